Background: an optimization exercise with open tools, aiming at small area. Do not read the settings as production practice.
Where RTL was checked, it was by simulation tests only, not by an equivalence proof against the original.
The runs stand in the order in which they began. Some may have run side by side, so a run need not build on the results above it, and the first need not be the original design.
The series may have gaps, and a smaller design here may also do less where the tests do not look.
No functional check of the RTL was part of run 4.
The flow treats the clock pin as an ideal source, which a real chip does not have.
Power figures rest on the tool's default switching activity, not on a simulated workload.

`design/flow/config.mk`:
```
export PLATFORM = sky130hd
export DESIGN_NAME = top
export DESIGN_NICKNAME = top
export VERILOG_FILES = /design/flow/design.v
export SDC_FILE = /design/flow/constraint.sdc
export NUM_CORES = 4
export LEC_CHECK = 0
export CAP_MARGIN = 20
export CORE_MARGIN = 2
export CORE_UTILIZATION = 40
export SLEW_MARGIN = 20
```
`design/flow/constraint.sdc`:
```
create_clock -name core_clock -period 5.0 [get_ports {clk}]
set_input_delay 1.0000 -clock core_clock [delete_from_list [all_inputs] [get_ports {clk}]]
set_output_delay 1.0000 -clock core_clock [all_outputs]
set_load 0.01 [all_outputs]
```
`design/flow/design.v`:
```
module ALU( 
    input bit [7:0] reg_1, input bit [7:0] reg_2, 
    input bit [3:0]op, 
    output bit [7:0] out); 
    logic [15:0] selReg[1:0];
    logic [15:0] midReg[1:0];
    logic [7:0] res[15:0];
    assign selReg[0] = reg_1;
    assign selReg[1] = reg_2;
    assign res[0] = selReg[0]+selReg[1];
    assign res[1] = selReg[0]-selReg[1];
    assign res[2] = selReg[0]&selReg[1];
    assign res[3] = selReg[0]|selReg[1];
    assign res[4] = selReg[0]<selReg[1];
    assign res[5] = selReg[0]^selReg[1];
    assign res[6] = selReg[0]<<selReg[1][2:0];
    assign res[7] = selReg[0]>>selReg[1][2:0];
    assign res[8] = 0;
    assign res[9] = 0;
    assign res[10] = 0;
    assign res[11] = 0;
    assign res[12] = 0;
    assign res[13] = 0;
    assign res[14] = 0;
    assign res[15] = 0;
    assign out = res[op];
endmodule
module reg_file (
    input clk, input rw, input reset, 
    input [2:0] RS, RT, RD,
    input [7:0] RD_data, 
    output reg [7:0] RS_data, RT_data);
    reg [7:0] file [7:1];
    always @(posedge clk)begin
        if(reset) begin
            for( int i = 1; i < 8; i++ ) begin
                file[i] <= 0;
            end
        end else begin
            if( RD && rw )begin
                file[RD] <= RD_data;
            end else begin
            end
        end
    end
    always @ (*) begin
        if( RS )begin
            RS_data <= file[RS];
        end else begin
            RS_data <= 0;
        end
        if( RT )begin
            RT_data <= file[RT];
        end else begin
            RT_data <= 0;
        end
    end
endmodule
module core
    #(
        parameter pc_start = 0
    )
    (
    input bit clk, input bit reset,
    input bit grant_given, 
    output bit grant_request, output bit rw,
    input bit[7:0] data_in, output bit[7:0] data_out,
    output bit [8:0] address 
    );
    localparam o_ALU   =  0;
    localparam o_JMP   =  2;
    localparam o_JEQ   =  4;
    localparam o_ALUI  =  8;
    localparam o_LOAD  = 32;
    localparam o_STORE = 40;
    localparam f_ADD = 32;
    localparam f_SUB = 34;
    localparam f_AND = 36;
    localparam f_OR  = 37;
    localparam f_XOR = 38;
    localparam f_SLT = 42;
    localparam f_SHIFT_LEFT = 4;
    localparam f_SHIFT_RIGHT = 7;
    bit [3:0] state;
    bit [7:0] PC;
    bit [31:0] IR;
    bit [7:0] alu_data1,alu_data2,alu_result;
    bit [3:0] alu_op; 
    bit [7:0] data_rs,data_rt,data_rd;
    bit [2:0] rs,rt,rd;
    bit reg_rw;
    reg_file register_file(
        .clk(clk),
        .reset(reset),
        .rw(reg_rw),
        .RS(rs), .RT(rt), .RD(rd),
        .RS_data(data_rs),
        .RT_data(data_rt),
        .RD_data(data_rd)
    );
    ALU alu(
        .reg_1(alu_data1),
        .reg_2(alu_data2),
        .op(alu_op),
        .out(alu_result)
    );
    always @ (posedge clk) begin
        if( reset ) begin
            state <= 0;
            PC <= pc_start;
            IR <= 0;
            rw <= 0;
            grant_request <= 0;
            address <= 0;
            data_out <= 0;
            alu_data1 <= 0;
            alu_data2 <= 0;
            alu_op <= 0;
            data_rd <= 0;
            rs <= 0;
            rt <= 0;
            rd <= 0;
            reg_rw <= 0;
        end else begin
        case(state)
            0: begin 
                reg_rw <= 0; 
                rw <= 0;
                if( grant_given == 0 ) begin
                    address <= {1'b0,PC};
                    grant_request <= 1;
                end else begin
                    PC <= PC + 1;
                    grant_request <= 0;
                    IR[31:24] <= data_in;
                    state <= 1;
                end
            end
            1: begin 
                if( grant_given == 0 ) begin
                    address <= {1'b0,PC};
                    grant_request <= 1;
                end else begin
                    PC <= PC + 1;
                    grant_request <= 0;
                    IR[23:16] <= data_in;
                    state <= 2;
                end
            end
            2: begin 
                if( grant_given == 0 ) begin
                    address <= {1'b0,PC};
                    grant_request <= 1;
                end else begin
                    PC <= PC + 1;
                    grant_request <= 0;
                    IR[15:8] <= data_in;
                    state <= 3;
                end
            end
            3: begin 
                if( grant_given == 0 ) begin
                    address <= {1'b0,PC};
                    grant_request <= 1;
                end else begin
                    PC <= PC + 1;
                    grant_request <= 0;
                    IR[7:0] <= data_in;
                    state <= 4;
                end
            end
            4: begin 
                case(IR[31:26])
                    o_ALU: begin
                        rw <= 0;
                        rs <= IR[23:21];
                        rt <= IR[18:16];
                        rd <= IR[13:11];
                        case(IR[5:0]) 
                            f_ADD: begin
                                alu_op <= 0;
                            end
                            f_SUB: begin
                                alu_op <= 1;
                            end
                            f_AND: begin
                                alu_op <= 2;
                            end
                            f_OR: begin
                                alu_op <= 3;
                            end
                            f_SLT: begin
                                alu_op <= 4;
                            end
                            f_XOR: begin
                                alu_op <= 5;
                            end
                            f_SHIFT_LEFT: begin
                                alu_op <= 6;
                            end
                            f_SHIFT_RIGHT: begin
                                alu_op <= 7;
                            end
                        endcase
                        state <= 5;
                    end
                    o_JMP: begin
                        PC <= IR[7:0];
                        state <= 0;
                    end
                    o_JEQ: begin
                        rs <= IR[23:21];
                        rt <= IR[18:16];
                        rd <= 0;
                        alu_op <= 5; 
                        state <= 5;
                        alu_data1 <= data_rs;
                        alu_data2 <= data_rt;
                    end
                    o_ALUI: begin 
                        rs <= IR[23:21];
                        rt <= IR[18:16];
                        rd <= IR[13:11];
                        alu_data1 <= data_rs;
                        alu_data2 <= IR[7:0];
                        state <= 5;
                    end
                    o_LOAD: begin
                        data_rd <= data_rd;        
                        if( grant_given == 0 ) begin
                            address <= {1'b0,IR[8:0]};
                            grant_request <= 1;
                            rw <= 0;
                        end else begin
                            reg_rw <= 1;
                            grant_request <= 0;
                            data_rd <= data_in; 
                            rd <= IR[18:16];
                            state <= 0;
                        end
                    end
                    o_STORE: begin
                            address <= {1'b0,IR[8:0]};
                            state <= 5;
                            rt <= IR[18:16];
                    end
                endcase
            end
            5: begin 
                case(IR[31:26])
                    o_ALU:begin
                        alu_data1 <= data_rs;
                        alu_data2 <= data_rt;
                        state <= 6;
                    end
                    o_JEQ:begin
                        alu_data1 <= data_rs;
                        alu_data2 <= data_rt;
                        state <= 6;
                    end
                    o_ALUI: begin
                        alu_data1 <= data_rs;
                        alu_data2 <= IR[7:0];
                        state <= 6;
                    end
                    o_STORE: begin 
                        if( grant_given == 0 ) begin
                            grant_request <= 1;
                            rw <= 1;
                            data_out <= data_rt;
                        end else begin
                            grant_request <= 0;
                            state <= 0;
                        end
                    end
                endcase
            end
            6: begin 
                case(IR[31:26])
                    o_ALU: begin 
                        data_rd <= alu_result;
                        reg_rw <= 1;
                        state <= 0;
                    end
                    o_ALUI: begin
                        rd <= rt;
                        data_rd <= alu_result;
                        reg_rw <= 1;
                        state <= 0;
                    end
                    o_JEQ: begin
                        if( alu_result == 0 )
                            PC <= PC + (IR[7:0]) - 4;
                        state <= 0;
                    end
                endcase
            end
            default: begin
                state <= 0; 
                PC <= 0; 
            end
        endcase
        end
    end
endmodule
module bus(
    input bit clk,
    input bit reset,
    input bit core0_request,
    input bit core0_rw,
    output bit core0_grant,
    input bit [7:0] core0_data_in,
    output bit [7:0] core0_data_out,
    input bit [8:0] core0_address,
    input bit core1_request,
    input bit core1_rw,
    output bit core1_grant,
    input bit [7:0] core1_data_in,
    output bit [7:0] core1_data_out,
    input bit [8:0] core1_address,
    output bit [8:0] RAM_address,
    output bit [7:0] RAM_data_in,
    input bit  [7:0] RAM_data_out,
    output bit rw
);
    bit [1:0] in_progress;
    bit [1:0] grant_given;
    bit [1:0] grant_request;
    bit [1:0] grant_request_type;
    bit patron;
    bit [8:0] addr [1:0];
    bit [7:0] data_in [1:0];
    bit [7:0] data_out [1:0];
    parameter wait_state = 0;
    parameter write_state = 1;
    parameter read_request_state = 2;
    parameter read_deliver_state = 3;
    bit [2:0] state;
    always @ ( posedge clk ) begin
        if( reset ) begin
            grant_given[0] <= 0;
            grant_given[1] <= 0;
            rw <= 0;
            patron <= 0;
            state <= wait_state;
            RAM_address <= 0;
            RAM_data_in <= 0;
            data_out[0] <= 0;
            data_out[1] <= 0;
        end else begin
            case(state)
            wait_state: begin
                grant_given[patron] <= 0;
                if( grant_request[~patron] ) begin 
                    patron <= ~patron;
                    case(grant_request_type[~patron])
                        1: state <= write_state;
                        0: state <= read_request_state;
                    endcase
                end else if(grant_request[patron]) begin
                    case(grant_request_type[patron])
                        1: state <= write_state;
                        0: state <= read_request_state;
                    endcase
                end
            end
            write_state: begin
                RAM_data_in <= data_in[patron];
                RAM_address <= addr[patron];
                rw <= 1;
                state <= 7;
                grant_given[patron] <= 1;
            end
            read_request_state: begin
                RAM_address <= addr[patron];
                rw <= 0;
                state <= read_deliver_state;
            end
            read_deliver_state: begin
                data_out[patron] <= RAM_data_out;
                state <= 7;
                grant_given[patron] <= 1;
            end
            default:begin
                state <= wait_state;
                rw <= 0;
                grant_given[patron] <= 0;
            end
            endcase
        end
    end
    assign core0_data_out = data_out[0];
    assign core1_data_out = data_out[1];
    assign data_in[0] = core0_data_in;
    assign data_in[1] = core1_data_in;
    assign addr[0] = core0_address;
    assign addr[1] = core1_address;
    assign grant_request[0] = core0_request;
    assign grant_request[1] = core1_request;
    assign grant_request_type[0] = core0_rw;
    assign grant_request_type[1] = core1_rw;
    assign core0_grant = grant_given[0];
    assign core1_grant = grant_given[1];
endmodule
`timescale 1ns/1ps
module top(
    input clk,
    input rst,
    output [8:0] RAM_address,
    output [7:0] RAM_data_in,
    input  [7:0] RAM_data_out,
    output RAM_rw
);
wire grant_given_cpu0, grant_request_cpu0, rw_cpu0;
wire [7:0] data_in_cpu0, data_out_cpu0;
wire [8:0] address_cpu0;
wire grant_given_cpu1, grant_request_cpu1, rw_cpu1;
wire [7:0] data_in_cpu1, data_out_cpu1;
wire [8:0] address_cpu1;
core #(.pc_start(0)) core0 (
    .clk(clk),
    .reset(rst),
    .grant_given(grant_given_cpu0),
    .grant_request(grant_request_cpu0),
    .rw(rw_cpu0),
    .data_in(data_in_cpu0),
    .data_out(data_out_cpu0),
    .address(address_cpu0)
    );
core #(.pc_start(4)) core1 (
    .clk(clk),
    .reset(rst),
    .grant_given(grant_given_cpu1),
    .grant_request(grant_request_cpu1),
    .rw(rw_cpu1),
    .data_in(data_in_cpu1),
    .data_out(data_out_cpu1),
    .address(address_cpu1)
    );
bus system_bus(
    .clk(clk),
    .reset(rst),
    .core0_request(grant_request_cpu0),
    .core0_grant(grant_given_cpu0),
    .core0_data_in(data_out_cpu0),
    .core0_data_out(data_in_cpu0),
    .core0_address(address_cpu0),
    .core0_rw(rw_cpu0),
    .core1_request(grant_request_cpu1),
    .core1_grant(grant_given_cpu1),
    .core1_data_in(data_out_cpu1),
    .core1_data_out(data_in_cpu1),
    .core1_address(address_cpu1),
    .core1_rw(rw_cpu1),
    .RAM_address(RAM_address),
    .RAM_data_in(RAM_data_in),
    .RAM_data_out(RAM_data_out),
    .rw(RAM_rw)
);
endmodule
```
`design/flow/run.sh`:
```
#!/bin/bash
# synth_recipe.tcl (not shown) runs the flow's synth.tcl, then flattens the netlist and writes it again
# the make line also repeats each setting of config.mk as NAME=value (left out here)
make -C /OpenROAD-flow-scripts/flow DESIGN_CONFIG=/design/flow/config.mk WORK_HOME=/design/flow/orfs CLKGATE_MAP_FILE= SYNTH_SCRIPT=/design/flow/synth_recipe.tcl finish
```
==> results of run 1 <==
[how the worst min path moves through the flow]
stage               slack (ns)        startpoint  cells past startpoint                to
floorplan                 0.43  core1.address[8]                      2  core1.address[8]
global placement          0.45  core1.address[8]                      2  core1.address[8]
detailed placement        0.46  core1.address[8]                      2  core1.address[8]
CTS                       0.46  core1.address[8]                      2  core1.address[8]
global route              0.50  core1.address[8]                      2  core1.address[8]
finish                    0.46  core1.address[8]                      2  core1.address[8]
[state kept, by name, summed over array words and instances (netlist names), 9 cells and up, named ones only]
signal and count:
core0.register_file.file 64, core1.register_file.file 64, core0.IR 24, core1.IR 24
system_bus.data_out 16, core0.address 9, core1.address 9, system_bus.RAM_address 9
[placed cells by master, fill, tap and decap left out, types with 12 or more instances in the layout]
| cell | instances |
|---|---|
| sky130_fd_sc_hd__a211oi_1 | 40 |
| sky130_fd_sc_hd__a21oi_1 | 108 |
| sky130_fd_sc_hd__a311oi_1 | 33 |
| sky130_fd_sc_hd__a31oi_1 | 13 |
| sky130_fd_sc_hd__and2_1 | 135 |
| sky130_fd_sc_hd__and3_1 | 12 |
| sky130_fd_sc_hd__buf_4 | 27 |
| sky130_fd_sc_hd__clkbuf_16 | 43 |
| sky130_fd_sc_hd__clkbuf_8 | 12 |
| sky130_fd_sc_hd__clkdlybuf4s50_1 | 26 |
| sky130_fd_sc_hd__conb_1 | 18 |
| sky130_fd_sc_hd__dfxtp_1 | 218 |
| sky130_fd_sc_hd__edfxtp_1 | 144 |
| sky130_fd_sc_hd__ha_1 | 78 |
| sky130_fd_sc_hd__inv_1 | 111 |
| sky130_fd_sc_hd__mux2i_1 | 167 |
| sky130_fd_sc_hd__mux4_2 | 76 |
| sky130_fd_sc_hd__nand2_1 | 137 |
| sky130_fd_sc_hd__nand2b_1 | 20 |
| sky130_fd_sc_hd__nand3_1 | 52 |
| sky130_fd_sc_hd__nor2_1 | 311 |
| sky130_fd_sc_hd__nor2b_1 | 17 |
| sky130_fd_sc_hd__nor3_1 | 50 |
| sky130_fd_sc_hd__nor4_1 | 12 |
| sky130_fd_sc_hd__o211ai_1 | 17 |
| sky130_fd_sc_hd__o21ai_0 | 64 |
| sky130_fd_sc_hd__or2_2 | 12 |
| sky130_fd_sc_hd__xnor2_1 | 22 |
[where the power goes]
part,switching (mW),internal [mW]
sequential,0.0748,3.17
clock,1.25,1.86
combinational,0.223,0.160
total,1.55,5.19
[cell usage after synthesis, types with 20 or more instances]
cell type                  instances
sky130_fd_sc_hd__edfxtp_1        144
sky130_fd_sc_hd__mux2i_1         167
sky130_fd_sc_hd__nor2_1          313
sky130_fd_sc_hd__clkbuf_1        100
sky130_fd_sc_hd__a211oi_1         40
sky130_fd_sc_hd__nand3_1          52
sky130_fd_sc_hd__nand2b_1         20
sky130_fd_sc_hd__a311oi_1         33
sky130_fd_sc_hd__o21ai_0          68
sky130_fd_sc_hd__inv_1           111
sky130_fd_sc_hd__mux4_2           76
sky130_fd_sc_hd__dfxtp_1         220
sky130_fd_sc_hd__xnor2_1          22
sky130_fd_sc_hd__nand2_1         137
sky130_fd_sc_hd__nor3_1           50
sky130_fd_sc_hd__and2_1          135
sky130_fd_sc_hd__a21oi_1         109
sky130_fd_sc_hd__ha_1             78
[layer usage]
metal / vias to the layer above / track usage (%) / share of wire, %
met5: - / 0 / 0
met3: 76 / 3.01 / 5.6
met1: 8142 / 31.8 / 49
met4: 0 / 4.64 / 1.7
met2: 501 / 32.2 / 44
li1: 7932 / - / -
[kinds of logic (layout without fill, tap and decap cells)]
logic type	count (synthesis)	after routing	share of synthesized area, %
buffers and inverters	244	239	4.43
muxes	259	259	17.0
AOI/OAI and AO/OA	406	406	13.0
other	1	19	0.0176
and+or+nand+nor	806	806	18.3
DFF	364	364	40.9
adders and majority gates	87	87	5.27
xor gates and xnor gates	29	29	1.19
[cell type report]
type,count,area share (%)
multi-input cells,1605,49.7
flip-flops and latches,364,36.9
clock buffers,62,5.36
well taps,688,3.64
repair buffers,55,2.09
inverters,112,1.78
clock inverters,10,0.566
diodes,1,0.0106
[worst max-delay path: stages, from the launching register on]
cell                       delay, ns
sky130_fd_sc_hd__dfxtp_1        0.51
sky130_fd_sc_hd__inv_1          0.23
sky130_fd_sc_hd__ha_1           0.50
sky130_fd_sc_hd__nor3_1         0.15
sky130_fd_sc_hd__o311ai_0       0.67
sky130_fd_sc_hd__nand3_1        0.14
sky130_fd_sc_hd__a211oi_1       0.37
sky130_fd_sc_hd__o32ai_1        0.18
sky130_fd_sc_hd__nor4_4         0.59
sky130_fd_sc_hd__a21oi_2        0.17
sky130_fd_sc_hd__mux2_4         0.32
==> summary.txt, run 1 <==
Timing
The minimum clock period after layout is 3.95 ns. Static timing analysis puts the maximum clock frequency at 253 MHz. The final worst-path setup slack is 1.05 ns. The worst slew slack as a fraction of its limit is 28.9%. The setup total negative slack is 0 ns.

Setup repair after global routing left no endpoint under its margin. Dividing the final minimum period by the clock period gives between 70% and 80%. The final-report max-slew violation count is 0. For the pin with the worst max-slew slack, the measured transition is 1.06 ns. Hold is met by roughly 0.46 ns.

The number of endpoints with negative hold slack in the final report is 0. Setup violations remaining at the end of the flow were counted as 0. On the final layout, the worst clock skew is 0.0200 ns.

Floorplan
Once the floorplan was initialized, standard cells occupied between 40% and 50% of the core. The die is around 240 um tall. The die is between 200 and 250 um wide. During I/O placement, the number of pins put on the boundary was 28. The number of placement rows is 84. The core region is between 50,000 and 60,000 sq um. The die covers 55,300 sq um.

Logic synthesis
Summed over all instances, the cell type with the most area after synthesis is sky130_fd_sc_hd__dfxtp_1. The synthesized area per cell is a little under 10 sq um. The most used flip-flop cell after synthesis is sky130_fd_sc_hd__dfxtp_1. By area the synthesized netlist is led by sky130_fd_sc_hd__dfxtp_1 (21%), sky130_fd_sc_hd__edfxtp_1 (20%), sky130_fd_sc_hd__mux4_2 (8.0%). The share of synthesized area occupied by flip-flops and latches is between 40% and 50%. The netlist area before placement is about 21,000 sq um. Yosys mapped a number of flops with a built-in enable equal to 144. The post-synthesis cell type count is between 80 and 90.

The async set-reset flop share out of synthesis is 0%. The total number of yosys warnings is 9. Synthesis produced ~2,200 cells. The top cell type's share of synthesized area is around 21%. The count of state elements after synthesis is 364.

Worst hold path
The worst hold path class is flip-flop to flip-flop.

Setup path
In this run the critical register-to-register path is captured at core0.PC[1]. The critical path in this run is classified as flip-flop to flip-flop. STA classifies the critical path startpoint as a flip-flop. The critical path ends at core0.PC[1]. The startpoint identified for the worst register-to-register timing path is core0.alu_data2[2]. Setup slack on the worst reg-to-reg path comes out at around 1.0 ns. The critical path starts at core0.alu_data2[2]. In this run the worst path has a maximum fanout of 9. The kind of end point of the critical path is a flip-flop.

The worst path arrival time is 4.41 ns. The number of cells on the worst reg-to-reg path is 10. The required time at the endpoint of the critical path is roughly 5.5 ns.

Route
The DRC violation count after routing is 0. The routed layout has 16,700 vias. The total wire length after detailed routing is 59,300 um.

The routed length per instance is 20.5 um. The antenna violation net count after detailed routing is 0. The number of detailed-routing iterations run before antenna repair is 8.

The first routing iteration left roughly 1,600 violations. Using the TritonRoute via totals, the vias-per-cell ratio works out to roughly 5.7.

Global route
The total global routing overflow is 0. The number of global-route vias before repair is 16,000. The first global-routing pass estimated between 90,000 and 100,000 um of wire.

The global-route total usage across every layer is between 20% and 30%. Entering global routing, the biggest net connects around 140 pins. The initial antenna violation count came to 0.

Outcome
The run finished with no timing, DRC or antenna violations.

Clocking
The TritonCTS clock tree is done. The number of gates resized after CTS is 0. For the worst-skew pair, the clock arrives at the later sink with an insertion delay of about 0.58 ns. CTS placed an instance of sky130_fd_sc_hd__clkbuf_16 at the clock tree root. After clock tree synthesis, the clock-pin slew on the worst setup and hold paths is approximately 0.070 ns.

The number of H-tree levels is 2. The buffer levels on the longest clock path is 3. The clock net in this run drives a total of 364 sinks. Clock tree synthesis inserted a total of 41 buffers. The number of hold buffers added after CTS was 0. Post-CTS timing repair inserted 0 buffers for setup.

Cells and area
The post-route cell area is roughly 24,000 sq um. The fraction of final layout cells sized beyond drive strength 1 is about a tenth. The fill cell instance count of the final layout is about 5,000. The multi-input combinational cells in the finished layout cover a total of around 12,000 sq um.

The sequential standard cell area is roughly 8700 sq um. The final layout contains approximately 2,300 nets. The filler-free cell count of the finished design is 2,897. The core utilization of the finished layout is 44.9%. The post-synthesis to final-layout area growth is 10.8%.

Placed design
The placement-stage worst setup slack is around 1.0 ns. The detailed-placement wirelength estimate is around 43,000 um. The placed standard-cell area is 22,300 sq um. The total instance count after detailed placement is 2,824. The last weighted congestion value of the routability-driven placer is between 0.8 and 0.9. Buffers placed on the I/O ports in this run total 27.

Power
The cell leakage power is ~8.5 nW. In this run the power density over the cells is ~280 nW/um^2. The total design power is between 6 and 7 mW. The worst-case IR drop observed on VDD is around 220 uV.

Job
The number of max-cap violations is 0.
==> run 2, diff against run 1 <==
==> design/flow/design.v (replaced) <==
`timescale 1ns/1ps
module top(
    input clk,
    input rst,
    output [8:0] RAM_address,
    output [7:0] RAM_data_in,
    input  [7:0] RAM_data_out,
    output RAM_rw
);
    localparam [2:0] CA = 3'd0;   
    localparam [2:0] CJ = 3'd1;   
    localparam [2:0] CE = 3'd2;   
    localparam [2:0] CI = 3'd3;   
    localparam [2:0] CL = 3'd4;   
    localparam [2:0] CS = 3'd5;   
    localparam [2:0] OADD = 3'd0, OSUB = 3'd1, OAND = 3'd2, OOR = 3'd3,
                     OSLT = 3'd4, OXOR = 3'd5, OSHL = 3'd6, OSHR = 3'd7;
    reg  [7:0] t;             
    wire [2:0] ph  = t[2:0];
    wire [4:0] stp = t[7:3];
    reg        clr;           
    reg        cur;           
    reg  [2:0] cls;           
    reg  [7:0] A;             
    reg        A8;            
    reg  [7:0] D;             
    reg        C, Z;
    reg  [2:0] S;             
    reg  [7:0] R0 [1:7];      
    reg  [7:0] R1 [1:7];      
    reg  [7:0] PC0, PC1;
    reg  [2:0] OP0, OP1;
    wire p0 = (ph == 3'd0);
    wire p7 = (ph == 3'd7);
    wire [7:0] dm = RAM_data_out;
    wire dp = dm[ph];                     
    wire Dout = D[0];
    wire pc_out = cur ? PC1[0] : PC0[0];
    wire [2:0] op = cur ? OP1 : OP0;
    reg       as;             
    reg [1:0] k;
    reg [1:0] fsel;           
    reg [2:0] dsrc;           
    reg       sload, we, pcw, zcmp, zld, ald, opx, opf, rw, last, region;
    always @* begin
        as = 0; k = 2'd0; fsel = 2'd0; dsrc = 3'd0;
        sload = 0; we = 0; pcw = 0; zcmp = 0; zld = 0; ald = 0;
        opx = 0; opf = 0; rw = 0; last = 0; region = 0;
        if (stp == 5'd0) begin
            as = 1; k = 2'd0;
        end else case (cls)
            CA: case (stp)
                5'd1:  begin as = 1; k = 2'd3; end
                5'd2:  begin as = 1; k = 2'd1; opf = 1; end
                5'd3:  begin dsrc = 3'd1; fsel = 2'd0; sload = 1; end
                5'd4:  begin dsrc = 3'd3; fsel = 2'd1; end
                5'd16: begin as = 1; k = 2'd2; end
                5'd17: begin we = 1; fsel = 2'd2; pcw = 1; last = 1; end
                default: region = stp[3];
            endcase
            CI: case (stp)
                5'd1:  begin as = 1; k = 2'd3; end
                5'd2:  begin dsrc = 3'd2; sload = 1; end
                5'd3:  begin as = 1; k = 2'd1; end
                5'd4:  begin dsrc = 3'd3; fsel = 2'd1; end
                5'd17: begin we = 1; fsel = 2'd0; pcw = 1; last = 1; end
                default: region = stp[3] & ~stp[4];
            endcase
            CE: case (stp)
                5'd1:  begin as = 1; k = 2'd1; end
                5'd2:  begin dsrc = 3'd1; fsel = 2'd1; end
                5'd3:  begin zcmp = 1; fsel = 2'd0; end
                5'd4:  begin as = 1; k = 2'd3; opx = 1; end
                5'd5:  begin pcw = 1; last = 1; end
                default: ;
            endcase
            CJ: case (stp)
                5'd1:  begin as = 1; k = 2'd3; end
                5'd2:  begin pcw = 1; last = 1; end
                default: ;
            endcase
            default: case (stp)   
                5'd1:  begin as = 1; k = 2'd1; end
                5'd2:  begin dsrc = 3'd2; sload = 1; end
                5'd3:  begin as = 1; k = 2'd2; end
                5'd4:  begin as = 1; k = 2'd3; zld = 1; end
                5'd5:  begin dsrc = 3'd2; end
                5'd6:  begin ald = 1; end
                5'd7:  begin dsrc = (cls == CL) ? 3'd2 : 3'd1; fsel = 2'd3; pcw = 1; end
                5'd8:  begin we = (cls == CL); fsel = 2'd3; rw = (cls == CS); last = 1; end
                default: ;
            endcase
        endcase
    end
    reg [2:0] f;
    always @* begin
        case (fsel)
            2'd0: f = dm[2:0];
            2'd1: f = dm[7:5];
            2'd2: f = dm[5:3];
            default: f = S;
        endcase
    end
    reg P;
    always @* begin
        P = 1'b0;
        if (f != 3'd0) P = cur ? R1[f][0] : R0[f][0];
    end
    wire subm = (op == OSUB) || (op == OSLT);
    wire bb   = Dout ^ subm;
    wire acin = p0 ? subm : C;
    wire asum = P ^ bb ^ acin;
    wire acout = (P & bb) | (acin & (P | bb));
    reg  ares;
    always @* begin
        case (op)
            OADD, OSUB: ares = asum;
            OAND: ares = P & Dout;
            OOR:  ares = P | Dout;
            OXOR: ares = P ^ Dout;
            OSLT: ares = 1'b0;
            default: ares = P;       
        endcase
    end
    wire kact = (stp[2:0] < S);
    wire shl  = region & (op == OSHL) & kact;
    wire shr  = region & (op == OSHR) & kact;
    wire sltf = region & (op == OSLT) & (stp[2:0] == 3'd0);
    wire kb   = (p0 & k[0]) | ((ph == 3'd1) & k[1]);
    wire pb   = as ? kb : ((cls == CE) & ~Z) ? dp : (ph == 3'd2);
    wire pcin = p0 ? 1'b0 : C;
    wire psum = pc_out ^ pb ^ pcin;
    wire pcout = (pc_out & pb) | (pcin & (pc_out | pb));
    wire pcnew = (cls == CJ) ? dp : psum;
    reg Din;
    always @* begin
        case (dsrc)
            3'd1: Din = P;
            3'd2: Din = dp;
            3'd3: Din = ares;
            default: begin
                if (shl) Din = p0 ? 1'b0 : C;
                else if (sltf) Din = p0 ? ~C : C;
                else if (shr) Din = p7 ? 1'b0 : D[1];
                else Din = Dout;
            end
        endcase
    end
    reg [2:0] fop;
    reg       fok;
    always @* begin
        fok = 1'b1;
        case (dm[5:0])
            6'd32: fop = OADD;
            6'd34: fop = OSUB;
            6'd36: fop = OAND;
            6'd37: fop = OOR;
            6'd38: fop = OXOR;
            6'd42: fop = OSLT;
            6'd4:  fop = OSHL;
            6'd7:  fop = OSHR;
            default: begin fop = OADD; fok = 1'b0; end
        endcase
    end
    reg [2:0] ncls;
    always @* begin
        if (dm[7]) ncls = dm[5] ? CS : CL;
        else if (dm[5]) ncls = CI;
        else if (dm[4]) ncls = CE;
        else if (dm[3]) ncls = CJ;
        else ncls = CA;
    end
    wire wbit = Dout & ~clr;
    wire opw  = opx | (opf & p0 & fok);
    wire [2:0] opn = opx ? OXOR : fop;
    integer i;
    always @(posedge clk) begin
        if (rst) begin
            t   <= 8'd0;
            clr <= 1'b1;
            cur <= 1'b0;
        end else if (clr) begin
            t   <= 8'd0;
            t[2:0] <= ph + 3'd1;
            if (p7) clr <= 1'b0;
        end else if (last & p7) begin
            t   <= 8'd0;
            cur <= ~cur;
        end else begin
            t <= t + 8'd1;
        end
        if (stp == 5'd1 && p0) cls <= ncls;
        if (as) begin
            A  <= {psum, A[7:1]};
            A8 <= 1'b0;
        end else if (ald) begin
            A  <= {Dout, A[7:1]};
            A8 <= Z;
        end
        D <= {Din, D[7:1]};
        if (sload && ph < 3'd3) S <= {Din, S[2:1]};
        if (as || pcw) C <= pcout;
        else if (dsrc == 3'd3) C <= acout;
        else if (shl || sltf) C <= Dout;
        if (zcmp) Z <= (p0 ? 1'b0 : Z) | (Dout ^ P);
        else if (zld && p0) Z <= dm[0];
        for (i = 1; i < 8; i = i + 1) begin
            R0[i] <= {(clr || (we && !cur && f == i)) ? wbit : R0[i][0], R0[i][7:1]};
            R1[i] <= {(clr || (we &&  cur && f == i)) ? wbit : R1[i][0], R1[i][7:1]};
        end
        PC0 <= {clr ? 1'b0 : (pcw && !cur) ? pcnew : PC0[0], PC0[7:1]};
        PC1 <= {clr ? (ph == 3'd2) : (pcw && cur) ? pcnew : PC1[0], PC1[7:1]};
        if (clr) begin
            OP0 <= OADD;
            OP1 <= OADD;
        end else if (opw) begin
            if (cur) OP1 <= opn; else OP0 <= opn;
        end
    end
    assign RAM_address = {A8, A};
    assign RAM_data_in = D;
    assign RAM_rw = rw & p0 & ~clr;
endmodule
==> run 2 against run 1 <==
Global-route usage shrank 5.0 points. Fmax shrank 7.6%. Count of clock-buffer cells in the layout fell by 45. Sequential share of layout area up 14 points. Wire length shrank 80%. Synthesized cell count shrank 76%. Design area fell by 71%. Critical path depth increased by 5. Register-to-register slack worse by 0.33 ns. Critical endpoint is now S[2]. Largest cell class is now sequential cells. Largest power group unchanged.
==> summary.txt, run 2 <==
Cells and area
The fraction of final layout cells sized beyond drive strength 1 is 10.6% (+0.82 points). The core utilization of the finished layout came to 47.9% (+2.9 points). The library cell used most frequently in the layout, excluding fill and tap cells, is sky130_fd_sc_hd__dfxtp_1. The post-route cell area is 6930 sq um (-71%). The library cells used most frequently in the layout, excluding fill and tap cells, are sky130_fd_sc_hd__dfxtp_1 (153), sky130_fd_sc_hd__nor2_1 (61), sky130_fd_sc_hd__nand2_1 (42).

The filler-free cell count of the finished design is 757 (-74%). The layout net count was 582 (-74%). From synthesis to final layout, the design area changed by 17.0%.

The largest registers in the layout are R0 x56, R1 x56. The fill cell instance count of the final layout was 1,336 (-73%). The number of antenna repair diodes came to 0 (-1).

Clocking
The cell sitting at the root of the clock tree is a sky130_fd_sc_hd__clkbuf_16. The number of H-tree levels is 4 (+2). The TritonCTS clock tree is done. The number of setup buffers added after CTS is 0 (unchanged). The buffer levels on the longest clock path is 2 (-1).

The number of buffers inserted for hold repair after clock tree synthesis was 0 (unchanged). The number of gates resized after CTS was 0 (unchanged). The clock-pin slew on the worst setup and hold paths is 0.07 ns (about the same). The sink count of the clock tree was 169 (-54%). The clock network latency to the later pin of the worst-skew pair was 0.42 ns (-0.16 ns). The CTS buffer count was 17 (-59%).

Setup path
The worst path arrival time was 4.55 ns (+0.14 ns). The number of cells on the critical path is 15 (+5). The number of cells on the worst reg-to-reg path is 15 (+5). The category of the most critical setup path is flip-flop to flip-flop. The worst-case register-to-register setup slack came to 0.72 ns (-0.33 ns). The critical path launch point type is a flip-flop. The most critical setup path has its startpoint at t[3].

The beginning of the worst register-to-register path is t[3]. The sum of buffers and inverters on the critical path is 0 (-1). The signal on the critical path passes through nand4bb_1 > o21ai_4 > a21oi_2 > o21a_1 > nor3_4 > mux4_2 > nand2_1 > a32o_2 > fa_1 > a21oi_1 > nor2_1 > nor3b_1 > nor2_1 > a32o_1 > a31oi_2. For this design, the slowest cell found on the critical path is sky130_fd_sc_hd__dfxtp_1. In this design, the critical path's most frequently occurring cell is sky130_fd_sc_hd__nor2_1. The worst register-to-register path ends at S[2]. The kind of end point of the critical path is a flip-flop.

The cell family contributing the most delay on the critical path is compound AO/OA/AOI/OAI gates. The critical path ends at S[2]. The maximum net fanout on the critical path is 14 (+5).

The required time at the endpoint of the critical path is 5.27 ns (-0.19 ns). The largest incremental delay on the critical path is 0.71 ns (+0.04 ns).

Logic synthesis
The async set-reset flop share out of synthesis is 0% (unchanged). The count of state elements after synthesis is 169 (-54%). The most instantiated library cell after synthesis is sky130_fd_sc_hd__dfxtp_1. Summed over all instances, the cell type with the most area after synthesis is sky130_fd_sc_hd__dfxtp_1. The synthesized area per cell was 11.1 sq um (+14%).

For this run, the leading register cell type out of synthesis is sky130_fd_sc_hd__dfxtp_1. The top cell type's share of synthesized area came to 51.7% (+31 points). The number of enable-type register cells in the synthesized netlist came to 16 (-89%). Ranked by total cell area, the synthesized netlist is headed by sky130_fd_sc_hd__dfxtp_1 (52%), sky130_fd_sc_hd__edfxtp_1 (8.1%), sky130_fd_sc_hd__mux2i_1 (6.1%). The post-synthesis cell type count is 73 (-17%). The post-synthesis instance total is 533 (-76%). The netlist area before placement came to 5920 sq um (-72%). The total number of yosys warnings is 19 (+10). After synthesis, the most frequently instantiated cells are sky130_fd_sc_hd__dfxtp_1 (153), sky130_fd_sc_hd__nor2_1 (61), sky130_fd_sc_hd__nand2_1 (42).

The share of synthesized area occupied by flip-flops and latches is 59.8% (+19 points).

Route
The vias after detailed routing was 3,819 (-77%). The total wire length after detailed routing was 11,900 um (-80%). The number of detailed-routing iterations run before antenna repair is 4 (-4). The antenna violation net count after detailed routing is 0 (unchanged).

The number of vias per cell after detailed routing is 5.04 (-12%). The DRC violation count after routing was 0 (unchanged). The routed length per instance is 15.8 um (-23%). The number of violations reported at the end of detailed-routing iteration 0 is 275 (-83%).

Outcome
The flow ran to the end and the layout has no timing, DRC or antenna violations.

Placed design
The last weighted congestion value of the routability-driven placer came to 0.893 (+0.60%). The detailed-placement wirelength estimate was 8570 um (-80%). The placed standard-cell area was 6350 sq um (-71%). The placement-stage worst setup slack is 0.394 ns (-0.640 ns). The number of input and output port buffers inserted is 27 (unchanged). The total instance count after detailed placement is 725 (-74%).

Floorplan
The number of primary I/O pins is 28 (unchanged). The number of placement rows was 44 (-48%). The die span in x is 126 um (-47%). The core footprint is 14,500 sq um (-73%). The height of the die is 126 um (-47%). The full die area is 15,800 sq um (-71%). The initial cell density of the core was 40.9% (+0.33 points).

Power
The cell leakage power is 2.66 nW (-69%). The maximum resistive drop on vdd was 327 uV (+47%). The power per cell area is 391 nW/um^2 (+37%).

Timing
The setup total negative slack is 0 ns (unchanged). The share of the cycle needed by the critical path after routing is 85.6% (+6.5 points). The worst slew slack as a fraction of its limit is 35.1% (+6.2 points).

The final worst-path setup slack was 0.721 ns (-0.326 ns). The final setup skew came to 0.00990 ns (-0.0101 ns). The number of endpoints with negative hold slack in the final report is 0 (unchanged). The timing-limited maximum frequency is 234 MHz (-7.6%).

The slew of the pin with the lowest slew margin was 0.973 ns (-0.0861 ns). The minimum clock period after layout is 4.28 ns (+0.326 ns). The final-report max-slew violation count is 0 (unchanged).

The total setup violations reported at the end of the flow is 0 (unchanged). Setup repair after global routing left no endpoint under its margin.

Global route
The met3 routing resource usage after global routing was 5.06% (+2.0 points). The total global routing overflow is 0 (unchanged). The routing layer with the top usage in global route is met2.

The first-pass GRT wire length is 19,900 um (-79%). The largest net degree at the start of global routing is 27 (-81%). The met1 routing resource usage after global routing is 21.2% (-11 points). The number of global-route vias before repair is 3,830 (-76%). The initial antenna violation count is 0 (unchanged). The global-route total usage across every layer is 16.2% (-5.0 points).

The met2 usage in global routing came to 24.9% (-7.3 points).

Job
The number of max-cap violations is 0 (unchanged).

Worst hold path
The worst hold path class is flip-flop to flip-flop.
run 2: final cells by class:
class	count	area [sq um]	area share (%)
Tap cell	184	230	3.32
Clock inverter	15	154	2.22
Multi-Input combinational cell	317	2170	31.3
Inverter	20	75.1	1.08
Sequential cell	169	3540	51.1
Clock buffer	17	425	6.14
Timing Repair Buffer	35	330	4.77
run 2: cell families after synthesis:
kind of cell	Yosys count	share of synthesized area [%]
XOR/XNOR	12	1.78
AND/OR/NAND/NOR	173	14.2
buffers and inverters	47	3.49
flip-flops	169	59.8
AO/OA/AOI/OAI	78	10.1
multiplexers	41	7.61
adder cells (fa/ha/maj)	13	2.96
run 2: how the worst min path moves through the flow:
stage,depth (start not counted),startpoint,endpoint
after global placement,0,R0[6][2],R0[6][1]
after global routing,0,R0[4][1],R0[4][0]
final,0,R1[7][1],R1[7][0]
after CTS,0,R1[6][2],R1[6][1]
after detailed placement,0,R1[2][1],R1[2][0]
after floorplan,0,PC0[1],PC0[0]
run 2: through the flow:
stage	power [mW]	hold WS [ns]
finish	2.71	0.321
global route	2.81	0.325
CTS	2.74	0.325
detailed placement	1.47	0.312
global placement	1.47	0.310
floorplan	1.45	0.310
run 2: worst reg2reg max path, stage by stage (launching register included):
cell                        delay [ns]
sky130_fd_sc_hd__dfxtp_1          0.71
sky130_fd_sc_hd__nand4bb_1        0.39
sky130_fd_sc_hd__o21ai_4          0.27
sky130_fd_sc_hd__a21oi_2          0.06
sky130_fd_sc_hd__o21a_1           0.23
sky130_fd_sc_hd__nor3_4           0.24
sky130_fd_sc_hd__mux4_2           0.54
sky130_fd_sc_hd__nand2_1          0.08
sky130_fd_sc_hd__a32o_2           0.24
sky130_fd_sc_hd__fa_1             0.41
sky130_fd_sc_hd__a21oi_1          0.13
sky130_fd_sc_hd__nor2_1           0.05
sky130_fd_sc_hd__nor3b_1          0.30
sky130_fd_sc_hd__nor2_1           0.08
sky130_fd_sc_hd__a32o_1           0.23
sky130_fd_sc_hd__a31oi_2          0.15
run 2: report_power, final:
group	internal (mW)	total [mW]	switching (mW)	leakage, nW
clock network	0.704	1.27	0.566	0.283
logic	0.0276	0.0611	0.0335	0.964
registers	1.37	1.38	0.00709	1.41
run 2: layer usage:
| metal | vias up | routed length [um] |
|---|---|---|
| li1 | 1903 | - |
| met1 | 1806 | 5780 |
| met2 | 93 | 5370 |
| met3 | 17 | 536 |
| met4 | 0 | 255 |
| met5 | - | 0 |
==> run 3, diff against run 2 <==
==> design/flow/flow/run.sh (new file) <==
#!/bin/bash
# Standard layout, but with the smallest buffer on the ports and a clock tree
# built from small clock buffers without dummy loads.
set -e
cp standard.sh standard.sh.txt
export BUFFER_PORTS_ARGS="-buffer_cell sky130_fd_sc_hd__buf_1"
export CTS_ARGS="-sink_clustering_enable -repair_clock_nets -dont_use_dummy_load -buf_list {sky130_fd_sc_hd__clkbuf_4 sky130_fd_sc_hd__clkbuf_8}"
bash standard.sh > standard.log 2>&1
==> design/flow/standard.sh (new file) <==
#!/bin/bash
# synth_recipe.tcl (not shown) runs the flow's synth.tcl, then flattens the netlist and writes it again
# the make line also repeats each setting of config.mk as NAME=value (left out here)
make -C /OpenROAD-flow-scripts/flow DESIGN_CONFIG=/design/flow/config.mk WORK_HOME=/design/flow/orfs CLKGATE_MAP_FILE= SYNTH_SCRIPT=/design/flow/synth_recipe.tcl "${@:-finish}"
removed: design/flow/run.sh
==> run 3 against run 2 <==
Global-route usage shrank 0.52 points. Die area is the same. Critical path type unchanged. Largest cell class unchanged. Count of clock-buffer cells in the layout is the same. Critical endpoint unchanged.
==> summary.txt, run 3 <==
Outcome
The flow ran to the end and the layout has no timing, DRC or antenna violations.

Cells and area
Relative to the synthesized area, the layout overhead comes to 8.09%. The post-route cell area is 6400 sq um (-7.6%). The largest registers in the layout are R0 x56, R1 x56. The sequential standard cell area is 3540 sq um (unchanged).

The area of the multi-input gates is 2170 sq um (unchanged). The fill cell instance count of the final layout is 1,363 (+2.0%). The core utilization of the finished layout is 44.2% (-3.7 points). Leaving out fill and tap cells, the most frequent cells in the layout are sky130_fd_sc_hd__dfxtp_1 (153), sky130_fd_sc_hd__nor2_1 (61), sky130_fd_sc_hd__nand2_1 (42). The number of antenna repair diodes is 0 (unchanged). The commonest non-fill, non-tap cell in the layout is sky130_fd_sc_hd__dfxtp_1. The layout net count came to 580 (-0.34%).

The fraction of final layout cells sized beyond drive strength 1 is 7.91% (-2.7 points).

Route
The antenna violation net count after detailed routing is 0 (unchanged). The total wire length after detailed routing is 11,700 um (-2.4%). The number of violations reported at the end of detailed-routing iteration 0 was 384 (+40%). The routed length per instance was 15.7 um (-0.17%). The vias after detailed routing was 3,820 (+0.026%). The number of detailed-routing iterations run before antenna repair is 4 (unchanged). The DRC violation count after routing is 0 (unchanged). The number of vias per cell after detailed routing is 5.16 (+2.3%).

Timing
Setup repair after global routing left no endpoint under its margin. The minimum clock period after layout is 4.25 ns (-0.0301 ns). The final worst-path setup slack is 0.751 ns (+0.0301 ns). The number of endpoints with negative hold slack in the final report is 0 (unchanged).

The worst hold margin was 0.296 ns (-0.0244 ns). The worst slew slack as a fraction of its limit is 36.1% (+1.0 points). The setup total negative slack was 0 ns (unchanged). The total setup violations reported at the end of the flow was 0 (unchanged). The timing-limited maximum frequency is 235 MHz (+0.71%). The final-report max-slew violation count is 0 (unchanged). The final setup skew is 0.0390 ns (+0.0291 ns). The share of the cycle needed by the critical path after routing is 85.0% (-0.60 points). The slew of the pin with the lowest slew margin was 0.957 ns (-0.0155 ns).

Floorplan
The number of primary I/O pins came to 28 (unchanged). The number of placement rows is 44 (unchanged). The die span in x is 126 um (unchanged). The initial cell density of the core is 40.9% (unchanged). The height of the die is 126 um (unchanged).

The core footprint is 14,500 sq um (unchanged). The full die area came to 15,800 sq um (unchanged).

Logic synthesis
The synthesized area per cell is 11.1 sq um (unchanged). The post-synthesis instance total is 533 (unchanged). The most common cell in the synthesized netlist is sky130_fd_sc_hd__dfxtp_1. The share of synthesized area occupied by flip-flops and latches is 59.8% (unchanged). The top cell type's share of synthesized area was 51.7% (unchanged). The async set-reset flop share out of synthesis is 0% (unchanged). The number of enable-type register cells in the synthesized netlist is 16 (unchanged). Ranked by instance count, the synthesized netlist is headed by sky130_fd_sc_hd__dfxtp_1 (153), sky130_fd_sc_hd__nor2_1 (61), sky130_fd_sc_hd__nand2_1 (42). The count of state elements after synthesis is 169 (unchanged). The netlist area before placement was 5920 sq um (unchanged). Among all flip-flop cells after synthesis, the most frequent one is sky130_fd_sc_hd__dfxtp_1.

By area the synthesized netlist is led by sky130_fd_sc_hd__dfxtp_1 (52%), sky130_fd_sc_hd__edfxtp_1 (8.1%), sky130_fd_sc_hd__mux2i_1 (6.1%). The post-synthesis cell type count was 73 (unchanged). The total number of yosys warnings was 19 (unchanged). Summed over all instances, the cell type with the most area after synthesis is sky130_fd_sc_hd__dfxtp_1.

Power
The net switching component of the power is 0.428 mW (-29%). The cell leakage power is 2.42 nW (-8.8%). The proportion of total power due to net switching is 20.2% (-2.2 points). The sequential power share is 65.0% (+14 points).

The share of total power in combinational logic is 2.6% (+0.3 points). The internal power is 1.69 mW (-20%). The maximum resistive drop on vdd is 271 uV (-17%). The power per cell area is 332 nW/um^2 (-15%).

The share of total power in the clock network is 32.5% (-14 points).

Setup path
The worst setup path is of the flip-flop to flip-flop kind. The required time at the endpoint of the critical path is 5.27 ns (about the same). The worst path arrival time came to 4.52 ns (-0.03 ns). The startpoint identified for the worst register-to-register timing path is cls[1]. The worst-case register-to-register setup slack is 0.75 ns (+0.03 ns). The cell family contributing the most delay on the critical path is simple AND/OR/NAND/NOR gates. The largest incremental delay on the critical path is 0.62 ns (-0.09 ns). The maximum net fanout on the critical path is 13 (-1). The sum of buffers and inverters on the critical path is 0 (unchanged). The number of cells on the worst reg-to-reg path is 15 (unchanged).

In this design, the critical path's most frequently occurring cell is sky130_fd_sc_hd__nor2_1. The worst setup path is captured at a flip-flop. The cell with the largest stage delay on the worst path is sky130_fd_sc_hd__edfxtp_1. STA classifies the critical path startpoint as a flip-flop.

Traced cell by cell, the critical path runs through nand2b_1 > o22ai_2 > nand2_1 > nor4_2 > or3_4 > nor2_1 > a221o_1 > a32o_2 > fa_1 > a21oi_1 > nor2_1 > nor3b_1 > nor2_1 > a32o_1 > a31oi_2. In this run the critical register-to-register path is captured at S[2].

Global route
The global-route total usage across every layer was 15.7% (-0.52 points). The number of global-route vias before repair was 3,733 (-2.5%). The first-pass GRT wire length is 19,300 um (-3.1%). In this run the most used layer during global routing was met2. The total global routing overflow is 0 (unchanged). The largest net degree at the start of global routing is 27 (unchanged). The met1 routing resource usage after global routing is 20.9% (-0.32 points). The initial antenna violation count is 0 (unchanged). The met3 routing resource usage after global routing came to 4.50% (-0.55 points).

The met2 usage in global routing is 23.9% (-0.95 points).

Job
The number of max-cap violations is 0 (unchanged).

Placed design
The detailed-placement wirelength estimate is 8500 um (-0.79%). The placed standard-cell area is 6170 sq um (-2.9%). The last weighted congestion value of the routability-driven placer is 0.896 (+0.34%). The placement-stage worst setup slack is 0.509 ns (+0.115 ns).

The number of input and output port buffers inserted is 27 (unchanged).

Clocking
The buffer levels on the longest clock path is 2 (unchanged). The number of setup buffers added after CTS is 0 (unchanged). The sink count of the clock tree came to 169 (unchanged). The clock network latency to the later pin of the worst-skew pair came to 0.45 ns (+0.03 ns). The TritonCTS clock tree is done. The CTS buffer count came to 17 (unchanged). The number of buffers inserted for hold repair after clock tree synthesis is 0 (unchanged). The number of H-tree levels came to 4 (unchanged). The number of gates resized after CTS was 0 (unchanged). The clock-pin slew on the worst setup and hold paths is 0.10 ns (+0.03 ns).

The clock tree root driver cell is sky130_fd_sc_hd__clkbuf_8.

Worst hold path
The startpoint identified for the worst hold timing path is R0[1][6]. The worst hold path class is flip-flop to flip-flop. For hold timing, the worst endpoint is R0[1][5].

The cell depth of the worst hold path is 0 (unchanged).
==> run 3: cell counts after synthesis <==
No cell type changed its count.
==> run 3: final cells by class <==
class	instances	share of cell area, %
sequential	169	55.4
multi-input combinational	317	33.9
clock buffer	17	3.66
tap	184	3.60
timing repair buffer	33	2.29
inverter	20	1.17
==> run 3: cells by family after synthesis <==
logic type | after synthesis | share of synthesized area, %
mux | 41 | 7.61
xor+xnor | 12 | 1.78
simple gates | 173 | 14.2
compound gates | 78 | 10.1
flops | 169 | 59.8
buf+inv | 47 | 3.49
fa+ha+maj | 13 | 2.96
==> run 3: metrics by stage <==
stage          std cells  power [mW]
2_1_floorplan        533        1.45
3_3_place_gp         723        1.46
3_5_place_dp         723        1.46
4_1_cts              740        2.15
5_1_grt              740        2.22
6_report             740        2.12
==> run 3: how the worst max path moves through the flow <==
stage / cells after the start / slack [ns] / end / startpoint
after CTS: 15 / 0.78 / S[2] / cls[1]
after global placement: 15 / 0.69 / S[2] / RAM_data_out[5]
after detailed placement: 15 / 0.51 / S[2] / RAM_data_out[5]
after global routing: 14 / 0.43 / S[2] / t[7]
final: 15 / 0.75 / S[2] / cls[1]
after floorplan: 16 / 0.95 / S[2] / RAM_data_out[5]
==> run 3: power groups by stage <==
stage	sequential (mW)	clock (mW)	combinational [mW]
3_3_place_gp	1.41	0	0.0527
6_report	1.38	0.689	0.0543
5_1_grt	1.38	0.776	0.0609
4_1_cts	1.38	0.721	0.0543
3_5_place_dp	1.41	0	0.0540
2_1_floorplan	1.41	0	0.0407
==> run 3: layer usage <==
layer,up-vias,wire (um)
met4,0,200
met3,12,517
met5,-,0
met1,1830,5620
li1,1884,-
met2,94,5310
==> run 4, diff against run 3 <==
==> design/flow/design.v (replaced) <==
`timescale 1ns/1ps
module top(
    input clk,
    input rst,
    output [8:0] RAM_address,
    output [7:0] RAM_data_in,
    input  [7:0] RAM_data_out,
    output RAM_rw
);
    localparam [2:0] CA = 3'd0;   
    localparam [2:0] CJ = 3'd1;   
    localparam [2:0] CE = 3'd3;   
    localparam [2:0] CI = 3'd2;   
    localparam [2:0] CL = 3'd4;   
    localparam [2:0] CS = 3'd6;   
    localparam [2:0] OADD = 3'd0, OSUB = 3'd1, OAND = 3'd2, OOR = 3'd3,
                     OSLT = 3'd4, OXOR = 3'd5, OSHL = 3'd6, OSHR = 3'd7;
    wire [2:0] ph;
    wire [3:0] stp;
    wire clr, cur;
    wire [2:0] cls;
    wire as, sload, we, pcw, zcmp, zld, ald, opx, opf, rw, last, region;
    wire [1:0] k, fsel;
    wire [2:0] dsrc;
    ctl u_ctl(.clk(clk), .rst(rst), .dm(RAM_data_out), .ph(ph), .stp(stp), .clr(clr), .cur(cur),
              .cls(cls), .as(as), .k(k), .fsel(fsel), .dsrc(dsrc), .sload(sload), .we(we), .pcw(pcw),
              .zcmp(zcmp), .zld(zld), .ald(ald), .opx(opx), .opf(opf), .rw(rw), .region(region));
    wire [2:0] S;
    reg  [2:0] f;
    always @* begin
        case (fsel)
            2'd0: f = RAM_data_out[2:0];
            2'd1: f = RAM_data_out[7:5];
            2'd2: f = RAM_data_out[5:3];
            default: f = S;
        endcase
    end
    wire P, wbit;
    rf u_rf(.clk(clk), .cur(cur), .f(f), .we(we), .clr(clr), .wbit(wbit), .P(P));
    wire pc_out, pcnew;
    wire [2:0] op;
    pcop u_pcop(.clk(clk), .cur(cur), .clr(clr), .ph(ph), .pcw(pcw), .pcnew(pcnew), .pc_out(pc_out),
                .dm(RAM_data_out), .opx(opx), .opf(opf), .op(op));
    dp u_dp(.clk(clk), .ph(ph), .stp(stp), .cls(cls), .clr(clr), .dm(RAM_data_out), .P(P), .pc_out(pc_out),
            .op(op), .as(as), .k(k), .dsrc(dsrc), .sload(sload), .pcw(pcw), .zcmp(zcmp), .zld(zld),
            .ald(ald), .region(region), .S(S), .wbit(wbit), .pcnew(pcnew),
            .RAM_address(RAM_address), .RAM_data_in(RAM_data_in));
    assign RAM_rw = rw & (ph == 3'd0) & ~clr;
endmodule
module ctl(
    input clk, input rst, input [7:0] dm,
    output [2:0] ph, output [3:0] stp, output reg clr, output reg cur, output reg [2:0] cls,
    output reg as, output reg [1:0] k, output reg [1:0] fsel, output reg [2:0] dsrc,
    output reg sload, output reg we, output reg pcw, output reg zcmp, output reg zld,
    output reg ald, output reg opx, output reg opf, output reg rw, output reg region
);
    localparam [2:0] CA = 3'd0, CJ = 3'd1, CE = 3'd3, CI = 3'd2, CL = 3'd4, CS = 3'd6;
    reg [6:0] t;
    assign ph = t[2:0];
    assign stp = t[6:3];
    reg last;
    wire iA = (cls == CA), iI = (cls == CI), iE = (cls == CE), iJ = (cls == CJ);
    wire iM = cls[2];                        
    wire iL = iM & ~cls[1];
    wire s0 = (stp == 4'd0), s1 = (stp == 4'd1), s2 = (stp == 4'd2), s3 = (stp == 4'd3);
    wire s4 = (stp == 4'd4), s5 = (stp == 4'd5), s6 = (stp == 4'd6), s7 = (stp == 4'd7);
    wire s8 = (stp == 4'd8), s12 = (stp == 4'd12), s13 = (stp == 4'd13);
    wire ai = iA | iI;
    always @* begin
        as    = s0 | s1 | (iA & (s2 | s12)) | (iI & s3) | ((iE | iM) & s4) | (iM & s3);
        k[0]  = ~s0 & ~(iA & s12) & ~(iM & s3);
        k[1]  = (s1 & ~(iE | iM)) | (iA & s12) | s4 | (iM & s3);
        fsel[0] = (ai & s4) | (iE & s2) | (iM & (s7 | s8));
        fsel[1] = (iA & s13) | (iM & (s7 | s8));
        dsrc[2] = 1'b0;
        dsrc[0] = (iA & s3) | (ai & s4) | (iE & s2) | (iM & s7 & ~iL);
        dsrc[1] = (iI & s2) | (ai & s4) | (iM & (s2 | s5 | (s7 & iL)));
        sload = ((iI | iM) & s2) | (iA & s3);
        we    = (iA & s13) | (iI & s12) | (iL & s8);
        pcw   = (iA & s13) | (iI & s12) | (iE & s5) | (iJ & s2) | (iM & s7);
        last  = (iA & s13) | (iI & s12) | (iE & s5) | (iJ & s2) | (iM & s8);
        zcmp  = iE & s3;
        zld   = iM & s4;
        ald   = iM & s6;
        opx   = iE & s4;
        opf   = iA & s2;
        rw    = iM & cls[1] & s8;
        region = ai & ~s0 & ~s1 & ~s2 & ~s3 & ~s4 & ~s12 & ~s13 & ~stp[3] | ai & stp[3] & ~stp[2];
    end
    always @(posedge clk) begin
        if (rst) begin
            t   <= 7'd0;
            clr <= 1'b1;
            cur <= 1'b0;
        end else if (clr) begin
            t   <= 7'd0;
            t[2:0] <= ph + 3'd1;
            if (ph == 3'd7) clr <= 1'b0;
        end else if (last & (ph == 3'd7)) begin
            t   <= 7'd0;
            cur <= ~cur;
        end else begin
            t <= t + 7'd1;
        end
        if (stp == 4'd1 && ph == 3'd0) cls <= {dm[7], dm[5] | dm[4], dm[4] | dm[3]};
    end
endmodule
module rf(input clk, input cur, input [2:0] f, input we, input clr, input wbit, output reg P);
    reg [7:0] R0 [1:7];
    reg [7:0] R1 [1:7];
    always @* begin
        P = 1'b0;
        if (f != 3'd0) P = cur ? R1[f][0] : R0[f][0];
    end
    wire [1:0] wc = {clr | (we & cur), clr | (we & ~cur)};
    wire [3:0] lo = {clr | (f[1:0] == 2'd3), clr | (f[1:0] == 2'd2), clr | (f[1:0] == 2'd1), clr | (f[1:0] == 2'd0)};
    wire [1:0] hi = {clr | f[2], clr | ~f[2]};
    integer i;
    always @(posedge clk) begin
        for (i = 1; i < 8; i = i + 1) begin
            R0[i] <= {(wc[0] & lo[i % 4] & hi[i / 4]) ? wbit : R0[i][0], R0[i][7:1]};
            R1[i] <= {(wc[1] & lo[i % 4] & hi[i / 4]) ? wbit : R1[i][0], R1[i][7:1]};
        end
    end
endmodule
module pcop(input clk, input cur, input clr, input [2:0] ph, input pcw, input pcnew, output pc_out,
            input [7:0] dm, input opx, input opf, output [2:0] op);
    localparam [2:0] OADD = 3'd0, OSUB = 3'd1, OAND = 3'd2, OOR = 3'd3,
                     OSLT = 3'd4, OXOR = 3'd5, OSHL = 3'd6, OSHR = 3'd7;
    reg [7:0] PC0, PC1;
    reg [2:0] OP0, OP1;
    assign pc_out = cur ? PC1[0] : PC0[0];
    assign op = cur ? OP1 : OP0;
    reg [2:0] fop;
    reg       fok;
    always @* begin
        fok = 1'b1;
        case (dm[5:0])
            6'd32: fop = OADD;
            6'd34: fop = OSUB;
            6'd36: fop = OAND;
            6'd37: fop = OOR;
            6'd38: fop = OXOR;
            6'd42: fop = OSLT;
            6'd4:  fop = OSHL;
            6'd7:  fop = OSHR;
            default: begin fop = OADD; fok = 1'b0; end
        endcase
    end
    wire opw  = opx | (opf & (ph == 3'd0) & fok);
    wire [2:0] opn = opx ? OXOR : fop;
    always @(posedge clk) begin
        PC0 <= {clr ? 1'b0 : (pcw && !cur) ? pcnew : PC0[0], PC0[7:1]};
        PC1 <= {clr ? (ph == 3'd2) : (pcw && cur) ? pcnew : PC1[0], PC1[7:1]};
        if (clr) begin
            OP0 <= OADD;
            OP1 <= OADD;
        end else if (opw) begin
            if (cur) OP1 <= opn; else OP0 <= opn;
        end
    end
endmodule
module dp(
    input clk, input [2:0] ph, input [3:0] stp, input [2:0] cls, input clr, input [7:0] dm,
    input P, input pc_out, input [2:0] op,
    input as, input [1:0] k, input [2:0] dsrc, input sload, input pcw, input zcmp, input zld,
    input ald, input region,
    output reg [2:0] S, output wbit, output pcnew,
    output [8:0] RAM_address, output [7:0] RAM_data_in
);
    localparam [2:0] CE = 3'd3, CJ = 3'd1;
    localparam [2:0] OADD = 3'd0, OSUB = 3'd1, OAND = 3'd2, OOR = 3'd3,
                     OSLT = 3'd4, OXOR = 3'd5, OSHL = 3'd6, OSHR = 3'd7;
    reg [7:0] A;
    reg       A8;
    reg [7:0] D;
    reg       C, Z;
    wire p0 = (ph == 3'd0);
    wire p7 = (ph == 3'd7);
    wire dp = dm[ph];
    wire Dout = D[0];
    wire subm = (op == OSUB) || (op == OSLT);
    wire bb   = Dout ^ subm;
    wire acin = p0 ? subm : C;
    wire asum = P ^ bb ^ acin;
    wire acout = (P & bb) | (acin & (P | bb));
    reg  ares;
    always @* begin
        case (op)
            OADD, OSUB: ares = asum;
            OAND: ares = P & Dout;
            OOR:  ares = P | Dout;
            OXOR: ares = P ^ Dout;
            OSLT: ares = 1'b0;
            default: ares = P;
        endcase
    end
    wire [2:0] kk = {stp[3], stp[1:0]};
    wire kact = (kk <= S);
    wire shl  = region & (op == OSHL) & kact;
    wire shr  = region & (op == OSHR) & kact;
    wire sltf = region & (op == OSLT) & (kk == 3'd1);
    wire kb   = (p0 & k[0]) | ((ph == 3'd1) & k[1]);
    wire pb   = as ? kb : ((cls == CE) & ~Z) ? dp : (ph == 3'd2);
    wire pcin = p0 ? 1'b0 : C;
    wire psum = pc_out ^ pb ^ pcin;
    wire pcout = (pc_out & pb) | (pcin & (pc_out | pb));
    assign pcnew = (cls == CJ) ? dp : psum;
    reg Din;
    always @* begin
        case (dsrc)
            3'd1: Din = P;
            3'd2: Din = dp;
            3'd3: Din = ares;
            default: begin
                if (shl) Din = p0 ? 1'b0 : C;
                else if (sltf) Din = p0 ? ~C : C;
                else if (shr) Din = p7 ? 1'b0 : D[1];
                else Din = Dout;
            end
        endcase
    end
    assign wbit = Dout & ~clr;
    always @(posedge clk) begin
        if (as) begin
            A  <= {psum, A[7:1]};
            A8 <= 1'b0;
        end else if (ald) begin
            A  <= {Dout, A[7:1]};
            A8 <= Z;
        end
        D <= {Din, D[7:1]};
        if (sload && ph < 3'd3) S <= {Din, S[2:1]};
        if (as || pcw) C <= pcout;
        else if (dsrc == 3'd3) C <= acout;
        else if (shl || sltf) C <= Dout;
        if (zcmp) Z <= (p0 ? 1'b0 : Z) | (Dout ^ P);
        else if (zld && p0) Z <= dm[0];
    end
    assign RAM_address = {A8, A};
    assign RAM_data_in = D;
endmodule
==> design/flow/flow/run.sh (replaced) <==
#!/bin/bash
# The standard layout (standard.sh, unchanged synthesis), but with the
# smallest buffer on each port and a clock tree of small clock buffers
# without dummy loads. Each tool's output goes to the ORFS logs; the make
# output goes to standard.log here.
set -e
export BUFFER_PORTS_ARGS="-buffer_cell sky130_fd_sc_hd__buf_1"
export CTS_ARGS="-sink_clustering_enable -repair_clock_nets -dont_use_dummy_load -buf_list {sky130_fd_sc_hd__clkbuf_8} -sink_clustering_size 24 -sink_clustering_max_diameter 60"
bash standard.sh > standard.log 2>&1
--- a/design/flow/config.mk
+++ b/design/flow/config.mk
@@ -5,7 +5,8 @@
 export SDC_FILE = /design/flow/constraint.sdc
 export NUM_CORES = 4
 export LEC_CHECK = 0
+export ABC_AREA = 1
 export CAP_MARGIN = 20
 export CORE_MARGIN = 2
-export CORE_UTILIZATION = 40
+export CORE_UTILIZATION = 70
 export SLEW_MARGIN = 20
==> run 4 against run 3 <==
Via count up 11%. Hold slack better by 0.012 ns. Total power up 0.98%. Die area down 44%. First-iteration DRC count up 9.6%. Worst setup slack better by 0.32 ns. Count of clock-buffer cells in the layout unchanged. Design area down 5.0%. Synthesized area down 4.1%. Critical endpoint is now u_dp.S[2].
==> summary.txt, run 4 <==
Outcome
The flow ran to the end and the layout has no timing, DRC or antenna violations.

Logic synthesis
The top cell type's share of synthesized area came to 53.6% (+1.9 points). The total number of yosys warnings is 23 (+4). The post-synthesis instance total is 567 (+6.4%). The number of enable-type register cells in the synthesized netlist is 16 (unchanged). Summed over all instances, the cell type with the most area after synthesis is sky130_fd_sc_hd__dfxtp_1. The most instantiated library cell after synthesis is sky130_fd_sc_hd__dfxtp_1. The most used flip-flop cell after synthesis is sky130_fd_sc_hd__dfxtp_1. By count the netlist is led by sky130_fd_sc_hd__dfxtp_1 (152), sky130_fd_sc_hd__nand2_1 (94), sky130_fd_sc_hd__inv_1 (49). In the post-synthesis netlist, the biggest area contributors are sky130_fd_sc_hd__dfxtp_1 (54%), sky130_fd_sc_hd__edfxtp_1 (8.5%), sky130_fd_sc_hd__nand2_1 (6.2%). The share of synthesized area occupied by flip-flops and latches is 62.1% (+2.2 points). The netlist area before placement is 5680 sq um (-4.1%).

The async set-reset flop share out of synthesis is 0% (unchanged). The count of state elements after synthesis is 168 (-0.59%). The synthesized area per cell came to 10.0 sq um (-9.9%).

The post-synthesis cell type count is 45 (-38%).

Clocking
The sink count of the clock tree is 168 (-0.59%). The number of H-tree levels was 4 (unchanged). The clock network latency to the later pin of the worst-skew pair is 0.46 ns (about the same). The buffer levels on the longest clock path is 2 (unchanged). The tree is rooted in a sky130_fd_sc_hd__clkbuf_8.

The CTS buffer count is 17 (unchanged). The TritonCTS clock tree is done. The number of setup buffers added after CTS came to 0 (unchanged). The clock-pin slew on the worst setup and hold paths came to 0.09 ns (about the same).

The number of gates resized after CTS was 0 (unchanged). The number of buffers inserted for hold repair after clock tree synthesis is 0 (unchanged).

Power
The proportion of total power due to net switching came to 21.5% (+1.3 points). The sequential power share was 64.0% (-1.0 points). The cell leakage power was 2.53 nW (+4.6%). The share of total power in combinational logic is 3.0% (+0.4 points). The internal power came to 1.68 mW (-0.65%). The maximum resistive drop on vdd was 308 uV (+14%).

The power per cell area is 352 nW/um^2 (+6.3%). The net switching component of the power is 0.460 mW (+7.5%). The share of total power in the clock network was 32.9% (+0.4 points).

Global route
After global routing, the most crowded layer is met2. The largest net degree at the start of global routing came to 17 (-37%). The met1 routing resource usage after global routing came to 36.6% (+16 points). The first-pass GRT wire length is 21,700 um (+13%).

The met2 usage in global routing was 57.0% (+33 points). The number of global-route vias before repair is 4,213 (+13%). The global-route total usage across every layer is 33.9% (+18 points). The initial antenna violation count came to 0 (unchanged).

The total global routing overflow was 0 (unchanged). The met3 routing resource usage after global routing came to 9.79% (+5.3 points).

Route
The number of vias per cell after detailed routing came to 6.02 (+17%). The total wire length after detailed routing is 13,700 um (+18%). The routed length per instance was 19.5 um (+24%). The vias after detailed routing is 4,235 (+11%). The DRC violation count after routing is 0 (unchanged).

The number of detailed-routing iterations run before antenna repair is 6 (+2). The number of violations reported at the end of detailed-routing iteration 0 is 421 (+9.6%). The antenna violation net count after detailed routing is 0 (unchanged).

Floorplan
The die span in x is 94.1 um (-25%). The number of primary I/O pins came to 28 (unchanged). The full die area was 8850 sq um (-44%). The core footprint is 7810 sq um (-46%). The height of the die is 94.1 um (-25%). The initial cell density of the core is 72.7% (+32 points). The number of placement rows came to 32 (-27%).

Setup path
The cell family contributing the most delay on the critical path is simple AND/OR/NAND/NOR gates. The beginning of the worst register-to-register path is u_ctl.t[6]. STA classifies the critical path endpoint as a flip-flop. Walking the worst path, the cells encountered are inv_2 > nor2_1 > nand3_2 > nand2_4 > nor2_2 > nand3_1 > nand3_2 > nand2_4 > inv_2 > o21ai_0 > nand3_2 > nand2_1 > fa_1 > o211ai_1 > o2111ai_1 > o21ai_0 > inv_1 > a21oi_2. The largest incremental delay on the critical path is 0.65 ns (+0.03 ns).

The worst-case register-to-register setup slack is 1.07 ns (+0.32 ns). The worst path arrival time is 4.22 ns (-0.30 ns). The category of the most critical setup path is flip-flop to flip-flop. The maximum net fanout on the critical path is 10 (-3). The cell with the largest stage delay on the worst path is sky130_fd_sc_hd__dfxtp_1. The capture point of the worst path is u_dp.S[2]. The required time at the endpoint of the critical path is 5.29 ns (+0.02 ns). The sum of buffers and inverters on the critical path was 3 (+3). The endpoint identified for the worst register-to-register timing path is u_dp.S[2]. STA classifies the critical path startpoint as a flip-flop. The number of cells on the worst reg-to-reg path was 18 (+3).

The cell that appears most often on the critical path is sky130_fd_sc_hd__nand3_2. The number of cells on the critical path came to 18 (+3). The most critical setup path has its startpoint at u_ctl.t[6].

Cells and area
The fraction of final layout cells sized beyond drive strength 1 is 9.65% (+1.7 points). In the layout the commonest cells are sky130_fd_sc_hd__dfxtp_1 (152), sky130_fd_sc_hd__nand2_1 (94), sky130_fd_sc_hd__inv_1 (49). The post-synthesis to final-layout area growth is 7.10%. The layout net count was 626 (+7.9%). The library cell used most frequently in the layout, excluding fill and tap cells, is sky130_fd_sc_hd__dfxtp_1.

The number of antenna repair diodes is 0 (unchanged). In the final layout, the registers with the most flip-flops are u_rf.R0 x56, u_rf.R1 x56. The core utilization of the finished layout is 77.9% (+34 points).

Timing
The share of the cycle needed by the critical path after routing is 78.6% (-6.4 points). The timing-limited maximum frequency is 254 MHz (+8.1%). The total setup violations reported at the end of the flow is 0 (unchanged). Setup repair after global routing left no endpoint under its margin. The number of endpoints with negative hold slack in the final report was 0 (unchanged). The final setup skew was 0.0319 ns (-0.00709 ns). The final-report max-slew violation count is 0 (unchanged). The slew of the pin with the lowest slew margin is 0.680 ns (-0.277 ns).

The setup total negative slack came to 0 ns (unchanged). The minimum clock period after layout was 3.93 ns (-0.318 ns). The worst slew slack as a fraction of its limit is 54.4% (+18 points).

Worst hold path
The worst hold path class is flip-flop to flip-flop.

Placed design
The last weighted congestion value of the routability-driven placer is 0.933 (+4.1%). The number of input and output port buffers inserted is 27 (unchanged). The detailed-placement wirelength estimate is 9430 um (+11%).

Job
The number of max-cap violations came to 0 (unchanged).
run 4: changes by cell type in the layout (fill, tap and decap cells not counted), sizes merged, moves of 6 or more:
cell,previous run,this run
nand2,43,104
nor3,16,7
xnor2,8,0
o211ai,2,8
a21oi,12,18
mux2i,36,1
inv,20,58
nand3,11,47
nor2,62,55
nand2b,13,0
buf,33,27
o21ai,13,45
run 4: how the worst min path moves through the flow:
stage,slack [ns],end,from,depth (start not counted)
2_1_floorplan,0.31,u_pcop.PC0[0],u_pcop.PC0[1],0
3_3_place_gp,0.31,u_rf.R0[3][3],u_rf.R0[3][4],0
3_5_place_dp,0.31,u_rf.R1[1][6],u_rf.R1[1][7],0
4_1_cts,0.31,u_rf.R1[1][3],u_rf.R1[1][4],0
5_1_grt,0.31,u_rf.R1[1][3],u_rf.R1[1][4],0
6_report,0.31,u_rf.R1[1][3],u_rf.R1[1][4],0
run 4: power by group through the flow:
stage                     clock network, mW  logic, mW  registers, mW
after floorplan                           0     0.0406           1.40
after global placement                    0     0.0563           1.40
after detailed placement                  0     0.0603           1.40
after CTS                             0.710     0.0625           1.37
after global routing                  0.751     0.0703           1.37
final                                 0.706     0.0652           1.37
run 4: metrics by stage:
stage,cells,total power [mW],instance area (sq um),setup WS [ns],hold WS [ns]
after floorplan,567,1.44,5680,1.72,0.310
after global placement,686,1.46,5850,1.50,0.311
after detailed placement,686,1.46,5850,1.23,0.313
after CTS,703,2.14,6080,1.18,0.310
after global routing,703,2.19,6080,0.850,0.313
final,703,2.14,6080,1.07,0.309
run 4: per-layer routing:
| layer | up-vias | part of all wire [%] |
|---|---|---|
| met5 | - | 0 |
| met4 | 0 | 7.5 |
| met3 | 98 | 7.9 |
| met2 | 269 | 49 |
| met1 | 1939 | 35 |
| li1 | 1929 | - |
run 4: worst reg2reg max path, stage by stage (launching register included):
cell and delay (ns):
sky130_fd_sc_hd__dfxtp_1 0.65, sky130_fd_sc_hd__inv_2 0.08, sky130_fd_sc_hd__nor2_1 0.19, sky130_fd_sc_hd__nand3_2 0.16, sky130_fd_sc_hd__nand2_4 0.15, sky130_fd_sc_hd__nor2_2 0.06
sky130_fd_sc_hd__nand3_1 0.09, sky130_fd_sc_hd__nand3_2 0.08, sky130_fd_sc_hd__nand2_4 0.17, sky130_fd_sc_hd__inv_2 0.10, sky130_fd_sc_hd__o21ai_0 0.41, sky130_fd_sc_hd__nand3_2 0.17
sky130_fd_sc_hd__nand2_1 0.17, sky130_fd_sc_hd__fa_1 0.44, sky130_fd_sc_hd__o211ai_1 0.28, sky130_fd_sc_hd__o2111ai_1 0.17, sky130_fd_sc_hd__o21ai_0 0.18, sky130_fd_sc_hd__inv_1 0.07
sky130_fd_sc_hd__a21oi_2 0.15
run 4: final cells by class:
type | count | area [sq um]
multi-input cells | 331 | 1870
fillers | 461 | 1730
well taps | 102 | 128
repair buffers | 27 | 101
flip-flops and latches | 168 | 3520
inverters | 58 | 220
clock buffers | 17 | 234
run 4: kinds of logic after synthesis:
family                   count (synthesis)  synth area share (%)
AND/OR/NAND/NOR                        225                  19.9
multiplexers                             1                 0.176
AO/OA/AOI/OAI                           88                  9.15
flip-flops                             168                  62.1
buffers and inverters                   68                  4.94
XOR/XNOR                                 4                 0.617
adder cells (fa/ha/maj)                 13                  3.13
==> run 5, diff against run 4 <==
--- a/design/flow/design.v
+++ b/design/flow/design.v
@@ -49,7 +49,7 @@
 endmodule
 module ctl(
     input clk, input rst, input [7:0] dm,
-    output [2:0] ph, output [3:0] stp, output reg clr, output reg cur, output reg [2:0] cls,
+    output [2:0] ph, output [3:0] stp, output clr, output reg cur, output reg [2:0] cls,
     output reg as, output reg [1:0] k, output reg [1:0] fsel, output reg [2:0] dsrc,
     output reg sload, output reg we, output reg pcw, output reg zcmp, output reg zld,
     output reg ald, output reg opx, output reg opf, output reg rw, output reg region
@@ -59,6 +59,7 @@
     assign ph = t[2:0];
     assign stp = t[6:3];
     reg last;
+    assign clr = &stp;
     wire iA = (cls == CA), iI = (cls == CI), iE = (cls == CE), iJ = (cls == CJ);
     wire iM = cls[2];                        
     wire iL = iM & ~cls[1];
@@ -89,13 +90,8 @@
     end
     always @(posedge clk) begin
         if (rst) begin
-            t   <= 7'd0;
-            clr <= 1'b1;
+            t   <= 7'b1111_000;
             cur <= 1'b0;
-        end else if (clr) begin
-            t   <= 7'd0;
-            t[2:0] <= ph + 3'd1;
-            if (ph == 3'd7) clr <= 1'b0;
         end else if (last & (ph == 3'd7)) begin
             t   <= 7'd0;
             cur <= ~cur;
@@ -233,7 +229,7 @@
         if (sload && ph < 3'd3) S <= {Din, S[2:1]};
         if (as || pcw) C <= pcout;
         else if (dsrc == 3'd3) C <= acout;
-        else if (shl || sltf) C <= Dout;
+        else C <= Dout;
         if (zcmp) Z <= (p0 ? 1'b0 : Z) | (Dout ^ P);
         else if (zld && p0) Z <= dm[0];
     end
==> design/flow/flow/run.sh (replaced) <==
#!/bin/bash
# The standard layout (standard.sh) with three changes:
#  - synthesis maps the logic with the area-oriented ABC script in
#    flow/abc_area.script and without the full-adder extraction (same
#    Yosys passes otherwise, same registers and names);
#  - each port gets the smallest buffer (buf_1);
#  - the clock tree is built from small clock buffers, without dummy loads.
# The ORFS logs of every step stay under orfs/logs; make's output goes to
# standard.log here.
set -e
rm -rf scripts_area
cp -r "$FLOW_HOME/scripts" scripts_area
cp flow/abc_area.script scripts_area/abc_area.script
export SCRIPTS_DIR="$PWD/scripts_area"
export ADDER_MAP_FILE=
export BUFFER_PORTS_ARGS="-buffer_cell sky130_fd_sc_hd__buf_1"
export CTS_ARGS="-sink_clustering_enable -repair_clock_nets -dont_use_dummy_load -buf_list {sky130_fd_sc_hd__clkbuf_8}"
bash standard.sh > standard.log 2>&1
==> design/flow/flow/abc_area.script (new file) <==
strash
ifraig
scorr
dc2
strash
dch -f
amap
==> run 5 against run 4 <==
Highest routed layer unchanged. Still clean. Worst setup slack got worse by 0.92 ns. Non-clock buffer count grew 6. Combinational power rose by 63%. Hold slack gained 0.019 ns. Fmax decreased by 19%. Synthesized area is 9.5% lower.
==> summary.txt, run 5 <==
Cells and area
The fill cell instance count of the final layout is 423 (-8.2%). The post-synthesis to final-layout area growth is 10.3%. The core utilization of the finished layout is 79.0% (+1.2 points).

The post-route cell area was 5670 sq um (-6.7%). The largest registers in the layout are u_rf.R0 x56, u_rf.R1 x56. Leaving out fill and tap cells, the most frequent cells in the layout are sky130_fd_sc_hd__dfxtp_1 (151), sky130_fd_sc_hd__nor2_1 (84), sky130_fd_sc_hd__clkinv_1 (51). The fraction of final layout cells sized beyond drive strength 1 is 6.03% (-3.6 points).

The layout net count was 559 (-11%). The library cell used most frequently in the layout, excluding fill and tap cells, is sky130_fd_sc_hd__dfxtp_1. The number of antenna repair diodes came to 0 (unchanged).

Floorplan
The die span in x came to 89.7 um (-4.7%). The core footprint is 7180 sq um (-8.1%). The height of the die is 89.7 um (-4.7%). The number of placement rows was 31 (-3.1%). The full die area is 8040 sq um (-9.1%).

The initial cell density of the core is 71.6% (-1.1 points). The number of primary I/O pins was 28 (unchanged).

Setup path
The critical path launch point type is a flip-flop. The most common cell type on the critical path is sky130_fd_sc_hd__clkinv_1. The worst-case register-to-register setup slack came to 0.15 ns (-0.92 ns). The first element of the critical path is u_ctl.t[4].

The worst setup path is of the flip-flop to flip-flop kind. The number of cells on the worst reg-to-reg path came to 25 (+7). The required time at the endpoint of the critical path was 5.17 ns (-0.12 ns). The number of cells on the critical path is 25 (+7). The kind of end point of the critical path is a flip-flop. Grouping stages by cell kind, the critical path spends the most delay in compound AO/OA/AOI/OAI gates. The worst path arrival time is 5.03 ns (+0.81 ns). The largest incremental delay on the critical path is 0.45 ns (-0.20 ns).

The worst register-to-register path ends at u_dp.S[2]. Following the worst setup path forward leads to its endpoint at u_dp.S[2]. The maximum net fanout on the critical path is 7 (-3).

The sum of buffers and inverters on the critical path is 6 (+3). In this run the critical register-to-register path is launched from u_ctl.t[4]. Among all stages on the critical path, the largest delay is contributed by sky130_fd_sc_hd__a2111oi_2.

Route
The number of detailed-routing iterations run before antenna repair is 10 (+4). The number of vias per cell after detailed routing is 6.62 (+10%). The antenna violation net count after detailed routing is 0 (unchanged). The DRC violation count after routing came to 0 (unchanged). The total wire length after detailed routing is 14,300 um (+4.4%).

The number of violations reported at the end of detailed-routing iteration 0 came to 740 (+76%). The vias after detailed routing is 4,279 (+1.0%). The routed length per instance is 22.2 um (+14%).

Clocking
The number of buffers inserted for hold repair after clock tree synthesis is 0 (unchanged). The number of setup buffers added after CTS is 0 (unchanged). The CTS buffer count is 17 (unchanged). The sink count of the clock tree was 167 (-0.60%). The buffer levels on the longest clock path was 2 (unchanged). The clock network latency to the later pin of the worst-skew pair is 0.46 ns (about the same). TritonCTS built the clock tree. The clock-pin slew on the worst setup and hold paths was 0.08 ns (about the same). The clock tree root driver cell is sky130_fd_sc_hd__clkbuf_8.

The number of H-tree levels is 4 (unchanged).

Global route
The number of global-route vias before repair is 4,083 (-3.1%). The first-pass GRT wire length came to 21,400 um (-1.3%). The global-route total usage across every layer is 37.9% (+4.0 points). The initial antenna violation count came to 0 (unchanged). The total global routing overflow is 0 (unchanged). The largest net degree at the start of global routing is 26 (+9).

Outcome
The flow ran to the end and the layout has no timing, DRC or antenna violations.

Logic synthesis
The synthesized design spends more area on one cell type than any other, namely sky130_fd_sc_hd__dfxtp_1. After synthesis, the most frequently instantiated cells are sky130_fd_sc_hd__dfxtp_1 (152), sky130_fd_sc_hd__nor2_1 (87), sky130_fd_sc_hd__clkinv_1 (53). The number of enable-type register cells in the synthesized netlist is 15 (-1). By instance count, the leading cell after synthesis is sky130_fd_sc_hd__dfxtp_1. The total number of yosys warnings is 23 (unchanged). In the post-synthesis netlist, the biggest area contributors are sky130_fd_sc_hd__dfxtp_1 (59%), sky130_fd_sc_hd__edfxtp_1 (8.8%), sky130_fd_sc_hd__nor2_1 (6.4%).

The post-synthesis instance total is 499 (-12%). The count of state elements after synthesis came to 167 (-0.60%). The top cell type's share of synthesized area was 59.2% (+5.6 points). The share of synthesized area occupied by flip-flops and latches is 68.0% (+5.9 points). The synthesized area per cell is 10.3 sq um (+2.9%). The most used flip-flop cell after synthesis is sky130_fd_sc_hd__dfxtp_1. The netlist area before placement came to 5140 sq um (-9.5%). The async set-reset flop share out of synthesis is 0% (unchanged). The post-synthesis cell type count came to 36 (-20%).

Power
The net switching component of the power came to 0.539 mW (+17%). The sequential power share is 64.1% (about the same). The proportion of total power due to net switching is 23.3% (+1.8 points). The cell leakage power was 2.12 nW (-16%). The share of total power in combinational logic came to 4.6% (+1.6 points). The share of total power in the clock network is 31.3% (-1.6 points).

The internal power is 1.77 mW (+5.2%). The power per cell area is 407 nW/um^2 (+16%). The maximum resistive drop on vdd came to 424 uV (+38%).

Timing
The share of the cycle needed by the critical path after routing came to 97.1% (+18 points). The timing-limited maximum frequency was 206 MHz (-19%). The worst slew slack as a fraction of its limit is 42.0% (-12 points). The final-report max-slew violation count is 0 (unchanged).

The slew of the pin with the lowest slew margin is 0.848 ns (+0.168 ns). The worst hold margin came to 0.328 ns (+0.0193 ns). The minimum clock period after layout is 4.85 ns (+0.922 ns). The number of endpoints with negative hold slack in the final report was 0 (unchanged). The final setup skew is 0.0401 ns (+0.00816 ns). The setup total negative slack is 0 ns (unchanged). The total setup violations reported at the end of the flow was 0 (unchanged).

Placed design
The number of input and output port buffers inserted is 27 (unchanged). The detailed-placement wirelength estimate is 9490 um (+0.62%). The last weighted congestion value of the routability-driven placer was 1.01 (+8.7%).

The placed standard-cell area is 5400 sq um (-7.7%).

Job
The number of max-cap violations came to 0 (unchanged).

Worst hold path
The worst hold path class is flip-flop to flip-flop.
## run 5: cell types whose count changed after synthesis, sizes merged, moves of 23 or more
| cell | delta |
|---|---|
| nand3 | -33 |
| inv | -58 |
| clkinv | +53 |
| o21ai | -23 |
| nor2 | +32 |
| nand2 | -79 |
## run 5: power groups by stage
stage	sequential, mW	combinational [mW]	clock, mW
global route	1.48	0.112	0.775
finish	1.48	0.106	0.722
floorplan	1.49	0.0619	0
CTS	1.48	0.0990	0.718
detailed placement	1.50	0.0960	0
global placement	1.49	0.0889	0
## run 5: worst min-delay path by stage
stage | startpoint | endpoint | slack, ns | depth (start not counted)
6_report | u_rf.R0[7][2] | u_rf.R0[7][1] | 0.33 | 0
5_1_grt | u_rf.R0[7][2] | u_rf.R0[7][1] | 0.32 | 0
4_1_cts | u_pcop.PC1[5] | u_pcop.PC1[4] | 0.32 | 0
3_5_place_dp | u_rf.R0[5][5] | u_rf.R0[5][4] | 0.31 | 0
3_3_place_gp | u_rf.R1[7][1] | u_rf.R1[7][0] | 0.31 | 0
2_1_floorplan | u_pcop.PC0[1] | u_pcop.PC0[0] | 0.31 | 0
## run 5: layer usage
layer	share of wire, %	wire length (um)	track usage (%)	vias to the layer above
met2	47	6790	59.8	364
met5	0	0	0	-
met3	10	1450	13.1	128
met1	34	4900	41.8	1954
met4	8.1	1170	29.0	0
li1	-	-	-	1833
## run 5: worst reg2reg max path: stages, from the launching register on
cell                        delay, ns
sky130_fd_sc_hd__dfxtp_1         0.41
sky130_fd_sc_hd__nor2_4          0.15
sky130_fd_sc_hd__clkinv_1        0.10
sky130_fd_sc_hd__nor2_1          0.15
sky130_fd_sc_hd__clkinv_1        0.17
sky130_fd_sc_hd__nor2_2          0.21
sky130_fd_sc_hd__clkinv_1        0.18
sky130_fd_sc_hd__o21ai_2         0.14
sky130_fd_sc_hd__clkinv_1        0.17
sky130_fd_sc_hd__nand3_1         0.14
sky130_fd_sc_hd__nor2_1          0.08
sky130_fd_sc_hd__o32ai_2         0.26
sky130_fd_sc_hd__buf_4           0.21
sky130_fd_sc_hd__nor3_1          0.08
sky130_fd_sc_hd__nand2_1         0.10
sky130_fd_sc_hd__o211ai_1        0.17
sky130_fd_sc_hd__a2111oi_2       0.45
sky130_fd_sc_hd__o22ai_1         0.18
sky130_fd_sc_hd__nand2_1         0.21
sky130_fd_sc_hd__clkinv_1        0.13
sky130_fd_sc_hd__nor2b_1         0.17
sky130_fd_sc_hd__or2_0           0.18
sky130_fd_sc_hd__nor2_1          0.05
sky130_fd_sc_hd__a21oi_1         0.13
sky130_fd_sc_hd__o2111ai_1       0.12
sky130_fd_sc_hd__a31o_1          0.25
## run 5: logic make-up after synthesis
group | count (synthesis) | synth area share (%)
compound gates | 113 | 14.0
buf+inv | 55 | 4.16
flops | 167 | 68.0
simple gates | 164 | 13.9
## run 5: what timing repair did
action                     4_1_cts  5_1_grt
gates cloned                     0        0
resized for setup                1       14
setup endpoints to repair        1        3
pin swaps                        0        1
hold endpoints to repair         0        0
## run 5: metrics by stage
stage,total power [mW],setup slack (ns),cells
floorplan,1.55,0.731,499
global placement,1.58,0.506,629
detailed placement,1.60,0.0578,629
CTS,2.30,0.000703,646
global route,2.37,-0.177,646
finish,2.31,0.147,646
## run 5: final cells by class
cell class                      instances  area (sq um)  share of cell area [%]
Clock buffer                           17           234                    4.13
Inverter                               53           199                    3.51
Multi-Input combinational cell        277          1470                    26.0
Sequential cell                       167          3490                    61.6
Tap cell                               99           124                    2.18
Timing Repair Buffer                   33           146                    2.58
==> run 6, diff against run 5 <==
--- a/design/flow/design.v
+++ b/design/flow/design.v
@@ -22,9 +22,10 @@
     wire as, sload, we, pcw, zcmp, zld, ald, opx, opf, rw, last, region;
     wire [1:0] k, fsel;
     wire [2:0] dsrc;
+    wire g;
     ctl u_ctl(.clk(clk), .rst(rst), .dm(RAM_data_out), .ph(ph), .stp(stp), .clr(clr), .cur(cur),
               .cls(cls), .as(as), .k(k), .fsel(fsel), .dsrc(dsrc), .sload(sload), .we(we), .pcw(pcw),
-              .zcmp(zcmp), .zld(zld), .ald(ald), .opx(opx), .opf(opf), .rw(rw), .region(region));
+              .zcmp(zcmp), .zld(zld), .ald(ald), .opx(opx), .opf(opf), .rw(rw), .region(region), .g(g));
     wire [2:0] S;
     reg  [2:0] f;
     always @* begin
@@ -36,7 +37,7 @@
         endcase
     end
     wire P, wbit;
-    rf u_rf(.clk(clk), .cur(cur), .f(f), .we(we), .clr(clr), .wbit(wbit), .P(P));
+    rf u_rf(.clk(clk), .f(f), .we(we), .clr(clr), .wbit(wbit), .P(P));
     wire pc_out, pcnew;
     wire [2:0] op;
     pcop u_pcop(.clk(clk), .cur(cur), .clr(clr), .ph(ph), .pcw(pcw), .pcnew(pcnew), .pc_out(pc_out),
@@ -52,14 +53,15 @@
     output [2:0] ph, output [3:0] stp, output clr, output reg cur, output reg [2:0] cls,
     output reg as, output reg [1:0] k, output reg [1:0] fsel, output reg [2:0] dsrc,
     output reg sload, output reg we, output reg pcw, output reg zcmp, output reg zld,
-    output reg ald, output reg opx, output reg opf, output reg rw, output reg region
+    output reg ald, output reg opx, output reg opf, output reg rw, output reg region,
+    output reg g
 );
     localparam [2:0] CA = 3'd0, CJ = 3'd1, CE = 3'd3, CI = 3'd2, CL = 3'd4, CS = 3'd6;
     reg [6:0] t;
     assign ph = t[2:0];
     assign stp = t[6:3];
     reg last;
-    assign clr = &stp;
+    assign clr = &stp[3:1];
     wire iA = (cls == CA), iI = (cls == CI), iE = (cls == CE), iJ = (cls == CJ);
     wire iM = cls[2];                        
     wire iL = iM & ~cls[1];
@@ -67,56 +69,63 @@
     wire s4 = (stp == 4'd4), s5 = (stp == 4'd5), s6 = (stp == 4'd6), s7 = (stp == 4'd7);
     wire s8 = (stp == 4'd8), s12 = (stp == 4'd12), s13 = (stp == 4'd13);
     wire ai = iA | iI;
-    always @* begin
-        as    = s0 | s1 | (iA & (s2 | s12)) | (iI & s3) | ((iE | iM) & s4) | (iM & s3);
-        k[0]  = ~s0 & ~(iA & s12) & ~(iM & s3);
-        k[1]  = (s1 & ~(iE | iM)) | (iA & s12) | s4 | (iM & s3);
+    wire rstep = (iA & (s3 | s4 | s13)) | (iI & (s4 | s12)) | (iE & (s2 | s3)) | (iM & (iL ? s8 : s7));
+    wire stall = rstep & (g ^ cur);
+    always @* begin
+        as    = s0 | s1 | (iA & (s2 | s12)) | (iI & s3) | (iE & s4) | (iM & (s3 | s5));
+        k[0]  = ~s0 & ~(iA & s12) & ~(iM & s5);
+        k[1]  = (s1 & ~(iE | iM)) | (iA & s12) | s4 | (iM & (s3 | s5));
         fsel[0] = (ai & s4) | (iE & s2) | (iM & (s7 | s8));
         fsel[1] = (iA & s13) | (iM & (s7 | s8));
         dsrc[2] = 1'b0;
         dsrc[0] = (iA & s3) | (ai & s4) | (iE & s2) | (iM & s7 & ~iL);
-        dsrc[1] = (iI & s2) | (ai & s4) | (iM & (s2 | s5 | (s7 & iL)));
+        dsrc[1] = (iI & s2) | (ai & s4) | (iM & (s2 | s4 | (s7 & iL)));
         sload = ((iI | iM) & s2) | (iA & s3);
         we    = (iA & s13) | (iI & s12) | (iL & s8);
         pcw   = (iA & s13) | (iI & s12) | (iE & s5) | (iJ & s2) | (iM & s7);
         last  = (iA & s13) | (iI & s12) | (iE & s5) | (iJ & s2) | (iM & s8);
         zcmp  = iE & s3;
-        zld   = iM & s4;
+        zld   = 1'b0;
         ald   = iM & s6;
         opx   = iE & s4;
         opf   = iA & s2;
         rw    = iM & cls[1] & s8;
         region = ai & ~s0 & ~s1 & ~s2 & ~s3 & ~s4 & ~s12 & ~s13 & ~stp[3] | ai & stp[3] & ~stp[2];
+        if (stall) begin
+            dsrc = 3'd0; sload = 0; we = 0; pcw = 0; last = 0; zcmp = 0;
+        end
     end
     always @(posedge clk) begin
         if (rst) begin
-            t   <= 7'b1111_000;
+            t   <= 7'b1110_000;
             cur <= 1'b0;
-        end else if (last & (ph == 3'd7)) begin
-            t   <= 7'd0;
-            cur <= ~cur;
+            g   <= 1'b0;
         end else begin
-            t <= t + 7'd1;
+            g <= g ^ (ph == 3'd7);
+            if (last & (ph == 3'd7)) begin
+                t   <= 7'd0;
+                cur <= ~cur;
+            end else begin
+                t[2:0] <= ph + 3'd1;
+                if ((ph == 3'd7) & ~stall) t[6:3] <= stp + 4'd1;
+            end
         end
         if (stp == 4'd1 && ph == 3'd0) cls <= {dm[7], dm[5] | dm[4], dm[4] | dm[3]};
     end
 endmodule
-module rf(input clk, input cur, input [2:0] f, input we, input clr, input wbit, output reg P);
-    reg [7:0] R0 [1:7];
-    reg [7:0] R1 [1:7];
+module rf(input clk, input [2:0] f, input we, input clr, input wbit, output reg P);
+    reg [15:0] R [1:7];
     always @* begin
         P = 1'b0;
-        if (f != 3'd0) P = cur ? R1[f][0] : R0[f][0];
-    end
-    wire [1:0] wc = {clr | (we & cur), clr | (we & ~cur)};
+        if (f != 3'd0) P = R[f][0];
+    end
     wire [3:0] lo = {clr | (f[1:0] == 2'd3), clr | (f[1:0] == 2'd2), clr | (f[1:0] == 2'd1), clr | (f[1:0] == 2'd0)};
     wire [1:0] hi = {clr | f[2], clr | ~f[2]};
+    wire w = clr | we;
     integer i;
     always @(posedge clk) begin
-        for (i = 1; i < 8; i = i + 1) begin
-            R0[i] <= {(wc[0] & lo[i % 4] & hi[i / 4]) ? wbit : R0[i][0], R0[i][7:1]};
-            R1[i] <= {(wc[1] & lo[i % 4] & hi[i / 4]) ? wbit : R1[i][0], R1[i][7:1]};
-        end
+        for (i = 1; i < 8; i = i + 1)
+            R[i] <= {(w & lo[i % 4] & hi[i / 4]) ? wbit : R[i][0], R[i][15:1]};
     end
 endmodule
 module pcop(input clk, input cur, input clr, input [2:0] ph, input pcw, input pcnew, output pc_out,
@@ -223,7 +232,7 @@
             A8 <= 1'b0;
         end else if (ald) begin
             A  <= {Dout, A[7:1]};
-            A8 <= Z;
+            if (p0) A8 <= dm[0];
         end
         D <= {Din, D[7:1]};
         if (sload && ph < 3'd3) S <= {Din, S[2:1]};
==> design/flow/flow/run.sh (replaced) <==
#!/bin/bash
# The standard layout (standard.sh) with these changes:
#  - synthesis maps the logic with the area-oriented ABC script in
#    flow/abc_area.script and without the full-adder extraction (same
#    Yosys passes otherwise, same registers and names);
#  - each port gets the smallest buffer (buf_1);
#  - the clock tree is built from clkbuf_8 without dummy loads, and right
#    after it is built each clock buffer is swapped for the smallest clock
#    buffer that keeps every flip-flop clock pin's slew under a margin
#    (flow/clkbuf_downsize.tcl).
# The ORFS logs of every step stay under orfs/logs; make's output goes to
# standard.log here.
set -e
rm -rf scripts_area
cp -r "$FLOW_HOME/scripts" scripts_area
cp flow/abc_area.script scripts_area/abc_area.script
cp flow/clkbuf_downsize.tcl scripts_area/clkbuf_downsize.tcl
sed -i 's|^log_cmd clock_tree_synthesis {\*}\$cts_args$|&\nsource $::env(SCRIPTS_DIR)/clkbuf_downsize.tcl|' scripts_area/cts.tcl
grep -q clkbuf_downsize scripts_area/cts.tcl
export SCRIPTS_DIR="$PWD/scripts_area"
export ADDER_MAP_FILE=
export BUFFER_PORTS_ARGS="-buffer_cell sky130_fd_sc_hd__buf_1"
export CTS_ARGS="-sink_clustering_enable -repair_clock_nets -dont_use_dummy_load -buf_list sky130_fd_sc_hd__clkbuf_8"
bash standard.sh > standard.log 2>&1
==> design/flow/flow/clkbuf_downsize.tcl (new file) <==
proc clkds_worst_slew {} {
  set worst 0
  foreach pin [get_pins -hierarchical */CLK] {
    set s [get_property $pin slew_max]
    if { $s > $worst } { set worst $s }
  }
  return $worst
}
set clkds_lim 0.105
estimate_parasitics -placement
puts "clkbuf_downsize: worst flip-flop clock slew before: [clkds_worst_slew]"
foreach clkds_inst [[ord::get_db_block] getInsts] {
  set clkds_master [[$clkds_inst getMaster] getName]
  if { ![string match sky130_fd_sc_hd__clkbuf_* $clkds_master] } { continue }
  set clkds_name [$clkds_inst getName]
  set clkds_leaf 0
  foreach clkds_it [[[$clkds_inst findITerm X] getNet] getITerms] {
    if { [[$clkds_it getMTerm] getName] == "CLK" } { set clkds_leaf 1 }
  }
  if { $clkds_leaf } {
    set clkds_cands {sky130_fd_sc_hd__clkbuf_4}
  } else {
    set clkds_cands {sky130_fd_sc_hd__clkbuf_2 sky130_fd_sc_hd__clkbuf_4}
  }
  foreach clkds_cand $clkds_cands {
    if { $clkds_cand == $clkds_master } { break }
    replace_cell [get_cells $clkds_name] $clkds_cand
    estimate_parasitics -placement
    if { [clkds_worst_slew] <= $clkds_lim } {
      puts "clkbuf_downsize: $clkds_name $clkds_master -> $clkds_cand"
      break
    }
    replace_cell [get_cells $clkds_name] $clkds_master
    estimate_parasitics -placement
  }
}
puts "clkbuf_downsize: worst flip-flop clock slew after: [clkds_worst_slew]"
--- a/design/flow/config.mk
+++ b/design/flow/config.mk
@@ -8,5 +8,5 @@
 export ABC_AREA = 1
 export CAP_MARGIN = 20
 export CORE_MARGIN = 2
-export CORE_UTILIZATION = 70
+export CORE_UTILIZATION = 65
 export SLEW_MARGIN = 20
==> run 6 against run 5 <==
Sequential power decreased by 5%. Non-clock buffer count shrank 2. Sequential share of layout area grew 2.5 points. Core utilization decreased by 7.4 points. Synthesized cell count is 2.8% lower. Register-to-register slack gained 0.15 ns. Count of clock-buffer cells in the layout unchanged. Worst setup slack improved by 0.15 ns. Critical path depth decreased by 7. Largest power group unchanged.
==> summary.txt, run 6 <==
Outcome
The flow ran to the end and the layout has no timing, DRC or antenna violations.

Cells and area
The fraction of final layout cells sized beyond drive strength 1 is 4.33% (-1.7 points). The commonest non-fill, non-tap cell in the layout is sky130_fd_sc_hd__dfxtp_1. The number of flip-flops in the largest register is 112.

The filler-free cell count of the finished design is 633 (-2.0%). The library cells used most frequently in the layout, excluding fill and tap cells, are sky130_fd_sc_hd__dfxtp_1 (153), sky130_fd_sc_hd__nor2_1 (87), sky130_fd_sc_hd__clkinv_1 (60). The post-route cell area is 5480 sq um (-3.4%). The register with the most flip-flops in the final layout is u_rf.R.

The layout net count was 543 (-2.9%). The post-synthesis to final-layout area growth is 8.42%. The number of antenna repair diodes is 0 (unchanged).

Timing
The final setup skew came to 0.0408 ns (+0.000698 ns). The worst slew slack as a fraction of its limit is 40.0% (-2.0 points). The final-report max-slew violation count is 0 (unchanged). The total setup violations reported at the end of the flow is 0 (unchanged).

The slew of the pin with the lowest slew margin came to 0.888 ns (+0.0400 ns). The setup total negative slack was 0 ns (unchanged). The timing-limited maximum frequency was 213 MHz (+3.2%). The share of the cycle needed by the critical path after routing is 94.1% (-3.0 points). Setup repair after global routing left no endpoint under its margin. The number of endpoints with negative hold slack in the final report is 0 (unchanged).

The minimum clock period after layout came to 4.70 ns (-0.150 ns).

Route
The DRC violation count after routing was 0 (unchanged). The antenna violation net count after detailed routing is 0 (unchanged). The number of vias per cell after detailed routing is 5.88 (-11%). The total wire length after detailed routing is 11,700 um (-18%).

The number of detailed-routing iterations run before antenna repair was 6 (-4). The routed length per instance is 18.5 um (-17%). The vias after detailed routing is 3,725 (-13%). The number of violations reported at the end of detailed-routing iteration 0 is 455 (-39%).

Logic synthesis
Among all flip-flop cells after synthesis, the most frequent one is sky130_fd_sc_hd__dfxtp_1. The post-synthesis instance total is 485 (-2.8%). In the post-synthesis netlist, the cell with the most instances is sky130_fd_sc_hd__dfxtp_1. The netlist area before placement is 5050 sq um (-1.7%).

The synthesized area per cell is 10.4 sq um (+1.2%). The cell type with the highest aggregate area in the netlist is sky130_fd_sc_hd__dfxtp_1. The top cell type's share of synthesized area is 60.6% (+1.4 points). Counting instances in the post-synthesis netlist gives the leading cell types as sky130_fd_sc_hd__dfxtp_1 (153), sky130_fd_sc_hd__nor2_1 (87), sky130_fd_sc_hd__clkinv_1 (60). The total number of yosys warnings came to 22 (-4.3%). The async set-reset flop share out of synthesis was 0% (unchanged).

The count of state elements after synthesis is 168 (+0.60%). The number of enable-type register cells in the synthesized netlist is 15 (unchanged). Ranked by total cell area, the synthesized netlist is headed by sky130_fd_sc_hd__dfxtp_1 (61%), sky130_fd_sc_hd__edfxtp_1 (8.9%), sky130_fd_sc_hd__nor2_1 (6.5%). The post-synthesis cell type count is 36 (unchanged).

The share of synthesized area occupied by flip-flops and latches is 69.5% (+1.6 points).

Setup path
The maximum net fanout on the critical path is 7 (unchanged). The slowest stage of the critical path belongs to the cell sky130_fd_sc_hd__o21ai_0. The worst setup path is captured at a flip-flop. The worst path arrival time came to 5.15 ns (+0.12 ns). The sum of buffers and inverters on the critical path is 4 (-2). Walking the worst path, the cells encountered are clkinv_1 > nand2_1 > nor2_1 > clkinv_1 > nor2_1 > nor2_1 > nand3_1 > o21ai_0 > clkinv_1 > nand3_1 > nand3_1 > o22ai_1 > clkinv_1 > o21ai_0 > nor4_1 > or4_1 > o311ai_0 > o311ai_0.

The kind of cell with the highest combined delay along the critical path is compound AO/OA/AOI/OAI gates. The largest incremental delay on the critical path is 0.64 ns (+0.19 ns). The critical path launch point type is a flip-flop. The required time at the endpoint of the critical path is 5.45 ns (+0.28 ns).

The category of the most critical setup path is flip-flop to flip-flop. The most common cell type on the critical path is sky130_fd_sc_hd__clkinv_1.

Placed design
The number of input and output port buffers inserted is 27 (unchanged). The last weighted congestion value of the routability-driven placer came to 1.02 (+0.48%). The placed standard-cell area is 5300 sq um (-1.8%).

The total instance count after detailed placement came to 616 (-2.1%). The detailed-placement wirelength estimate is 8510 um (-10%).

Floorplan
The full die area is 8500 sq um (+5.6%). The number of placement rows is 32 (+3.2%). The die span in x is 92.2 um (+2.8%). The initial cell density of the core is 66.1% (-5.5 points). The height of the die was 92.2 um (+2.8%). The core footprint is 7650 sq um (+6.6%). The number of primary I/O pins came to 28 (unchanged).

Power
The power per cell area is 375 nW/um^2 (-7.8%). The proportion of total power due to net switching came to 21.2% (-2.1 points). The sequential power share is 68.4% (+4.3 points). The share of total power in the clock network is 28.6% (-2.7 points). The cell leakage power is 1.99 nW (-6.2%). The net switching component of the power is 0.437 mW (-19%).

The share of total power in combinational logic is 3.0% (-1.6 points). The maximum resistive drop on vdd came to 311 uV (-27%). The total design power is 2.06 mW (-11%). The internal power came to 1.62 mW (-8.5%).

Clocking
The CTS buffer count is 17 (unchanged). The clock-pin slew on the worst setup and hold paths is 0.11 ns (+0.03 ns). The number of setup buffers added after CTS is 0 (unchanged). The number of gates resized after CTS is 0 (-1). The clock network latency to the later pin of the worst-skew pair came to 0.73 ns (+0.27 ns). The number of buffers inserted for hold repair after clock tree synthesis is 0 (unchanged). TritonCTS built the clock tree. The sink count of the clock tree is 168 (+0.60%).

Global route
The first-pass GRT wire length is 18,400 um (-14%). The total global routing overflow is 0 (unchanged). The global-route total usage across every layer is 29.3% (-8.5 points). The number of global-route vias before repair is 3,621 (-11%).

The largest net degree at the start of global routing is 18 (-31%). The initial antenna violation count is 0 (unchanged).

Job
The number of max-cap violations is 0 (unchanged).

Worst hold path
The worst hold path class is flip-flop to flip-flop.
==> run 6: cell count changes in the layout (fill, tap and decap cells not counted), moves of 4 or more <==
cell                       delta
sky130_fd_sc_hd__a21oi_1     -13
sky130_fd_sc_hd__clkbuf_8    -10
sky130_fd_sc_hd__nor4_1       +4
sky130_fd_sc_hd__clkinv_1     +9
sky130_fd_sc_hd__clkbuf_4     +9
sky130_fd_sc_hd__o22ai_1      -5
==> run 6: worst register-to-register path, cell delays in order, from the launching register on <==
cell and delay [ns]:
sky130_fd_sc_hd__dfxtp_1 0.45, sky130_fd_sc_hd__clkinv_1 0.22, sky130_fd_sc_hd__nand2_1 0.16, sky130_fd_sc_hd__nor2_1 0.10
sky130_fd_sc_hd__clkinv_1 0.07, sky130_fd_sc_hd__nor2_1 0.05, sky130_fd_sc_hd__nor2_1 0.32, sky130_fd_sc_hd__nand3_1 0.19
sky130_fd_sc_hd__o21ai_0 0.64, sky130_fd_sc_hd__clkinv_1 0.28, sky130_fd_sc_hd__nand3_1 0.16, sky130_fd_sc_hd__nand3_1 0.09
sky130_fd_sc_hd__o22ai_1 0.36, sky130_fd_sc_hd__clkinv_1 0.22, sky130_fd_sc_hd__o21ai_0 0.31, sky130_fd_sc_hd__nor4_1 0.08
sky130_fd_sc_hd__or4_1 0.47, sky130_fd_sc_hd__o311ai_0 0.09, sky130_fd_sc_hd__o311ai_0 0.22
==> run 6: layer usage <==
metal | share of wire (%) | wire length (um) | GRT usage (%) | up-vias
li1 | - | - | - | 1741
met1 | 40 | 4660 | 33.8 | 1735
met2 | 49 | 5760 | 49.9 | 192
met3 | 6.4 | 746 | 7.72 | 57
met4 | 4.5 | 523 | 16.0 | 0
met5 | 0 | 0 | 0 | -
==> run 6: stage by stage <==
stage	util [%]	hold slack, ns	setup WS, ns
6_report	71.6	0.304	0.297
5_1_grt	71.6	0.307	0.0703
4_1_cts	71.5	0.304	0.223
3_5_place_dp	69.3	0.312	0.207
3_3_place_gp	69.3	0.312	0.564
2_1_floorplan	-	0.310	1.06
==> run 6: cell families after synthesis <==
kind of cell / count (synthesis) / synth area share, %
compound gates: 90 / 11.7
buf+inv: 62 / 4.75
flops: 168 / 69.5
simple gates: 165 / 14.0
==> run 6: final timing paths <==
| kind | startpoint | end | slack [ns] | depth (start not counted) |
|---|---|---|---|---|
| hold reg to reg | u_rf.R[1][7] | u_rf.R[1][6] | 0.30 | 0 |
| setup / recovery | u_ctl.t[6] | u_dp.S[2] | 0.30 | 18 |
| hold / removal | u_rf.R[1][7] | u_rf.R[1][6] | 0.30 | 0 |
| setup reg to reg | u_ctl.t[6] | u_dp.S[2] | 0.30 | 18 |
==> run 6: area by class of cell <==
cell class                 instances  area (sq um)
multi-input combinational        255          1310
clock buffer                      17           169
fill                             523          2170
tap                              102           128
timing repair buffer              31           131
sequential                       168          3510
inverter                          60           225
==> run 6: power groups by stage <==
stage               registers (mW)  logic [mW]  clock network (mW)
floorplan                     1.43      0.0383                   0
global placement              1.43      0.0552                   0
detailed placement            1.44      0.0580                   0
CTS                           1.41      0.0586               0.599
global route                  1.41      0.0660               0.643
finish                        1.41      0.0614               0.588
==> run 7, diff against run 6 <==
--- a/design/flow/config.mk
+++ b/design/flow/config.mk
@@ -8,5 +8,5 @@
 export ABC_AREA = 1
 export CAP_MARGIN = 20
 export CORE_MARGIN = 2
-export CORE_UTILIZATION = 65
+export CORE_UTILIZATION = 55
 export SLEW_MARGIN = 20
==> run 7 against run 6 <==
Still clean. Clock skew fell by 0.0051 ns. Design area up 0.53%. Register-to-register slack gained 0.18 ns. Fmax grew 4.0%. Non-clock buffer count unchanged. Sequential cell count did not move. Final cell count is 0.95% higher. Core utilization is 9.1 points lower. Largest power group unchanged.
==> summary.txt, run 7 <==
Outcome
The run finished with no timing, DRC or antenna violations.

Cells and area
The filler-free cell count of the finished design came to 639 (+0.95%). The post-synthesis to final-layout area growth is 8.99%. The library cells used most frequently in the layout, excluding fill and tap cells, are sky130_fd_sc_hd__dfxtp_1 (153), sky130_fd_sc_hd__nor2_1 (86), sky130_fd_sc_hd__clkinv_1 (60). The fill cell instance count of the final layout is 722 (+38%). The area of the multi-input gates came to 1320 sq um (+0.67%). The register with the highest flop count is u_rf.R. The layout net count is 543 (unchanged).

The core utilization of the finished layout is 62.5% (-9.1 points). The sequential standard cell area came to 3510 sq um (unchanged). The fraction of final layout cells sized beyond drive strength 1 is 4.71% (+0.38 points). Leaving out fill and tap cells, the most frequent cell in the layout is sky130_fd_sc_hd__dfxtp_1. The number of flip-flops in the largest register is 112 (unchanged). The number of antenna repair diodes is 0 (unchanged).

Route
The number of vias per cell after detailed routing is 5.57 (-5.4%). The routed length per instance came to 16.5 um (-11%). The number of violations reported at the end of detailed-routing iteration 0 is 256 (-44%). The number of detailed-routing iterations run before antenna repair came to 5 (-1). The total wire length after detailed routing came to 10,500 um (-9.8%). The vias after detailed routing is 3,559 (-4.5%). The DRC violation count after routing was 0 (unchanged). The antenna violation net count after detailed routing is 0 (unchanged).

Setup path
The worst-case register-to-register setup slack was 0.48 ns (+0.18 ns). The required time at the endpoint of the critical path is 5.37 ns (-0.08 ns). The kind of end point of the critical path is a flip-flop. The beginning of the worst register-to-register path is u_ctl.t[6]. The category of the most critical setup path is flip-flop to flip-flop. Counting stages on the worst path, the most repeated cell is sky130_fd_sc_hd__nor2_1. The largest incremental delay on the critical path is 0.53 ns (-0.11 ns). Walking the worst path, the cells encountered are clkinv_1 > nand2_1 > nor2_1 > clkinv_1 > nor2_1 > nor2_1 > nand3_1 > o21ai_0 > clkinv_1 > nand2_1 > a31oi_1 > o22ai_2 > clkinv_1 > nor2b_1 > nor2_1 > nor2_1 > a2111oi_0 > or4_1 > o311ai_0 > o311ai_0.

The worst path arrival time came to 4.89 ns (-0.26 ns). The number of cells on the worst reg-to-reg path is 20 (+2). The endpoint of the worst-slack reg-to-reg timing path is u_dp.S[2].

The maximum net fanout on the critical path came to 7 (unchanged). The worst setup path is launched from a flip-flop. The cell with the largest stage delay on the worst path is sky130_fd_sc_hd__o21ai_0. The sum of buffers and inverters on the critical path is 4 (unchanged). Broken down by cell family, the worst path's largest delay share belongs to simple AND/OR/NAND/NOR gates. The number of cells on the critical path was 20 (+2).

Placed design
The number of input and output port buffers inserted is 27 (unchanged). The detailed-placement wirelength estimate came to 7580 um (-11%). The total instance count after detailed placement is 622 (+0.97%). The last weighted congestion value of the routability-driven placer is 0.970 (-4.8%).

Timing
The share of the cycle needed by the critical path after routing is 90.5% (-3.6 points). The total setup violations reported at the end of the flow is 0 (unchanged). The timing-limited maximum frequency is 221 MHz (+4.0%). The minimum clock period after layout is 4.52 ns (-0.179 ns). The final setup skew was 0.0357 ns (-0.00506 ns). The number of endpoints with negative hold slack in the final report is 0 (unchanged). The slew of the pin with the lowest slew margin is 0.795 ns (-0.0927 ns). The final-report max-slew violation count is 0 (unchanged). The worst slew slack as a fraction of its limit is 46.3% (+6.3 points).

Logic synthesis
By count the netlist is led by sky130_fd_sc_hd__dfxtp_1 (153), sky130_fd_sc_hd__nor2_1 (87), sky130_fd_sc_hd__clkinv_1 (60). The post-synthesis cell type count is 36 (unchanged). The share of synthesized area occupied by flip-flops and latches is 69.5% (unchanged). The async set-reset flop share out of synthesis was 0% (unchanged). The most used flip-flop cell after synthesis is sky130_fd_sc_hd__dfxtp_1. Ranked by total cell area, the synthesized netlist is headed by sky130_fd_sc_hd__dfxtp_1 (61%), sky130_fd_sc_hd__edfxtp_1 (8.9%), sky130_fd_sc_hd__nor2_1 (6.5%). The total number of yosys warnings came to 22 (unchanged). The cell type with the highest aggregate area in the netlist is sky130_fd_sc_hd__dfxtp_1.

The most instantiated library cell after synthesis is sky130_fd_sc_hd__dfxtp_1. The synthesized area per cell is 10.4 sq um (unchanged). The count of state elements after synthesis is 168 (unchanged).

The top cell type's share of synthesized area came to 60.6% (unchanged). The post-synthesis instance total is 485 (unchanged). The netlist area before placement came to 5050 sq um (unchanged). The number of enable-type register cells in the synthesized netlist is 15 (unchanged).

Global route
The global-route total usage across every layer was 22.9% (-6.4 points). The initial antenna violation count was 0 (unchanged). The first-pass GRT wire length is 17,500 um (-4.6%).

The total global routing overflow came to 0 (unchanged). The number of global-route vias before repair was 3,553 (-1.9%). The largest net degree at the start of global routing was 18 (unchanged).

Worst hold path
The path with the worst hold slack has its endpoint at u_rf.R[4][1]. The cell depth of the worst hold path is 0 (unchanged). The hold path startpoint is u_rf.R[4][2]. The worst hold path class is flip-flop to flip-flop.

Clocking
The CTS buffer count is 17 (unchanged). The sink count of the clock tree is 168 (unchanged). The clock network latency to the later pin of the worst-skew pair is 0.68 ns (-0.05 ns).

The clock-pin slew on the worst setup and hold paths is 0.10 ns (about the same). The TritonCTS clock tree is done.

Floorplan
The number of primary I/O pins is 28 (unchanged). The initial cell density of the core came to 57.4% (-8.7 points). The die span in x was 99.9 um (+8.3%). The full die area was 9970 sq um (+17%). The number of placement rows came to 34 (+6.3%). The height of the die was 99.9 um (+8.3%). The core footprint is 8810 sq um (+15%).

Job
The number of max-cap violations is 0 (unchanged).

Power
The power per cell area is 377 nW/um^2 (+0.54%). The maximum resistive drop on vdd came to 309 uV (-0.90%). The total design power is 2.08 mW (+1.1%). The cell leakage power came to 2.00 nW (+0.67%).
## run 7: metrics by stage
step,setup TNS [ns],area (sq um),worst slack (ns),hold slack (ns)
2_1_floorplan,0,5050,1.06,0.310
3_3_place_gp,0,5310,0.547,0.311
3_5_place_dp,0,5310,0.269,0.312
4_1_cts,0,5490,0.209,0.299
5_1_grt,-0.00310,5510,-0.00310,0.304
6_report,0,5510,0.476,0.299
## run 7: per-layer routing
metal | wire (um) | track usage, % | vias to the layer above | part of all wire, %
met5 | 0 | 0 | - | 0
met4 | 274 | 11.5 | 0 | 2.6
met3 | 413 | 4.32 | 22 | 3.9
met2 | 5160 | 38.8 | 104 | 49
met1 | 4690 | 28.1 | 1689 | 45
li1 | - | - | 1744 | -
## run 7: logic make-up (layout without fill, tap and decap cells)
kind of cell / count (synthesis) / after routing / synth area share (%)
flops: 168 / 168 / 69.5
buf+inv: 62 / 108 / 4.75
compound gates: 90 / 90 / 11.7
simple gates: 165 / 165 / 14.0
## run 7: where the power goes
group | switching [mW] | internal (mW) | leakage [nW]
Combinational | 0.0425 | 0.0173 | 0.526
Sequential | 0.0122 | 1.39 | 1.38
Clock | 0.387 | 0.226 | 0.101
Total | 0.442 | 1.64 | 2.00
## run 7: worst reg2reg max path, stage by stage (launching register included)
cell and delay, ns:
sky130_fd_sc_hd__dfxtp_1 0.46, sky130_fd_sc_hd__clkinv_1 0.24, sky130_fd_sc_hd__nand2_1 0.16, sky130_fd_sc_hd__nor2_1 0.09, sky130_fd_sc_hd__clkinv_1 0.07, sky130_fd_sc_hd__nor2_1 0.06, sky130_fd_sc_hd__nor2_1 0.34, sky130_fd_sc_hd__nand3_1 0.20
sky130_fd_sc_hd__o21ai_0 0.53, sky130_fd_sc_hd__clkinv_1 0.22, sky130_fd_sc_hd__nand2_1 0.11, sky130_fd_sc_hd__a31oi_1 0.10, sky130_fd_sc_hd__o22ai_2 0.27, sky130_fd_sc_hd__clkinv_1 0.18, sky130_fd_sc_hd__nor2b_1 0.18, sky130_fd_sc_hd__nor2_1 0.08
sky130_fd_sc_hd__nor2_1 0.10, sky130_fd_sc_hd__a2111oi_0 0.07, sky130_fd_sc_hd__or4_1 0.40, sky130_fd_sc_hd__o311ai_0 0.11, sky130_fd_sc_hd__o311ai_0 0.26
## run 7: repair_timing
item,CTS,global route
hold buffers,0,0
setup endpoints to repair,0,2
resized for setup,0,4
buffers inserted,0,0
## run 7: worst max path at each step
stage                           end        from  slack, ns
after global routing      u_dp.S[2]  u_ctl.t[4]     -0.003
after global placement    u_dp.S[2]  u_ctl.t[4]       0.55
after floorplan           u_dp.S[2]  u_ctl.t[4]       1.06
final                     u_dp.S[2]  u_ctl.t[6]       0.48
after detailed placement  u_dp.S[2]  u_ctl.t[4]       0.27
after CTS                 u_dp.S[2]  u_ctl.t[4]       0.21
## run 7: final cells by class
class	count	area share (%)
Clock buffer	17	3.29
Tap cell	108	2.45
Inverter	60	4.09
Timing Repair Buffer	31	2.39
Sequential cell	168	63.8
Multi-Input combinational cell	255	24.0
==> run 8, diff against run 7 <==
--- a/design/flow/design.v
+++ b/design/flow/design.v
@@ -87,7 +87,7 @@
         zcmp  = iE & s3;
         zld   = 1'b0;
         ald   = iM & s6;
-        opx   = iE & s4;
+        opx   = iE & s2;                     
         opf   = iA & s2;
         rw    = iM & cls[1] & s8;
         region = ai & ~s0 & ~s1 & ~s2 & ~s3 & ~s4 & ~s12 & ~s13 & ~stp[3] | ai & stp[3] & ~stp[2];
@@ -176,16 +176,14 @@
     localparam [2:0] CE = 3'd3, CJ = 3'd1;
     localparam [2:0] OADD = 3'd0, OSUB = 3'd1, OAND = 3'd2, OOR = 3'd3,
                      OSLT = 3'd4, OXOR = 3'd5, OSHL = 3'd6, OSHR = 3'd7;
-    reg [7:0] A;
-    reg       A8;
+    reg [8:0] A;              
     reg [7:0] D;
     reg       C, Z;
     wire p0 = (ph == 3'd0);
     wire p7 = (ph == 3'd7);
     wire dp = dm[ph];
-    wire Dout = D[0];
     wire subm = (op == OSUB) || (op == OSLT);
-    wire bb   = Dout ^ subm;
+    wire bb   = D[0] ^ subm;
     wire acin = p0 ? subm : C;
     wire asum = P ^ bb ^ acin;
     wire acout = (P & bb) | (acin & (P | bb));
@@ -193,9 +191,9 @@
     always @* begin
         case (op)
             OADD, OSUB: ares = asum;
-            OAND: ares = P & Dout;
-            OOR:  ares = P | Dout;
-            OXOR: ares = P ^ Dout;
+            OAND: ares = P & D[0];
+            OOR:  ares = P | D[0];
+            OXOR: ares = P ^ D[0];
             OSLT: ares = 1'b0;
             default: ares = P;
         endcase
@@ -221,27 +219,26 @@
                 if (shl) Din = p0 ? 1'b0 : C;
                 else if (sltf) Din = p0 ? ~C : C;
                 else if (shr) Din = p7 ? 1'b0 : D[1];
-                else Din = Dout;
+                else Din = D[0];
             end
         endcase
     end
-    assign wbit = Dout & ~clr;
+    assign wbit = D[0] & ~clr;
     always @(posedge clk) begin
         if (as) begin
-            A  <= {psum, A[7:1]};
-            A8 <= 1'b0;
+            A  <= {1'b0, psum, A[7:1]};
         end else if (ald) begin
-            A  <= {Dout, A[7:1]};
-            if (p0) A8 <= dm[0];
+            A[7:0] <= {D[0], A[7:1]};
+            if (p0) A[8] <= dm[0];
         end
         D <= {Din, D[7:1]};
         if (sload && ph < 3'd3) S <= {Din, S[2:1]};
         if (as || pcw) C <= pcout;
         else if (dsrc == 3'd3) C <= acout;
-        else C <= Dout;
-        if (zcmp) Z <= (p0 ? 1'b0 : Z) | (Dout ^ P);
+        else C <= D[0];
+        if (zcmp) Z <= (p0 ? 1'b0 : Z) | ares;
         else if (zld && p0) Z <= dm[0];
     end
-    assign RAM_address = {A8, A};
+    assign RAM_address = A;
     assign RAM_data_in = D;
 endmodule
--- a/design/flow/flow/clkbuf_downsize.tcl
+++ b/design/flow/flow/clkbuf_downsize.tcl
@@ -6,15 +6,27 @@
   }
   return $worst
 }
+proc clkds_net_slew { net } {
+  set worst 0
+  foreach it [$net getITerms] {
+    if { [[$it getMTerm] getName] == "CLK" } {
+      set s [get_property [get_pins [$it getName]] slew_max]
+      if { $s > $worst } { set worst $s }
+    }
+  }
+  return $worst
+}
 set clkds_lim 0.105
 estimate_parasitics -placement
-puts "clkbuf_downsize: worst flip-flop clock slew before: [clkds_worst_slew]"
+set clkds_start [clkds_worst_slew]
+puts "clkbuf_downsize: worst flip-flop clock slew before: $clkds_start"
 foreach clkds_inst [[ord::get_db_block] getInsts] {
   set clkds_master [[$clkds_inst getMaster] getName]
   if { ![string match sky130_fd_sc_hd__clkbuf_* $clkds_master] } { continue }
   set clkds_name [$clkds_inst getName]
+  set clkds_net [[$clkds_inst findITerm X] getNet]
   set clkds_leaf 0
-  foreach clkds_it [[[$clkds_inst findITerm X] getNet] getITerms] {
+  foreach clkds_it [$clkds_net getITerms] {
     if { [[$clkds_it getMTerm] getName] == "CLK" } { set clkds_leaf 1 }
   }
   if { $clkds_leaf } {
@@ -26,7 +38,10 @@
     if { $clkds_cand == $clkds_master } { break }
     replace_cell [get_cells $clkds_name] $clkds_cand
     estimate_parasitics -placement
-    if { [clkds_worst_slew] <= $clkds_lim } {
+    set clkds_ok 1
+    if { $clkds_leaf && [clkds_net_slew $clkds_net] > $clkds_lim } { set clkds_ok 0 }
+    if { [clkds_worst_slew] > [expr { max($clkds_lim, $clkds_start) }] } { set clkds_ok 0 }
+    if { $clkds_ok } {
       puts "clkbuf_downsize: $clkds_name $clkds_master -> $clkds_cand"
       break
     }
--- a/design/flow/config.mk
+++ b/design/flow/config.mk
@@ -8,5 +8,5 @@
 export ABC_AREA = 1
 export CAP_MARGIN = 20
 export CORE_MARGIN = 2
-export CORE_UTILIZATION = 55
+export CORE_UTILIZATION = 60
 export SLEW_MARGIN = 20
==> run 8 against run 7 <==
First-iteration DRC count grew 46%. Sequential power about the same. Wire length rose by 2.5%. Critical path type unchanged. Global-route usage grew 2.5 points. Sequential share of layout area grew 0.78 points. Hold slack improved by 0.012 ns. Via count up 1.3%. Critical path depth fell by 1. Still clean. Final cell count shrank 2.5%. Largest power group unchanged. Clock skew is essentially flat.
==> summary.txt, run 8 <==
Route
The DRC violation count after routing was 0 (unchanged). The total wire length after detailed routing was 10,800 um (+2.5%). The routed wire length on met3 was 864 um (+110%). The total met2 wirelength after detailed routing was 4910 um (-4.8%). Routed signal wires occupy layers up through met4. The number of violations reported at the end of detailed-routing iteration 0 came to 374 (+46%). The number of detailed-routing iterations run before antenna repair came to 5 (unchanged).

The routed length per instance is 17.3 um (+5.2%). The vias after detailed routing is 3,605 (+1.3%). The wire length on met1 came to 4800 um (+2.3%). The number of vias per cell after detailed routing was 5.79 (+3.9%). The antenna violation net count after detailed routing is 0 (unchanged).

Job
The number of max-cap violations was 0 (unchanged).

Power
The cell leakage power came to 1.98 nW (-1.0%). The power per cell area is 373 nW/um^2 (-1.1%). The maximum resistive drop on vdd came to 270 uV (-12%). The total design power is 2.03 mW (-2.2%).

Floorplan
The core footprint is 8180 sq um (-7.2%). The height of the die is 95.5 um (-4.4%). The initial cell density of the core came to 61.4% (+4.0 points). The full die area is 9110 sq um (-8.6%).

The die span in x is 95.5 um (-4.4%). The number of placement rows is 33 (-2.9%). The number of primary I/O pins was 28 (unchanged).

Logic synthesis
The number of enable-type register cells in the synthesized netlist is 15 (unchanged). The post-synthesis instance total was 472 (-2.7%). The synthesized area per cell is 10.6 sq um (+2.1%). In the post-synthesis netlist, the cell with the most instances is sky130_fd_sc_hd__dfxtp_1. The netlist area before placement was 5020 sq um (-0.67%). The post-synthesis cell type count is 31 (-14%). After synthesis, the cell types taking the most area are sky130_fd_sc_hd__dfxtp_1 (61%), sky130_fd_sc_hd__edfxtp_1 (9.0%), sky130_fd_sc_hd__nor2_1 (6.5%). By count the netlist is led by sky130_fd_sc_hd__dfxtp_1 (153), sky130_fd_sc_hd__nor2_1 (87), sky130_fd_sc_hd__clkinv_1 (50). The top cell type's share of synthesized area was 61.0% (+0.41 points). The cell type with the highest aggregate area in the netlist is sky130_fd_sc_hd__dfxtp_1. The count of state elements after synthesis was 168 (unchanged). The async set-reset flop share out of synthesis came to 0% (unchanged). The share of synthesized area occupied by flip-flops and latches is 70.0% (+0.47 points). The most used flip-flop cell after synthesis is sky130_fd_sc_hd__dfxtp_1. The total number of yosys warnings came to 22 (unchanged).

Cells and area
Counting flops per register, the top entry is u_rf.R. The fraction of final layout cells sized beyond drive strength 1 is 4.05% (-0.65 points). The commonest non-fill, non-tap cell in the layout is sky130_fd_sc_hd__dfxtp_1. The layout net count was 530 (-2.4%). The post-synthesis to final-layout area growth is 8.40%. The largest registers in the layout are u_rf.R x112, u_dp.A x9. In the layout the commonest cells are sky130_fd_sc_hd__dfxtp_1 (153), sky130_fd_sc_hd__nor2_1 (86), sky130_fd_sc_hd__clkinv_1 (49). The number of flip-flops in the largest register came to 112 (unchanged). The number of antenna repair diodes is 0 (unchanged).

Timing
The setup total negative slack is 0 ns (unchanged). The share of the cycle needed by the critical path after routing is 92.2% (+1.7 points). The total setup violations reported at the end of the flow was 0 (unchanged). The number of endpoints with negative hold slack in the final report was 0 (unchanged). Setup repair after global routing left no endpoint under its margin. The final-report max-slew violation count is 0 (unchanged). The worst slew slack as a fraction of its limit came to 49.0% (+2.7 points). The minimum clock period after layout came to 4.61 ns (+0.0845 ns). The slew of the pin with the lowest slew margin was 0.755 ns (-0.0406 ns).

The timing-limited maximum frequency is 217 MHz (-1.8%). The final setup skew came to 0.0357 ns (+0.0000249 ns).

Global route
The number of global-route vias before repair is 3,395 (-4.4%). The first-pass GRT wire length is 16,900 um (-3.6%). The global-route total usage across every layer is 25.4% (+2.5 points). The largest net degree at the start of global routing is 21 (+3).

The total global routing overflow was 0 (unchanged). The initial antenna violation count came to 0 (unchanged).

Placed design
The number of input and output port buffers inserted was 27 (unchanged). The detailed-placement wirelength estimate is 8020 um (+5.8%). The last weighted congestion value of the routability-driven placer is 0.945 (-2.5%).

Setup path
The maximum net fanout on the critical path is 10 (+3). By startpoint and endpoint, the worst setup path is classified as flip-flop to flip-flop. The kind of end point of the critical path is a flip-flop. The required time at the endpoint of the critical path is 5.21 ns (-0.16 ns).

The worst setup path is launched from a flip-flop. The worst path arrival time is 4.82 ns (-0.07 ns).

Clocking
TritonCTS built the clock tree. The number of setup buffers added after CTS was 0 (unchanged). The number of buffers inserted for hold repair after clock tree synthesis is 0 (unchanged). The sink count of the clock tree was 168 (unchanged). The clock-pin slew on the worst setup and hold paths is 0.09 ns (about the same). The CTS buffer count is 17 (unchanged). The clock network latency to the later pin of the worst-skew pair is 0.42 ns (-0.26 ns).

Worst hold path
The min-delay analysis places its worst path in the category flip-flop to flip-flop.

Outcome
The run finished with no timing, DRC or antenna violations.
-- run 8: cell types whose count changed after synthesis, sizes merged, moves of 3 or more --
cell / delta
o32ai: +4
clkinv: -10
o22ai: -9
a32oi: +3
-- run 8: final timing paths --
check	from	to	slack [ns]	cells past startpoint
setup / recovery	u_ctl.cls[2]	u_dp.S[2]	0.39	19
hold / removal	u_rf.R[7][13]	u_rf.R[7][12]	0.31	0
setup reg to reg	u_ctl.cls[2]	u_dp.S[2]	0.39	19
hold reg to reg	u_rf.R[7][13]	u_rf.R[7][12]	0.31	0
-- run 8: cells by family after synthesis --
group,share of synthesized area (%)
and+or+nand+nor,14.5
AOI/OAI and AO/OA,11.8
DFF,70.0
buffers and inverters,3.74
-- run 8: worst max-delay path, stage by stage, from the launching register on --
cell and delay (ns):
sky130_fd_sc_hd__edfxtp_1 0.47, sky130_fd_sc_hd__clkinv_1 0.21, sky130_fd_sc_hd__nand3_1 0.23, sky130_fd_sc_hd__or3_1 0.38, sky130_fd_sc_hd__nor2_1 0.21, sky130_fd_sc_hd__clkinv_1 0.15
sky130_fd_sc_hd__nand3_1 0.13, sky130_fd_sc_hd__nor2_1 0.06, sky130_fd_sc_hd__o32ai_1 0.44, sky130_fd_sc_hd__inv_2 0.15, sky130_fd_sc_hd__a32oi_1 0.23, sky130_fd_sc_hd__nand3_1 0.09
sky130_fd_sc_hd__o21ai_1 0.20, sky130_fd_sc_hd__clkinv_1 0.21, sky130_fd_sc_hd__nor2b_1 0.18, sky130_fd_sc_hd__nor2_1 0.08, sky130_fd_sc_hd__a2111oi_0 0.44, sky130_fd_sc_hd__or4_1 0.18
sky130_fd_sc_hd__o21ai_0 0.11, sky130_fd_sc_hd__o21ai_0 0.25
-- run 8: area by class of cell --
class                           instances  area (sq um)
Fill cell                             614          2730
Multi-Input combinational cell        254          1320
Inverter                               50           188
Clock buffer                           17           171
Timing Repair Buffer                   29           116
Tap cell                              105           131
Sequential cell                       168          3510
-- run 8: per-stage QoR --
step | util, % | setup WS (ns) | std cells | area, sq um | hold WS (ns)
floorplan | - | 1.10 | 472 | 5020 | 0.310
global placement | 64.4 | 0.533 | 606 | 5270 | 0.311
detailed placement | 64.4 | 0.250 | 606 | 5270 | 0.312
CTS | 66.5 | 0.192 | 623 | 5440 | 0.310
global route | 66.6 | 0.152 | 623 | 5440 | 0.312
finish | 66.6 | 0.392 | 623 | 5440 | 0.311
-- run 8: metal layers --
| metal | global-route usage [%] | up-vias |
|---|---|---|
| li1 | - | 1725 |
| met1 | 33.7 | 1680 |
| met2 | 39.2 | 173 |
| met3 | 7.67 | 27 |
| met4 | 10.1 | 0 |
| met5 | 0 | - |
-- run 8: timing repair --
item                                    4_1_cts  5_1_grt
gates resized for setup                       0        3
hold endpoints to repair                      0        0
endpoints found under the setup margin        0        3
-- run 8: where the power goes --
part           leakage [nW]  switching [mW]  total, mW  internal [mW]
clock                0.0963           0.370      0.588          0.218
sequential             1.37         0.00764       1.38           1.38
combinational         0.521          0.0431     0.0595         0.0164
==> run 9, diff against run 8 <==
--- a/design/flow/design.v
+++ b/design/flow/design.v
@@ -13,8 +13,8 @@
     localparam [2:0] CI = 3'd2;   
     localparam [2:0] CL = 3'd4;   
     localparam [2:0] CS = 3'd6;   
-    localparam [2:0] OADD = 3'd0, OSUB = 3'd1, OAND = 3'd2, OOR = 3'd3,
-                     OSLT = 3'd4, OXOR = 3'd5, OSHL = 3'd6, OSHR = 3'd7;
+    localparam [2:0] OADD = 3'd0, OSUB = 3'd2, OAND = 3'd4, OOR = 3'd5,
+                     OSLT = 3'd3, OXOR = 3'd6, OSHL = 3'd1, OSHR = 3'd7;
     wire [2:0] ph;
     wire [3:0] stp;
     wire clr, cur;
@@ -130,28 +130,17 @@
 endmodule
 module pcop(input clk, input cur, input clr, input [2:0] ph, input pcw, input pcnew, output pc_out,
             input [7:0] dm, input opx, input opf, output [2:0] op);
-    localparam [2:0] OADD = 3'd0, OSUB = 3'd1, OAND = 3'd2, OOR = 3'd3,
-                     OSLT = 3'd4, OXOR = 3'd5, OSHL = 3'd6, OSHR = 3'd7;
+    localparam [2:0] OADD = 3'd0, OSUB = 3'd2, OAND = 3'd4, OOR = 3'd5,
+                     OSLT = 3'd3, OXOR = 3'd6, OSHL = 3'd1, OSHR = 3'd7;
     reg [7:0] PC0, PC1;
     reg [2:0] OP0, OP1;
     assign pc_out = cur ? PC1[0] : PC0[0];
     assign op = cur ? OP1 : OP0;
-    reg [2:0] fop;
-    reg       fok;
-    always @* begin
-        fok = 1'b1;
-        case (dm[5:0])
-            6'd32: fop = OADD;
-            6'd34: fop = OSUB;
-            6'd36: fop = OAND;
-            6'd37: fop = OOR;
-            6'd38: fop = OXOR;
-            6'd42: fop = OSLT;
-            6'd4:  fop = OSHL;
-            6'd7:  fop = OSHR;
-            default: begin fop = OADD; fok = 1'b0; end
-        endcase
-    end
+    wire [5:0] fn = dm[5:0];
+    wire [2:0] fop = fn[5] ? {fn[2], fn[1], fn[0] | fn[3]} : {fn[1], fn[1], 1'b1};
+    wire fok = ~fn[4] & (fn[5] ? ((~fn[3] & ~fn[2] & ~fn[0]) | (~fn[3] & fn[2] & ~(fn[1] & fn[0])) |
+                                  (fn[3] & ~fn[2] & fn[1] & ~fn[0]))
+                               : (~fn[3] & fn[2] & ~(fn[1] ^ fn[0])));
     wire opw  = opx | (opf & (ph == 3'd0) & fok);
     wire [2:0] opn = opx ? OXOR : fop;
     always @(posedge clk) begin
@@ -174,8 +163,8 @@
     output [8:0] RAM_address, output [7:0] RAM_data_in
 );
     localparam [2:0] CE = 3'd3, CJ = 3'd1;
-    localparam [2:0] OADD = 3'd0, OSUB = 3'd1, OAND = 3'd2, OOR = 3'd3,
-                     OSLT = 3'd4, OXOR = 3'd5, OSHL = 3'd6, OSHR = 3'd7;
+    localparam [2:0] OADD = 3'd0, OSUB = 3'd2, OAND = 3'd4, OOR = 3'd5,
+                     OSLT = 3'd3, OXOR = 3'd6, OSHL = 3'd1, OSHR = 3'd7;
     reg [8:0] A;              
     reg [7:0] D;
     reg       C, Z;
==> run 9 against run 8 <==
Register-to-register slack improved by 0.02 ns. Synthesized cell count rose by 0.42%. Sequential power barely moved. Non-clock buffer count rose by 2. First-iteration DRC count fell by 6.7%. Still clean. Sequential share of layout area rose by 0.19 points. Core utilization rose by 0.14 points. Synthesized area fell by 0.55%.
==> summary.txt, run 9 <==
Logic synthesis
The share of synthesized area occupied by flip-flops and latches is 70.4% (+0.39 points). The count of state elements after synthesis is 168 (unchanged). The post-synthesis instance total is 474 (+0.42%).

The cell type with the highest aggregate area in the netlist is sky130_fd_sc_hd__dfxtp_1. The netlist area before placement is 4990 sq um (-0.55%). The post-synthesis cell type count is 32 (+3.2%). The top cell type's share of synthesized area is 61.4% (+0.34 points).

The async set-reset flop share out of synthesis is 0% (unchanged). By area the synthesized netlist is led by sky130_fd_sc_hd__dfxtp_1 (61%), sky130_fd_sc_hd__edfxtp_1 (9.0%), sky130_fd_sc_hd__nor2_1 (6.5%). In the synthesized netlist the dominant register cell turns out to be sky130_fd_sc_hd__dfxtp_1. The total number of yosys warnings is 22 (unchanged). Yosys instantiated no cell more often than sky130_fd_sc_hd__dfxtp_1. In the synthesized netlist, the cells that appear most often are sky130_fd_sc_hd__dfxtp_1 (153), sky130_fd_sc_hd__nor2_1 (87), sky130_fd_sc_hd__clkinv_1 (50). The synthesized area per cell is 10.5 sq um (-0.97%). The number of enable-type register cells in the synthesized netlist is 15 (unchanged).

Placed design
The placement-stage worst setup slack is 0.402 ns (+0.152 ns). The detailed-placement wirelength estimate was 8960 um (+12%). The last weighted congestion value of the routability-driven placer is 0.963 (+1.9%). The number of input and output port buffers inserted is 27 (unchanged).

Setup path
The beginning of the worst register-to-register path is u_ctl.t[3]. The number of cells on the worst reg-to-reg path is 23 (+4). The cell with the largest stage delay on the worst path is sky130_fd_sc_hd__or4_1. The maximum net fanout on the critical path came to 7 (-3).

The most common cell type on the critical path is sky130_fd_sc_hd__nor2_1. The category of the most critical setup path is flip-flop to flip-flop. The largest incremental delay on the critical path is 0.41 ns (-0.06 ns).

The worst-case register-to-register setup slack came to 0.41 ns (+0.02 ns). STA classifies the critical path startpoint as a flip-flop. The cell family contributing the most delay on the critical path is simple AND/OR/NAND/NOR gates. The endpoint of the worst-slack reg-to-reg timing path is u_dp.Z.

The worst path arrival time is 4.83 ns (about the same). The required time at the endpoint of the critical path was 5.24 ns (+0.03 ns). The critical path goes through nor2_1 > clkinv_1 > nor2_1 > clkinv_1 > nor2_1 > clkinv_1 > nor2_1 > nor2_1 > clkinv_1 > nand2_1 > o2111ai_1 > clkinv_1 > nor2_1 > nand2_1 > a31oi_1 > o21ai_1 > nor2_1 > a21oi_1 > nor2_1 > a2111oi_0 > or4_1 > o21ai_0 > o21ai_0. The kind of end point of the critical path is a flip-flop.

The sum of buffers and inverters on the critical path is 5 (+1).

Floorplan
The die span in x was 95.2 um (-0.26%). The number of placement rows is 33 (unchanged). The number of primary I/O pins came to 28 (unchanged). The core footprint is 8130 sq um (-0.51%). The initial cell density of the core is 61.4% (about the same). The full die area is 9070 sq um (-0.52%). The height of the die is 95.2 um (-0.26%).

Timing
The worst hold margin is 0.311 ns (-0.000219 ns). The slew of the pin with the lowest slew margin is 0.725 ns (-0.0297 ns). The minimum clock period after layout is 4.59 ns (-0.0157 ns). The share of the cycle needed by the critical path after routing is 91.9% (-0.31 points). The final worst-path setup slack is 0.407 ns (+0.0157 ns). The number of endpoints with negative hold slack in the final report is 0 (unchanged). The timing-limited maximum frequency was 218 MHz (+0.34%).

The worst slew slack as a fraction of its limit is 51.2% (+2.2 points). The final-report max-slew violation count is 0 (unchanged). Setup repair after global routing left no endpoint under its margin. The setup total negative slack is 0 ns (unchanged). The final setup skew was 0.0285 ns (-0.00720 ns).

The total setup violations reported at the end of the flow is 0 (unchanged).

Clocking
The CTS buffer count is 17 (unchanged). The number of gates resized after CTS is 0 (unchanged). TritonCTS built the clock tree. The number of setup buffers added after CTS came to 0 (unchanged). The clock-pin slew on the worst setup and hold paths is 0.10 ns (about the same). The clock network latency to the later pin of the worst-skew pair is 0.52 ns (+0.10 ns). The sink count of the clock tree is 168 (unchanged). The number of buffers inserted for hold repair after clock tree synthesis came to 0 (unchanged).

Worst hold path
The hold path startpoint is u_rf.R[1][5]. The cell depth of the worst hold path is 0 (unchanged). The worst hold path terminates at u_rf.R[1][4]. The path class of the tightest hold or removal check is flip-flop to flip-flop.

Cells and area
The fraction of final layout cells sized beyond drive strength 1 was 4.60% (+0.54 points). The top cell types in the final layout, fill and taps aside, are sky130_fd_sc_hd__dfxtp_1 (153), sky130_fd_sc_hd__nor2_1 (87), sky130_fd_sc_hd__clkinv_1 (49). The core utilization of the finished layout is 66.7% (+0.14 points). The number of flip-flops in the largest register was 112 (unchanged). The area growth from synthesis to layout is 8.67%.

The register with the highest flop count is u_rf.R. Leaving out fill and tap cells, the most frequent cell in the layout is sky130_fd_sc_hd__dfxtp_1. The layout net count was 534 (+0.75%). The number of antenna repair diodes was 0 (unchanged). In the final layout, the registers with the most flip-flops are u_rf.R x112, u_dp.A x9. The fill cell instance count of the final layout was 596 (-2.9%).

Global route
The met2 usage in global routing is 49.9% (+11 points). The number of global-route vias before repair came to 3,774 (+11%). The total global routing overflow is 0 (unchanged).

The global-route total usage across every layer was 29.3% (+3.9 points). The met3 routing resource usage after global routing is 7.19% (-0.47 points). The initial antenna violation count is 0 (unchanged).

The first-pass GRT wire length is 19,400 um (+15%). The largest net degree at the start of global routing is 19 (-9.5%). The layer flagged by global routing as most heavily used is met2. The met1 routing resource usage after global routing is 34.4% (+0.68 points).

Route
The antenna violation net count after detailed routing is 0 (unchanged). The number of vias per cell after detailed routing is 5.95 (+2.8%). The total wire length after detailed routing is 12,200 um (+13%).

The number of detailed-routing iterations run before antenna repair is 6 (+1). The number of violations reported at the end of detailed-routing iteration 0 is 349 (-6.7%). The DRC violation count after routing was 0 (unchanged). The vias after detailed routing was 3,729 (+3.4%).

The routed length per instance was 19.4 um (+12%).

Power
The cell leakage power is 1.99 nW (+0.56%). The maximum resistive drop on vdd came to 406 uV (+50%). The power per cell area is 371 nW/um^2 (-0.66%). The total design power is 2.01 mW (-0.96%).

Outcome
The run finished with no timing, DRC or antenna violations.

Job
The number of max-cap violations came to 0 (unchanged).
run 9: layout make-up:
cell class / instances / area [sq um] / share of cell area (%)
flip-flops and latches: 168 / 3510 / 64.8
multi-input cells: 256 / 1300 / 24.0
inverters: 50 / 188 / 3.46
clock buffers: 17 / 159 / 2.93
repair buffers: 31 / 131 / 2.42
well taps: 105 / 131 / 2.42
run 9: worst reg2reg max path: cells and delay by family (launching register included):
kind | cells | cell delay (ns)
AOI/OAI and AO/OA | 7 | 1.04
buffers and inverters | 5 | 0.82
DFF | 1 | 0.40
and+or+nand+nor | 11 | 2.03
run 9: per-stage QoR:
| step | cells | cell area, sq um |
|---|---|---|
| 2_1_floorplan | 474 | 4990 |
| 3_3_place_gp | 610 | 5260 |
| 3_5_place_dp | 610 | 5260 |
| 4_1_cts | 627 | 5410 |
| 5_1_grt | 627 | 5430 |
| 6_report | 627 | 5430 |
run 9: cells by family after synthesis:
| family | after synthesis | synth area share [%] |
|---|---|---|
| simple gates | 171 | 15.0 |
| flops | 168 | 70.4 |
| compound gates | 85 | 10.9 |
| buf+inv | 50 | 3.76 |
run 9: how the worst max path moves through the flow:
stage / from / end / slack (ns) / cells after the start
detailed placement: u_ctl.t[3] / u_dp.Z / 0.40 / 21
global route: u_ctl.t[3] / u_dp.Z / 0.03 / 21
finish: u_ctl.t[3] / u_dp.Z / 0.41 / 23
CTS: u_ctl.t[6] / u_dp.Z / 0.29 / 16
global placement: u_ctl.t[3] / u_dp.Z / 0.57 / 21
floorplan: u_ctl.t[6] / u_dp.Z / 1.33 / 18
run 9: report_power, final:
group          internal [mW]  switching [mW]
Sequential              1.38         0.00863
Combinational         0.0164          0.0420
Clock                  0.198           0.371
run 9: per-layer routing:
metal | wire length [um] | vias to the layer above
li1 | - | 1710
met2 | 6070 | 199
met1 | 4800 | 1765
met4 | 477 | 0
met3 | 803 | 55
met5 | 0 | -
==> run 10, diff against run 9 <==
--- a/design/flow/config.mk
+++ b/design/flow/config.mk
@@ -8,5 +8,6 @@
 export ABC_AREA = 1
 export CAP_MARGIN = 20
 export CORE_MARGIN = 2
-export CORE_UTILIZATION = 60
+export CORE_UTILIZATION = 55
+export PLACE_DENSITY = 0.85
 export SLEW_MARGIN = 20
==> run 10 against run 9 <==
Still clean on timing, DRC and antenna. Final cell count is 0.16% higher. Combinational power is 3.8% lower. Design area is 0.12% higher. Clock power is 6.9% higher. Register-to-register slack better by 0.22 ns. Die area is 8.7% higher. Count of clock-buffer cells in the layout stayed put. Non-clock buffer count is 2 lower. Fmax is 5.1% higher. Wire length is 8.7% lower. Critical path type unchanged.
==> summary.txt, run 10 <==
Route
The number of violations reported at the end of detailed-routing iteration 0 came to 327 (-6.3%). The total wire length after detailed routing came to 11,100 um (-8.7%). The vias after detailed routing is 3,577 (-4.1%). The number of vias per cell after detailed routing is 5.70 (-4.2%).

The uppermost layer routed is met4. The routed length per instance was 17.7 um (-8.8%). The wire length on met1 was 4630 um (-3.7%).

The routed wire length on met3 is 780 um (-2.9%). The DRC violation count after routing is 0 (unchanged). The total met2 wirelength after detailed routing is 5220 um (-14%). The antenna violation net count after detailed routing is 0 (unchanged).

The number of detailed-routing iterations run before antenna repair is 5 (-1).

Cells and area
The largest registers in the layout are u_rf.R x112, u_dp.A x9. The layout net count came to 532 (-0.37%). The library cells used most frequently in the layout, excluding fill and tap cells, are sky130_fd_sc_hd__dfxtp_1 (153), sky130_fd_sc_hd__nor2_1 (87), sky130_fd_sc_hd__clkinv_1 (50).

The number of flip-flops in the largest register is 112 (unchanged). The core utilization of the finished layout came to 62.0% (-4.7 points). Compared with the post-synthesis result, the final layout area differs by 8.80%.

The number of antenna repair diodes was 0 (unchanged). The commonest non-fill, non-tap cell in the layout is sky130_fd_sc_hd__dfxtp_1. The fill cell instance count of the final layout is 711 (+19%). The register with the highest flop count is u_rf.R. The fraction of final layout cells sized beyond drive strength 1 is 3.85% (-0.75 points).

Floorplan
The initial cell density of the core was 57.0% (-4.4 points). The core footprint is 8760 sq um (+7.7%). The height of the die is 99.3 um (+4.3%). The number of primary I/O pins is 28 (unchanged). The number of placement rows was 34 (+3.0%). The full die area is 9850 sq um (+8.7%). The die span in x is 99.3 um (+4.3%).

Logic synthesis
The netlist area before placement is 4990 sq um (unchanged). The count of state elements after synthesis is 168 (unchanged). The total number of yosys warnings was 22 (unchanged). The commonest cells after synthesis are sky130_fd_sc_hd__dfxtp_1 (153), sky130_fd_sc_hd__nor2_1 (87), sky130_fd_sc_hd__clkinv_1 (50). The most instantiated library cell after synthesis is sky130_fd_sc_hd__dfxtp_1. By area the synthesized netlist is led by sky130_fd_sc_hd__dfxtp_1 (61%), sky130_fd_sc_hd__edfxtp_1 (9.0%), sky130_fd_sc_hd__nor2_1 (6.5%).

Of all cell types, the one taking the most synthesized area is sky130_fd_sc_hd__dfxtp_1. The post-synthesis cell type count is 32 (unchanged). The post-synthesis instance total came to 474 (unchanged). The top cell type's share of synthesized area is 61.4% (unchanged). The synthesized area per cell came to 10.5 sq um (unchanged). The most used flip-flop cell after synthesis is sky130_fd_sc_hd__dfxtp_1. The share of synthesized area occupied by flip-flops and latches is 70.4% (unchanged). The number of enable-type register cells in the synthesized netlist is 15 (unchanged). The async set-reset flop share out of synthesis is 0% (unchanged).

Clocking
The CTS buffer count is 17 (unchanged). The number of setup buffers added after CTS came to 0 (unchanged). The clock network latency to the later pin of the worst-skew pair is 0.69 ns (+0.17 ns). The TritonCTS clock tree is done. The sink count of the clock tree is 168 (unchanged).

The clock-pin slew on the worst setup and hold paths is 0.10 ns (about the same).

Power
The maximum resistive drop on vdd is 276 uV (-32%). The power per cell area is 377 nW/um^2 (+1.7%). The cell leakage power is 1.99 nW (about the same).

Setup path
The number of cells on the worst reg-to-reg path is 18 (-22%). The worst setup path is captured at a flip-flop. The setup path with the least slack is of type flip-flop to flip-flop. The endpoint identified for the worst register-to-register timing path is u_dp.Z. The worst path arrival time was 4.81 ns (-0.02 ns). The maximum net fanout on the critical path came to 9 (+2). The worst-case register-to-register setup slack is 0.63 ns (+0.22 ns). The required time at the endpoint of the critical path is 5.44 ns (+0.20 ns). The worst register-to-register path begins at u_ctl.t[6]. STA classifies the critical path startpoint as a flip-flop.

Worst hold path
For hold timing, the worst endpoint is u_rf.R[6][7]. The worst hold path begins at u_rf.R[6][8]. The cell depth of the worst hold path is 0 (unchanged).

The path class of the tightest hold or removal check is flip-flop to flip-flop.

Timing
The final setup skew was 0.0399 ns (+0.0114 ns). The minimum clock period after layout is 4.37 ns (-0.222 ns). The slew of the pin with the lowest slew margin is 1.03 ns (+0.309 ns). The total setup violations reported at the end of the flow came to 0 (unchanged). The timing-limited maximum frequency was 229 MHz (+5.1%). The final-report max-slew violation count is 0 (unchanged). The worst slew slack as a fraction of its limit is 30.5% (-21 points). Setup repair after global routing left no endpoint under its margin. The setup total negative slack came to 0 ns (unchanged). The share of the cycle needed by the critical path after routing is 87.4% (-4.4 points). The number of endpoints with negative hold slack in the final report is 0 (unchanged).

Global route
The number of global-route vias before repair came to 3,537 (-6.3%). The initial antenna violation count came to 0 (unchanged). The first-pass GRT wire length is 18,000 um (-7.1%).

The largest net degree at the start of global routing was 18 (-1). The total global routing overflow is 0 (unchanged). The global-route total usage across every layer is 24.4% (-4.9 points).

Outcome
The run finished with no timing, DRC or antenna violations.

Job
The number of max-cap violations is 0 (unchanged).

Placed design
The last weighted congestion value of the routability-driven placer was 1.06 (+9.8%). The detailed-placement wirelength estimate was 8240 um (-8.1%). The number of input and output port buffers inserted is 27 (unchanged).
==> run 10: cell count changes in the layout (fill, tap and decap cells not counted), sizes merged <==
cell,change
buf,-2
clkinv,+1
inv,-1
==> run 10: final cells by class <==
| class | count | area (sq um) | area share, % |
|---|---|---|---|
| Multi-Input combinational cell | 256 | 1300 | 23.9 |
| Sequential cell | 168 | 3510 | 64.7 |
| Clock buffer | 17 | 181 | 3.34 |
| Tap cell | 108 | 135 | 2.49 |
| Timing Repair Buffer | 29 | 116 | 2.14 |
| Inverter | 50 | 188 | 3.46 |
==> run 10: worst max path at each step <==
stage / start / endpoint / cells past startpoint
2_1_floorplan: u_ctl.t[6] / u_dp.Z / 18
3_3_place_gp: u_ctl.cls[2] / u_dp.Z / 17
3_5_place_dp: u_ctl.t[6] / u_dp.Z / 18
4_1_cts: u_ctl.t[6] / u_dp.Z / 18
5_1_grt: u_ctl.t[6] / u_dp.S[2] / 17
6_report: u_ctl.t[6] / u_dp.Z / 18
==> run 10: what timing repair did <==
item                       4_1_cts  5_1_grt
hold buffers                     0        0
resized for setup                0        2
setup endpoints to repair        0        2
==> run 10: through the flow <==
| stage | setup slack [ns] | hold slack [ns] | instance area (sq um) | std cells | total power, mW |
|---|---|---|---|---|---|
| after floorplan | 1.33 | 0.310 | 4990 | 474 | 1.45 |
| after global placement | 0.733 | 0.311 | 5240 | 611 | 1.47 |
| after detailed placement | 0.665 | 0.312 | 5240 | 611 | 1.47 |
| after CTS | 0.612 | 0.302 | 5430 | 628 | 2.07 |
| after global routing | 0.149 | 0.293 | 5430 | 628 | 2.13 |
| final | 0.629 | 0.299 | 5430 | 628 | 2.05 |
==> run 10: metal layers <==
metal / vias up / GRT usage, %
li1: 1718 / -
met3: 42 / 5.55
met4: 0 / 13.0
met2: 182 / 39.1
met1: 1635 / 30.8
met5: - / 0
==> run 10: critical path: stages (launching register included) <==
cell	delay, ns
sky130_fd_sc_hd__dfxtp_1	0.53
sky130_fd_sc_hd__clkinv_1	0.24
sky130_fd_sc_hd__nor2_1	0.19
sky130_fd_sc_hd__clkinv_1	0.12
sky130_fd_sc_hd__nor3_1	0.30
sky130_fd_sc_hd__clkinv_1	0.26
sky130_fd_sc_hd__nand3_1	0.16
sky130_fd_sc_hd__nor2_1	0.05
sky130_fd_sc_hd__o22ai_1	0.24
sky130_fd_sc_hd__clkinv_1	0.24
sky130_fd_sc_hd__a32oi_1	0.26
sky130_fd_sc_hd__nand3_1	0.09
sky130_fd_sc_hd__o21ai_1	0.21
sky130_fd_sc_hd__clkinv_1	0.17
sky130_fd_sc_hd__nor2_1	0.20
sky130_fd_sc_hd__o31ai_1	0.10
sky130_fd_sc_hd__or4_1	0.50
sky130_fd_sc_hd__o21ai_0	0.12
sky130_fd_sc_hd__o21ai_0	0.12
==> run 10: cell families (layout without fill, tap and decap cells) <==
family,Yosys count,count (layout),share of synthesized area (%)
flip-flops,168,168,70.4
AND/OR/NAND/NOR,171,171,15.0
AO/OA/AOI/OAI,85,85,10.9
buffers and inverters,50,96,3.76
==> run 10: where the power goes <==
part,switching (mW),internal [mW]
registers,0.00729,1.38
clock network,0.382,0.226
logic,0.0399,0.0163
total,0.429,1.62
==> run 11, diff against run 10 <==
--- a/design/flow/design.v
+++ b/design/flow/design.v
@@ -167,7 +167,7 @@
                      OSLT = 3'd3, OXOR = 3'd6, OSHL = 3'd1, OSHR = 3'd7;
     reg [8:0] A;              
     reg [7:0] D;
-    reg       C, Z;
+    reg       C;
     wire p0 = (ph == 3'd0);
     wire p7 = (ph == 3'd7);
     wire dp = dm[ph];
@@ -193,7 +193,7 @@
     wire shr  = region & (op == OSHR) & kact;
     wire sltf = region & (op == OSLT) & (kk == 3'd1);
     wire kb   = (p0 & k[0]) | ((ph == 3'd1) & k[1]);
-    wire pb   = as ? kb : ((cls == CE) & ~Z) ? dp : (ph == 3'd2);
+    wire pb   = as ? kb : ((cls == CE) & ~S[2]) ? dp : (ph == 3'd2);
     wire pcin = p0 ? 1'b0 : C;
     wire psum = pc_out ^ pb ^ pcin;
     wire pcout = (pc_out & pb) | (pcin & (pc_out | pb));
@@ -222,11 +222,10 @@
         end
         D <= {Din, D[7:1]};
         if (sload && ph < 3'd3) S <= {Din, S[2:1]};
+        else if (zcmp) S[2] <= (p0 ? 1'b0 : S[2]) | ares;
         if (as || pcw) C <= pcout;
         else if (dsrc == 3'd3) C <= acout;
         else C <= D[0];
-        if (zcmp) Z <= (p0 ? 1'b0 : Z) | ares;
-        else if (zld && p0) Z <= dm[0];
     end
     assign RAM_address = A;
     assign RAM_data_in = D;
==> run 11 against run 10 <==
Clock power down 0.8%. Combinational power is 4.3% higher. Critical path depth up 2. Worst setup slack got worse by 0.21 ns. Fmax shrank 4.5%. Critical path type unchanged. Largest cell class unchanged. Largest power group unchanged.
==> summary.txt, run 11 <==
Cells and area
The filler-free cell count of the finished design came to 633 (+0.80%). The sequential standard cell area is 3480 sq um (-0.85%). Leaving out fill and tap cells, the most frequent cell in the layout is sky130_fd_sc_hd__dfxtp_1. The library cells used most frequently in the layout, excluding fill and tap cells, are sky130_fd_sc_hd__dfxtp_1 (153), sky130_fd_sc_hd__nor2_1 (81), sky130_fd_sc_hd__clkinv_1 (58).

The largest registers in the layout are u_rf.R x112, u_dp.A x9. The layout net count is 537 (+0.94%). The register with the most flip-flops in the final layout is u_rf.R. The post-synthesis to final-layout area growth is 9.13%. The number of flip-flops in the largest register is 112 (unchanged). The number of antenna repair diodes was 0 (unchanged). The fraction of final layout cells sized beyond drive strength 1 is 4.19% (+0.34 points).

The area of the multi-input gates was 1280 sq um (-1.3%). The fill cell instance count of the final layout is 751 (+5.6%).

Clocking
TritonCTS built the clock tree. The sink count of the clock tree is 167 (-0.60%). The number of gates resized after CTS is 0 (unchanged). The clock network latency to the later pin of the worst-skew pair was 0.69 ns (about the same). The number of setup buffers added after CTS came to 0 (unchanged). The number of buffers inserted for hold repair after clock tree synthesis is 0 (unchanged).

The CTS buffer count was 17 (unchanged). The clock-pin slew on the worst setup and hold paths is 0.10 ns (about the same).

Global route
The global-route total usage across every layer is 22.4% (-1.9 points). The initial antenna violation count is 0 (unchanged). The largest net degree at the start of global routing is 17 (-1). The total global routing overflow was 0 (unchanged).

The first-pass GRT wire length is 16,800 um (-6.6%). The number of global-route vias before repair is 3,374 (-4.6%).

Timing
Setup repair after global routing left no endpoint under its margin. The timing-limited maximum frequency came to 218 MHz (-4.5%). The final-report max-slew violation count is 0 (unchanged). The slew of the pin with the lowest slew margin is 1.00 ns (-0.0289 ns). The total setup violations reported at the end of the flow came to 0 (unchanged). The worst slew slack as a fraction of its limit is 32.3% (+1.9 points).

The final setup skew is 0.0335 ns (-0.00642 ns). The minimum clock period after layout was 4.58 ns (+0.206 ns). The worst hold margin came to 0.313 ns (+0.0134 ns).

The setup total negative slack is 0 ns (unchanged). The number of endpoints with negative hold slack in the final report was 0 (unchanged). The share of the cycle needed by the critical path after routing came to 91.5% (+4.1 points).

Route
The total wire length after detailed routing is 10,300 um (-6.9%). The routed length per instance came to 16.3 um (-7.6%). The number of violations reported at the end of detailed-routing iteration 0 is 209 (-36%). The vias after detailed routing is 3,526 (-1.4%).

The antenna violation net count after detailed routing is 0 (unchanged). The number of vias per cell after detailed routing is 5.57 (-2.2%). The DRC violation count after routing was 0 (unchanged).

The number of detailed-routing iterations run before antenna repair is 4 (-1).

Logic synthesis
The main combinational cell family by area after synthesis is simple AND/OR/NAND/NOR gates. The count of state elements after synthesis is 167 (-0.60%). The synthesized area per cell is 10.4 sq um (-1.2%). The top cell type's share of synthesized area came to 61.6% (+0.22 points). The compound-gate portion of the synthesized area was 11.7% (+0.79 points). In the synthesized netlist, the cells that appear most often are sky130_fd_sc_hd__dfxtp_1 (153), sky130_fd_sc_hd__nor2_1 (82), sky130_fd_sc_hd__clkinv_1 (58). The netlist area before placement came to 4970 sq um (-0.35%). The async set-reset flop share out of synthesis came to 0% (unchanged). The number of enable-type register cells in the synthesized netlist is 14 (-1). The area share of fa/ha/maj cells after synthesis is 0% (unchanged). The share of synthesized area occupied by flip-flops and latches came to 70.0% (-0.36 points).

The area fraction in and, or, nand and nor cells after synthesis is 13.9% (-1.1 points). The post-synthesis cell type count is 31 (-3.1%). Sorting the synthesized cells by area gives the leading types as sky130_fd_sc_hd__dfxtp_1 (62%), sky130_fd_sc_hd__edfxtp_1 (8.5%), sky130_fd_sc_hd__nor2_1 (6.2%). The post-synthesis instance total was 478 (+0.84%). The cell type with the highest aggregate area in the netlist is sky130_fd_sc_hd__dfxtp_1. The most used flip-flop cell after synthesis is sky130_fd_sc_hd__dfxtp_1.

The most instantiated library cell after synthesis is sky130_fd_sc_hd__dfxtp_1. The multiplexer share of the synthesized area was 0% (unchanged). The post-synthesis share of cell area spent on xor and xnor gates is 0% (unchanged). The total number of yosys warnings is 22 (unchanged).

Setup path
The worst path arrival time is 4.99 ns (+0.18 ns). The beginning of the worst register-to-register path is u_ctl.t[3]. The worst setup path is captured at a flip-flop. The maximum net fanout on the critical path is 7 (-2). The first element of the critical path is u_ctl.t[3]. The critical path in this run is classified as flip-flop to flip-flop. The required time at the endpoint of the critical path is 5.41 ns (-0.03 ns).

The worst setup path is launched from a flip-flop.

Power
The proportion of total power due to net switching is 20.5% (-0.45 points). The sequential power share came to 67.5% (about the same). The net switching component of the power was 0.417 mW (-2.7%). The total design power is 2.04 mW (-0.58%). The maximum resistive drop on vdd is 272 uV (-1.8%). The cell leakage power is 2.00 nW (+0.19%). The share of total power in combinational logic is 2.9% (+0.2 points).

The share of total power in the clock network was 29.6% (about the same). The internal power is 1.62 mW (about the same). The power per cell area was 375 nW/um^2 (-0.53%).

Floorplan
The number of primary I/O pins is 28 (unchanged). The die span in x is 99.1 um (-0.17%). The initial cell density of the core was 56.8% (-0.20 points). The full die area is 9820 sq um (-0.33%). The number of placement rows is 34 (unchanged).

The core footprint is 8760 sq um (unchanged). The height of the die is 99.1 um (-0.17%).

Placed design
The last weighted congestion value of the routability-driven placer is 0.895 (-15%). The number of input and output port buffers inserted is 27 (unchanged). The total instance count after detailed placement is 616 (+0.82%). The detailed-placement wirelength estimate is 7610 um (-7.6%).

Outcome
The run finished with no timing, DRC or antenna violations.

Job
The number of max-cap violations is 0 (unchanged).

Worst hold path
The worst hold path belongs to the class flip-flop to flip-flop. The hold path startpoint is u_rf.R[5][9].
[run 11: changes by cell type after synthesis, sizes merged, moves of 4 or more]
cell,delta
clkinv,+8
nor2,-5
o21ai,+4
nor4,-6
nand3,+4
[run 11: critical path, stage by stage (launching register included)]
cell and delay, ns:
sky130_fd_sc_hd__dfxtp_1 0.46, sky130_fd_sc_hd__clkinv_1 0.19, sky130_fd_sc_hd__nand3_1 0.25, sky130_fd_sc_hd__nor2_1 0.15, sky130_fd_sc_hd__nor2_1 0.27, sky130_fd_sc_hd__clkinv_1 0.18
sky130_fd_sc_hd__a22oi_1 0.22, sky130_fd_sc_hd__o211ai_1 0.11, sky130_fd_sc_hd__o21ai_0 0.22, sky130_fd_sc_hd__clkinv_1 0.25, sky130_fd_sc_hd__nor2_1 0.19, sky130_fd_sc_hd__a31oi_1 0.06
sky130_fd_sc_hd__o22ai_1 0.38, sky130_fd_sc_hd__clkinv_1 0.15, sky130_fd_sc_hd__nor2_1 0.18, sky130_fd_sc_hd__o31ai_1 0.08, sky130_fd_sc_hd__or4_1 0.50, sky130_fd_sc_hd__o21ai_0 0.13
sky130_fd_sc_hd__o21ai_0 0.16, sky130_fd_sc_hd__nand2_1 0.08, sky130_fd_sc_hd__o21ai_0 0.07
[run 11: area by class of cell]
cell class / instances / area share, %
Tap cell: 108 / 2.49
Sequential cell: 167 / 64.2
Inverter: 58 / 4.01
Timing Repair Buffer: 30 / 2.28
Clock buffer: 17 / 3.46
Multi-Input combinational cell: 253 / 23.6
[run 11: power groups by stage]
stage / sequential [mW] / combinational, mW / clock, mW
floorplan: 1.40 / 0.0365 / 0
global placement: 1.40 / 0.0549 / 0
detailed placement: 1.41 / 0.0572 / 0
CTS: 1.37 / 0.0574 / 0.632
global route: 1.38 / 0.0646 / 0.678
finish: 1.37 / 0.0586 / 0.603
[run 11: cells by family (layout without fill, tap and decap cells)]
logic type	after synthesis	in the layout
AOI/OAI and AO/OA	91	91
buffers and inverters	58	105
DFF	167	167
and+or+nand+nor	162	162
[run 11: worst paths after layout]
check	endpoint	slack (ns)	cells past startpoint
max	u_dp.S[2]	0.42	20
min	u_rf.R[5][8]	0.31	0
max reg2reg	u_dp.S[2]	0.42	20
min reg2reg	u_rf.R[5][8]	0.31	0
[run 11: stage by stage]
| step | area (sq um) | util [%] | worst slack [ns] |
|---|---|---|---|
| detailed placement | 5230 | 59.7 | 0.553 |
| CTS | 5420 | 61.9 | 0.499 |
| finish | 5430 | 62.0 | 0.423 |
| floorplan | 4970 | - | 1.26 |
| global placement | 5230 | 59.7 | 0.780 |
| global route | 5430 | 62.0 | 0.0161 |
[run 11: layer usage]
| metal | GRT usage (%) | wire [um] |
|---|---|---|
| met1 | 30.5 | 4780 |
| met3 | 5.69 | 692 |
| met5 | 0 | 0 |
| met2 | 34.7 | 4710 |
| met4 | 8.96 | 166 |
==> run 12, diff against run 11 <==
--- a/design/flow/design.v
+++ b/design/flow/design.v
@@ -92,7 +92,8 @@
         rw    = iM & cls[1] & s8;
         region = ai & ~s0 & ~s1 & ~s2 & ~s3 & ~s4 & ~s12 & ~s13 & ~stp[3] | ai & stp[3] & ~stp[2];
         if (stall) begin
-            dsrc = 3'd0; sload = 0; we = 0; pcw = 0; last = 0; zcmp = 0;
+            if (dsrc[1]) dsrc = 3'd0;
+            we = 0; pcw = 0; last = 0;
         end
     end
     always @(posedge clk) begin
==> run 12 against run 11 <==
Fmax is 0.87% higher. Sequential power is essentially flat. Global-route usage rose by 0.17 points. Sequential share of layout area barely moved. Worst setup slack better by 0.040 ns. Non-clock buffer count up 1. First-iteration DRC count up 80%. Total power about the same. Combinational power grew 0.7%. Largest cell class unchanged. Largest power group unchanged. Highest routed layer unchanged.
==> summary.txt, run 12 <==
Outcome
The run finished with no timing, DRC or antenna violations.

Route
The routed length per instance is 16.8 um (+2.9%). The detailed router used layers up to and including met4. The number of detailed-routing iterations run before antenna repair is 5 (+1). The antenna violation net count after detailed routing came to 0 (unchanged). The DRC violation count after routing came to 0 (unchanged). The vias after detailed routing is 3,520 (-0.17%). The number of vias per cell after detailed routing came to 5.66 (+1.6%). The wire length on met1 is 4830 um (+1.0%). The routed wire length on met3 came to 741 um (+7.1%). The total wire length after detailed routing is 10,500 um (+1.1%). The number of violations reported at the end of detailed-routing iteration 0 is 377 (+80%).

The total met2 wirelength after detailed routing came to 4710 um (about the same).

Clocking
The clock network latency to the later pin of the worst-skew pair is 0.55 ns (-0.14 ns). The sink count of the clock tree is 167 (unchanged). The CTS buffer count is 17 (unchanged). The number of gates resized after CTS is 0 (unchanged). TritonCTS built the clock tree. The number of setup buffers added after CTS is 0 (unchanged).

The number of buffers inserted for hold repair after clock tree synthesis is 0 (unchanged). The clock-pin slew on the worst setup and hold paths is 0.11 ns (about the same).

Setup path
The beginning of the worst register-to-register path is u_ctl.cls[1]. The worst setup path is launched from a flip-flop. STA classifies the critical path endpoint as a flip-flop.

The worst-case register-to-register setup slack came to 0.46 ns (+0.04 ns). The maximum net fanout on the critical path was 6 (-1). The required time at the endpoint of the critical path was 5.35 ns (-0.06 ns). The most common cell type on the critical path is sky130_fd_sc_hd__nor2_1. The worst register-to-register path ends at u_dp.S[2]. The number of cells on the worst reg-to-reg path came to 24 (+20%). The largest incremental delay on the critical path is 0.43 ns (-0.07 ns). The sum of buffers and inverters on the critical path came to 5 (+1). The worst path arrival time was 4.88 ns (-0.11 ns).

Traced cell by cell, the critical path runs through clkinv_1 > nor2_1 > nand2_1 > nor2_1 > clkinv_1 > o21ai_2 > clkinv_1 > nand3_1 > nor2_1 > o32ai_4 > clkinv_1 > nor2_1 > clkinv_1 > nor2_1 > o22ai_2 > o21ai_0 > nor2_1 > a2111oi_1 > a2111o_1 > a21boi_0 > nand2_1 > nand2_1 > nand2_1 > o21ai_0. The worst setup path is of the flip-flop to flip-flop kind. The cell family contributing the most delay on the critical path is compound AO/OA/AOI/OAI gates. The cell with the largest stage delay on the worst path is sky130_fd_sc_hd__edfxtp_1.

Timing
The share of the cycle needed by the critical path after routing came to 90.7% (-0.79 points). The timing-limited maximum frequency is 220 MHz (+0.87%). The final-report max-slew violation count is 0 (unchanged).

The final setup skew is 0.0359 ns (+0.00244 ns). The number of endpoints with negative hold slack in the final report is 0 (unchanged). The slew of the pin with the lowest slew margin is 0.680 ns (-0.324 ns).

The final worst-path setup slack came to 0.463 ns (+0.0397 ns). The minimum clock period after layout is 4.54 ns (-0.0397 ns). The total setup violations reported at the end of the flow is 0 (unchanged). The setup total negative slack is 0 ns (unchanged).

The worst slew slack as a fraction of its limit came to 54.2% (+22 points).

Logic synthesis
For this run, the leading register cell type out of synthesis is sky130_fd_sc_hd__dfxtp_1. In the post-synthesis netlist, the biggest area contributors are sky130_fd_sc_hd__dfxtp_1 (62%), sky130_fd_sc_hd__edfxtp_1 (8.5%), sky130_fd_sc_hd__nor2_1 (5.9%). sky130_fd_sc_hd__dfxtp_1 is the most common cell in the netlist.

The count of state elements after synthesis is 167 (unchanged). The main combinational cell family by area after synthesis is simple AND/OR/NAND/NOR gates. The total number of yosys warnings is 22 (unchanged). The synthesized area per cell came to 10.6 sq um (+2.1%). The area share of fa/ha/maj cells after synthesis was 0% (unchanged).

The area fraction in and, or, nand and nor cells after synthesis was 13.7% (-0.28 points). The post-synthesis share of cell area spent on xor and xnor gates is 0% (unchanged). Sorting the synthesized cells by how often they occur yields sky130_fd_sc_hd__dfxtp_1 (153), sky130_fd_sc_hd__nor2_1 (78), sky130_fd_sc_hd__clkinv_1 (52). The post-synthesis instance total is 466 (-2.5%). The share of synthesized area occupied by flip-flops and latches is 70.4% (+0.35 points).

The top cell type's share of synthesized area is 61.9% (+0.31 points). The netlist area before placement is 4950 sq um (-0.50%). The compound-gate portion of the synthesized area is 12.0% (+0.36 points). The number of enable-type register cells in the synthesized netlist is 14 (unchanged). The biggest area contributor in the post-synthesis netlist is sky130_fd_sc_hd__dfxtp_1. The post-synthesis cell type count came to 32 (+3.2%). The multiplexer share of the synthesized area is 0% (unchanged). The async set-reset flop share out of synthesis was 0% (unchanged).

Cells and area
The fraction of final layout cells sized beyond drive strength 1 was 5.06% (+0.87 points). The fill cell instance count of the final layout was 704 (-6.3%). From synthesis to final layout, the design area changed by 9.71%. The largest registers in the layout are u_rf.R x112, u_dp.A x9. Counting flops per register, the top entry is u_rf.R. The library cells used most frequently in the layout, excluding fill and tap cells, are sky130_fd_sc_hd__dfxtp_1 (153), sky130_fd_sc_hd__nor2_1 (77), sky130_fd_sc_hd__clkinv_1 (51). The layout net count was 526 (-2.0%). The commonest non-fill, non-tap cell in the layout is sky130_fd_sc_hd__dfxtp_1. The number of flip-flops in the largest register is 112 (unchanged). The number of antenna repair diodes came to 0 (unchanged). The filler-free cell count of the finished design is 622 (-1.7%).

Power
The cell leakage power was 1.98 nW (-0.99%). The total design power was 2.03 mW (about the same). The maximum resistive drop on vdd was 240 uV (-11%). The power per cell area is 375 nW/um^2 (-0.12%).

Global route
The initial antenna violation count is 0 (unchanged). The first-pass GRT wire length is 17,100 um (+1.5%). The global-route total usage across every layer is 22.6% (+0.17 points). The largest net degree at the start of global routing was 19 (+2).

The number of global-route vias before repair is 3,497 (+3.6%). The total global routing overflow came to 0 (unchanged).

Worst hold path
The hold-critical path endpoint is u_rf.R[2][0]. The cell depth of the worst hold path is 0 (unchanged). In this run the worst hold path is classified as flip-flop to flip-flop. The hold path startpoint is u_rf.R[2][1].

Floorplan
The number of placement rows is 34 (unchanged). The height of the die was 98.9 um (-0.24%). The die span in x came to 98.9 um (-0.24%). The initial cell density of the core is 56.8% (about the same). The number of primary I/O pins came to 28 (unchanged).

The full die area is 9770 sq um (-0.48%). The core footprint is 8720 sq um (-0.49%).

Job
The number of max-cap violations is 0 (unchanged).

Placed design
The placement-stage worst setup slack was 0.0887 ns (-0.464 ns). The total instance count after detailed placement is 605 (-1.8%). The number of input and output port buffers inserted is 27 (unchanged). The last weighted congestion value of the routability-driven placer is 0.939 (+4.8%).

The detailed-placement wirelength estimate was 7450 um (-2.2%).
-- run 12: worst reg2reg max path: stages (launching register included) --
cell and delay (ns):
sky130_fd_sc_hd__edfxtp_1 0.43, sky130_fd_sc_hd__clkinv_1 0.20, sky130_fd_sc_hd__nor2_1 0.19, sky130_fd_sc_hd__nand2_1 0.09, sky130_fd_sc_hd__nor2_1 0.25, sky130_fd_sc_hd__clkinv_1 0.20
sky130_fd_sc_hd__o21ai_2 0.13, sky130_fd_sc_hd__clkinv_1 0.11, sky130_fd_sc_hd__nand3_1 0.13, sky130_fd_sc_hd__nor2_1 0.08, sky130_fd_sc_hd__o32ai_4 0.30, sky130_fd_sc_hd__clkinv_1 0.20
sky130_fd_sc_hd__nor2_1 0.21, sky130_fd_sc_hd__clkinv_1 0.12, sky130_fd_sc_hd__nor2_1 0.14, sky130_fd_sc_hd__o22ai_2 0.15, sky130_fd_sc_hd__o21ai_0 0.28, sky130_fd_sc_hd__nor2_1 0.09
sky130_fd_sc_hd__a2111oi_1 0.30, sky130_fd_sc_hd__a2111o_1 0.16, sky130_fd_sc_hd__a21boi_0 0.26, sky130_fd_sc_hd__nand2_1 0.10, sky130_fd_sc_hd__nand2_1 0.11, sky130_fd_sc_hd__nand2_1 0.05
sky130_fd_sc_hd__o21ai_0 0.09
-- run 12: how the worst max path moves through the flow --
| stage | depth (start not counted) | slack (ns) | from | to |
|---|---|---|---|---|
| finish | 24 | 0.46 | u_ctl.cls[1] | u_dp.S[2] |
| CTS | 23 | 0.07 | u_ctl.t[5] | u_dp.S[2] |
| global route | 24 | -0.02 | u_ctl.t[5] | u_dp.S[2] |
| detailed placement | 23 | 0.09 | u_ctl.t[5] | u_dp.S[2] |
| floorplan | 24 | 0.90 | u_ctl.t[4] | u_dp.S[2] |
| global placement | 24 | 0.44 | u_ctl.t[4] | u_dp.S[2] |
-- run 12: layer usage --
metal	vias to the layer above	global-route usage, %
li1	1701	-
met1	1629	30.6
met2	169	34.7
met3	21	6.52
met4	0	8.43
met5	-	0
-- run 12: cells by family (layout without fill, tap and decap cells) --
group / after synthesis / in the layout
simple gates: 157 / 157
flops: 167 / 167
compound gates: 90 / 90
buf+inv: 52 / 100
-- run 12: area by class of cell --
cell class | instances | area (sq um) | area share (%)
clock buffers | 17 | 178 | 3.27
inverters | 52 | 199 | 3.66
multi-input cells | 247 | 1300 | 24.0
flip-flops and latches | 167 | 3480 | 64.1
well taps | 108 | 135 | 2.49
repair buffers | 31 | 131 | 2.42
-- run 12: power by group --
part	internal, mW	leakage [nW]	switching (mW)
Sequential	1.37	1.37	0.00797
Clock	0.222	0.0989	0.377
Combinational	0.0190	0.507	0.0399
-- run 12: through the flow --
stage | hold slack (ns) | cell area [sq um] | utilization (%)
finish | 0.303 | 5430 | 62.3
global placement | 0.312 | 5220 | 59.8
detailed placement | 0.312 | 5220 | 59.8
floorplan | 0.310 | 4950 | -
CTS | 0.309 | 5390 | 61.9
global route | 0.312 | 5430 | 62.3
==> run 13, diff against run 12 <==
--- a/design/flow/flow/clkbuf_downsize.tcl
+++ b/design/flow/flow/clkbuf_downsize.tcl
@@ -16,7 +16,7 @@
   }
   return $worst
 }
-set clkds_lim 0.105
+set clkds_lim 0.110
 estimate_parasitics -placement
 set clkds_start [clkds_worst_slew]
 puts "clkbuf_downsize: worst flip-flop clock slew before: $clkds_start"
==> run 13 against run 12 <==
Clock power is 1% lower. Worst setup slack gained 0.032 ns. Critical path depth shrank 1. Final cell count stayed put. Via count about the same. Largest cell class unchanged. Count of clock-buffer cells in the layout did not move.
==> summary.txt, run 13 <==
Clocking
The CTS buffer count is 17 (unchanged). TritonCTS built the clock tree. The sink count of the clock tree is 167 (unchanged). The clock network latency to the later pin of the worst-skew pair was 0.70 ns (+0.15 ns). The clock-pin slew on the worst setup and hold paths is 0.10 ns (about the same).

The number of buffers inserted for hold repair after clock tree synthesis is 0 (unchanged).

Cells and area
The commonest non-fill, non-tap cell in the layout is sky130_fd_sc_hd__dfxtp_1. The top cell types in the final layout, fill and taps aside, are sky130_fd_sc_hd__dfxtp_1 (153), sky130_fd_sc_hd__nor2_1 (77), sky130_fd_sc_hd__clkinv_1 (51). The number of antenna repair diodes is 0 (unchanged). The register with the highest flop count is u_rf.R.

The core utilization of the finished layout is 62.2% (about the same). The filler-free cell count of the finished design is 622 (unchanged). The post-synthesis to final-layout area growth was 9.66% (about the same). The layout net count came to 526 (unchanged). The fill cell instance count of the final layout was 705 (+0.14%).

The fraction of final layout cells sized beyond drive strength 1 is 5.06% (unchanged). The largest registers in the layout are u_rf.R x112, u_dp.A x9. The number of flip-flops in the largest register is 112 (unchanged). The post-route cell area is 5430 sq um (about the same).

Power
The share of total power in the clock network came to 29.3% (-0.2 points). The proportion of total power due to net switching is 20.9% (about the same). The sequential power share is 67.8% (+0.2 points). The maximum resistive drop on vdd is 238 uV (-1.1%).

The power per cell area is 374 nW/um^2 (-0.25%). The cell leakage power came to 1.98 nW (about the same). The share of total power in combinational logic came to 2.9% (about the same). The internal power is 1.60 mW (-0.28%). The net switching component of the power is 0.424 mW (-0.34%).

Timing
The share of the cycle needed by the critical path after routing is 90.1% (-0.63 points). The final-report max-slew violation count came to 0 (unchanged). The timing-limited maximum frequency is 222 MHz (+0.70%).

The minimum clock period after layout is 4.51 ns (-0.0316 ns). The worst hold margin came to 0.300 ns (-0.00299 ns). The total setup violations reported at the end of the flow is 0 (unchanged). The number of endpoints with negative hold slack in the final report is 0 (unchanged). The setup total negative slack came to 0 ns (unchanged). The worst slew slack as a fraction of its limit was 54.0% (-0.11 points). The slew of the pin with the lowest slew margin came to 0.682 ns (+0.00166 ns). The final setup skew came to 0.0408 ns (+0.00488 ns).

Placed design
The number of input and output port buffers inserted is 27 (unchanged). The last weighted congestion value of the routability-driven placer was 0.939 (unchanged). The detailed-placement wirelength estimate is 7450 um (unchanged).

The total instance count after detailed placement is 605 (unchanged). The placed standard-cell area was 5220 sq um (unchanged).

Logic synthesis
The most instantiated library cell after synthesis is sky130_fd_sc_hd__dfxtp_1. The top cell type's share of synthesized area came to 61.9% (unchanged). The netlist area before placement was 4950 sq um (unchanged). The post-synthesis instance total is 466 (unchanged). The count of state elements after synthesis is 167 (unchanged). The most used flip-flop cell after synthesis is sky130_fd_sc_hd__dfxtp_1. The synthesized area per cell is 10.6 sq um (unchanged). By count the netlist is led by sky130_fd_sc_hd__dfxtp_1 (153), sky130_fd_sc_hd__nor2_1 (78), sky130_fd_sc_hd__clkinv_1 (52). The post-synthesis cell type count is 32 (unchanged).

The total number of yosys warnings is 22 (unchanged). The share of synthesized area occupied by flip-flops and latches is 70.4% (unchanged). The number of enable-type register cells in the synthesized netlist was 14 (unchanged). Summed over all instances, the cell type with the most area after synthesis is sky130_fd_sc_hd__dfxtp_1.

The async set-reset flop share out of synthesis is 0% (unchanged). By area the synthesized netlist is led by sky130_fd_sc_hd__dfxtp_1 (62%), sky130_fd_sc_hd__edfxtp_1 (8.5%), sky130_fd_sc_hd__nor2_1 (5.9%).

Worst hold path
The worst hold path class is flip-flop to flip-flop.

Route
The total wire length after detailed routing is 10,500 um (+0.24%). The number of vias per cell after detailed routing was 5.65 (about the same). The antenna violation net count after detailed routing is 0 (unchanged). The routed length per instance is 16.9 um (+0.24%). The number of detailed-routing iterations run before antenna repair came to 6 (+1).

The DRC violation count after routing is 0 (unchanged). The vias after detailed routing is 3,517 (-0.085%). The number of violations reported at the end of detailed-routing iteration 0 is 377 (unchanged).

Setup path
The worst path arrival time is 5.01 ns (+0.13 ns). The worst setup path is captured at a flip-flop. The category of the most critical setup path is flip-flop to flip-flop. The maximum net fanout on the critical path is 6 (unchanged). The critical path launch point type is a flip-flop.

The required time at the endpoint of the critical path came to 5.50 ns (+0.15 ns).

Floorplan
The number of placement rows is 34 (unchanged). The core footprint is 8720 sq um (unchanged). The number of primary I/O pins is 28 (unchanged). The initial cell density of the core came to 56.8% (unchanged).

The height of the die is 98.9 um (unchanged). The full die area came to 9770 sq um (unchanged). The die span in x came to 98.9 um (unchanged).

Global route
The total global routing overflow is 0 (unchanged). The first-pass GRT wire length is 17,100 um (unchanged). The initial antenna violation count is 0 (unchanged).

The number of global-route vias before repair is 3,497 (unchanged). The global-route total usage across every layer is 22.6% (unchanged). The largest net degree at the start of global routing is 19 (unchanged).

Outcome
The flow ran to the end and the layout has no timing, DRC or antenna violations.

Job
The number of max-cap violations is 0 (unchanged).
run 13: cell types whose count changed in the layout (fill, tap and decap cells not counted):
cell and delta:
sky130_fd_sc_hd__clkbuf_4 -1, sky130_fd_sc_hd__clkbuf_2 +1
run 13: cells by family (layout without fill, tap and decap cells):
family / count (synthesis) / after routing / synth area share, %
DFF: 167 / 167 / 70.4
and+or+nand+nor: 157 / 157 / 13.7
buffers and inverters: 52 / 100 / 3.94
AOI/OAI and AO/OA: 90 / 90 / 12.0
run 13: final timing paths:
kind / from / slack, ns / endpoint / cells after the start
worst min-delay path: u_rf.R[4][3] / 0.30 / u_rf.R[4][2] / 0
worst max register to register: u_ctl.t[6] / 0.49 / u_dp.S[2] / 23
worst max-delay path: u_ctl.t[6] / 0.49 / u_dp.S[2] / 23
worst min register to register: u_rf.R[4][3] / 0.30 / u_rf.R[4][2] / 0
run 13: metal layers:
metal / GRT usage, % / vias up / part of all wire, %
met3: 6.52 / 19 / 7.4
met5: 0 / - / 0
met1: 30.6 / 1640 / 45
met2: 34.7 / 158 / 45
li1: - / 1700 / -
met4: 8.43 / 0 / 1.8
run 13: critical path: stages, from the launching register on:
cell and delay [ns]:
sky130_fd_sc_hd__dfxtp_1 0.40, sky130_fd_sc_hd__nor2_1 0.26, sky130_fd_sc_hd__nand3_1 0.20, sky130_fd_sc_hd__nor2_1 0.30
sky130_fd_sc_hd__clkinv_1 0.20, sky130_fd_sc_hd__o21ai_2 0.13, sky130_fd_sc_hd__clkinv_1 0.11, sky130_fd_sc_hd__nand3_1 0.12
sky130_fd_sc_hd__nor2_1 0.08, sky130_fd_sc_hd__o32ai_4 0.29, sky130_fd_sc_hd__clkinv_1 0.20, sky130_fd_sc_hd__nor2_1 0.21
sky130_fd_sc_hd__clkinv_1 0.11, sky130_fd_sc_hd__nor2_1 0.14, sky130_fd_sc_hd__o22ai_2 0.15, sky130_fd_sc_hd__o21ai_0 0.28
sky130_fd_sc_hd__nor2_1 0.09, sky130_fd_sc_hd__a2111oi_1 0.30, sky130_fd_sc_hd__a2111o_1 0.16, sky130_fd_sc_hd__a21boi_0 0.25
sky130_fd_sc_hd__nand2_1 0.10, sky130_fd_sc_hd__nand2_1 0.11, sky130_fd_sc_hd__nand2_1 0.05, sky130_fd_sc_hd__o21ai_0 0.09
run 13: power by group through the flow:
stage               sequential (mW)  clock (mW)  combinational (mW)
floorplan                      1.40           0              0.0366
global route                   1.38       0.657              0.0649
detailed placement             1.41           0              0.0551
CTS                            1.38       0.610              0.0552
finish                         1.38       0.594              0.0589
global placement               1.41           0              0.0536
run 13: what timing repair did:
item                                    4_1_cts  5_1_grt
resized for setup                             0        9
buffers inserted                              0        0
endpoints found under the setup margin        0        2
run 13: layout make-up:
| cell class | instances | area (sq um) | share of cell area, % |
|---|---|---|---|
| Multi-Input combinational cell | 247 | 1300 | 24.0 |
| Sequential cell | 167 | 3480 | 64.2 |
| Clock buffer | 17 | 175 | 3.23 |
| Tap cell | 108 | 135 | 2.49 |
| Inverter | 52 | 199 | 3.67 |
| Timing Repair Buffer | 31 | 131 | 2.42 |
run 13: stage by stage:
stage	power (mW)	setup slack [ns]
CTS	2.04	0.0733
detailed placement	1.46	0.0887
finish	2.03	0.494
global placement	1.46	0.436
global route	2.10	-0.0168
floorplan	1.44	0.902
==> run 14, diff against run 13 <==
==> design/flow/flow/abc_area.script (replaced) <==
strash
ifraig
scorr
dc2
dc2
strash
dch -f
amap -F 3 -A 8
--- a/design/flow/flow/clkbuf_downsize.tcl
+++ b/design/flow/flow/clkbuf_downsize.tcl
@@ -16,7 +16,7 @@
   }
   return $worst
 }
-set clkds_lim 0.110
+set clkds_lim 0.105
 estimate_parasitics -placement
 set clkds_start [clkds_worst_slew]
 puts "clkbuf_downsize: worst flip-flop clock slew before: $clkds_start"
==> run 14 against run 13 <==
Critical path depth unchanged. Global-route usage up 0.068 points. Final cell count down 0.64%. Count of clock-buffer cells in the layout unchanged. Core utilization down 0.057 points. Register-to-register slack worse by 0.06 ns. Non-clock buffer count up 1. Hold slack better by 0.0015 ns. First-iteration DRC count down 10%. Synthesized cell count down 1.1%. Via count up 1.3%. Sequential share of layout area up 0.059 points. Largest cell class unchanged.
==> summary.txt, run 14 <==
Outcome
The flow ran to the end and the layout has no timing, DRC or antenna violations.

Global route
The first-pass GRT wire length came to 17,000 um (-0.16%). The largest net degree at the start of global routing is 21 (+2). The initial antenna violation count is 0 (unchanged). The total global routing overflow is 0 (unchanged). The global-route total usage across every layer is 22.7% (+0.068 points). The number of global-route vias before repair is 3,420 (-2.2%).

Floorplan
The initial cell density of the core is 56.5% (-0.22 points). The number of placement rows is 34 (unchanged). The height of the die came to 98.7 um (-0.18%). The full die area is 9740 sq um (-0.36%). The core footprint came to 8720 sq um (unchanged). The die span in x was 98.7 um (-0.18%). The number of primary I/O pins is 28 (unchanged).

Cells and area
In the layout the commonest cells are sky130_fd_sc_hd__dfxtp_1 (153), sky130_fd_sc_hd__nor2_1 (65), sky130_fd_sc_hd__clkinv_1 (55). The layout net count came to 522 (-0.76%). The register with the highest flop count is u_rf.R. From synthesis to final layout, the design area changed by 9.97%. The library cell used most frequently in the layout, excluding fill and tap cells, is sky130_fd_sc_hd__dfxtp_1. The number of antenna repair diodes is 0 (unchanged). The number of flip-flops in the largest register came to 112 (unchanged). The fraction of final layout cells sized beyond drive strength 1 is 5.88% (+0.82 points). In the final layout, the registers with the most flip-flops are u_rf.R x112, u_dp.A x9.

Timing
The number of endpoints with negative hold slack in the final report is 0 (unchanged). The worst slew slack as a fraction of its limit is 33.7% (-20 points). The share of the cycle needed by the critical path after routing is 91.4% (+1.3 points). The final setup skew is 0.0289 ns (-0.0119 ns). The minimum clock period after layout was 4.57 ns (+0.0638 ns). The timing-limited maximum frequency came to 219 MHz (-1.4%).

The slew of the pin with the lowest slew margin is 0.991 ns (+0.309 ns). The total setup violations reported at the end of the flow is 0 (unchanged). The worst hold margin is 0.302 ns (+0.00149 ns). The setup total negative slack came to 0 ns (unchanged).

Setup repair after global routing left no endpoint under its margin. The final worst-path setup slack came to 0.431 ns (-0.0638 ns). The final-report max-slew violation count came to 0 (unchanged).

Power
The total design power came to 2.04 mW (+0.44%). The cell leakage power came to 2.02 nW (+2.0%). The power per cell area came to 376 nW/um^2 (+0.54%).

The maximum resistive drop on vdd came to 381 uV (+60%).

Worst hold path
The worst hold path class is flip-flop to flip-flop.

Setup path
The required time at the endpoint of the critical path is 5.16 ns (-0.34 ns). The worst path arrival time is 4.73 ns (-0.28 ns). The maximum net fanout on the critical path was 5 (-1).

STA classifies the critical path endpoint as a flip-flop. The setup path with the least slack is of type flip-flop to flip-flop. The critical path launch point type is a flip-flop.

Route
The antenna violation net count after detailed routing is 0 (unchanged). The number of vias per cell after detailed routing was 5.76 (+1.9%). The vias after detailed routing came to 3,562 (+1.3%). The number of violations reported at the end of detailed-routing iteration 0 is 338 (-10%). The total wire length after detailed routing is 10,400 um (-0.51%). The routed length per instance was 16.9 um (+0.14%). The number of detailed-routing iterations run before antenna repair is 5 (-1). The DRC violation count after routing is 0 (unchanged).

Logic synthesis
The commonest cells after synthesis are sky130_fd_sc_hd__dfxtp_1 (153), sky130_fd_sc_hd__nor2_1 (67), sky130_fd_sc_hd__clkinv_1 (57). For this run, the leading register cell type out of synthesis is sky130_fd_sc_hd__dfxtp_1. The most common cell in the synthesized netlist is sky130_fd_sc_hd__dfxtp_1. sky130_fd_sc_hd__dfxtp_1 takes more of the synthesized area than any other cell. The total number of yosys warnings was 22 (unchanged). The number of enable-type register cells in the synthesized netlist is 14 (unchanged). The synthesized area per cell is 10.7 sq um (+0.70%). The post-synthesis cell type count is 31 (-3.1%). The netlist area before placement was 4930 sq um (-0.38%). The top cell type's share of synthesized area is 62.1% (+0.24 points).

In the post-synthesis netlist, the biggest area contributors are sky130_fd_sc_hd__dfxtp_1 (62%), sky130_fd_sc_hd__edfxtp_1 (8.5%), sky130_fd_sc_hd__nor2_1 (5.1%). The post-synthesis instance total is 461 (-1.1%). The share of synthesized area occupied by flip-flops and latches came to 70.6% (+0.27 points). The count of state elements after synthesis is 167 (unchanged).

The async set-reset flop share out of synthesis came to 0% (unchanged).

Placed design
The detailed-placement wirelength estimate came to 7540 um (+1.3%). The number of input and output port buffers inserted is 27 (unchanged). The placement-stage worst setup slack is -0.0591 ns (-0.148 ns). The last weighted congestion value of the routability-driven placer was 0.900 (-4.1%).

Clocking
The clock-pin slew on the worst setup and hold paths is 0.10 ns (about the same). The sink count of the clock tree was 167 (unchanged). The number of buffers inserted for hold repair after clock tree synthesis is 0 (unchanged). The TritonCTS clock tree is done.

The CTS buffer count is 17 (unchanged). The clock network latency to the later pin of the worst-skew pair is 0.42 ns (-0.28 ns).

Job
The number of max-cap violations is 0 (unchanged).
run 14: changes by cell type after synthesis, sizes merged, moves of 3 or more:
cell	before	now
nor2b	4	0
o21ai	23	35
nor3	19	8
o41ai	0	3
a21oi	12	21
clkinv	52	57
nor2	78	67
a31oi	8	3
nand3	9	6
nor4	10	5
run 14: final cells by class:
| class | count | area [sq um] |
|---|---|---|
| flip-flops and latches | 167 | 3480 |
| fillers | 733 | 3300 |
| multi-input cells | 237 | 1260 |
| inverters | 57 | 214 |
| clock buffers | 17 | 190 |
| repair buffers | 32 | 139 |
| well taps | 108 | 135 |
run 14: cells by family after synthesis:
family	after synthesis	share of synthesized area (%)
flip-flops	167	70.6
buffers and inverters	57	4.34
AND/OR/NAND/NOR	127	10.8
AO/OA/AOI/OAI	110	14.3
run 14: worst max-delay path: stages (launching register included):
cell	delay [ns]
sky130_fd_sc_hd__edfxtp_1	0.48
sky130_fd_sc_hd__buf_4	0.18
sky130_fd_sc_hd__nand2_1	0.10
sky130_fd_sc_hd__nor2_1	0.10
sky130_fd_sc_hd__nor2_1	0.27
sky130_fd_sc_hd__clkinv_1	0.15
sky130_fd_sc_hd__nor3_2	0.17
sky130_fd_sc_hd__clkinv_1	0.14
sky130_fd_sc_hd__o22ai_1	0.20
sky130_fd_sc_hd__o22ai_1	0.12
sky130_fd_sc_hd__buf_4	0.17
sky130_fd_sc_hd__nand2_1	0.09
sky130_fd_sc_hd__clkinv_1	0.08
sky130_fd_sc_hd__a222oi_1	0.36
sky130_fd_sc_hd__nand3_1	0.12
sky130_fd_sc_hd__o21ai_1	0.19
sky130_fd_sc_hd__clkinv_1	0.19
sky130_fd_sc_hd__nor2_1	0.16
sky130_fd_sc_hd__a21oi_1	0.07
sky130_fd_sc_hd__o21ai_0	0.16
sky130_fd_sc_hd__a211oi_1	0.08
sky130_fd_sc_hd__o41ai_1	0.35
sky130_fd_sc_hd__o21ai_0	0.18
sky130_fd_sc_hd__a22o_1	0.22
run 14: report_power, final:
part	leakage [nW]	switching (mW)	internal, mW
clock	0.104	0.374	0.243
combinational	0.551	0.0362	0.0155
sequential	1.36	0.00638	1.36
run 14: metrics by stage:
stage	cell area, sq um	utilization (%)	instances
global route	5420	62.2	618
global placement	5200	59.6	600
CTS	5390	61.8	617
finish	5420	62.2	618
floorplan	4930	-	461
detailed placement	5200	59.6	600
run 14: what timing repair did:
item                                    in CTS  in global routing
cloned                                       0                  0
buffers inserted                             0                  1
endpoints found under the setup margin       1                  2
gates resized for setup                      1                 11
run 14: layer usage:
layer	global-route usage (%)	up-vias	share of wire [%]
met5	0	-	0
met4	9.27	0	3.0
met3	5.11	33	7.8
met2	35.5	179	45
met1	30.8	1668	44
li1	-	1682	-
run 14: worst paths after layout:
path                 from      endpoint  slack, ns  depth (start not counted)
max          u_ctl.cls[2]     u_dp.S[2]       0.43                         23
min          u_rf.R[5][8]  u_rf.R[5][7]       0.30                          0
max reg2reg  u_ctl.cls[2]     u_dp.S[2]       0.43                         23
min reg2reg  u_rf.R[5][8]  u_rf.R[5][7]       0.30                          0
==> run 15, diff against run 14 <==
--- a/design/flow/config.mk
+++ b/design/flow/config.mk
@@ -9,5 +9,6 @@
 export CAP_MARGIN = 20
 export CORE_MARGIN = 2
 export CORE_UTILIZATION = 55
+export GPL_TIMING_DRIVEN = 0
 export PLACE_DENSITY = 0.85
 export SLEW_MARGIN = 20
==> run 15 against run 14 <==
Still clean on timing, DRC and antenna. Sequential power about the same. Die area unchanged. Hold slack got worse by 0.0024 ns. First-iteration DRC count is 13% lower. Largest cell class unchanged.
==> summary.txt, run 15 <==
Logic synthesis
The count of state elements after synthesis is 167 (unchanged). The cell type with the highest aggregate area in the netlist is sky130_fd_sc_hd__dfxtp_1. The post-synthesis cell type count is 31 (unchanged).

The top cell type's share of synthesized area is 62.1% (unchanged). The number of enable-type register cells in the synthesized netlist is 14 (unchanged). Yosys instantiated no cell more often than sky130_fd_sc_hd__dfxtp_1. Sorting the synthesized cells by how often they occur yields sky130_fd_sc_hd__dfxtp_1 (153), sky130_fd_sc_hd__nor2_1 (67), sky130_fd_sc_hd__clkinv_1 (57).

By area the synthesized netlist is led by sky130_fd_sc_hd__dfxtp_1 (62%), sky130_fd_sc_hd__edfxtp_1 (8.5%), sky130_fd_sc_hd__nor2_1 (5.1%). The netlist area before placement came to 4930 sq um (unchanged). The share of synthesized area occupied by flip-flops and latches is 70.6% (unchanged). The total number of yosys warnings is 22 (unchanged).

The most used flip-flop cell after synthesis is sky130_fd_sc_hd__dfxtp_1. The async set-reset flop share out of synthesis was 0% (unchanged). The synthesized area per cell is 10.7 sq um (unchanged). The post-synthesis instance total is 461 (unchanged).

Placed design
The placed standard-cell area is 5170 sq um (-0.58%). The detailed-placement wirelength estimate was 7190 um (-4.6%). The number of input and output port buffers inserted is 27 (unchanged). The last weighted congestion value of the routability-driven placer is 0.916 (+1.8%).

Power
The sequential power share is 68.4% (+1.3 points). The share of total power in combinational logic is 2.6% (about the same). The net switching component of the power is 0.415 mW (-0.51%). The power per cell area came to 371 nW/um^2 (-1.2%). The cell leakage power was 1.99 nW (-1.2%). The share of total power in the clock network is 29.0% (-1.3 points). The maximum resistive drop on vdd came to 295 uV (-23%). The internal power is 1.58 mW (-2.3%). The proportion of total power due to net switching is 20.8% (+0.29 points).

Timing
The final-report max-slew violation count came to 0 (unchanged). The setup total negative slack is 0 ns (unchanged). The final setup skew is 0.0291 ns (+0.000216 ns). The number of endpoints with negative hold slack in the final report is 0 (unchanged). The timing-limited maximum frequency is 213 MHz (-2.5%). The worst slew slack as a fraction of its limit is 36.3% (+2.6 points). The minimum clock period after layout is 4.69 ns (+0.118 ns). The total setup violations reported at the end of the flow is 0 (unchanged). The slew of the pin with the lowest slew margin is 0.952 ns (-0.0389 ns). The share of the cycle needed by the critical path after routing was 93.7% (+2.4 points).

The worst hold margin is 0.299 ns (-0.00237 ns).

Setup path
The setup path with the least slack is of type flip-flop to flip-flop. STA classifies the critical path endpoint as a flip-flop. The signal on the critical path passes through clkinv_1 > nor4_2 > nor2_1 > clkinv_1 > nor3_2 > clkinv_1 > o22ai_1 > o22ai_2 > nor2_1 > a222oi_1 > nor2_1 > o21ai_2 > clkinv_1 > nor2_1 > a21oi_1 > o21ai_0 > a211oi_1 > o41ai_2 > o21ai_0 > a22o_1. The endpoint of the worst-slack reg-to-reg timing path is u_dp.S[2].

The largest incremental delay on the critical path is 0.61 ns (+0.13 ns). The required time at the endpoint of the critical path is 5.28 ns (+0.12 ns). The beginning of the worst register-to-register path is u_ctl.t[6]. The maximum net fanout on the critical path came to 6 (+1). The worst path arrival time is 4.97 ns (+0.24 ns).

The critical path launch point type is a flip-flop. The worst-case register-to-register setup slack came to 0.31 ns (-0.12 ns). The number of cells on the worst reg-to-reg path was 20 (-13%). The cell with the largest stage delay on the worst path is sky130_fd_sc_hd__nor4_2. The first element of the critical path is u_ctl.t[6].

Route
The antenna violation net count after detailed routing is 0 (unchanged). The number of violations reported at the end of detailed-routing iteration 0 is 295 (-13%). The DRC violation count after routing is 0 (unchanged). The total wire length after detailed routing is 10,100 um (-2.9%). The number of vias per cell after detailed routing is 5.67 (-1.6%). The vias after detailed routing is 3,477 (-2.4%). The routed length per instance came to 16.5 um (-2.1%).

The number of detailed-routing iterations run before antenna repair was 5 (unchanged).

Cells and area
Counting flops per register, the top entry is u_rf.R. The number of flip-flops in the largest register is 112 (unchanged). In the layout the commonest cells are sky130_fd_sc_hd__dfxtp_1 (153), sky130_fd_sc_hd__nor2_1 (65), sky130_fd_sc_hd__clkinv_1 (55).

The fraction of final layout cells sized beyond drive strength 1 is 5.94% (+0.058 points). The number of antenna repair diodes was 0 (unchanged). The largest registers in the layout are u_rf.R x112, u_dp.A x9. The post-route cell area is 5380 sq um (-0.72%). The commonest non-fill, non-tap cell in the layout is sky130_fd_sc_hd__dfxtp_1. The layout net count is 517 (-0.96%).

The post-synthesis to final-layout area growth is 9.19%. The core utilization of the finished layout is 61.7% (-0.44 points).

Global route
The first-pass GRT wire length is 16,400 um (-4.0%). The initial antenna violation count is 0 (unchanged). The global-route total usage across every layer is 22.0% (-0.67 points).

The total global routing overflow is 0 (unchanged). The number of global-route vias before repair is 3,341 (-2.3%). The largest net degree at the start of global routing is 20 (-4.8%).

Clocking
The CTS buffer count was 17 (unchanged). The clock network latency to the later pin of the worst-skew pair is 0.52 ns (+0.10 ns). The number of setup buffers added after CTS is 0 (unchanged).

The clock-pin slew on the worst setup and hold paths is 0.10 ns (about the same). TritonCTS built the clock tree. The number of buffers inserted for hold repair after clock tree synthesis is 0 (unchanged). The sink count of the clock tree is 167 (unchanged).

Floorplan
The number of placement rows is 34 (unchanged). The full die area is 9740 sq um (unchanged). The number of primary I/O pins is 28 (unchanged). The initial cell density of the core is 56.5% (unchanged). The die span in x was 98.7 um (unchanged).

The height of the die is 98.7 um (unchanged). The core footprint was 8720 sq um (unchanged).

Worst hold path
For hold timing, the worst endpoint is u_pcop.PC1[1]. The hold path startpoint is u_pcop.PC1[2]. The worst hold path belongs to the class flip-flop to flip-flop. The cell depth of the worst hold path came to 0 (unchanged).

Job
The number of max-cap violations is 0 (unchanged).

Outcome
The flow ran to the end and the layout has no timing, DRC or antenna violations.
-- run 15: timing repair --
action,CTS,global route
pin swaps,0,0
resized for setup,6,11
setup endpoints to repair,2,2
-- run 15: layout make-up --
| type | count | area (sq um) |
|---|---|---|
| Timing Repair Buffer | 27 | 101 |
| Clock buffer | 17 | 165 |
| Fill cell | 707 | 3340 |
| Inverter | 57 | 214 |
| Multi-Input combinational cell | 237 | 1280 |
| Tap cell | 108 | 135 |
| Sequential cell | 167 | 3480 |
-- run 15: worst max-delay path, delay by kind of cell (launching register included) --
kind            cells  cell delay (ns)
compound gates     10             2.04
buf+inv             4             0.65
flops               1             0.51
simple gates        6             1.26
-- run 15: worst max-delay path by stage --
stage | to | cells past startpoint
after CTS | u_dp.S[2] | 23
after global placement | u_dp.S[2] | 23
after floorplan | u_dp.S[2] | 23
after detailed placement | u_dp.S[2] | 23
after global routing | u_dp.S[2] | 23
final | u_dp.S[2] | 20
-- run 15: power groups by stage --
| stage | Sequential (mW) | Clock (mW) | Combinational, mW |
|---|---|---|---|
| final | 1.37 | 0.579 | 0.0517 |
| after floorplan | 1.40 | 0 | 0.0308 |
| after global placement | 1.40 | 0 | 0.0475 |
| after detailed placement | 1.40 | 0 | 0.0482 |
| after CTS | 1.37 | 0.591 | 0.0492 |
| after global routing | 1.37 | 0.648 | 0.0563 |
-- run 15: per-stage QoR --
step                cells  total power [mW]  setup slack (ns)
CTS                   613              2.01            0.0708
global route          613              2.07          -0.00409
detailed placement    596              1.45            -0.434
global placement      596              1.45            -0.375
finish                613              2.00             0.313
floorplan             461              1.43             0.688
-- run 15: routing by layer --
layer | global-route usage (%) | vias to the layer above | wire length, um
li1 | - | 1685 | -
met5 | 0 | - | 0
met4 | 10.1 | 0 | 264
met2 | 32.8 | 158 | 4510
met3 | 5.74 | 23 | 707
met1 | 30.4 | 1611 | 4640
-- run 15: kinds of logic (layout without fill, tap and decap cells) --
kind of cell    count (synthesis)  in the layout  synth area share, %
flops                         167            167                 70.6
buf+inv                        57            101                 4.34
simple gates                  127            127                 10.8
compound gates                110            110                 14.3
==> run 16, diff against run 15 <==
--- a/design/flow/design.v
+++ b/design/flow/design.v
@@ -222,7 +222,7 @@
             if (p0) A[8] <= dm[0];
         end
         D <= {Din, D[7:1]};
-        if (sload && ph < 3'd3) S <= {Din, S[2:1]};
+        if (sload && ph != 3'd0 && ph < 3'd4) S <= {D[7], S[2:1]};
         else if (zcmp) S[2] <= (p0 ? 1'b0 : S[2]) | ares;
         if (as || pcw) C <= pcout;
         else if (dsrc == 3'd3) C <= acout;
==> run 16 against run 15 <==
Still clean on timing, DRC and antenna. Design area decreased by 0.77%. Via count unchanged. Clock power increased by 3%. Non-clock buffer count unchanged. Core utilization decreased by 0.17 points. Total power increased by 1.7%. Register-to-register slack got worse by 0.02 ns. Clock skew about the same. Largest cell class unchanged. Largest power group unchanged.
==> summary.txt, run 16 <==
Placed design
The placed standard-cell area is 5160 sq um (-0.19%). The detailed-placement wirelength estimate is 7340 um (+2.1%). The number of input and output port buffers inserted was 27 (unchanged). The last weighted congestion value of the routability-driven placer was 0.991 (+8.2%).

Setup path
The category of the most critical setup path is flip-flop to flip-flop. The required time at the endpoint of the critical path came to 5.39 ns (+0.11 ns). The worst path arrival time is 5.10 ns (+0.13 ns). The kind of end point of the critical path is a flip-flop. The beginning of the worst register-to-register path is u_ctl.t[6].

The endpoint of the worst-slack reg-to-reg timing path is u_dp.D[7]. The worst-case register-to-register setup slack is 0.29 ns (-0.02 ns). The number of cells on the worst reg-to-reg path is 15 (-25%). The maximum net fanout on the critical path is 8 (+2). The critical path launch point type is a flip-flop.

Global route
The global-route total usage across every layer was 22.3% (+0.27 points). The number of global-route vias before repair is 3,425 (+2.5%). The first-pass GRT wire length was 16,800 um (+2.3%). The largest net degree at the start of global routing is 20 (unchanged). The initial antenna violation count is 0 (unchanged). The total global routing overflow was 0 (unchanged).

Route
The vias after detailed routing is 3,477 (unchanged). The total wire length after detailed routing came to 10,200 um (+0.88%). The DRC violation count after routing is 0 (unchanged).

The number of vias per cell after detailed routing came to 5.74 (+1.2%). The antenna violation net count after detailed routing was 0 (unchanged). The number of detailed-routing iterations run before antenna repair is 5 (unchanged). The routed length per instance was 16.9 um (+2.0%). The number of violations reported at the end of detailed-routing iteration 0 is 219 (-26%).

Power
The maximum resistive drop on vdd is 332 uV (+13%). The power per cell area came to 380 nW/um^2 (+2.5%). The cell leakage power is 1.97 nW (-0.85%).

Timing
The total setup violations reported at the end of the flow was 0 (unchanged). The number of endpoints with negative hold slack in the final report came to 0 (unchanged). The final setup skew is 0.0288 ns (-0.000281 ns).

The worst slew slack as a fraction of its limit was 39.0% (+2.6 points). Setup repair after global routing left no endpoint under its margin. The slew of the pin with the lowest slew margin is 0.907 ns (-0.0445 ns). The share of the cycle needed by the critical path after routing is 94.2% (+0.50 points). The final-report max-slew violation count was 0 (unchanged). The timing-limited maximum frequency came to 212 MHz (-0.53%).

The setup total negative slack is 0 ns (unchanged). The minimum clock period after layout came to 4.71 ns (+0.0249 ns). The worst hold margin is 0.302 ns (+0.00295 ns).

Logic synthesis
The post-synthesis instance total is 454 (-1.5%). The area share of fa/ha/maj cells after synthesis was 0% (unchanged). The count of state elements after synthesis came to 167 (unchanged). The total number of yosys warnings is 22 (unchanged). The main combinational cell family by area after synthesis is compound AO/OA/AOI/OAI gates. The most common cell in the synthesized netlist is sky130_fd_sc_hd__dfxtp_1. The async set-reset flop share out of synthesis came to 0% (unchanged). After synthesis, the most frequently instantiated cells are sky130_fd_sc_hd__dfxtp_1 (153), sky130_fd_sc_hd__nor2_1 (79), sky130_fd_sc_hd__clkinv_1 (51). By area the synthesized netlist is led by sky130_fd_sc_hd__dfxtp_1 (62%), sky130_fd_sc_hd__edfxtp_1 (8.5%), sky130_fd_sc_hd__nor2_1 (6.0%). The netlist area before placement is 4920 sq um (-0.20%). The post-synthesis cell type count came to 34 (+9.7%). The multiplexer share of the synthesized area is 0% (unchanged). The compound-gate portion of the synthesized area is 13.5% (-0.78 points).

The share of synthesized area occupied by flip-flops and latches came to 70.8% (+0.14 points). The top cell type's share of synthesized area is 62.2% (+0.13 points). sky130_fd_sc_hd__dfxtp_1 takes more of the synthesized area than any other cell.

The most used flip-flop cell after synthesis is sky130_fd_sc_hd__dfxtp_1. The synthesized area per cell was 10.8 sq um (+1.3%). The post-synthesis share of cell area spent on xor and xnor gates is 0% (unchanged). The number of enable-type register cells in the synthesized netlist is 14 (unchanged). The area fraction in and, or, nand and nor cells after synthesis is 11.8% (+1.1 points).

Job
The number of max-cap violations is 0 (unchanged).

Worst hold path
The hold path startpoint is u_rf.R[1][10]. The worst hold path class is flip-flop to flip-flop. The hold-critical path endpoint is u_rf.R[1][9].

The cell depth of the worst hold path was 0 (unchanged).

Floorplan
The full die area is 9720 sq um (-0.19%). The core footprint is 8680 sq um (-0.49%). The number of placement rows is 34 (unchanged). The initial cell density of the core is 56.7% (+0.16 points). The height of the die is 98.6 um (about the same). The die span in x came to 98.6 um (about the same). The number of primary I/O pins is 28 (unchanged).

Cells and area
The post-route cell area is 5340 sq um (-0.77%). The fraction of final layout cells sized beyond drive strength 1 was 3.82% (-2.1 points). The layout net count came to 510 (-1.4%). The post-synthesis to final-layout area growth is 8.57%.

The number of antenna repair diodes is 0 (unchanged). In the final layout, the registers with the most flip-flops are u_rf.R x112, u_dp.A x9. The number of flip-flops in the largest register came to 112 (unchanged).

The top cell types in the final layout, fill and taps aside, are sky130_fd_sc_hd__dfxtp_1 (153), sky130_fd_sc_hd__nor2_1 (79), sky130_fd_sc_hd__clkinv_1 (51). The register with the highest flop count is u_rf.R. The commonest non-fill, non-tap cell in the layout is sky130_fd_sc_hd__dfxtp_1.

Outcome
The run finished with no timing, DRC or antenna violations.

Clocking
The clock network latency to the later pin of the worst-skew pair is 0.53 ns (about the same). The sink count of the clock tree is 167 (unchanged). The CTS buffer count is 17 (unchanged). The number of buffers inserted for hold repair after clock tree synthesis is 0 (unchanged). TritonCTS built the clock tree. The clock-pin slew on the worst setup and hold paths is 0.11 ns (about the same).
## run 16: critical path: stages, from the launching register on
cell	delay, ns
sky130_fd_sc_hd__dfxtp_1	0.46
sky130_fd_sc_hd__clkinv_1	0.30
sky130_fd_sc_hd__nor4_1	0.77
sky130_fd_sc_hd__nor2_1	0.21
sky130_fd_sc_hd__o21ai_0	0.68
sky130_fd_sc_hd__nor2_1	0.12
sky130_fd_sc_hd__a222oi_1	0.42
sky130_fd_sc_hd__nor2_1	0.10
sky130_fd_sc_hd__o21ai_2	0.28
sky130_fd_sc_hd__clkinv_1	0.15
sky130_fd_sc_hd__nor2_1	0.16
sky130_fd_sc_hd__or2_0	0.17
sky130_fd_sc_hd__nand2_1	0.07
sky130_fd_sc_hd__o2111ai_1	0.08
sky130_fd_sc_hd__a32oi_1	0.20
sky130_fd_sc_hd__a221o_1	0.40
## run 16: worst max path at each step
stage / startpoint / to / slack (ns) / cells past startpoint
global placement: u_ctl.cls[2] / u_dp.D[7] / 0.1 / 20
CTS: u_ctl.cls[2] / u_dp.D[7] / 0.1 / 20
detailed placement: u_ctl.t[4] / u_dp.S[2] / -0.15 / 20
global route: u_ctl.cls[2] / u_dp.D[7] / 0.05 / 20
floorplan: u_ctl.t[4] / u_dp.S[2] / 0.98 / 20
finish: u_ctl.t[6] / u_dp.D[7] / 0.29 / 15
## run 16: layout make-up
type	count	area, sq um
Sequential cell	167	3480
Fill cell	727	3340
Inverter	51	191
Timing Repair Buffer	27	101
Clock buffer	17	178
Tap cell	108	135
Multi-Input combinational cell	236	1250
## run 16: repair_timing
action	CTS	global route
resized for setup	2	3
setup buffers	0	0
setup endpoints to repair	2	2
## run 16: report_power, final
group	internal (mW)	switching [mW]	leakage, nW
Clock	0.223	0.372	0.0989
Combinational	0.0192	0.0413	0.513
Sequential	1.37	0.00833	1.36
## run 16: kinds of logic after synthesis
family / Yosys count
flops: 167
simple gates: 138
compound gates: 98
buf+inv: 51
## run 16: through the flow
| step | worst slack (ns) | instances | total power [mW] | util [%] |
|---|---|---|---|---|
| global route | 0.0470 | 606 | 2.11 | 61.6 |
| finish | 0.288 | 606 | 2.03 | 61.6 |
| floorplan | 0.981 | 454 | 1.44 | - |
| global placement | 0.0968 | 589 | 1.46 | 59.4 |
| CTS | 0.0967 | 606 | 2.05 | 61.5 |
| detailed placement | -0.149 | 589 | 1.47 | 59.4 |
## run 16: routing by layer
layer	share of wire, %	global-route usage [%]
met1	45	28.9
met2	45	34.1
met3	6.9	7.09
met4	2.5	10.6
met5	0	0
==> run 17, diff against run 16 <==
--- a/design/flow/flow/clkbuf_downsize.tcl
+++ b/design/flow/flow/clkbuf_downsize.tcl
@@ -16,7 +16,7 @@
   }
   return $worst
 }
-set clkds_lim 0.105
+set clkds_lim 0.110
 estimate_parasitics -placement
 set clkds_start [clkds_worst_slew]
 puts "clkbuf_downsize: worst flip-flop clock slew before: $clkds_start"
==> run 17 against run 16 <==
Non-clock buffer count unchanged. Register-to-register slack about the same. Clock skew increased by 0.0025 ns. Hold slack got worse by 0.00071 ns. Die area unchanged. Largest cell class unchanged.
==> summary.txt, run 17 <==
Outcome
The flow ran to the end and the layout has no timing, DRC or antenna violations.

Timing
The minimum clock period after layout is 4.72 ns (+0.00938 ns). The number of endpoints with negative hold slack in the final report is 0 (unchanged). The final setup skew was 0.0313 ns (+0.00251 ns). The timing-limited maximum frequency came to 212 MHz (-0.20%). The total setup violations reported at the end of the flow is 0 (unchanged). The final worst-path setup slack came to 0.279 ns (-0.00938 ns).

Setup repair after global routing left no endpoint under its margin. The worst slew slack as a fraction of its limit was 39.4% (+0.40 points). The share of the cycle needed by the critical path after routing is 94.4% (+0.19 points). The slew of the pin with the lowest slew margin was 0.901 ns (-0.00597 ns). The final-report max-slew violation count is 0 (unchanged).

Cells and area
The layout net count came to 510 (unchanged). The fill cell instance count of the final layout was 729 (+0.28%). The library cells used most frequently in the layout, excluding fill and tap cells, are sky130_fd_sc_hd__dfxtp_1 (153), sky130_fd_sc_hd__nor2_1 (79), sky130_fd_sc_hd__clkinv_1 (51).

The register with the highest flop count is u_rf.R. The number of flip-flops in the largest register is 112 (unchanged). The post-route cell area is 5340 sq um (about the same).

The commonest non-fill, non-tap cell in the layout is sky130_fd_sc_hd__dfxtp_1. The post-synthesis to final-layout area growth is 8.52% (about the same). The fraction of final layout cells sized beyond drive strength 1 is 3.82% (unchanged). In the final layout, the registers with the most flip-flops are u_rf.R x112, u_dp.A x9. The number of antenna repair diodes is 0 (unchanged).

Setup path
The sum of buffers and inverters on the critical path was 3 (+1). The slowest stage of the critical path is the sky130_fd_sc_hd__edfxtp_1 cell. The worst path arrival time was 5.27 ns (+0.17 ns).

The cell family contributing the most delay on the critical path is compound AO/OA/AOI/OAI gates. The largest incremental delay on the critical path was 0.47 ns (-0.30 ns). The critical path goes through clkinv_1 > nand3_1 > nor2_1 > clkinv_1 > o21ai_2 > nor4_1 > a222oi_1 > nand2_1 > o21ai_0 > nor2_1 > a222oi_1 > nor2_1 > o21ai_2 > clkinv_1 > nor2_1 > or2_0 > nand2_1 > o2111ai_1 > a32oi_1 > a221o_1. The kind of end point of the critical path is a flip-flop.

The maximum net fanout on the critical path is 8 (unchanged). The critical path launch point type is a flip-flop. The worst setup path is of the flip-flop to flip-flop kind. The required time at the endpoint of the critical path came to 5.55 ns (+0.16 ns). In this design, the critical path's most frequently occurring cell is sky130_fd_sc_hd__nor2_1.

Power
The sequential power share is 67.8% (about the same). The power per cell area is 380 nW/um^2 (about the same). The share of total power in combinational logic is 3.0% (about the same). The share of total power in the clock network is 29.2% (about the same).

The cell leakage power is 1.97 nW (about the same). The proportion of total power due to net switching is 20.9% (+0.14 points). The internal power is 1.61 mW (-0.29%).

The net switching component of the power came to 0.424 mW (+0.57%). The maximum resistive drop on vdd is 332 uV (about the same).

Floorplan
The number of placement rows is 34 (unchanged). The number of primary I/O pins is 28 (unchanged). The die span in x is 98.6 um (unchanged).

The initial cell density of the core was 56.7% (unchanged). The height of the die is 98.6 um (unchanged). The core footprint is 8680 sq um (unchanged). The full die area is 9720 sq um (unchanged).

Logic synthesis
The async set-reset flop share out of synthesis is 0% (unchanged). The synthesized area per cell is 10.8 sq um (unchanged). After synthesis, the cell types taking the most area are sky130_fd_sc_hd__dfxtp_1 (62%), sky130_fd_sc_hd__edfxtp_1 (8.5%), sky130_fd_sc_hd__nor2_1 (6.0%).

The netlist area before placement is 4920 sq um (unchanged). The most common cell in the synthesized netlist is sky130_fd_sc_hd__dfxtp_1. The share of synthesized area occupied by flip-flops and latches is 70.8% (unchanged). The cell type with the highest aggregate area in the netlist is sky130_fd_sc_hd__dfxtp_1.

Ranked by instance count, the synthesized netlist is headed by sky130_fd_sc_hd__dfxtp_1 (153), sky130_fd_sc_hd__nor2_1 (79), sky130_fd_sc_hd__clkinv_1 (51). The top cell type's share of synthesized area is 62.2% (unchanged). For this run, the leading register cell type out of synthesis is sky130_fd_sc_hd__dfxtp_1. The total number of yosys warnings was 22 (unchanged).

The number of enable-type register cells in the synthesized netlist is 14 (unchanged). The post-synthesis cell type count is 34 (unchanged). The count of state elements after synthesis is 167 (unchanged). The post-synthesis instance total was 454 (unchanged).

Clocking
The CTS buffer count is 17 (unchanged). The number of setup buffers added after CTS is 0 (unchanged). The clock network latency to the later pin of the worst-skew pair came to 0.70 ns (+0.17 ns).

The clock-pin slew on the worst setup and hold paths is 0.10 ns (about the same). The sink count of the clock tree is 167 (unchanged). The TritonCTS clock tree is done.

Route
The number of violations reported at the end of detailed-routing iteration 0 came to 249 (+14%). The number of detailed-routing iterations run before antenna repair was 5 (unchanged). The DRC violation count after routing is 0 (unchanged). The antenna violation net count after detailed routing is 0 (unchanged). The number of vias per cell after detailed routing is 5.70 (-0.58%).

The total wire length after detailed routing is 10,200 um (unchanged). The routed length per instance is 16.9 um (unchanged). The vias after detailed routing is 3,457 (-0.58%).

Global route
The first-pass GRT wire length is 16,800 um (unchanged). The number of global-route vias before repair is 3,430 (+0.15%). The largest net degree at the start of global routing came to 20 (unchanged).

The global-route total usage across every layer is 22.3% (unchanged). The initial antenna violation count is 0 (unchanged). The total global routing overflow was 0 (unchanged).

Placed design
The last weighted congestion value of the routability-driven placer came to 0.991 (unchanged). The number of input and output port buffers inserted is 27 (unchanged). The placement-stage worst setup slack came to -0.149 ns (unchanged).

The placed standard-cell area is 5160 sq um (unchanged). The detailed-placement wirelength estimate came to 7340 um (unchanged).

Job
The number of max-cap violations is 0 (unchanged).

Worst hold path
The worst hold path class is flip-flop to flip-flop.
## run 17: cell types whose count changed in the layout (fill, tap and decap cells not counted)
cell	delta
sky130_fd_sc_hd__clkbuf_4	-1
sky130_fd_sc_hd__clkbuf_2	+1
## run 17: cells by family (layout without fill, tap and decap cells)
kind of cell | Yosys count | count (layout) | synth area share (%)
flip-flops | 167 | 167 | 70.8
AO/OA/AOI/OAI | 98 | 98 | 13.5
AND/OR/NAND/NOR | 138 | 138 | 11.8
buffers and inverters | 51 | 95 | 3.89
## run 17: worst register-to-register path: stages (launching register included)
cell and delay, ns:
sky130_fd_sc_hd__edfxtp_1 0.47, sky130_fd_sc_hd__clkinv_1 0.13, sky130_fd_sc_hd__nand3_1 0.31, sky130_fd_sc_hd__nor2_1 0.32, sky130_fd_sc_hd__clkinv_1 0.22, sky130_fd_sc_hd__o21ai_2 0.20
sky130_fd_sc_hd__nor4_1 0.11, sky130_fd_sc_hd__a222oi_1 0.30, sky130_fd_sc_hd__nand2_1 0.08, sky130_fd_sc_hd__o21ai_0 0.30, sky130_fd_sc_hd__nor2_1 0.12, sky130_fd_sc_hd__a222oi_1 0.41
sky130_fd_sc_hd__nor2_1 0.10, sky130_fd_sc_hd__o21ai_2 0.29, sky130_fd_sc_hd__clkinv_1 0.15, sky130_fd_sc_hd__nor2_1 0.16, sky130_fd_sc_hd__or2_0 0.17, sky130_fd_sc_hd__nand2_1 0.07
sky130_fd_sc_hd__o2111ai_1 0.08, sky130_fd_sc_hd__a32oi_1 0.21, sky130_fd_sc_hd__a221o_1 0.40
## run 17: final cells by class
| class | instances | area (sq um) | share of cell area, % |
|---|---|---|---|
| Inverter | 51 | 191 | 3.58 |
| Sequential cell | 167 | 3480 | 65.2 |
| Tap cell | 108 | 135 | 2.53 |
| Timing Repair Buffer | 27 | 101 | 1.90 |
| Clock buffer | 17 | 175 | 3.28 |
| Multi-Input combinational cell | 236 | 1250 | 23.5 |
## run 17: what timing repair did
| action | CTS | global route |
|---|---|---|
| setup endpoints to repair | 2 | 2 |
| hold buffers | 0 | 0 |
| resized for setup | 2 | 3 |
## run 17: stage by stage
stage | utilization, % | instances | power (mW) | hold slack, ns | TNS, ns
after detailed placement | 59.4 | 589 | 1.47 | 0.312 | -0.294
after CTS | 61.4 | 606 | 2.05 | 0.305 | 0
after global placement | 59.4 | 589 | 1.46 | 0.311 | 0
final | 61.5 | 606 | 2.03 | 0.301 | 0
after global routing | 61.5 | 606 | 2.11 | 0.306 | 0
after floorplan | - | 454 | 1.44 | 0.310 | 0
## run 17: power groups by stage
| stage | sequential, mW | combinational [mW] | clock (mW) |
|---|---|---|---|
| 4_1_cts | 1.38 | 0.0583 | 0.615 |
| 3_3_place_gp | 1.41 | 0.0553 | 0 |
| 6_report | 1.38 | 0.0606 | 0.592 |
| 3_5_place_dp | 1.41 | 0.0578 | 0 |
| 5_1_grt | 1.38 | 0.0656 | 0.662 |
| 2_1_floorplan | 1.40 | 0.0381 | 0 |
## run 17: final timing paths
path                  endpoint  cells past startpoint    startpoint  slack [ns]
setup / recovery     u_dp.D[7]                     20  u_ctl.cls[2]        0.28
hold reg to reg   u_rf.R[5][4]                      0  u_rf.R[5][5]        0.30
hold / removal    u_rf.R[5][4]                      0  u_rf.R[5][5]        0.30
setup reg to reg     u_dp.D[7]                     20  u_ctl.cls[2]        0.28
## run 17: per-layer routing
layer	vias up	GRT usage [%]	routed length, um
li1	1662	-	-
met4	0	10.6	271
met5	-	0	0
met1	1612	28.9	4550
met2	159	34.1	4620
met3	24	7.09	766

==> re-timing with driven ports <==
Ports are ideal in the flow. The routed layouts listed here were re-timed in OpenROAD.
Step 1 sets driving cells, clkbuf_16 on the clock port and buf_2 on the other inputs (assumed; they add their load-dependent delay and slew).
Step 2 times the ports against the registers' clock, not the clock port: input delays grow and output delays shrink by t, the midpoint of the rising clock arrivals with the driver on.
Slacks: ideal / step 1 / step 2; pairs: ideal / step 1.
| run | shift t [ns] | setup slack, ns | hold WS [ns] | worst data-port slew with drivers (ns) |
|---|---|---|---|---|
| run 1 | 0.630 | 1.047 / 1.047 / 1.047 | 0.465 / 0.465 / 0.465 | 0.04 |
| run 2 | 0.457 | 0.721 / 0.721 / 0.351 | 0.321 / 0.321 / 0.321 | 0.03 |
| run 3 | 0.465 | 0.751 / 0.751 / 0.482 | 0.296 / 0.296 / 0.296 | 0.03 |
| run 4 | 0.477 | 1.069 / 1.069 / 0.956 | 0.309 / 0.309 / 0.309 | 0.03 |
| run 5 | 0.474 | 0.147 / 0.147 / 0.147 | 0.328 / 0.328 / 0.328 | 0.03 |
| run 6 | 0.737 | 0.297 / 0.297 / 0.297 | 0.304 / 0.304 / 0.304 | 0.05 |
| run 7 | 0.692 | 0.476 / 0.476 / 0.476 | 0.299 / 0.299 / 0.299 | 0.04 |
| run 8 | 0.436 | 0.392 / 0.392 / 0.392 | 0.311 / 0.311 / 0.311 | 0.04 |
| run 9 | 0.538 | 0.407 / 0.407 / 0.407 | 0.311 / 0.311 / 0.311 | 0.03 |
| run 10 | 0.696 | 0.629 / 0.629 / 0.629 | 0.299 / 0.299 / 0.299 | 0.03 |
| run 11 | 0.702 | 0.423 / 0.423 / 0.423 | 0.313 / 0.313 / 0.313 | 0.04 |
| run 12 | 0.558 | 0.463 / 0.463 / 0.463 | 0.303 / 0.303 / 0.303 | 0.03 |
| run 13 | 0.714 | 0.494 / 0.494 / 0.494 | 0.300 / 0.300 / 0.300 | 0.03 |
| run 14 | 0.435 | 0.431 / 0.431 / 0.431 | 0.302 / 0.302 / 0.302 | 0.03 |
| run 15 | 0.536 | 0.313 / 0.313 / 0.313 | 0.299 / 0.299 / 0.299 | 0.03 |
| run 16 | 0.549 | 0.288 / 0.288 / 0.288 | 0.302 / 0.302 / 0.302 | 0.04 |
| run 17 | 0.710 | 0.279 / 0.279 / 0.279 | 0.301 / 0.301 / 0.301 | 0.04 |
After both steps every run listed still meets setup and hold. The setup slack of run 2, which loses most, moves by 0.000 ns with the drivers and by -0.370 ns with both steps.
